This design comes from an exercise in tuning for a short achievable clock period and few clock cycles on the open sky130 flow, not from production work.
Where RTL was checked, it was by simulation tests only, not by an equivalence proof against the original.
Order is by start time. A run may have started before the one above it ended, and the first run may already hold edits.
Some runs may be left out. An edit can pass the tests and still lose a function that they never use.
For run 2, only the layout was checked, not whether the RTL still works.
No activity file was given, so power comes from the tool's default toggle rates.

<file path="design.v">
module ADDx1(A, B, C, S, carry);
    input A,B,C;
    output S, carry;
    wire w1, w2, w3;
    xor(w1, A, B);
    xor(S, w1, C);
    and(w2, A, B);
    and(w3, w1, C);
    or(carry, w3, w2);
endmodule
module ADDx64(A, B, sum, OF);
input signed [63:0] A;
input signed [63:0] B;
output signed [63:0] sum;
output OF;
wire [64:0] carry;
assign carry[0]=1'b0;
genvar j;
generate for(j = 0; j < 64; j = j + 1)
begin
    ADDx1 A11(A[j], B[j], carry[j], sum[j], carry[j+1]);
end
endgenerate
wire OF1, OF2, na, nb, ns;
not(ns, sum[63]);
not(nb, B[63]);
not(na, A[63]);
and(OF1, na, nb, sum[63]);
and(OF2, A[63], B[63], ns);
or(OF, OF1, OF2);
endmodule
module SUBx1(A, B, borrow_in, borrow_out, diff);
input A, B, borrow_in;
output diff, borrow_out;
xor X1(w1, A, B);
xor X2(diff, w1, borrow_in);
xnor XN1(w2, A, B);
and A1(w3, borrow_in, w2);
not NT1(w4, A);
and A2(w5, w4, B);
or O1(borrow_out, w3, w5);
endmodule
module SUBx64(num1, num2, diff, overflow);
input signed [63:0] num1, num2;
output signed [63:0] diff;
output overflow;
wire b[64:0];
assign b[0]=1'b0;
genvar x;
generate for(x=0;x<64;x=x+1)
begin
    SUBx1 M1(num1[x], num2[x], b[x], b[x+1], diff[x]);
end
endgenerate
xor X1(overflow, b[64], b[63]);
endmodule
module ANDx64(A, B, out);
input signed [63:0] A;
input signed [63:0] B;
output signed [63:0] out;
genvar j;
generate for(j = 0; j < 64; j = j + 1)
begin
    and(out[j], A[j], B[j]);
end
endgenerate
endmodule
module XORx64(num1, num2, result);
input signed[63:0] num1, num2;
output signed[63:0] result;
genvar x;
for(x=0;x<64;x=x+1)
begin
    xor (result[x], num1[x], num2[x]);
end
endmodule
module ALU(A, B, control, result, overflow);
input signed [63:0] A,B;
input signed [1:0] control;
output signed [63:0] result;
reg signed [63:0] result;
output signed overflow;
reg overflow;
wire signed [63:0] out_sum;
wire signed [63:0] out_diff;
wire signed [63:0] out_and;
wire signed [63:0] out_xor;
wire OF_add, OF_diff;
ADDx64 G1(A, B, out_sum, OF_sum);
SUBx64 G2(A, B, out_diff, OF_diff);
ANDx64 G3(A, B, out_and);
XORx64 G4(A, B, out_xor);
always @(*)
begin
case(control)
2'b00:
begin
result = out_sum;
overflow = OF_sum;
end
2'b01:
begin
result = out_diff;
overflow = OF_diff;
end
2'b10:
begin
result = out_and;
overflow = 0;
end
2'b11:
begin
result = out_xor;
overflow = 0;
end
endcase
end
endmodule
module pipe_control (
    F_stall,
    D_icode, d_srcA, d_srcB,
    D_stall, D_bubble,
    E_icode, E_dstM, e_cnd,
    E_bubble,
    M_icode, m_stat,
    M_bubble,
    W_stat,
    W_stall,
    set_cc
);
input [3:0] D_icode, d_srcA, d_srcB;
input [3:0] E_icode, E_dstM;
input e_cnd;
input [3:0] M_icode;
input [0:3] m_stat;
input [0:3] W_stat;
output reg set_cc, F_stall, D_stall, D_bubble, E_bubble, M_bubble, W_stall;
reg ret_hazard, mispredict, load_use, exception;
always @(*)
begin
    ret_hazard = (D_icode==4'b1001 | E_icode==4'b1001 | M_icode==4'b1001);
    mispredict = (E_icode==4'b0111 & !e_cnd);
    load_use = (E_icode == 4'b0101 | E_icode == 4'b1011) & (E_dstM==d_srcA | E_dstM==d_srcB);
    exception = (m_stat!=4'b1000) | (W_stat!=4'b1000);
    F_stall = load_use | ret_hazard;
    D_stall = load_use;
    D_bubble = mispredict | (ret_hazard & !load_use);
    E_bubble = mispredict | load_use;
    M_bubble = exception;
    W_stall = (W_stat!=4'b1000);
    set_cc = (E_icode == 4'b0110) & !exception;
end
endmodule
module fetch (
    clk, rst,
    F_stall,
    M_icode, W_icode, M_valA, W_valM, M_cnd,  
    imem_addr, imem_data,
    D_stall,
    D_bubble,
    D_icode, D_ifun,
    D_rA, D_rB,
    D_valC, D_valP,
    D_stat
);
input clk, rst;
input F_stall, D_stall, D_bubble, M_cnd;             
input [3:0] M_icode, W_icode;                        
input [63:0] M_valA, W_valM;                         
output [11:0] imem_addr;                             
input [79:0] imem_data;                              
output reg [3:0] D_icode, D_ifun, D_rA, D_rB;        
output reg signed [63:0] D_valC, D_valP;             
output reg [0:3] D_stat;                             
reg [63:0] F_predictedPC;                            
reg [63:0] f_predictedPC;                            
reg [3:0] icode, ifun, rA, rB;                       
reg [63:0] valC, valP;
reg [0:3] stat;                                      
wire [0:79] instruction;
reg [63:0] PC;
reg imem_error;
reg instr_invalid;
always @(*)
begin
    if(W_icode==4'b1001)
        PC = W_valM;             
    else if(M_icode==4'b0111 & !M_cnd)
        PC = M_valA;             
    else
        PC = F_predictedPC;      
    imem_error = (PC > 64'd4095);
end
assign imem_addr = PC[11:0];
assign instruction = imem_data;
always @(*)
begin
    icode = instruction[0:3];
    ifun = instruction[4:7];
    if (imem_error)
    begin
        icode = 4'h1;            
        ifun = 4'h0;
    end
end
always @(*)
begin
    rA = 4'hF;
    rB = 4'hF;
    valC = 64'd0;
    valP = PC;
    f_predictedPC = PC;
    instr_invalid = 1'b0;
    if(icode==4'h0)                  
    begin
        valP = PC;
        f_predictedPC = valP;
    end
    else if (icode==4'h1)            
    begin
        valP = PC+1;
        f_predictedPC = valP;
    end
    else if (icode==4'h3)            
    begin
        rA = instruction[8:11];
        rB = instruction[12:15];
        valC = instruction[16:79];
        valP = PC+10;
        f_predictedPC = valP;
    end
    else if (icode==4'h4)            
    begin
        rA = instruction[8:11];
        rB = instruction[12:15];
        valC = instruction[16:79];
        valP = PC+10;
        f_predictedPC = valP;
    end
    else if (icode==4'h5)            
    begin
        rA = instruction[8:11];
        rB = instruction[12:15];
        valC = instruction[16:79];
        valP = PC+10;
        f_predictedPC = valP;
    end
    else if (icode==4'h2)            
    begin
        rA = instruction[8:11];
        rB = instruction[12:15];
        valP = PC+2;
        f_predictedPC = valP;
    end
    else if (icode==4'h6)            
    begin
        rA = instruction[8:11];
        rB = instruction[12:15];
        valP = PC+2;
        f_predictedPC = valP;
    end
    else if (icode==4'hA)            
    begin
        rA = instruction[8:11];
        rB = instruction[12:15];
        valP = PC+2;
        f_predictedPC = valP;
    end
    else if (icode==4'hB)            
    begin
        rA = instruction[8:11];
        rB = instruction[12:15];
        valP = PC+2;
        f_predictedPC = valP;
    end
    else if (icode==4'h7)            
    begin
        valC = instruction[8:71];
        valP = PC+9;
        f_predictedPC = valC;  
    end
    else if (icode==4'h8)            
    begin
        valC = instruction[8:71];
        valP = PC+9;
        f_predictedPC = valC;
    end
    else if (icode==4'h9)            
    begin
        valP = PC+1;
    end
    else
    begin                            
        instr_invalid=1'b1;
    end
end
always @(*)
begin
    if (imem_error)
    stat = 4'h2;
    else if (instr_invalid)
    stat = 4'h1;
    else if (icode==4'h0)
    stat = 4'h4;
    else
    stat = 4'h8;
end
always @(posedge clk)
begin
    if (rst)
        F_predictedPC <= 64'd0;
    else if (F_stall==1'b0)
        F_predictedPC <= f_predictedPC;
end
always @(posedge clk )
begin
    if (rst | (D_stall==1'b0 & D_bubble==1'b1))
    begin
        D_icode <= 4'h1;
        D_ifun <= 4'h0;
        D_rA <= 4'hF;
        D_rB <= 4'hF;
        D_valC <= 64'b0;
        D_valP <= 64'b0;
        D_stat <= 4'h8;
    end
    else if (D_stall==1'b0)
    begin
        D_icode <= icode;
        D_ifun <= ifun;
        D_rA <= rA;
        D_rB <= rB;
        D_valC <= valC;
        D_valP <= valP;
        D_stat <= stat;
    end
end
endmodule
module decode (
    clk, rst,
    D_icode,D_ifun,D_rA, D_rB, D_valC, D_valP,
    D_stat,
    d_srcA, d_srcB,
    E_icode, E_ifun, E_valC, E_valA, E_valB,
    E_srcA, E_srcB, E_dstE, E_dstM,
    E_stat,
    E_bubble,
    e_dstE, e_valE,
    M_dstE, M_valE,
    M_dstM, m_valM,
    W_dstE, W_valE,
    W_dstM, W_valM,
    W_stall
);
input clk, rst;
input [3:0] D_icode, D_ifun, D_rA, D_rB;
input signed [63:0] D_valC, D_valP;                                 
input [0:3] D_stat;                                              
output reg[3:0] d_srcA, d_srcB;                                  
output reg [3:0] E_icode, E_ifun;                                
output reg signed [63:0] E_valA, E_valB, E_valC;
output reg [3:0] E_srcA, E_srcB, E_dstE, E_dstM;
output reg [0:3] E_stat;
input E_bubble;                                                  
input W_stall;                                                   
input [3:0] e_dstE, M_dstE, M_dstM, W_dstE, W_dstM;              
input signed [63:0] e_valE, M_valE, m_valM, W_valE, W_valM;      
reg [3:0] d_dstE, d_dstM;
reg [63:0] d_valA, d_valB;                                       
reg [63:0] d_rvalA, d_rvalB;                                     
reg [63:0] register[0:14];                                       
always @(*)
begin
    if (D_icode==4'h8 | D_icode==4'h7)           
    begin
        d_valA = D_valP;
    end
    else if (d_srcA == e_dstE & e_dstE!=4'hF)    
    begin
        d_valA = e_valE;
    end
    else if (d_srcA == M_dstM & M_dstM!=4'hF)    
    begin
        d_valA = m_valM;
    end
    else if (d_srcA == M_dstE & M_dstE!=4'hF)    
    begin
        d_valA = M_valE;
    end
    else if (d_srcA == W_dstM & W_dstM!=4'hF)    
    begin
        d_valA = W_valM;
    end
    else if (d_srcA == W_dstE & W_dstE!=4'hF)    
    begin
        d_valA = W_valE;
    end
    else                                          
    begin
        d_valA = d_rvalA;
    end
    if (d_srcB == e_dstE & e_dstE!=4'hF)           
    begin
        d_valB = e_valE;
    end
    else if (d_srcB == M_dstM & M_dstM!=4'hF)           
    begin
        d_valB = m_valM;
    end
    else if (d_srcB == M_dstE & M_dstE!=4'hF)           
    begin
        d_valB = M_valE;
    end
    else if (d_srcB == W_dstM & W_dstM!=4'hF)           
    begin
        d_valB = W_valM;
    end
    else if (d_srcB == W_dstE & W_dstE!=4'hF)           
    begin
        d_valB = W_valE;
    end
    else                                 
    begin
        d_valB = d_rvalB;
    end
end
always @(*)
begin
    d_srcA = 4'hF;
    d_srcB = 4'hF;
    d_dstE = 4'hF;
    d_dstM = 4'hF;
    if (D_icode==4'h2)       
    begin
        d_srcA = D_rA;
        d_dstE = D_rB;
    end
    else if (D_icode==4'h3)  
    begin
        d_dstE = D_rB;
    end
    else if (D_icode==4'h4)  
    begin
        d_srcA = D_rA;
        d_srcB = D_rB;
    end
    else if (D_icode==4'h5)  
    begin
        d_srcB = D_rB;
        d_dstM = D_rA;
    end
    else if (D_icode==4'h6)  
    begin
        d_srcA = D_rA;
        d_srcB = D_rB;
        d_dstE = D_rB;
    end
    else if (D_icode==4'h8)  
    begin
        d_srcB = 4;
        d_dstE = 4;
    end
    else if (D_icode==4'h9)  
    begin
        d_srcA = 4;
        d_srcB = 4;
        d_dstE = 4;
    end
    else if (D_icode==4'hA)  
    begin
        d_srcA = D_rA;
        d_srcB = 4;
        d_dstE = 4;
    end
    else if (D_icode==4'hB)  
    begin
        d_srcA = 4;
        d_srcB = 4;
        d_dstE = 4;
        d_dstM = D_rA;
    end
end
always @(*)
begin
    d_rvalA = (d_srcA == 4'hF) ? 64'd0 : register[d_srcA];
    d_rvalB = (d_srcB == 4'hF) ? 64'd0 : register[d_srcB];
end
always @(posedge clk )
begin
    if (rst | E_bubble==1'b1)  
    begin
        E_icode <= 4'h1;
        E_ifun <= 4'h0;
        E_valC <= 64'h0;
        E_valA <= 64'h0;
        E_valB <= 64'h0;
        E_dstE <= 4'hF;
        E_dstM <= 4'hF;
        E_srcA <= 4'hF;
        E_srcB <= 4'hF;
        E_stat <= 4'h8;
    end
    else                 
    begin
        E_icode <= D_icode;
        E_ifun <= D_ifun;
        E_srcA <= d_srcA;
        E_srcB <= d_srcB;
        E_dstE <= d_dstE;
        E_dstM <= d_dstM;
        E_valA <= d_valA;
        E_valB <= d_valB;
        E_valC <= D_valC;
        E_stat <= D_stat;
    end
end
always @(posedge clk )
begin
    if (!W_stall)
    begin
        if (W_dstE != 4'hF && !(W_dstM == W_dstE))
            register[W_dstE] <= W_valE;
        if (W_dstM != 4'hF)
            register[W_dstM] <= W_valM;
    end
end
endmodule
module execute(clk, rst, E_stat, E_icode, E_ifun, E_valC, E_valA, E_valB, E_dstE, E_dstM, set_cc, M_bubble,
                M_stat, M_icode, M_cnd, M_valE, M_valA, e_valE, M_dstE, M_dstM, e_dstE, e_cnd);
input clk, rst;
input [0:3] E_stat;
input [3:0] E_icode, E_ifun, E_dstE, E_dstM;
input signed [63:0] E_valC, E_valA, E_valB;
input set_cc;
input M_bubble;
output reg [0:3] M_stat;
output reg [3:0] M_icode;
output reg signed [63:0] M_valE, M_valA, e_valE;
output reg [3:0] M_dstE, M_dstM, e_dstE;
output reg M_cnd;
output reg e_cnd;
reg [2:0] CC;    
wire ZF, SF, OF;   
wire e_OF;         
wire t_OF1, t_OF3, t_OF4;
wire [63:0] valE_BC, valE_OP, valE_IN, valE_DE;
ALU E1(E_valB, E_valC, 2'b00, valE_BC, t_OF1);
ALU E3(E_valB, E_valA, E_ifun[1:0], valE_OP, e_OF);
ALU E4(E_valB, 64'd1, 2'b00, valE_IN, t_OF3);
ALU E5(E_valB, 64'd1, 2'b01, valE_DE, t_OF4);
always @(*)
begin
    case(E_icode)
    4'b0010: e_valE = E_valA;        
    4'b0011: e_valE = 0 + E_valC;    
    4'b0100: e_valE = valE_BC;       
    4'b0101: e_valE = valE_BC;       
    4'b0110: e_valE = valE_OP;       
    4'b1000: e_valE = valE_DE;      
    4'b1001: e_valE = valE_IN;      
    4'b1010: e_valE = valE_DE;      
    4'b1011: e_valE = valE_IN;      
    default: e_valE = 64'd0;
    endcase
end
always @(posedge clk)
begin
    if (rst)
        CC <= 3'b000;
    else if (set_cc)
    begin
        CC[0] <= (valE_OP == 0) ? 1'b1:1'b0;    
        CC[1] <= valE_OP[63];                   
        CC[2] <= e_OF;                          
    end
end
assign ZF = CC[0];
assign SF = CC[1];
assign OF = CC[2];
always @(*)
begin
    e_cnd = 1'b0;
    if(E_icode == 2 || E_icode == 7)   
    begin
        case(E_ifun)
        4'b0000: e_cnd = 1;            
        4'b0001: e_cnd = (OF^SF)|ZF;   
        4'b0010: e_cnd = (OF^SF);      
        4'b0011: e_cnd = ZF;           
        4'b0100: e_cnd = ~ZF;          
        4'b0101: e_cnd = ~(SF^OF);     
        4'b0110: e_cnd = ~(SF^OF)&~ZF; 
        default: e_cnd = 1'b0;
        endcase
    end
end
always @(*)
begin
    if(E_icode == 2)
    begin
        e_dstE = (e_cnd == 1) ? E_dstE : 4'b1111;     
    end
    else
    begin
        e_dstE = E_dstE;
    end
end
always @(posedge clk)
begin
    if (rst | M_bubble)
    begin
        M_stat <= 4'h8;
        M_icode <= 4'h1;
        M_cnd <= 1'b0;
        M_valE <= 64'd0;
        M_valA <= 64'd0;
        M_dstE <= 4'hF;
        M_dstM <= 4'hF;
    end
    else
    begin
        M_stat <= E_stat;
        M_icode <= E_icode;
        M_cnd <= e_cnd;
        M_valE <= e_valE;
        M_valA <= E_valA;
        M_dstE <= e_dstE;
        M_dstM <= E_dstM;
    end
end
endmodule
module memory ( clk, rst, M_stat, M_icode, M_cnd, M_valE, M_valA, M_dstE, M_dstM, W_stall,
                dmem_addr, dmem_wdata, dmem_we, dmem_rdata,
                W_stat, W_icode, W_valE, W_valM, W_dstE, W_dstM, m_valM, m_stat);
input clk, rst;
input [0:3] M_stat;
input [3:0] M_icode;
input M_cnd;
input signed [63:0] M_valE;
input signed [63:0] M_valA;
input [3:0] M_dstE;
input [3:0] M_dstM;
input W_stall;
output [13:0] dmem_addr;             
output [63:0] dmem_wdata;            
output dmem_we;                      
input [63:0] dmem_rdata;             
output reg [0:3] W_stat;
output reg [3:0] W_icode;
output reg signed [63:0] W_valE, W_valM;
output reg [3:0] W_dstE, W_dstM;
output reg signed [63:0] m_valM;
output reg [3:0] m_stat;
reg [63:0] mem_addr;
reg mem_read, mem_write;
reg mainmem_err;
always @(*)
begin
    mem_addr = M_valE;
    mem_read = 1'b0;
    mem_write = 1'b0;
    case(M_icode)
    4'b0100: mem_write = 1'b1;                       
    4'b0101: mem_read = 1'b1;                        
    4'b1000: mem_write = 1'b1;                       
    4'b1001: begin mem_read = 1'b1; mem_addr = M_valA; end   
    4'b1010: mem_write = 1'b1;                       
    4'b1011: begin mem_read = 1'b1; mem_addr = M_valA; end   
    default: ;
    endcase
    mainmem_err = (mem_read | mem_write) & (mem_addr > 16383);
    m_valM = mem_read ? dmem_rdata : 64'd0;
end
assign dmem_addr = mem_addr[13:0];
assign dmem_wdata = M_valA;
assign dmem_we = mem_write & !mainmem_err;
always @(*)
begin
    if(mainmem_err == 1)
        m_stat = 4'b0010;
    else
        m_stat = M_stat;
end
always @(posedge clk)
begin
    if (rst)
    begin
        W_dstE <= 4'hF;
        W_valE <= 64'd0;
        W_valM <= 64'd0;
        W_dstM <= 4'hF;
        W_stat <= 4'h8;
        W_icode <= 4'h1;
    end
    else if (!W_stall)
    begin
        W_dstE <= M_dstE;
        W_valE <= M_valE;
        W_valM <= m_valM;
        W_dstM <= M_dstM;
        W_stat <= m_stat;
        W_icode <= M_icode;
    end
end
endmodule
module y86_pipe (
    input clk,
    input rst,                   
    output [11:0] imem_addr,     
    input  [79:0] imem_data,     
    output [13:0] dmem_addr,     
    output [63:0] dmem_wdata,    
    output dmem_we,              
    input  [63:0] dmem_rdata,    
    output [1:0] stat            
);
wire [3:0] D_icode, D_ifun, D_rA, D_rB;
wire signed [63:0] D_valC, D_valP;
wire [0:3] D_stat;
wire [3:0] d_srcA, d_srcB;
wire [3:0] E_icode, E_ifun;
wire signed [63:0] E_valA, E_valB, E_valC;
wire [3:0] E_srcA, E_srcB, E_dstE, E_dstM;
wire [0:3] E_stat;
wire [3:0] e_dstE;
wire signed [63:0] e_valE;
wire e_cnd;
wire [3:0] M_icode, M_dstE, M_dstM;
wire signed [63:0] M_valA, M_valE;
wire [0:3] M_stat;
wire M_cnd;
wire signed [63:0] m_valM;
wire [0:3] m_stat;
wire [0:3] W_stat;
wire [3:0] W_icode, W_dstE, W_dstM;
wire signed [63:0] W_valE, W_valM;
wire F_stall, D_stall, D_bubble, E_bubble, M_bubble, W_stall, set_cc;
fetch fetch(
    .clk(clk), .rst(rst),
    .F_stall(F_stall),
    .M_icode(M_icode),.W_icode(W_icode),.M_valA(M_valA),.W_valM(W_valM),.M_cnd(M_cnd),
    .imem_addr(imem_addr), .imem_data(imem_data),
    .D_stall(D_stall),.D_bubble(D_bubble),
    .D_icode(D_icode),.D_ifun(D_ifun),.D_rA(D_rA),.D_rB(D_rB),
    .D_valC(D_valC),.D_valP(D_valP),.D_stat(D_stat)
    );
decode decode(
    .clk(clk), .rst(rst),
    .D_icode(D_icode),.D_ifun(D_ifun),.D_rA(D_rA),.D_rB(D_rB),.D_valC(D_valC),.D_valP(D_valP),
    .D_stat(D_stat),
    .d_srcA(d_srcA),.d_srcB(d_srcB),
    .E_icode(E_icode),.E_ifun(E_ifun),.E_valC(E_valC),.E_valA(E_valA),.E_valB(E_valB),
    .E_srcA(E_srcA),.E_srcB(E_srcB),.E_dstE(E_dstE),.E_dstM(E_dstM),
    .E_stat(E_stat),
    .E_bubble(E_bubble),
    .e_dstE(e_dstE),.e_valE(e_valE),
    .M_dstE(M_dstE),.M_valE(M_valE),
    .M_dstM(M_dstM),.m_valM(m_valM),
    .W_dstE(W_dstE),.W_valE(W_valE),
    .W_dstM(W_dstM),.W_valM(W_valM),
    .W_stall(W_stall)
    );
execute execute(
    .clk(clk), .rst(rst),
    .E_stat(E_stat),.E_icode(E_icode),.E_ifun(E_ifun),.E_valC(E_valC),.E_valA(E_valA),.E_valB(E_valB),
    .E_dstE(E_dstE),.E_dstM(E_dstM),
    .set_cc(set_cc),.M_bubble(M_bubble),
    .M_stat(M_stat),.M_icode(M_icode),.M_cnd(M_cnd),.M_valE(M_valE),.M_valA(M_valA),
    .e_valE(e_valE),.M_dstE(M_dstE),.M_dstM(M_dstM),.e_dstE(e_dstE),.e_cnd(e_cnd)
    );
memory memory(
    .clk(clk), .rst(rst),
    .M_stat(M_stat),.M_icode(M_icode),.M_cnd(M_cnd),.M_valE(M_valE),.M_valA(M_valA),
    .M_dstE(M_dstE),.M_dstM(M_dstM),.W_stall(W_stall),
    .dmem_addr(dmem_addr),.dmem_wdata(dmem_wdata),.dmem_we(dmem_we),.dmem_rdata(dmem_rdata),
    .W_stat(W_stat),.W_icode(W_icode),.W_valE(W_valE),.W_valM(W_valM),.W_dstE(W_dstE),.W_dstM(W_dstM),
    .m_valM(m_valM),.m_stat(m_stat)
    );
pipe_control pipe_control(
    .F_stall(F_stall),
    .D_icode(D_icode),.d_srcA(d_srcA),.d_srcB(d_srcB),
    .D_stall(D_stall),.D_bubble(D_bubble),
    .E_icode(E_icode),.E_dstM(E_dstM),.e_cnd(e_cnd),
    .E_bubble(E_bubble),
    .M_icode(M_icode),.m_stat(m_stat),
    .M_bubble(M_bubble),
    .W_stat(W_stat),
    .W_stall(W_stall),
    .set_cc(set_cc)
    );
assign stat = (W_stat == 4'h4) ? 2'd1 :
              (W_stat == 4'h2) ? 2'd2 :
              (W_stat == 4'h1) ? 2'd3 : 2'd0;
endmodule
</file>
<file path="run.sh">
#!/bin/bash
# synth_recipe.tcl (not shown) runs the flow's synth.tcl, then flattens the netlist and writes it again
# the make line also repeats each setting of config.mk as NAME=value (left out here)
make -C /OpenROAD-flow-scripts/flow DESIGN_CONFIG=/design/flow/config.mk WORK_HOME=/design/flow/orfs CLKGATE_MAP_FILE= SYNTH_SCRIPT=/design/flow/synth_recipe.tcl finish
</file>
<file path="config.mk">
export PLATFORM = sky130hd
export DESIGN_NAME = y86_pipe
export DESIGN_NICKNAME = y86_pipe
export VERILOG_FILES = /design/flow/design.v
export SDC_FILE = /design/flow/constraint.sdc
export NUM_CORES = 4
export LEC_CHECK = 0
export CAP_MARGIN = 20
export CORE_MARGIN = 2
export CORE_UTILIZATION = 40
export SLEW_MARGIN = 20
</file>
<file path="constraint.sdc">
create_clock -name core_clock -period 26.0 [get_ports {clk}]
set_input_delay 5.2000 -clock core_clock [delete_from_list [all_inputs] [get_ports {clk}]]
set_output_delay 5.2000 -clock core_clock [all_outputs]
set_load 0.01 [all_outputs]
</file>
==> results of run 1 <==
[per-stage QoR]
step | utilization | hold slack, ps | instances | cell area [um2] | setup WS, ps
2_1_floorplan | - | 386.3 | 11729 | 104700 | 19.16
3_3_place_gp | 0.4227 | 398.4 | 14458 | 109800 | -1106
3_5_place_dp | 0.4228 | 403.7 | 14458 | 109800 | -1117
4_1_cts | 0.4481 | 412.9 | 14808 | 116400 | 25.15
5_1_grt | 0.4483 | 442.0 | 14818 | 116400 | 23.45
6_report | 0.4484 | 410.6 | 14833 | 116500 | 619.1
[area by class of cell]
cell class	count	area, um2
multi-input cells	8671	57070
inverters	208	780.7
well taps	3402	4257
fillers	25012	143300
repair buffers	501	4537
diodes	25	62.56
clock inverters	95	1315
clock buffers	255	5266
flip-flops and latches	1676	43170
[what timing repair did]
action / CTS / global route
gates resized for setup: 3 / 2
setup buffers: 0 / 0
setup endpoints to repair: 12 / 6
pin swaps: 25 / 42
[per-layer routing]
metal / vias to the layer above / part of all wire
li1: 42185 / -
met3: 1680 / 0.14
met2: 7931 / 0.41
met5: - / 0.00021
met1: 49185 / 0.38
met4: 12 / 0.071
[final timing paths]
kind	start	end	slack (ps)	cells past startpoint
worst max-delay path	decode.E_valC[0]	decode.E_valA[63]	620	73
worst min register to register	decode.E_stat[0]	execute.M_stat[0]	410	1
worst max register to register	decode.E_valC[0]	decode.E_valA[63]	620	73
worst min-delay path	decode.E_stat[0]	execute.M_stat[0]	410	1
[where the power goes]
group	internal, uW	switching, uW
registers	3110	336
clock network	1680	1230
logic	1570	3340
[layout by cell type (no fill, tap or decap), types with 99 or more instances in the layout]
cell and n:
a221oi_1 396, a21oi_1 722, a211oi_1 221, and2_1 188, nand3_1 978, o21ai_0 464, nand2_1 1567, clkbuf_16 193
mux2i_1 260, clkdlybuf4s50_1 237, edfxtp_1 960, o211ai_1 212, buf_4 249, inv_1 203, dfxtp_1 711, xnor2_1 144
ha_1 131, mux2_2 977, nor3_1 123, o221ai_1 153, a31oi_1 99, nor2_1 961
[state kept, by name, summed over array words and instances, names as in the netlist, 64 cells and up]
name and flops:
execute.M_valA 64, execute.M_valE 64, fetch.D_valP 64, memory.W_valM 64
decode.E_valC 64, decode.E_valA 64, fetch.F_predictedPC 64, decode.register 960
memory.W_valE 64, decode.E_valB 64, fetch.D_valC 64
[worst max-delay path: cells and delay by family (launching register included)]
family / cells / cell delay (ps)
flip-flops: 1 / 330
buffers and inverters: 3 / 180
adder cells (fa/ha/maj): 63 / 23750
AND/OR/NAND/NOR: 2 / 210
AO/OA/AOI/OAI: 4 / 570
XOR/XNOR: 1 / 180
[kinds of logic after synthesis]
family / after synthesis
buffers and inverters: 1382
muxes: 1237
adders and majority gates: 194
AOI/OAI and AO/OA: 2754
DFF: 1676
and+or+nand+nor: 4295
xor gates and xnor gates: 191
==> impl_metrics.json, run 1 <==
{
  "status": "finished clean",
  "fin_skew_ps": 51.14,
  "irDropWorstVdd_mv": 0.2217,
  "place.gp.congestion": 1.048,
  "synth-simple-area-share": 0.1854,
  "synthArstFlopShare": 0,
  "routed_wl_mm": 528.0,
  "dp_hpwl_mm": 340.0,
  "drv_cap": 0,
  "clkSinkCount": 1676,
  "start_util": 0.4024,
  "synth_mux_area_frac": 0.1302,
  "wl_per_cell_um": 35.60,
  "start_kind": "register",
  "gr-usage-met2": 0.5523,
  "power_density_mw_per_mm2": 96.71,
  "cts_buffer_depth": 3,
  "setup_violations": 0,
  "htree_levels": 4,
  "firstDrtPassIters": 10,
  "die_y_um": 515.2,
  "io_buffers": 238,
  "vias_per_cell": 6.809,
  "yosys.area_share.xor_xnor": 0.01601,
  "hold_buffers": 0,
  "clk_pin_slew_ps": 60,
  "slew-limit-headroom": 0.1495,
  "min_period_over_period": 0.9762,
  "synthAdderAreaFrac": 0.02775,
  "rsz0062_at_grt": "no",
  "routed-via-count": 100993,
  "grtUsageMet3": 0.1135,
  "row_count": 187,
  "synth_cell_types": 106,
  "yosysTopAreaCellShare": 0.2758,
  "crit_required_ps": 26720,
  "area_growth_pct": 11.43,
  "clk_latency_ps": 910,
  "synth.area.top_cells": "edfxtp_1 28%, dfxtp_1 14%, mux2_2 11%",
  "finalPower_uw": 11260,
  "synth_warnings": 13,
  "critical-path-max-stage-delay_ps": 460,
  "grt.busiest_layer": "met2",
  "synth-compound-area-share": 0.1778,
  "netlist_area_mm2": 0.1045,
  "cts_buffers": 191,
  "drc": 0,
  "synth_ff_type": "edfxtp_1",
  "die_x_um": 515.2,
  "p_leak_uw": 0.04246,
  "antenna_found_initial": 49,
  "drive_gt1_frac": 0.1558,
  "cts_tree": "built",
  "finalHoldViolations": 0,
  "syn_area_per_cell_um2": 8.911,
  "setup_tns_ps": 0,
  "dieArea_mm2": 0.2654,
  "slowest_stage": "fa_2",
  "grt_pass1_vias": 93847,
  "drtAntennaViolNets": 0,
  "synth.most_common_cell": "nand2_1",
  "ys_top_cells_by_count": "1,571 x nand2_1, 1,013 x clkbuf_1, 982 x nand3_1",
  "synth_area_leader_cell": "edfxtp_1",
  "groute.layer.met1.usage": 0.5015,
  "slew_violations": 0,
  "ys_seq_area_frac": 0.4130,
  "syn_inst": 11729,
  "grt_usage": 0.3821,
  "synth_seq_cells": 1676,
  "drt_iter0_drc": 16094,
  "worst_pin_slew_ps": 1262,
  "clock-root-buffer": "clkbuf_16",
  "core_area_mm2": 0.2597,
  "critical_path_class": "reg2reg",
  "min_path_type": "reg2reg",
  "cpMostUsedCell": "fa_2",
  "cp_max_fo": 3,
  "arrival_ps": 26100,
  "synth_top_family_by_area": "simple AND/OR/NAND/NOR gates",
  "synth_enable_flop_cells": 960,
  "endpoint_kind": "register",
  "fin_nets": 11589,
  "max_freq_mhz": 39.40,
  "grt_max_degree": 167,
  "fin_crit_ps": 25380,
  "io_pins": 239,
  "grt_pass1_wl_mm": 729.1,
  "overflow": 0
}
Testbench counts, summed over its fixed seeds: cycles 24,664.
==> run 2, diff against run 1 <==
==> design.v (replaced) <==
module y86_pipe (
    input clk,
    input rst,                   
    output [11:0] imem_addr,     
    input  [79:0] imem_data,     
    output [13:0] dmem_addr,     
    output [63:0] dmem_wdata,    
    output dmem_we,              
    input  [63:0] dmem_rdata,    
    output [1:0] stat            
);
localparam [3:0] I_HALT = 4'h0, I_NOP = 4'h1, I_CMOV = 4'h2, I_IRMOV = 4'h3,
                 I_RMMOV = 4'h4, I_MRMOV = 4'h5, I_OP = 4'h6, I_JXX = 4'h7,
                 I_CALL = 4'h8, I_RET = 4'h9, I_PUSH = 4'hA, I_POP = 4'hB;
localparam [3:0] RNONE = 4'hF, RSP = 4'h4;
function cond;
    input [3:0] fn;
    input [2:0] cc;              
    reg zf, sf, of;
    begin
        zf = cc[0]; sf = cc[1]; of = cc[2];
        case (fn)
        4'd0: cond = 1'b1;
        4'd1: cond = (sf ^ of) | zf;
        4'd2: cond = sf ^ of;
        4'd3: cond = zf;
        4'd4: cond = ~zf;
        4'd5: cond = ~(sf ^ of);
        4'd6: cond = ~(sf ^ of) & ~zf;
        default: cond = 1'b0;
        endcase
    end
endfunction
reg [11:0] F_pc;
reg        F_bad;                
reg        D_valid;
reg [79:0] D_raw;
reg [11:0] D_pc;
reg        D_bad;
reg [12:0] D_pred;               
reg        E_valid;
reg [3:0]  E_icode, E_ifun, E_dstE, E_dstM;
reg [63:0] E_valA, E_valB, E_valC;
reg        E_exc;
reg [1:0]  E_stat;
reg [12:0] E_pred;
reg        M_valid;
reg [13:0] M_addr;
reg [63:0] M_wdata;
reg        M_we;
reg [63:0] M_valE;
reg [3:0]  M_dstE, M_dstM;
reg        M_isOP, M_isRet;
reg [2:0]  M_flags;
reg        M_exc;
reg [1:0]  M_stat;
reg [12:0] M_pred;
reg        W_valid;
reg [63:0] W_valE, W_valM;
reg [3:0]  W_dstE, W_dstM;
reg        W_isOP, W_isRet;
reg [2:0]  W_flags;
reg [12:0] W_pred;
reg [2:0]  CC;                   
reg [1:0]  S_stat;               
reg        stop;                 
reg [63:0] regs [0:14];
reg [12:0] ras [0:7];
reg [2:0]  ras_sp;               
wire W_mismatch = W_valid & W_isRet & (W_valM != {51'd0, W_pred});
wire [11:0] w_pc  = W_valM[11:0];
wire        w_bad = |W_valM[63:12];
wire [3:0] D_icode = D_raw[79:76];
wire [3:0] D_ifun  = D_raw[75:72];
wire [3:0] D_rA    = D_raw[71:68];
wire [3:0] D_rB    = D_raw[67:64];
wire D_isJC  = (D_icode == I_JXX) | (D_icode == I_CALL);
wire [63:0] D_valC = D_isJC ? D_raw[71:8] : D_raw[63:0];
reg [3:0] d_len;
always @(*) begin
    case (D_icode)
    I_CMOV, I_OP, I_PUSH, I_POP: d_len = 4'd2;
    I_IRMOV, I_RMMOV, I_MRMOV:   d_len = 4'd10;
    I_JXX, I_CALL:               d_len = 4'd9;
    default:                     d_len = 4'd1;
    endcase
end
wire [12:0] D_valP = {1'b0, D_pc} + {9'd0, d_len};
wire d_invalid = (D_icode > I_POP);
wire d_exc = D_bad | d_invalid | (D_icode == I_HALT);
wire [1:0] d_stat = D_bad ? 2'd2 : d_invalid ? 2'd3 : (D_icode == I_HALT) ? 2'd1 : 2'd0;
wire dv   = D_valid & ~stop;             
wire dok  = dv & ~d_exc;                 
reg [3:0] d_srcA, d_srcB, d_dstE, d_dstM;
always @(*) begin
    d_srcA = RNONE; d_srcB = RNONE; d_dstE = RNONE; d_dstM = RNONE;
    if (dok) begin
        case (D_icode)
        I_CMOV:  begin d_srcA = D_rA; d_dstE = D_rB; end
        I_IRMOV: begin d_dstE = D_rB; end
        I_RMMOV: begin d_srcA = D_rA; d_srcB = D_rB; end
        I_MRMOV: begin d_srcB = D_rB; d_dstM = D_rA; end
        I_OP:    begin d_srcA = D_rA; d_srcB = D_rB; d_dstE = D_rB; end
        I_CALL:  begin d_srcB = RSP; d_dstE = RSP; end
        I_RET:   begin d_srcA = RSP; d_srcB = RSP; d_dstE = RSP; end
        I_PUSH:  begin d_srcA = D_rA; d_srcB = RSP; d_dstE = RSP; end
        I_POP:   begin d_srcA = RSP; d_srcB = RSP; d_dstE = RSP; d_dstM = D_rA; end
        default: ;
        endcase
    end
end
wire [63:0] e_valE;
wire [3:0]  e_dstE;
wire [2:0]  e_flags;
wire        E_isOP   = E_valid & (E_icode == I_OP);
wire        E_isLoad = E_valid & ((E_icode == I_MRMOV) | (E_icode == I_POP));
wire        E_isRet  = E_valid & (E_icode == I_RET);
wire        M_isLoadDst = (M_dstM != RNONE);
function [63:0] fwd;
    input [3:0] src;
    input [3:0] e_dst;  input [63:0] e_val;
    input [3:0] m_dm;   input [63:0] m_vm;
    input [3:0] m_de;   input [63:0] m_ve;
    input [3:0] w_dm;   input [63:0] w_vm;
    input [3:0] w_de;   input [63:0] w_ve;
    input [63:0] rf;
    begin
        if (src == RNONE)       fwd = 64'd0;
        else if (src == e_dst)  fwd = e_val;
        else if (src == m_dm)   fwd = m_vm;
        else if (src == m_de)   fwd = m_ve;
        else if (src == w_dm)   fwd = w_vm;
        else if (src == w_de)   fwd = w_ve;
        else                    fwd = rf;
    end
endfunction
wire [63:0] rfA = regs[d_srcA[3:0] == RNONE ? 4'd0 : d_srcA];
wire [63:0] rfB = regs[d_srcB[3:0] == RNONE ? 4'd0 : d_srcB];
wire [63:0] d_fwdA = fwd(d_srcA, e_dstE, e_valE, M_dstM, dmem_rdata, M_dstE, M_valE,
                         W_dstM, W_valM, W_dstE, W_valE, rfA);
wire [63:0] d_valB = fwd(d_srcB, e_dstE, e_valE, M_dstM, dmem_rdata, M_dstE, M_valE,
                         W_dstM, W_valM, W_dstE, W_valE, rfB);
wire [63:0] d_valA = (D_icode == I_CALL) ? {51'd0, D_valP} : d_fwdA;
wire [2:0] cc_E = M_isOP ? M_flags : W_isOP ? W_flags : CC;      
wire [2:0] cc_D = E_isOP ? e_flags : cc_E;                       
wire d_jmp      = dok & (D_icode == I_JXX);
wire d_mispred  = d_jmp & ~cond(D_ifun, cc_D);        
wire d_isStore  = (D_icode == I_RMMOV) | (D_icode == I_PUSH) | (D_icode == I_CALL);
wire lu_hazard  = E_isLoad & (E_dstM != RNONE) & ((E_dstM == d_srcA) | (E_dstM == d_srcB));
wire ret_store  = E_isRet & dok & d_isStore;
wire D_stall    = dv & (lu_hazard | ret_store);
wire d_advance  = dv & ~D_stall & ~W_mismatch & ~rst;
assign imem_addr = F_pc;
wire [3:0] f_icode = imem_data[79:76];
wire [12:0] f_p1  = {1'b0, F_pc} + 13'd1;
wire [12:0] f_p2  = {1'b0, F_pc} + 13'd2;
wire [12:0] f_p10 = {1'b0, F_pc} + 13'd10;
wire d_call = dok & (D_icode == I_CALL);
wire d_ret  = dok & (D_icode == I_RET);
wire [12:0] ras_top = d_call ? D_valP :
                      d_ret  ? ras[ras_sp - 3'd2] : ras[ras_sp - 3'd1];
wire D_tgt_bad = |D_raw[71:20];
wire f_bad = F_bad | (dok & D_isJC & D_tgt_bad);
reg [12:0] f_next;       
always @(*) begin
    case (f_icode)
    I_CMOV, I_OP, I_PUSH, I_POP: f_next = f_p2;
    I_IRMOV, I_RMMOV, I_MRMOV:   f_next = f_p10;
    I_JXX, I_CALL:               f_next = {1'b0, imem_data[19:8]};
    I_RET:                       f_next = ras_top;
    default:                     f_next = f_p1;
    endcase
end
always @(posedge clk) begin
    if (rst) begin
        F_pc <= 12'd0;
        F_bad <= 1'b0;
    end else if (W_mismatch) begin
        F_pc <= w_pc;
        F_bad <= w_bad;
    end else if (d_mispred) begin
        F_pc <= D_valP[11:0];
        F_bad <= D_valP[12];
    end else if (!D_stall) begin
        F_pc <= f_next[11:0];
        F_bad <= f_next[12] | f_bad;
    end
end
always @(posedge clk) begin
    if (rst | W_mismatch | d_mispred)
        D_valid <= 1'b0;
    else if (!D_stall)
        D_valid <= 1'b1;
    if (!D_stall) begin
        D_raw  <= imem_data;
        D_pc   <= F_pc;
        D_bad  <= f_bad;
        D_pred <= ras_top;
    end
end
always @(posedge clk) begin
    if (rst)
        ras_sp <= 3'd0;
    else if (d_advance & d_call) begin
        ras[ras_sp] <= D_valP;
        ras_sp <= ras_sp + 3'd1;
    end else if (d_advance & d_ret)
        ras_sp <= ras_sp - 3'd1;
end
always @(posedge clk) begin
    if (rst | W_mismatch)
        stop <= 1'b0;
    else if (d_advance & d_exc)
        stop <= 1'b1;
end
always @(posedge clk) begin
    if (rst | W_mismatch | ~d_advance)
        E_valid <= 1'b0;
    else
        E_valid <= 1'b1;
    E_icode <= d_exc ? I_NOP : D_icode;
    E_ifun  <= D_ifun;
    E_dstE  <= d_advance ? d_dstE : RNONE;
    E_dstM  <= d_advance ? d_dstM : RNONE;
    E_valA  <= d_valA;
    E_valB  <= d_valB;
    E_valC  <= D_valC;
    E_exc   <= d_exc;
    E_stat  <= d_stat;
    E_pred  <= D_pred;
end
wire [63:0] e_sum_bc = E_valB + E_valC;
wire [63:0] e_add    = E_valB + E_valA;
wire [63:0] e_sub    = E_valB - E_valA;
wire [63:0] e_inc    = E_valB + 64'd1;
wire [63:0] e_dec    = E_valB - 64'd1;
reg [63:0] e_op;
reg        e_of;
always @(*) begin
    case (E_ifun[1:0])
    2'd0: begin e_op = e_add; e_of = (E_valA[63] == E_valB[63]) & (e_add[63] != E_valB[63]); end
    2'd1: begin e_op = e_sub; e_of = (E_valA[63] != E_valB[63]) & (e_sub[63] != E_valB[63]); end
    2'd2: begin e_op = E_valB & E_valA; e_of = 1'b0; end
    default: begin e_op = E_valB ^ E_valA; e_of = 1'b0; end
    endcase
end
assign e_flags = {e_of, e_op[63], e_op == 64'd0};
reg [63:0] e_val;
always @(*) begin
    case (E_icode)
    I_CMOV:          e_val = E_valA;
    I_IRMOV:         e_val = E_valC;
    I_RMMOV, I_MRMOV: e_val = e_sum_bc;
    I_OP:            e_val = e_op;
    I_CALL, I_PUSH:  e_val = e_dec;
    I_RET, I_POP:    e_val = e_inc;
    default:         e_val = 64'd0;
    endcase
end
assign e_valE = e_val;
wire e_cnd = cond(E_ifun, cc_E);
assign e_dstE = (E_icode == I_CMOV && !e_cnd) ? RNONE : E_dstE;
wire e_isMem   = (E_icode == I_RMMOV) | (E_icode == I_MRMOV) | (E_icode == I_CALL) |
                 (E_icode == I_RET) | (E_icode == I_PUSH) | (E_icode == I_POP);
wire e_isStore = (E_icode == I_RMMOV) | (E_icode == I_CALL) | (E_icode == I_PUSH);
wire e_useA    = (E_icode == I_RET) | (E_icode == I_POP);
wire [63:0] e_addr = e_useA ? E_valA : (E_icode == I_RMMOV || E_icode == I_MRMOV) ? e_sum_bc : e_dec;
wire e_fault = e_isMem & (|e_addr[63:14]);
wire block_store = (M_valid & M_exc) | (S_stat != 2'd0);
always @(posedge clk) begin
    if (rst | W_mismatch | ~E_valid) begin
        M_valid <= 1'b0;
        M_we    <= 1'b0;
        M_dstE  <= RNONE;
        M_dstM  <= RNONE;
        M_isOP  <= 1'b0;
        M_isRet <= 1'b0;
        M_exc   <= 1'b0;
    end else begin
        M_valid <= 1'b1;
        M_we    <= e_isStore & ~e_fault & ~E_exc & ~block_store;
        M_dstE  <= e_dstE;
        M_dstM  <= E_dstM;
        M_isOP  <= (E_icode == I_OP);
        M_isRet <= (E_icode == I_RET) & ~e_fault;
        M_exc   <= E_exc | e_fault;
    end
    M_addr  <= e_addr[13:0];
    M_wdata <= E_valA;
    M_valE  <= e_valE;
    M_flags <= e_flags;
    M_stat  <= E_exc ? E_stat : 2'd2;
    M_pred  <= E_pred;
end
assign dmem_addr  = M_addr;
assign dmem_wdata = M_wdata;
assign dmem_we    = M_we;
always @(posedge clk) begin
    if (rst | W_mismatch | ~M_valid) begin
        W_valid <= 1'b0;
        W_dstE  <= RNONE;
        W_dstM  <= RNONE;
        W_isOP  <= 1'b0;
        W_isRet <= 1'b0;
    end else begin
        W_valid <= 1'b1;
        W_dstE  <= M_dstE;
        W_dstM  <= M_dstM;
        W_isOP  <= M_isOP;
        W_isRet <= M_isRet;
    end
    W_valE  <= M_valE;
    W_valM  <= dmem_rdata;
    W_flags <= M_flags;
    W_pred  <= M_pred;
end
always @(posedge clk) begin
    if (rst)
        S_stat <= 2'd0;
    else if (S_stat == 2'd0 && M_valid && M_exc && !W_mismatch)
        S_stat <= M_stat;
end
assign stat = S_stat;
always @(posedge clk) begin
    if (rst)
        CC <= 3'b000;
    else if (W_isOP)
        CC <= W_flags;
end
always @(posedge clk) begin
    if (W_dstE != RNONE && W_dstE != W_dstM)
        regs[W_dstE] <= W_valE;
    if (W_dstM != RNONE)
        regs[W_dstM] <= W_valM;
end
endmodule
==> impl_metrics.json, run 2 <==
{
  "drt_iter0_drc": 19262,
  "cts_tree": "built",
  "cp_max_fo": 94,
  "slew_violations": 0,
  "grt_usage": 0.3744,
  "area_growth_pct": 11.03,
  "yosysTopAreaCellShare": 0.3253,
  "drc": 0,
  "fin_skew_ps": 74.57,
  "crit_required_ps": 26720,
  "clk_latency_ps": 930,
  "grt_pass1_wl_mm": 738.2,
  "irDropWorstVdd_mv": 0.05973,
  "synth_area_leader_cell": "edfxtp_1",
  "overflow": 0,
  "top_register": "regs",
  "drv_cap": 0,
  "dieArea_mm2": 0.2742,
  "ys_seq_area_frac": 0.4326,
  "synth_seq_cells": 1749,
  "wl_per_cell_um": 35.78,
  "firstDrtPassIters": 12,
  "ys_top_cells_by_count": "1,893 x nand2_1, 1,170 x edfxtp_1, 1,029 x mux2_2",
  "io_pins": 239,
  "r2r.worst_path.cells": 17,
  "routed_wl_mm": 535.5,
  "synth_enable_flop_cells": 1170,
  "synth_cell_types": 97,
  "io_buffers": 238,
  "clock-root-buffer": "clkbuf_16",
  "min_path_type": "reg2reg",
  "largest_reg_flops": 960,
  "min_period_over_period": 0.3170,
  "final_common_cell": "nand2_1",
  "setup_violations": 0,
  "grt_pass1_vias": 96730,
  "power_density_mw_per_mm2": 74.42,
  "finalPower_uw": 8924,
  "p_leak_uw": 0.04370,
  "worst_pin_slew_ps": 1341,
  "slew-limit-headroom": 0.09484,
  "endpoint_kind": "register",
  "place.gp.congestion": 1.064,
  "dp_hpwl_mm": 350.1,
  "syn_inst": 11645,
  "synth_warnings": 1,
  "status": "finished clean",
  "fin_crit_ps": 8241,
  "hold_path_depth": 0,
  "start_util": 0.4027,
  "clk_pin_slew_ps": 60,
  "routed-via-count": 104450,
  "die_x_um": 523.6,
  "start_kind": "register",
  "die_y_um": 523.6,
  "syn_area_per_cell_um2": 9.274,
  "finalHoldViolations": 0,
  "cts_buffer_depth": 4,
  "postCtsSetupBuffers": 0,
  "synth.area.top_cells": "edfxtp_1 33%, dfxtp_1 11%, mux2_2 11%",
  "rsz0062_at_grt": "no",
  "antenna_found_initial": 43,
  "synthArstFlopShare": 0,
  "synth_ff_type": "edfxtp_1",
  "max_freq_mhz": 121.3,
  "arrival_ps": 8970,
  "critical_path_class": "reg2reg",
  "drtAntennaViolNets": 0,
  "vias_per_cell": 6.979,
  "netlist_area_mm2": 0.1080,
  "final_cell_mix": "1,878 x nand2_1, 1,170 x edfxtp_1, 1,029 x mux2_2",
  "cts_buffers": 195,
  "htree_levels": 4,
  "synth.most_common_cell": "nand2_1",
  "clkSinkCount": 1749,
  "row_count": 190,
  "top_regs": "regs x960, ras x104, D_raw x80",
  "grt_max_degree": 141,
  "hold_buffers": 0,
  "core_area_mm2": 0.2682,
  "setup_tns_ps": 0,
  "nFillCells": 25439,
  "drive_gt1_frac": 0.1614,
  "post_cts_resized": 0,
  "fin_nets": 11576
}
## run 2: where the power goes
group | leakage [uW] | internal [uW] | total [uW] | switching [uW]
combinational | 0.0250 | 889 | 2690 | 1800
clock | 0.00309 | 1590 | 2830 | 1240
sequential | 0.0156 | 3130 | 3410 | 278
total | 0.0437 | 5610 | 8920 | 3320
## run 2: layout make-up
class | instances | area [um2] | share of cell area
clock inverter | 80 | 747.0 | 0.006229
tap | 3552 | 4444 | 0.03706
antenna | 35 | 87.58 | 0.0007304
timing repair buffer | 512 | 4594 | 0.03831
clock buffer | 274 | 5540 | 0.04620
sequential | 1749 | 46730 | 0.3897
inverter | 201 | 757.0 | 0.006313
multi-input combinational | 8563 | 57010 | 0.4754
## run 2: final timing paths
kind              startpoint          to  slack (ps)
setup reg to reg   D_raw[76]  E_valA[40]       17760
hold / removal     E_pred[4]   M_pred[4]         330
setup / recovery   D_raw[76]  E_valA[40]       17760
hold reg to reg    E_pred[4]   M_pred[4]         330
## run 2: cell families (layout without fill, tap and decap cells)
logic type                 Yosys count  after routing  synth area share
AOI/OAI and AO/OA                 2910           2910            0.1812
xor gates and xnor gates           281            281           0.02279
adders and majority gates          209            209           0.02447
buffers and inverters             1333           1067           0.04654
DFF                               1749           1749            0.4326
muxes                             1153           1153            0.1249
other                                0             35                 0
and+or+nand+nor                   4010           4010            0.1674
## run 2: metrics by stage
step	worst slack, ps	cells	utilization	hold slack [ps]	instance area [um2]
after floorplan	18570	11645	-	309.6	108000
after global placement	17720	14572	0.4230	312.0	113400
after detailed placement	17830	14575	0.4232	312.1	113500
after CTS	17940	14929	0.4467	321.5	119800
after global routing	17580	14947	0.4470	326.5	119900
final	17760	14966	0.4472	325.0	119900
## run 2: critical path, stage by stage (launching register included)
cell      delay, ps
edfxtp_1        830
or4_1           250
nand4_1         420
nor3b_2         360
buf_4           610
buf_4           700
nor3_1          220
nor2_4          630
buf_4           820
buf_12          570
o221ai_1        220
nand3_1         160
a21oi_1          80
o311ai_0        790
o211ai_1        240
a21oi_1         200
a21oi_1          70
o21ai_0         660
## run 2: routing by layer
layer / part of all wire / GRT usage / vias up
li1: - / - / 42686
met2: 0.41 / 0.5380 / 9075
met1: 0.37 / 0.4874 / 50661
met4: 0.077 / 0.2369 / 38
met5: 0.00054 / 0 / -
met3: 0.14 / 0.1158 / 1990
==> run 3, diff against run 2 <==
==> design.v (replaced) <==
module y86_pipe (
    input clk,
    input rst,                   
    output [11:0] imem_addr,     
    input  [79:0] imem_data,     
    output [13:0] dmem_addr,     
    output [63:0] dmem_wdata,    
    output dmem_we,              
    input  [63:0] dmem_rdata,    
    output [1:0] stat            
);
localparam [3:0] I_HALT = 4'h0, I_NOP = 4'h1, I_CMOV = 4'h2, I_IRMOV = 4'h3,
                 I_RMMOV = 4'h4, I_MRMOV = 4'h5, I_OP = 4'h6, I_JXX = 4'h7,
                 I_CALL = 4'h8, I_RET = 4'h9, I_PUSH = 4'hA, I_POP = 4'hB;
localparam [3:0] RNONE = 4'hF, RSP = 4'h4;
function cond;
    input [3:0] fn;
    input [1:0] cc;              
    reg zf, lt;
    begin
        zf = cc[0]; lt = cc[1];
        case (fn)
        4'd0: cond = 1'b1;
        4'd1: cond = lt | zf;
        4'd2: cond = lt;
        4'd3: cond = zf;
        4'd4: cond = ~zf;
        4'd5: cond = ~lt;
        4'd6: cond = ~lt & ~zf;
        default: cond = 1'b0;
        endcase
    end
endfunction
reg [11:0] F_pc;
reg        F_bad;                
reg        D_valid;
reg [79:0] D_raw;
reg [11:0] D_pc;
reg        D_bad;
reg [12:0] D_pred;               
reg        D_predT;              
reg        E_valid;
reg [3:0]  E_icode, E_ifun, E_dstE, E_dstM;
reg [63:0] E_X, E_Y;             
reg        E_ci;                 
reg [63:0] E_A;                  
reg        E_exc;
reg [1:0]  E_stat;
reg [12:0] E_pred;
reg        M_valid;
reg [13:0] M_addr;
reg [63:0] M_wdata;
reg        M_we;
reg [63:0] M_valE;
reg [3:0]  M_dstE, M_dstM;
reg        M_isOP, M_isRet;
reg [1:0]  M_flags;
reg        M_exc;
reg [1:0]  M_stat;
reg [12:0] M_pred;
reg        W_valid;
reg [63:0] W_valE, W_valM;
reg [3:0]  W_dstE, W_dstM;
reg        W_isOP;
reg        W_mis;                
reg        W_bad;                
reg [1:0]  W_flags;
reg [1:0]  CC;                   
reg [1:0]  S_stat;               
reg        stop;                 
reg [63:0] regs [0:14];
reg [12:0] ras [0:7];
reg [2:0]  ras_sp;               
wire W_mismatch = W_mis;
wire [3:0] D_icode = D_raw[79:76];
wire [3:0] D_ifun  = D_raw[75:72];
wire [3:0] D_rA    = D_raw[71:68];
wire [3:0] D_rB    = D_raw[67:64];
wire D_isJC  = (D_icode == I_JXX) | (D_icode == I_CALL);
wire [63:0] D_valC = D_isJC ? D_raw[71:8] : D_raw[63:0];
reg [3:0] d_len;
always @(*) begin
    case (D_icode)
    I_CMOV, I_OP, I_PUSH, I_POP: d_len = 4'd2;
    I_IRMOV, I_RMMOV, I_MRMOV:   d_len = 4'd10;
    I_JXX, I_CALL:               d_len = 4'd9;
    default:                     d_len = 4'd1;
    endcase
end
wire [12:0] D_valP = {1'b0, D_pc} + {9'd0, d_len};
wire d_invalid = (D_icode > I_POP);
wire d_exc = D_bad | d_invalid | (D_icode == I_HALT);
wire [1:0] d_stat = D_bad ? 2'd2 : d_invalid ? 2'd3 : (D_icode == I_HALT) ? 2'd1 : 2'd0;
wire dv   = D_valid & ~stop;             
wire dok  = dv & ~d_exc;                 
reg [3:0] d_srcA, d_srcB, d_dstE, d_dstM;
always @(*) begin
    d_srcA = RNONE; d_srcB = RNONE; d_dstE = RNONE; d_dstM = RNONE;
    if (dok) begin
        case (D_icode)
        I_CMOV:  begin d_srcA = D_rA; d_dstE = D_rB; end
        I_IRMOV: begin d_dstE = D_rB; end
        I_RMMOV: begin d_srcA = D_rA; d_srcB = D_rB; end
        I_MRMOV: begin d_srcB = D_rB; d_dstM = D_rA; end
        I_OP:    begin d_srcA = D_rA; d_srcB = D_rB; d_dstE = D_rB; end
        I_CALL:  begin d_srcB = RSP; d_dstE = RSP; end
        I_RET:   begin d_srcA = RSP; d_srcB = RSP; d_dstE = RSP; end
        I_PUSH:  begin d_srcA = D_rA; d_srcB = RSP; d_dstE = RSP; end
        I_POP:   begin d_srcA = RSP; d_srcB = RSP; d_dstE = RSP; d_dstM = D_rA; end
        default: ;
        endcase
    end
end
wire [63:0] e_valE;
wire [3:0]  e_dstE;
wire [1:0]  e_flags;
wire        E_isOP   = E_valid & (E_icode == I_OP);
wire        E_isLoad = E_valid & ((E_icode == I_MRMOV) | (E_icode == I_POP));
function [63:0] fwd;
    input [3:0] src;
    input [3:0] e_dst;  input [63:0] e_val;
    input [3:0] m_de;   input [63:0] m_ve;
    input [3:0] w_dm;   input [63:0] w_vm;
    input [3:0] w_de;   input [63:0] w_ve;
    input [63:0] rf;
    begin
        if (src == RNONE)       fwd = 64'd0;
        else if (src == e_dst)  fwd = e_val;
        else if (src == m_de)   fwd = m_ve;
        else if (src == w_dm)   fwd = w_vm;
        else if (src == w_de)   fwd = w_ve;
        else                    fwd = rf;
    end
endfunction
wire [63:0] rfA = regs[d_srcA == RNONE ? 4'd0 : d_srcA];
wire [63:0] rfB = regs[d_srcB == RNONE ? 4'd0 : d_srcB];
wire d_mA = (d_srcA != RNONE) & (d_srcA != e_dstE) & (d_srcA == M_dstM);
wire d_mB = (d_srcB != RNONE) & (d_srcB != e_dstE) & (d_srcB == M_dstM);
wire [63:0] d_oA = fwd(d_srcA, e_dstE, e_valE, M_dstE, M_valE, W_dstM, W_valM, W_dstE, W_valE, rfA);
wire [63:0] d_oB = fwd(d_srcB, e_dstE, e_valE, M_dstE, M_valE, W_dstM, W_valM, W_dstE, W_valE, rfB);
wire d_sub  = (D_icode == I_OP) & (D_ifun[1:0] == 2'd1);
wire d_xB   = (D_icode == I_OP) | (D_icode == I_RMMOV) | (D_icode == I_MRMOV) |
              (D_icode == I_CALL) | (D_icode == I_RET) | (D_icode == I_PUSH) | (D_icode == I_POP);
wire d_yA   = (D_icode == I_OP) | (D_icode == I_CMOV);
wire d_yC   = (D_icode == I_RMMOV) | (D_icode == I_MRMOV) | (D_icode == I_IRMOV);
wire d_yM1  = (D_icode == I_CALL) | (D_icode == I_PUSH);
wire d_ci   = d_sub | (D_icode == I_RET) | (D_icode == I_POP);
wire d_aP   = (D_icode == I_CALL);
wire [63:0] x_o = d_xB ? d_oB : 64'd0;
wire [63:0] y_o = d_yA ? (d_oA ^ {64{d_sub}}) : d_yC ? D_valC : {64{d_yM1}};
wire [63:0] a_o = d_aP ? {51'd0, D_valP} : d_oA;
wire [63:0] x_n, y_n, a_n;
late_sel u_selx (.sel(d_xB & d_mB), .inv(1'b0),  .late(dmem_rdata), .other(x_o), .out(x_n));
late_sel u_sely (.sel(d_yA & d_mA), .inv(d_sub), .late(dmem_rdata), .other(y_o), .out(y_n));
late_sel u_sela (.sel(~d_aP & d_mA), .inv(1'b0), .late(dmem_rdata), .other(a_o), .out(a_n));
wire [1:0] cc_E = M_isOP ? M_flags : W_isOP ? W_flags : CC;      
wire [1:0] cc_D = E_isOP ? e_flags : cc_E;                       
wire d_jmp      = dok & (D_icode == I_JXX);
wire d_taken    = cond(D_ifun, cc_D);
wire d_mispred  = d_jmp & (d_taken != D_predT);
wire D_tgt_bad  = |D_raw[71:20];
wire [12:0] d_redir = d_taken ? {D_tgt_bad, D_valC[11:0]} : D_valP;
wire lu_hazard  = E_isLoad & (E_dstM != RNONE) & ((E_dstM == d_srcA) | (E_dstM == d_srcB));
wire d_replay   = dv & lu_hazard;
wire d_advance  = dv & ~d_replay & ~W_mismatch & ~rst;
assign imem_addr = F_pc;
wire d_call = dok & (D_icode == I_CALL);
wire d_ret  = dok & (D_icode == I_RET);
wire [12:0] ras_top = d_call ? D_valP :
                      d_ret  ? ras[ras_sp - 3'd2] : ras[ras_sp - 3'd1];
wire D_wentT = (D_icode == I_CALL) | D_predT;
wire f_bad = F_bad | (dok & D_isJC & D_wentT & D_tgt_bad);
wire f_cc_known = ~(dok & (D_icode == I_OP));
wire [15:0] f_tk;
genvar gk;
generate
    for (gk = 0; gk < 16; gk = gk + 1) begin : tk
        assign f_tk[gk] = ~f_cc_known | cond(gk, cc_D);
    end
endgenerate
wire        f_ovr = rst | W_mismatch | d_mispred | d_replay;
wire [12:0] f_ovr_val = rst        ? 13'd0 :
                        W_mismatch ? {W_bad, W_valM[11:0]} :
                        d_mispred  ? d_redir : {D_bad, D_pc};
wire [12:0] f_p1  = {1'b0, F_pc} + 13'd1;
wire [12:0] f_p2  = {1'b0, F_pc} + 13'd2;
wire [12:0] f_p9  = {1'b0, F_pc} + 13'd9;
wire [12:0] f_p10 = {1'b0, F_pc} + 13'd10;
wire [12:0] f_next;      
wire        f_taken;
fetch_next u_fnext (
    .icode(imem_data[79:76]), .ifun(imem_data[75:72]), .tgt(imem_data[19:8]),
    .p1(f_p1), .p2(f_p2), .p9(f_p9), .p10(f_p10),
    .bad(f_bad), .ras_top(ras_top), .tk(f_tk),
    .ovr(f_ovr), .ovr_val(f_ovr_val),
    .next(f_next), .taken(f_taken)
);
always @(posedge clk) begin
    F_pc  <= f_next[11:0];
    F_bad <= f_next[12];
end
always @(posedge clk) begin
    D_valid <= ~(rst | W_mismatch | d_mispred | d_replay);
    D_raw   <= imem_data;
    D_pc    <= F_pc;
    D_bad   <= f_bad;
    D_pred  <= ras_top;
    D_predT <= f_taken;
end
always @(posedge clk) begin
    if (rst)
        ras_sp <= 3'd0;
    else if (d_advance & d_call) begin
        ras[ras_sp] <= D_valP;
        ras_sp <= ras_sp + 3'd1;
    end else if (d_advance & d_ret)
        ras_sp <= ras_sp - 3'd1;
end
always @(posedge clk) begin
    if (rst | W_mismatch)
        stop <= 1'b0;
    else if (d_advance & d_exc)
        stop <= 1'b1;
end
always @(posedge clk) begin
    if (rst | W_mismatch | ~d_advance)
        E_valid <= 1'b0;
    else
        E_valid <= 1'b1;
    E_icode <= d_exc ? I_NOP : D_icode;
    E_ifun  <= D_ifun;
    E_dstE  <= d_advance ? d_dstE : RNONE;
    E_dstM  <= d_advance ? d_dstM : RNONE;
    E_X     <= x_n;
    E_Y     <= y_n;
    E_ci    <= d_ci;
    E_A     <= a_n;
    E_exc   <= d_exc;
    E_stat  <= d_stat;
    E_pred  <= D_pred;
end
wire [63:0] e_sum;
wire        e_co;
ks_add64 u_add (.a(E_X), .b(E_Y), .ci(E_ci), .s(e_sum), .co(e_co));
wire [63:0] e_and = E_X & E_Y;
wire [63:0] e_xor = E_X ^ E_Y;
wire        e_logic = (E_icode == I_OP) & E_ifun[1];
assign e_valE = e_logic ? (E_ifun[0] ? e_xor : e_and) : e_sum;
wire [63:0] e_or = E_X | E_Y;
wire z_sum = ~|(e_xor ^ {e_or[62:0], E_ci});
wire e_zf = e_logic ? (E_ifun[0] ? ~|e_xor : ~|e_and) : z_sum;
wire e_lt = e_logic ? (E_ifun[0] ? e_xor[63] : e_and[63]) : (E_X[63] ^ E_Y[63] ^ e_co);
assign e_flags = {e_lt, e_zf};
wire e_cnd = cond(E_ifun, cc_E);
assign e_dstE = (E_icode == I_CMOV && !e_cnd) ? RNONE : E_dstE;
wire e_isMem   = (E_icode == I_RMMOV) | (E_icode == I_MRMOV) | (E_icode == I_CALL) |
                 (E_icode == I_RET) | (E_icode == I_PUSH) | (E_icode == I_POP);
wire e_isStore = (E_icode == I_RMMOV) | (E_icode == I_CALL) | (E_icode == I_PUSH);
wire e_useX    = (E_icode == I_RET) | (E_icode == I_POP);   
wire [63:0] e_addr = e_useX ? E_X : e_sum;
wire e_fault = e_isMem & (|e_addr[63:14]);
wire block_store = (M_valid & M_exc) | (S_stat != 2'd0);
wire m_we_pre = ~(rst | W_mismatch | ~E_valid) & e_isStore & ~e_fault & ~E_exc & ~block_store;
wire m_ret    = M_isRet & ~rst & ~W_mismatch;
wire m_we_n, w_mis_n, m_hibad;
ret_check u_rchk (.rdata(dmem_rdata), .pred(M_pred), .is_ret(m_ret), .we_pre(m_we_pre),
                  .we(m_we_n), .mis(w_mis_n), .hibad(m_hibad));
always @(posedge clk) begin
    if (rst | W_mismatch | ~E_valid) begin
        M_valid <= 1'b0;
        M_dstE  <= RNONE;
        M_dstM  <= RNONE;
        M_isOP  <= 1'b0;
        M_isRet <= 1'b0;
        M_exc   <= 1'b0;
    end else begin
        M_valid <= 1'b1;
        M_dstE  <= e_dstE;
        M_dstM  <= E_dstM;
        M_isOP  <= (E_icode == I_OP);
        M_isRet <= (E_icode == I_RET) & ~e_fault;
        M_exc   <= E_exc | e_fault;
    end
    M_we    <= m_we_n;
    M_addr  <= e_addr[13:0];
    M_wdata <= E_A;
    M_valE  <= e_valE;
    M_flags <= e_flags;
    M_stat  <= E_exc ? E_stat : 2'd2;
    M_pred  <= E_pred;
end
assign dmem_addr  = M_addr;
assign dmem_wdata = M_wdata;
assign dmem_we    = M_we;
always @(posedge clk) begin
    if (rst | W_mismatch | ~M_valid) begin
        W_valid <= 1'b0;
        W_dstE  <= RNONE;
        W_dstM  <= RNONE;
        W_isOP  <= 1'b0;
    end else begin
        W_valid <= 1'b1;
        W_dstE  <= M_dstE;
        W_dstM  <= M_dstM;
        W_isOP  <= M_isOP;
    end
    W_mis   <= w_mis_n;
    W_valE  <= M_valE;
    W_valM  <= dmem_rdata;
    W_bad   <= m_hibad;
    W_flags <= M_flags;
end
always @(posedge clk) begin
    if (rst)
        S_stat <= 2'd0;
    else if (S_stat == 2'd0 && !W_mismatch) begin
        if (M_valid && M_exc)
            S_stat <= M_stat;
        else if (E_valid && (E_exc || e_fault) && !M_isRet)
            S_stat <= E_exc ? E_stat : 2'd2;
    end
end
assign stat = S_stat;
always @(posedge clk) begin
    if (rst)
        CC <= 2'b00;
    else if (W_isOP)
        CC <= W_flags;
end
always @(posedge clk) begin
    if (W_dstE != RNONE && W_dstE != W_dstM)
        regs[W_dstE] <= W_valE;
    if (W_dstM != RNONE)
        regs[W_dstM] <= W_valM;
end
endmodule
module fetch_next (
    input  [3:0]  icode,
    input  [3:0]  ifun,
    input  [11:0] tgt,
    input  [12:0] p1, p2, p9, p10,   
    input         bad,
    input  [12:0] ras_top,
    input  [15:0] tk,
    input         ovr,
    input  [12:0] ovr_val,
    output [12:0] next,
    output        taken
);
    assign taken = tk[ifun];
    wire to_tgt = (icode == 4'h8) | ((icode == 4'h7) & taken);
    reg [12:0] seq;
    always @(*) begin
        case (icode)
        4'h2, 4'h6, 4'hA, 4'hB: seq = p2;
        4'h3, 4'h4, 4'h5:       seq = p10;
        4'h7:                   seq = p9;
        4'h9:                   seq = ras_top;
        default:                seq = p1;
        endcase
    end
    assign next = ovr ? ovr_val :
                  to_tgt ? {bad, tgt} : {seq[12] | bad, seq[11:0]};
endmodule
module late_sel (
    input         sel,
    input         inv,
    input  [63:0] late,
    input  [63:0] other,
    output [63:0] out
);
    assign out = sel ? (late ^ {64{inv}}) : other;
endmodule
module ret_check (
    input  [63:0] rdata,
    input  [12:0] pred,
    input         is_ret,
    input         we_pre,
    output        we,
    output        mis,
    output        hibad
);
    wire differ = rdata != {51'd0, pred};
    assign mis   = is_ret & differ;
    assign we    = we_pre & ~(is_ret & differ);
    assign hibad = |rdata[63:12];
endmodule
module ks_add64 (input [63:0] a, input [63:0] b, input ci, output [63:0] s, output co);
    wire [63:0] p0 = a ^ b;
    wire [64:0] g [0:7];
    wire [64:0] p [0:7];
    assign g[0] = {a & b, ci};
    assign p[0] = {p0, 1'b0};
    genvar l, i;
    generate
        for (l = 0; l < 7; l = l + 1) begin : lvl
            for (i = 0; i < 65; i = i + 1) begin : bt
                if (i >= (1 << l)) begin : pg
                    assign g[l+1][i] = g[l][i] | (p[l][i] & g[l][i - (1 << l)]);
                    assign p[l+1][i] = p[l][i] & p[l][i - (1 << l)];
                end else begin : ps
                    assign g[l+1][i] = g[l][i];
                    assign p[l+1][i] = p[l][i];
                end
            end
        end
    endgenerate
    wire [64:0] c = g[7];        
    assign s  = p0 ^ c[63:0];
    assign co = c[64];
endmodule
==> flow/run.sh (new file) <==
#!/bin/bash
set -uo pipefail
cd "$(dirname "$0")/.."
MARGIN=$(cat flow/margin.txt)
bash standard.sh \
    SETUP_SLACK_MARGIN="$MARGIN" \
    MATCH_CELL_FOOTPRINT=0 \
    "BUFFER_PORTS_ARGS=-buffer_cell sky130_fd_sc_hd__buf_6" \
    finish > flow_standard.log 2>&1
status=$?
exit $status
==> flow/margin.txt (new file) <==
19.5
==> standard.sh (new file) <==
#!/bin/bash
# synth_recipe.tcl (not shown) runs the flow's synth.tcl, then flattens the netlist and writes it again
# the make line also repeats each setting of config.mk as NAME=value (left out here)
make -C /OpenROAD-flow-scripts/flow DESIGN_CONFIG=/design/flow/config.mk WORK_HOME=/design/flow/orfs CLKGATE_MAP_FILE= SYNTH_SCRIPT=/design/flow/synth_recipe.tcl "${@:-finish}"
--- a/config.mk
+++ b/config.mk
@@ -7,5 +7,6 @@
 export LEC_CHECK = 0
 export CAP_MARGIN = 20
 export CORE_MARGIN = 2
-export CORE_UTILIZATION = 40
+export CORE_UTILIZATION = 50
 export SLEW_MARGIN = 20
+export SYNTH_HIERARCHICAL = 1
removed: run.sh
==> impl_metrics.json, run 3 <==
{
  "yosysTopAreaCellShare": 0.3148,
  "critPathLaunch": "D_raw[77]",
  "slew_violations": 0,
  "status": "finished clean",
  "synth_top_family_by_area": "multiplexers",
  "antenna_found_initial": 23,
  "start_util": 0.5027,
  "row_count": 165,
  "vias_per_cell": 7.161,
  "rsz0062_at_grt": "yes",
  "critical_path_class": "reg2reg",
  "min_path_type": "reg2reg",
  "clk_latency_ps": 910,
  "synth.most_common_cell": "nand2_1",
  "synth-simple-area-share": 0.1281,
  "syn_inst": 10085,
  "p_leak_uw": 0.04201,
  "comb_power_share": 0.222,
  "clkSinkCount": 1735,
  "reg2reg_from": "D_raw[77]",
  "syn_area_per_cell_um2": 10.06,
  "endpoint_kind": "register",
  "slowest_stage": "nor3_1",
  "dieArea_mm2": 0.2066,
  "die_x_um": 454.5,
  "cts_buffers": 197,
  "power_density_mw_per_mm2": 69.95,
  "crit_buf_inv": 2,
  "hold_buffers": 0,
  "fin_nets": 10196,
  "synth_area_leader_cell": "edfxtp_1",
  "crit_required_ps": 26800,
  "r2r.worst_path.cells": 14,
  "fin_skew_ps": 55.32,
  "seqPwrFrac": 0.424,
  "overflow": 0,
  "firstDrtPassIters": 9,
  "cp_max_fo": 35,
  "die_y_um": 454.5,
  "synth_warnings": 9,
  "top_register": "regs",
  "final_common_cell": "nand2_1",
  "routed_wl_mm": 489.4,
  "synth_ff_type": "edfxtp_1",
  "largest_reg_flops": 960,
  "synthArstFlopShare": 0,
  "drtAntennaViolNets": 0,
  "synthAdderAreaFrac": 0.02540,
  "min_from": "E_A[0]",
  "io_buffers": 238,
  "yosys.area_share.xor_xnor": 0.03538,
  "grt_usage": 0.4602,
  "crit_family": "simple AND/OR/NAND/NOR gates",
  "cts_buffer_depth": 3,
  "irDropWorstVdd_mv": 0.07756,
  "grt_pass1_vias": 86399,
  "setup_violations": 0,
  "area_growth_pct": 11.74,
  "drv_cap": 0,
  "synth_seq_cells": 1735,
  "final_cell_mix": "1,256 x nand2_1, 1,064 x edfxtp_1, 1,003 x mux2_2",
  "top_regs": "regs x960, ras x104, D_raw x80",
  "p_sw_uw": 2602,
  "critical-path-max-stage-delay_ps": 1060,
  "grt_pass1_wl_mm": 669.8,
  "wl_per_cell_um": 38.54,
  "hold_path_depth": 0,
  "arrival_ps": 7570,
  "synth_enable_flop_cells": 1064,
  "dp_hpwl_mm": 308.0,
  "start_kind": "register",
  "grt_max_degree": 129,
  "drt_iter0_drc": 14843,
  "clk_pin_slew_ps": 60,
  "cts_tree": "built",
  "core_area_mm2": 0.2019,
  "whs_ps": 321.1,
  "worstPathCellList": "buf_4 > nor3_1 > or3_1 > nor2_1 > a32o_1 > o21ai_2 > nand2_4 > buf_4 > nor3_1 > o22ai_1 > o21ai_0 > o211a_1 > nor2_1 > a21oi_1",
  "drc": 0,
  "synth.area.top_cells": "edfxtp_1 31%, dfxtp_1 13%, mux2_2 11%",
  "place.gp.congestion": 1.077,
  "intPower_uw": 5332,
  "slew-limit-headroom": 0.1269,
  "max_freq_mhz": 147.7,
  "ys_top_cells_by_count": "1,269 x nand2_1, 1,064 x edfxtp_1, 1,004 x mux2_2",
  "drive_gt1_frac": 0.2206,
  "worst_pin_slew_ps": 1307,
  "path_depth": 14,
  "finalHoldViolations": 0,
  "clockPowerShare": 0.354,
  "switching_share": 0.3279,
  "ys_seq_area_frac": 0.4472,
  "setup_tns_ps": 0,
  "netlist_area_mm2": 0.1015,
  "htree_levels": 4,
  "clock-root-buffer": "clkbuf_16",
  "synth_mux_area_frac": 0.1616,
  "io_pins": 239,
  "fin_crit_ps": 6771,
  "min_period_over_period": 0.2604,
  "routed-via-count": 90950,
  "synth-compound-area-share": 0.1539,
  "synth_cell_types": 117
}
[run 3: kinds of logic after synthesis]
logic type / after synthesis
and+or+nand+nor: 2872
AOI/OAI and AO/OA: 2273
DFF: 1735
muxes: 1402
buffers and inverters: 1186
xor gates and xnor gates: 410
adders and majority gates: 205
other: 2
[run 3: per-module statistics from Yosys (local to each module, per instance)]
module      area, um2  cells  flip-flops and latches  copies in the design
ret_check       295.3     40                       0                     1
fetch_next       1242    175                       0                     1
late_sel         1286    213                       0                     3
y86_pipe        92470   8735                    1735                     1
ks_add64         3627    496                       0                     1
[run 3: repair_timing]
action                                 4_1_cts  5_1_grt
gates cloned                                 2        1
gates resized for setup                    115       26
pin swaps                                    3        8
endpoints found under the hold margin        0        0
setup endpoints to repair                  232      281
buffers inserted                            19        6
[run 3: power by group through the flow]
| stage | combinational [uW] | clock [uW] | sequential [uW] |
|---|---|---|---|
| 2_1_floorplan | 1040 | 0 | 3250 |
| 3_3_place_gp | 1610 | 0 | 3410 |
| 3_5_place_dp | 1630 | 0 | 3410 |
| 4_1_cts | 1660 | 2800 | 3350 |
| 5_1_grt | 1800 | 2910 | 3380 |
| 6_report | 1760 | 2810 | 3370 |
[run 3: stage by stage]
stage	setup WS, ps	area (um2)	std cells	power, uW	utilization
finish	19230	113400	12701	7933	0.5617
global route	19350	113400	12687	8084	0.5615
CTS	19350	113100	12673	7817	0.5602
detailed placement	18100	106400	12288	5046	0.5268
global placement	18160	106300	12286	5022	0.5266
floorplan	19300	101600	10086	4295	-
[run 3: path summary, 6_finish.rpt]
check | to | slack (ps)
max | E_Y[48] | 19230
min | M_wdata[0] | 320
max reg2reg | E_Y[48] | 19230
min reg2reg | M_wdata[0] | 320
[run 3: area by class of cell]
class                   count  area [um2]
well taps                2672        3343
repair buffers            503        4964
inverters                 241       904.6
clock inverters           104        1006
diodes                     18       45.04
multi-input cells        7168       52290
flip-flops and latches   1735       45540
fillers                 17475       88500
clock buffers             260        5318
[run 3: metal layers]
layer  global-route usage  wire length [um]  vias to the layer above
li1                     -                 -                    37136
met1               0.5612            170700                    44388
met2               0.6741            205500                     7503
met3               0.1297             63020                     1901
met4               0.3847             49970                       22
met5                    0               167                        -
[run 3: worst register-to-register path, stage by stage, from the launching register on]
cell and delay (ps):
dfxtp_1 300, buf_4 220, nor3_1 640, or3_1 740
nor2_1 400, a32o_1 350, o21ai_2 610, nand2_4 530
buf_4 500, nor3_1 1210, o22ai_1 540, o21ai_0 290
o211a_1 170, nor2_1 40, a21oi_1 160
Testbench counts for the RTL of run 3, summed over its fixed seeds: cycles 20,777.
==> run 4, diff against run 3 <==
--- a/design.v
+++ b/design.v
@@ -39,11 +39,17 @@
 reg        D_bad;
 reg [12:0] D_pred;               
 reg        D_predT;              
+reg [3:0]  D_srcA, D_srcB, D_dstE, D_dstM;
+reg [14:0] D_ohA, D_ohB;         
+reg        D_xB, D_yA, D_yC, D_yM1, D_ci, D_sub, D_isJC, D_isJxx, D_isCall, D_isRet,
+           D_isOP, D_isHalt, D_invalid, D_Adata;
+reg [12:0] D_valP;
 reg        E_valid;
 reg [3:0]  E_icode, E_ifun, E_dstE, E_dstM;
 reg [63:0] E_X, E_Y;             
 reg        E_ci;                 
 reg [63:0] E_A;                  
+reg        E_Afwd;               
 reg        E_exc;
 reg [1:0]  E_stat;
 reg [12:0] E_pred;
@@ -76,41 +82,12 @@
 wire [3:0] D_ifun  = D_raw[75:72];
 wire [3:0] D_rA    = D_raw[71:68];
 wire [3:0] D_rB    = D_raw[67:64];
-wire D_isJC  = (D_icode == I_JXX) | (D_icode == I_CALL);
 wire [63:0] D_valC = D_isJC ? D_raw[71:8] : D_raw[63:0];
-reg [3:0] d_len;
-always @(*) begin
-    case (D_icode)
-    I_CMOV, I_OP, I_PUSH, I_POP: d_len = 4'd2;
-    I_IRMOV, I_RMMOV, I_MRMOV:   d_len = 4'd10;
-    I_JXX, I_CALL:               d_len = 4'd9;
-    default:                     d_len = 4'd1;
-    endcase
-end
-wire [12:0] D_valP = {1'b0, D_pc} + {9'd0, d_len};
-wire d_invalid = (D_icode > I_POP);
-wire d_exc = D_bad | d_invalid | (D_icode == I_HALT);
-wire [1:0] d_stat = D_bad ? 2'd2 : d_invalid ? 2'd3 : (D_icode == I_HALT) ? 2'd1 : 2'd0;
+wire d_exc = D_bad | D_invalid | D_isHalt;
+wire [1:0] d_stat = D_bad ? 2'd2 : D_invalid ? 2'd3 : D_isHalt ? 2'd1 : 2'd0;
 wire dv   = D_valid & ~stop;             
 wire dok  = dv & ~d_exc;                 
-reg [3:0] d_srcA, d_srcB, d_dstE, d_dstM;
-always @(*) begin
-    d_srcA = RNONE; d_srcB = RNONE; d_dstE = RNONE; d_dstM = RNONE;
-    if (dok) begin
-        case (D_icode)
-        I_CMOV:  begin d_srcA = D_rA; d_dstE = D_rB; end
-        I_IRMOV: begin d_dstE = D_rB; end
-        I_RMMOV: begin d_srcA = D_rA; d_srcB = D_rB; end
-        I_MRMOV: begin d_srcB = D_rB; d_dstM = D_rA; end
-        I_OP:    begin d_srcA = D_rA; d_srcB = D_rB; d_dstE = D_rB; end
-        I_CALL:  begin d_srcB = RSP; d_dstE = RSP; end
-        I_RET:   begin d_srcA = RSP; d_srcB = RSP; d_dstE = RSP; end
-        I_PUSH:  begin d_srcA = D_rA; d_srcB = RSP; d_dstE = RSP; end
-        I_POP:   begin d_srcA = RSP; d_srcB = RSP; d_dstE = RSP; d_dstM = D_rA; end
-        default: ;
-        endcase
-    end
-end
+wire [3:0] d_srcA = D_srcA, d_srcB = D_srcB;
 wire [63:0] e_valE;
 wire [3:0]  e_dstE;
 wire [1:0]  e_flags;
@@ -118,59 +95,67 @@
 wire        E_isLoad = E_valid & ((E_icode == I_MRMOV) | (E_icode == I_POP));
 function [63:0] fwd;
     input [3:0] src;
-    input [3:0] e_dst;  input [63:0] e_val;
     input [3:0] m_de;   input [63:0] m_ve;
     input [3:0] w_dm;   input [63:0] w_vm;
     input [3:0] w_de;   input [63:0] w_ve;
     input [63:0] rf;
     begin
         if (src == RNONE)       fwd = 64'd0;
-        else if (src == e_dst)  fwd = e_val;
         else if (src == m_de)   fwd = m_ve;
         else if (src == w_dm)   fwd = w_vm;
         else if (src == w_de)   fwd = w_ve;
         else                    fwd = rf;
     end
 endfunction
-wire [63:0] rfA = regs[d_srcA == RNONE ? 4'd0 : d_srcA];
-wire [63:0] rfB = regs[d_srcB == RNONE ? 4'd0 : d_srcB];
-wire d_mA = (d_srcA != RNONE) & (d_srcA != e_dstE) & (d_srcA == M_dstM);
-wire d_mB = (d_srcB != RNONE) & (d_srcB != e_dstE) & (d_srcB == M_dstM);
-wire [63:0] d_oA = fwd(d_srcA, e_dstE, e_valE, M_dstE, M_valE, W_dstM, W_valM, W_dstE, W_valE, rfA);
-wire [63:0] d_oB = fwd(d_srcB, e_dstE, e_valE, M_dstE, M_valE, W_dstM, W_valM, W_dstE, W_valE, rfB);
-wire d_sub  = (D_icode == I_OP) & (D_ifun[1:0] == 2'd1);
-wire d_xB   = (D_icode == I_OP) | (D_icode == I_RMMOV) | (D_icode == I_MRMOV) |
-              (D_icode == I_CALL) | (D_icode == I_RET) | (D_icode == I_PUSH) | (D_icode == I_POP);
-wire d_yA   = (D_icode == I_OP) | (D_icode == I_CMOV);
-wire d_yC   = (D_icode == I_RMMOV) | (D_icode == I_MRMOV) | (D_icode == I_IRMOV);
-wire d_yM1  = (D_icode == I_CALL) | (D_icode == I_PUSH);
-wire d_ci   = d_sub | (D_icode == I_RET) | (D_icode == I_POP);
-wire d_aP   = (D_icode == I_CALL);
+reg [63:0] rfA, rfB;
+integer ri;
+always @(*) begin
+    rfA = 64'd0;
+    rfB = 64'd0;
+    for (ri = 0; ri < 15; ri = ri + 1) begin
+        rfA = rfA | (regs[ri] & {64{D_ohA[ri]}});
+        rfB = rfB | (regs[ri] & {64{D_ohB[ri]}});
+    end
+end
+wire d_eA = (d_srcA != RNONE) & (d_srcA == e_dstE);
+wire d_eB = (d_srcB != RNONE) & (d_srcB == e_dstE);
+wire d_mA = (d_srcA != RNONE) & ~d_eA & (d_srcA == M_dstM);
+wire d_mB = (d_srcB != RNONE) & ~d_eB & (d_srcB == M_dstM);
+wire [63:0] d_oA = fwd(d_srcA, M_dstE, M_valE, W_dstM, W_valM, W_dstE, W_valE, rfA);
+wire [63:0] d_oB = fwd(d_srcB, M_dstE, M_valE, W_dstM, W_valM, W_dstE, W_valE, rfB);
+wire d_sub = D_sub, d_xB = D_xB, d_yA = D_yA, d_yC = D_yC, d_yM1 = D_yM1, d_ci = D_ci;
+wire d_aP  = D_isCall;
 wire [63:0] x_o = d_xB ? d_oB : 64'd0;
 wire [63:0] y_o = d_yA ? (d_oA ^ {64{d_sub}}) : d_yC ? D_valC : {64{d_yM1}};
 wire [63:0] a_o = d_aP ? {51'd0, D_valP} : d_oA;
 wire [63:0] x_n, y_n, a_n;
-late_sel u_selx (.sel(d_xB & d_mB), .inv(1'b0),  .late(dmem_rdata), .other(x_o), .out(x_n));
-late_sel u_sely (.sel(d_yA & d_mA), .inv(d_sub), .late(dmem_rdata), .other(y_o), .out(y_n));
-late_sel u_sela (.sel(~d_aP & d_mA), .inv(1'b0), .late(dmem_rdata), .other(a_o), .out(a_n));
+fwd_sel u_selx (.sel_e(d_xB & d_eB), .sel_m(d_xB & d_mB), .inv(1'b0),
+                .e_val(e_valE), .m_val(dmem_rdata), .other(x_o), .out(x_n));
+fwd_sel u_sely (.sel_e(d_yA & d_eA), .sel_m(d_yA & d_mA), .inv(d_sub),
+                .e_val(e_valE), .m_val(dmem_rdata), .other(y_o), .out(y_n));
+fwd_sel u_sela (.sel_e(~d_aP & d_eA), .sel_m(~d_aP & d_mA), .inv(1'b0),
+                .e_val(e_valE), .m_val(dmem_rdata), .other(a_o), .out(a_n));
 wire [1:0] cc_E = M_isOP ? M_flags : W_isOP ? W_flags : CC;      
-wire [1:0] cc_D = E_isOP ? e_flags : cc_E;                       
-wire d_jmp      = dok & (D_icode == I_JXX);
-wire d_taken    = cond(D_ifun, cc_D);
-wire d_mispred  = d_jmp & (d_taken != D_predT);
+wire [1:0] cc_D;                                                 
+wire d_jmp      = dok & D_isJxx;
+wire d_taken, d_mispred;
+br_check u_brchk (.e_flags(e_flags), .e_op(E_isOP), .cc_e(cc_E), .fn(D_ifun), .jmp(d_jmp),
+                  .pred(D_predT), .cc(cc_D), .taken(d_taken), .mispred(d_mispred));
 wire D_tgt_bad  = |D_raw[71:20];
 wire [12:0] d_redir = d_taken ? {D_tgt_bad, D_valC[11:0]} : D_valP;
-wire lu_hazard  = E_isLoad & (E_dstM != RNONE) & ((E_dstM == d_srcA) | (E_dstM == d_srcB));
-wire d_replay   = dv & lu_hazard;
+wire d_Adata    = D_Adata;
+wire d_lA       = E_isLoad & (E_dstM != RNONE) & (E_dstM == d_srcA);
+wire lu_hazard  = (d_lA & ~d_Adata) | (E_isLoad & (E_dstM != RNONE) & (E_dstM == d_srcB));
+wire d_replay   = dok & lu_hazard;
 wire d_advance  = dv & ~d_replay & ~W_mismatch & ~rst;
 assign imem_addr = F_pc;
-wire d_call = dok & (D_icode == I_CALL);
-wire d_ret  = dok & (D_icode == I_RET);
+wire d_call = dok & D_isCall;
+wire d_ret  = dok & D_isRet;
 wire [12:0] ras_top = d_call ? D_valP :
                       d_ret  ? ras[ras_sp - 3'd2] : ras[ras_sp - 3'd1];
-wire D_wentT = (D_icode == I_CALL) | D_predT;
+wire D_wentT = D_isCall | D_predT;
 wire f_bad = F_bad | (dok & D_isJC & D_wentT & D_tgt_bad);
-wire f_cc_known = ~(dok & (D_icode == I_OP));
+wire f_cc_known = ~(dok & D_isOP);
 wire [15:0] f_tk;
 genvar gk;
 generate
@@ -199,9 +184,66 @@
     F_pc  <= f_next[11:0];
     F_bad <= f_next[12];
 end
+wire [3:0] f_ic = imem_data[79:76];
+wire [3:0] f_fn = imem_data[75:72];
+wire [3:0] f_rA = imem_data[71:68];
+wire [3:0] f_rB = imem_data[67:64];
+reg [3:0] f_srcA, f_srcB, f_dstE, f_dstM;
+reg [12:0] f_valP;
+always @(*) begin
+    f_srcA = RNONE; f_srcB = RNONE; f_dstE = RNONE; f_dstM = RNONE;
+    case (f_ic)
+    I_CMOV:  begin f_srcA = f_rA; f_dstE = f_rB; end
+    I_IRMOV: begin f_dstE = f_rB; end
+    I_RMMOV: begin f_srcA = f_rA; f_srcB = f_rB; end
+    I_MRMOV: begin f_srcB = f_rB; f_dstM = f_rA; end
+    I_OP:    begin f_srcA = f_rA; f_srcB = f_rB; f_dstE = f_rB; end
+    I_CALL:  begin f_srcB = RSP; f_dstE = RSP; end
+    I_RET:   begin f_srcA = RSP; f_srcB = RSP; f_dstE = RSP; end
+    I_PUSH:  begin f_srcA = f_rA; f_srcB = RSP; f_dstE = RSP; end
+    I_POP:   begin f_srcA = RSP; f_srcB = RSP; f_dstE = RSP; f_dstM = f_rA; end
+    default: ;
+    endcase
+    case (f_ic)
+    I_CMOV, I_OP, I_PUSH, I_POP: f_valP = f_p2;
+    I_IRMOV, I_RMMOV, I_MRMOV:   f_valP = f_p10;
+    I_JXX, I_CALL:               f_valP = f_p9;
+    default:                     f_valP = f_p1;
+    endcase
+end
+wire [14:0] f_ohA, f_ohB;
+genvar go;
+generate
+    for (go = 0; go < 15; go = go + 1) begin : oh
+        assign f_ohA[go] = (f_srcA == go);
+        assign f_ohB[go] = (f_srcB == go);
+    end
+endgenerate
 always @(posedge clk) begin
     D_valid <= ~(rst | W_mismatch | d_mispred | d_replay);
     D_raw   <= imem_data;
+    D_srcA  <= f_srcA;
+    D_srcB  <= f_srcB;
+    D_dstE  <= f_dstE;
+    D_dstM  <= f_dstM;
+    D_ohA   <= f_ohA;
+    D_ohB   <= f_ohB;
+    D_valP  <= f_valP;
+    D_sub   <= (f_ic == I_OP) & (f_fn[1:0] == 2'd1);
+    D_xB    <= (f_ic == I_OP) | (f_ic == I_RMMOV) | (f_ic == I_MRMOV) |
+               (f_ic == I_CALL) | (f_ic == I_RET) | (f_ic == I_PUSH) | (f_ic == I_POP);
+    D_yA    <= (f_ic == I_OP) | (f_ic == I_CMOV);
+    D_yC    <= (f_ic == I_RMMOV) | (f_ic == I_MRMOV) | (f_ic == I_IRMOV);
+    D_yM1   <= (f_ic == I_CALL) | (f_ic == I_PUSH);
+    D_ci    <= ((f_ic == I_OP) & (f_fn[1:0] == 2'd1)) | (f_ic == I_RET) | (f_ic == I_POP);
+    D_isJC  <= (f_ic == I_JXX) | (f_ic == I_CALL);
+    D_isJxx <= (f_ic == I_JXX);
+    D_isCall <= (f_ic == I_CALL);
+    D_isRet <= (f_ic == I_RET);
+    D_isOP  <= (f_ic == I_OP);
+    D_isHalt <= (f_ic == I_HALT);
+    D_invalid <= (f_ic > I_POP);
+    D_Adata <= (f_ic == I_RMMOV) | (f_ic == I_PUSH);
     D_pc    <= F_pc;
     D_bad   <= f_bad;
     D_pred  <= ras_top;
@@ -229,12 +271,13 @@
         E_valid <= 1'b1;
     E_icode <= d_exc ? I_NOP : D_icode;
     E_ifun  <= D_ifun;
-    E_dstE  <= d_advance ? d_dstE : RNONE;
-    E_dstM  <= d_advance ? d_dstM : RNONE;
+    E_dstE  <= (d_advance & ~d_exc) ? D_dstE : RNONE;
+    E_dstM  <= (d_advance & ~d_exc) ? D_dstM : RNONE;
     E_X     <= x_n;
     E_Y     <= y_n;
     E_ci    <= d_ci;
     E_A     <= a_n;
+    E_Afwd  <= d_lA & d_Adata;
     E_exc   <= d_exc;
     E_stat  <= d_stat;
     E_pred  <= D_pred;
@@ -260,6 +303,8 @@
 wire [63:0] e_addr = e_useX ? E_X : e_sum;
 wire e_fault = e_isMem & (|e_addr[63:14]);
 wire block_store = (M_valid & M_exc) | (S_stat != 2'd0);
+wire [63:0] e_wdata;
+late_sel u_selw (.sel(E_Afwd), .inv(1'b0), .late(dmem_rdata), .other(E_A), .out(e_wdata));
 wire m_we_pre = ~(rst | W_mismatch | ~E_valid) & e_isStore & ~e_fault & ~E_exc & ~block_store;
 wire m_ret    = M_isRet & ~rst & ~W_mismatch;
 wire m_we_n, w_mis_n, m_hibad;
@@ -283,7 +328,7 @@
     end
     M_we    <= m_we_n;
     M_addr  <= e_addr[13:0];
-    M_wdata <= E_A;
+    M_wdata <= e_wdata;
     M_valE  <= e_valE;
     M_flags <= e_flags;
     M_stat  <= E_exc ? E_stat : 2'd2;
@@ -362,6 +407,46 @@
     assign next = ovr ? ovr_val :
                   to_tgt ? {bad, tgt} : {seq[12] | bad, seq[11:0]};
 endmodule
+module br_check (
+    input  [1:0] e_flags,
+    input        e_op,
+    input  [1:0] cc_e,
+    input  [3:0] fn,
+    input        jmp,
+    input        pred,
+    output [1:0] cc,
+    output       taken,
+    output       mispred
+);
+    assign cc = e_op ? e_flags : cc_e;
+    wire zf = cc[0], lt = cc[1];
+    reg t;
+    always @(*) begin
+        case (fn)
+        4'd0: t = 1'b1;
+        4'd1: t = lt | zf;
+        4'd2: t = lt;
+        4'd3: t = zf;
+        4'd4: t = ~zf;
+        4'd5: t = ~lt;
+        4'd6: t = ~lt & ~zf;
+        default: t = 1'b0;
+        endcase
+    end
+    assign taken = t;
+    assign mispred = jmp & (t != pred);
+endmodule
+module fwd_sel (
+    input         sel_e,
+    input         sel_m,
+    input         inv,
+    input  [63:0] e_val,
+    input  [63:0] m_val,
+    input  [63:0] other,
+    output [63:0] out
+);
+    assign out = sel_e ? (e_val ^ {64{inv}}) : sel_m ? (m_val ^ {64{inv}}) : other;
+endmodule
 module late_sel (
     input         sel,
     input         inv,
==> impl_metrics.json, run 4 <==
{
  "endpoint_kind": "output port",
  "crit_required_ps": 20800,
  "nFillCells": 16608,
  "grt_pass1_vias": 81926,
  "whs_ps": 325.2,
  "clk_pin_slew_ps": 60,
  "setup_violations": 0,
  "clock-root-buffer": "clkbuf_16",
  "hold_path_depth": 0,
  "fin_crit_ps": 6663,
  "final_cell_mix": "1,064 x edfxtp_1, 976 x mux2_2, 660 x a22oi_1",
  "grt_usage": 0.4521,
  "clockPowerShare": 0.301,
  "p_sw_uw": 3376,
  "cts_buffers": 200,
  "dieArea_mm2": 0.2012,
  "power_density_mw_per_mm2": 89.05,
  "largest_reg_flops": 960,
  "start_util": 0.5022,
  "area_growth_pct": 11.13,
  "hold_end": "E_pred[10]",
  "comb_power_share": 0.276,
  "io_pins": 239,
  "cts_buffer_depth": 3,
  "io_buffers": 238,
  "min_path_type": "reg2reg",
  "slew-limit-headroom": 0.1421,
  "synth_warnings": 10,
  "grt_max_degree": 129,
  "synth.area.top_cells": "edfxtp_1 32%, dfxtp_1 15%, mux2_2 11%",
  "groute.layer.met1.usage": 0.5602,
  "finalPower_uw": 9782,
  "die_y_um": 448.6,
  "htree_levels": 4,
  "grt_pass1_wl_mm": 646.9,
  "drive_gt1_frac": 0.2378,
  "rrSetupSlack_ps": 19620,
  "finalHoldViolations": 0,
  "r2r.worst_path.cells": 18,
  "min_period_over_period": 0.2563,
  "p_leak_uw": 0.03881,
  "cts_tree": "built",
  "synth_enable_flop_cells": 1064,
  "routed-via-count": 86197,
  "slew_violations": 0,
  "critPathLaunch": "F_pc[6]",
  "grt.busiest_layer": "met2",
  "fin_nets": 8923,
  "min_from": "D_pred[10]",
  "routed_wl_mm": 474.2,
  "dp_hpwl_mm": 295.6,
  "hold_buffers": 0,
  "switching_share": 0.3452,
  "grtUsageMet3": 0.1352,
  "place.gp.congestion": 1.052,
  "syn_inst": 8837,
  "worstReg2RegEnd": "M_we",
  "wl_per_cell_um": 41.60,
  "yosysTopAreaCellShare": 0.3233,
  "drt_iter0_drc": 16257,
  "rsz0062_at_grt": "yes",
  "core_area_mm2": 0.1968,
  "final_common_cell": "edfxtp_1",
  "clkSinkCount": 1806,
  "drv_cap": 0,
  "start_kind": "register",
  "synth_seq_cells": 1806,
  "cp_max_fo": 2,
  "setup_tns_ps": 0,
  "critical_path_class": "reg2out",
  "reg2reg_from": "E_X[0]",
  "drtAntennaViolNets": 0,
  "status": "finished clean",
  "synth_cell_types": 101,
  "gr-usage-met2": 0.6528,
  "worst_pin_slew_ps": 1287,
  "vias_per_cell": 7.562,
  "drc": 0,
  "ys_seq_area_frac": 0.4736,
  "intPower_uw": 6405,
  "firstDrtPassIters": 13,
  "synthArstFlopShare": 0,
  "max_freq_mhz": 150.1,
  "overflow": 0,
  "placed_area_mm2": 0.1027,
  "row_count": 163,
  "seqPwrFrac": 0.423,
  "irDropWorstVdd_mv": 0.07479,
  "top_regs": "regs x960, ras x104, D_raw x80",
  "top_register": "regs",
  "ys_top_cells_by_count": "1,064 x edfxtp_1, 977 x mux2_2, 742 x dfxtp_1",
  "die_x_um": 448.6,
  "antenna_found_initial": 24,
  "synth.most_common_cell": "edfxtp_1",
  "synth_ff_type": "edfxtp_1",
  "netlist_area_mm2": 0.09884,
  "syn_area_per_cell_um2": 11.18,
  "arrival_ps": 1460,
  "clk_latency_ps": 900,
  "finalInstanceArea_mm2": 0.1098,
  "fin_skew_ps": 59.61,
  "synth_area_leader_cell": "edfxtp_1"
}
run 4: cell types whose count changed in the layout (fill, tap and decap cells not counted), sizes merged, moves of 104 or more:
cell,before,now
a22oi,50,661
a211oi,229,87
nand3,378,172
nor2,605,501
nand4,92,200
o22ai,154,274
a21oi,597,285
mux2i,310,178
xnor2,292,185
a221o,56,190
a222oi,17,129
a32o,4,190
a31oi,175,10
nand2,1274,235
run 4: Yosys stat by module, one instance, submodules excluded:
module	times used	cells inside	cell area, um2
late_sel	1	213	1286
ks_add64	1	546	3735
fetch_next	1	175	1242
ret_check	1	40	295.3
fwd_sel	3	249	1993
y86_pipe	1	7097	86160
br_check	1	19	140.1
run 4: cell type report:
| class | count | area (um2) | area share |
|---|---|---|---|
| diodes | 15 | 37.54 | 0.0003417 |
| clock buffers | 255 | 5430 | 0.04944 |
| repair buffers | 425 | 4143 | 0.03772 |
| well taps | 2640 | 3303 | 0.03007 |
| clock inverters | 114 | 1220 | 0.01111 |
| flip-flops and latches | 1806 | 47070 | 0.4285 |
| inverters | 188 | 706.9 | 0.006436 |
| multi-input cells | 5956 | 47930 | 0.4364 |
run 4: critical path, stage by stage, from the launching register on:
cell,delay [ps]
dfxtp_2,330
buf_12,140
buf_6,120
run 4: what timing repair did:
item,CTS,global route
cloned,0,1
buffers inserted,17,0
endpoints found under the setup margin,205,88
gates resized for setup,100,24
pin swaps,1,2
run 4: worst max-delay path by stage:
stage,end,slack [ps],cells after the start
4_1_cts,imem_addr[6],19310,2
3_5_place_dp,ras[7][5],18150,6
5_1_grt,imem_addr[6],19320,2
2_1_floorplan,ras[0][0],19390,6
6_report,imem_addr[6],19340,2
3_3_place_gp,ras[7][5],18230,6
run 4: kinds of logic (layout without fill, tap and decap cells):
kind of cell | count (synthesis) | in the layout | synth area share
xor+xnor | 288 | 288 | 0.02567
buf+inv | 1082 | 982 | 0.04867
other cells | 2 | 23 | 0.00007598
flops | 1806 | 1806 | 0.4736
simple gates | 1571 | 1572 | 0.08183
fa+ha+maj | 200 | 200 | 0.02539
mux | 1210 | 1210 | 0.1419
compound gates | 2678 | 2678 | 0.2029
run 4: stage by stage:
stage               worst slack (ps)  utilization  instances
CTS                            19310       0.5573      11381
global placement               18230       0.5217      10995
finish                         19340       0.5581      11399
global route                   19320       0.5579      11385
detailed placement             18150       0.5218      10995
floorplan                      19390            -       8843
run 4: layer usage:
metal / wire length [um] / vias to the layer above
li1: - / 34326
met5: 166 / -
met1: 165900 / 41788
met3: 63770 / 2177
met4: 47960 / 20
met2: 196400 / 7886
run 4: power groups by stage:
stage | Sequential, uW | Combinational, uW | Clock [uW]
2_1_floorplan | 3790 | 1760 | 0
4_1_cts | 4110 | 2590 | 2940
6_report | 4140 | 2700 | 2940
3_5_place_dp | 4170 | 2560 | 0
3_3_place_gp | 4160 | 2520 | 0
5_1_grt | 4150 | 2820 | 3050
Testbench counts for the RTL of run 4, summed over its fixed seeds: cycles 20,707.
==> run 5, diff against run 4 <==
--- a/design.v
+++ b/design.v
@@ -148,7 +148,7 @@
 wire lu_hazard  = (d_lA & ~d_Adata) | (E_isLoad & (E_dstM != RNONE) & (E_dstM == d_srcB));
 wire d_replay   = dok & lu_hazard;
 wire d_advance  = dv & ~d_replay & ~W_mismatch & ~rst;
-assign imem_addr = F_pc;
+assign imem_addr = F_pco;
 wire d_call = dok & D_isCall;
 wire d_ret  = dok & D_isRet;
 wire [12:0] ras_top = d_call ? D_valP :
@@ -173,21 +173,33 @@
 wire [12:0] f_p10 = {1'b0, F_pc} + 13'd10;
 wire [12:0] f_next;      
 wire        f_taken;
+wire [12:0] f_p3  = {1'b0, F_pc} + 13'd3;
+wire [12:0] f_p11 = {1'b0, F_pc} + 13'd11;
+wire        f_fold;
 fetch_next u_fnext (
-    .icode(imem_data[79:76]), .ifun(imem_data[75:72]), .tgt(imem_data[19:8]),
-    .p1(f_p1), .p2(f_p2), .p9(f_p9), .p10(f_p10),
+    .window(imem_data),
+    .p1(f_p1), .p2(f_p2), .p3(f_p3), .p9(f_p9), .p10(f_p10), .p11(f_p11),
     .bad(f_bad), .ras_top(ras_top), .tk(f_tk),
     .ovr(f_ovr), .ovr_val(f_ovr_val),
-    .next(f_next), .taken(f_taken)
+    .next(f_next), .taken(f_taken), .fold(f_fold)
 );
+wire [79:0] f_inst = f_fold ? {imem_data[71:0], 8'h00} : imem_data;
+reg [11:0] F_pco;
+always @(posedge clk) begin
+    if (rst) F_pco <= 12'd0;
+    else     F_pco <= f_next[11:0];
+end
 always @(posedge clk) begin
     F_pc  <= f_next[11:0];
     F_bad <= f_next[12];
 end
-wire [3:0] f_ic = imem_data[79:76];
-wire [3:0] f_fn = imem_data[75:72];
-wire [3:0] f_rA = imem_data[71:68];
-wire [3:0] f_rB = imem_data[67:64];
+wire [3:0] f_ic = f_inst[79:76];
+wire [3:0] f_fn = f_inst[75:72];
+wire [3:0] f_rA = f_inst[71:68];
+wire [3:0] f_rB = f_inst[67:64];
+wire [12:0] f_q1  = f_fold ? f_p2  : f_p1;
+wire [12:0] f_q2  = f_fold ? f_p3  : f_p2;
+wire [12:0] f_q9  = f_fold ? f_p10 : f_p9;
 reg [3:0] f_srcA, f_srcB, f_dstE, f_dstM;
 reg [12:0] f_valP;
 always @(*) begin
@@ -205,10 +217,10 @@
     default: ;
     endcase
     case (f_ic)
-    I_CMOV, I_OP, I_PUSH, I_POP: f_valP = f_p2;
-    I_IRMOV, I_RMMOV, I_MRMOV:   f_valP = f_p10;
-    I_JXX, I_CALL:               f_valP = f_p9;
-    default:                     f_valP = f_p1;
+    I_CMOV, I_OP, I_PUSH, I_POP: f_valP = f_q2;
+    I_IRMOV, I_RMMOV, I_MRMOV:   f_valP = f_p10;     
+    I_JXX, I_CALL:               f_valP = f_q9;
+    default:                     f_valP = f_q1;
     endcase
 end
 wire [14:0] f_ohA, f_ohB;
@@ -221,7 +233,7 @@
 endgenerate
 always @(posedge clk) begin
     D_valid <= ~(rst | W_mismatch | d_mispred | d_replay);
-    D_raw   <= imem_data;
+    D_raw   <= f_inst;
     D_srcA  <= f_srcA;
     D_srcB  <= f_srcB;
     D_dstE  <= f_dstE;
@@ -244,8 +256,8 @@
     D_isHalt <= (f_ic == I_HALT);
     D_invalid <= (f_ic > I_POP);
     D_Adata <= (f_ic == I_RMMOV) | (f_ic == I_PUSH);
-    D_pc    <= F_pc;
-    D_bad   <= f_bad;
+    D_pc    <= f_fold ? f_p1[11:0] : F_pc;
+    D_bad   <= f_bad | (f_fold & f_p1[12]);
     D_pred  <= ras_top;
     D_predT <= f_taken;
 end
@@ -380,28 +392,36 @@
 end
 endmodule
 module fetch_next (
-    input  [3:0]  icode,
-    input  [3:0]  ifun,
-    input  [11:0] tgt,
-    input  [12:0] p1, p2, p9, p10,   
+    input  [79:0] window,            
+    input  [12:0] p1, p2, p3, p9, p10, p11,   
     input         bad,
     input  [12:0] ras_top,
     input  [15:0] tk,
     input         ovr,
     input  [12:0] ovr_val,
     output [12:0] next,
-    output        taken
+    output        taken,
+    output        fold
 );
+    wire [3:0] ic0 = window[79:76], ic1 = window[71:68];
+    assign fold = (ic0 == 4'h1) & ~((ic1 == 4'h3) | (ic1 == 4'h4) | (ic1 == 4'h5)) & ~bad;
+    wire [3:0]  icode = fold ? ic1 : ic0;
+    wire [3:0]  ifun  = fold ? window[67:64] : window[75:72];
+    wire [11:0] tgt   = fold ? window[11:0] : window[19:8];
+    wire [12:0] q1  = fold ? p2  : p1;
+    wire [12:0] q2  = fold ? p3  : p2;
+    wire [12:0] q9  = fold ? p10 : p9;
+    wire [12:0] q10 = fold ? p11 : p10;
     assign taken = tk[ifun];
     wire to_tgt = (icode == 4'h8) | ((icode == 4'h7) & taken);
     reg [12:0] seq;
     always @(*) begin
         case (icode)
-        4'h2, 4'h6, 4'hA, 4'hB: seq = p2;
-        4'h3, 4'h4, 4'h5:       seq = p10;
-        4'h7:                   seq = p9;
+        4'h2, 4'h6, 4'hA, 4'hB: seq = q2;
+        4'h3, 4'h4, 4'h5:       seq = q10;
+        4'h7:                   seq = q9;
         4'h9:                   seq = ras_top;
-        default:                seq = p1;
+        default:                seq = q1;
         endcase
     end
     assign next = ovr ? ovr_val :
==> impl_metrics.json, run 5 <==
{
  "critical-path-max-stage-delay_ps": 520,
  "p_leak_uw": 0.04144,
  "core_area_mm2": 0.1997,
  "start_util": 0.5030,
  "finalHoldViolations": 0,
  "cts_buffer_depth": 3,
  "irDropWorstVdd_mv": 0.08055,
  "clk_latency_ps": 880,
  "die_y_um": 452.2,
  "row_count": 164,
  "final_cells": 11835,
  "crit_buf_inv": 9,
  "drc": 0,
  "power_density_mw_per_mm2": 89.58,
  "status": "finished clean",
  "die_x_um": 452.2,
  "hold_buffers": 0,
  "clkSinkCount": 1818,
  "overflow": 0,
  "io_pins": 239,
  "fin_skew_ps": 44.53,
  "drv_cap": 0,
  "fin_nets": 9347,
  "fin_crit_ps": 7297,
  "intPower_uw": 6579,
  "grt_pass1_wl_mm": 669.3,
  "dp_hpwl_mm": 315.4,
  "top_regs": "regs x960, ras x104, D_raw x80",
  "grt_pass1_vias": 85980,
  "p_sw_uw": 3660,
  "cts_buffers": 195,
  "firstDrtPassIters": 13,
  "antenna_found_initial": 29,
  "min_period_over_period": 0.2807,
  "area_growth_pct": 13.82,
  "critical_path_class": "in2reg",
  "clockPowerShare": 0.289,
  "final_common_cell": "edfxtp_1",
  "setup_violations": 0,
  "min_path_type": "reg2reg",
  "netlist_area_mm2": 0.1004,
  "synth_warnings": 10,
  "io_buffers": 238,
  "utilization": 0.5725,
  "arrival_ps": 8040,
  "syn_inst": 9112,
  "switching_share": 0.3575,
  "start_kind": "input port",
  "drtAntennaViolNets": 0,
  "rsz0062_at_grt": "yes",
  "cp_max_fo": 6,
  "worstPathCellList": "buf_12 > nor4b_4 > or4b_4 > buf_12 > clkinv_16 > buf_6 > buf_8 > mux2i_4 > buf_12 > clkinv_8 > nand2_8 > nor2_4 > nor2_4 > clkinv_4 > buf_4 > a22o_1 > a222oi_1 > nand2_1",
  "wl_per_cell_um": 41.43,
  "drt_iter0_drc": 17239,
  "top_register": "regs",
  "clk_pin_slew_ps": 70,
  "routed_wl_mm": 490.4,
  "place.gp.congestion": 1.053,
  "largest_reg_flops": 960,
  "seqPwrFrac": 0.408,
  "worst_pin_slew_ps": 1245,
  "slew-limit-headroom": 0.1610,
  "drive_gt1_frac": 0.2610,
  "nFillCells": 16739,
  "final_cell_mix": "1,064 x edfxtp_1, 1,024 x mux2_2, 640 x a22oi_1",
  "crit_required_ps": 26740,
  "comb_power_share": 0.303,
  "slowest_stage": "or4b_4",
  "clock-root-buffer": "clkbuf_16",
  "place_inst": 11346,
  "endpoint_kind": "register",
  "max_freq_mhz": 137.0,
  "dieArea_mm2": 0.2045,
  "placed_area_mm2": 0.1053,
  "slew_violations": 0,
  "cts_tree": "built",
  "cpMostUsedCell": "buf_12",
  "whs_ps": 324.8,
  "htree_levels": 4,
  "grt_max_degree": 80,
  "syn_area_per_cell_um2": 11.02,
  "finalInstanceArea_mm2": 0.1143,
  "vias_per_cell": 7.535,
  "routed-via-count": 89172,
  "grt_usage": 0.4611,
  "crit_family": "simple AND/OR/NAND/NOR gates",
  "setup_tns_ps": 0
}
-- run 5: cell types whose count changed in the layout (fill, tap and decap cells not counted), moves of 59 or more --
cell and delta:
nand2_1 +222, nand4_1 -59, nor4_1 +60, nor2_1 -144
buf_4 +111, a211o_1 -65, o31a_1 -63, xnor2_1 +88
or2_1 -63
-- run 5: path summary, 6_finish.rpt --
check / start / endpoint / slack [ps] / depth (start not counted)
setup / recovery: imem_data[79] / D_valP[9] / 18700 / 18
hold / removal: E_pred[12] / M_pred[12] / 320 / 0
setup reg to reg: E_X[16] / F_pco[10] / 18960 / 26
hold reg to reg: E_pred[12] / M_pred[12] / 320 / 0
-- run 5: timing repair --
action,CTS,global route
buffers inserted,77,23
pin swaps,66,48
cloned,10,0
endpoints found under the setup margin,275,263
resized for setup,224,100
-- run 5: stage by stage --
stage	setup WS (ps)	power, uW
6_report	18700	10240
5_1_grt	18600	10470
4_1_cts	18730	10060
3_5_place_dp	15970	7118
3_3_place_gp	16010	7070
2_1_floorplan	18050	5705
-- run 5: routing by layer --
metal / GRT usage / share of wire
met1: 0.5674 / 0.35
met2: 0.6850 / 0.43
met3: 0.1306 / 0.13
met4: 0.3513 / 0.093
met5: 0 / 0.00023
-- run 5: layout make-up --
class	count	area [um2]	share of cell area
clock inverter	84	918.4	0.008035
clock buffer	283	5804	0.05078
inverter	200	802.0	0.007017
antenna	10	25.02	0.0002189
sequential	1818	47300	0.4138
multi-input combinational	6200	50460	0.4414
timing repair buffer	580	5612	0.04909
timing repair inverter	4	63.81	0.0005583
tap	2656	3323	0.02907
-- run 5: power by group through the flow --
stage | sequential [uW] | combinational [uW] | clock, uW
floorplan | 3810 | 1890 | 0
finish | 4180 | 3100 | 2960
CTS | 4150 | 2970 | 2950
global route | 4190 | 3210 | 3060
detailed placement | 4200 | 2920 | 0
global placement | 4190 | 2880 | 0
Testbench counts for the RTL of run 5, summed over its fixed seeds: cycles 20,467.
==> run 6, diff against run 5 <==
--- a/design.v
+++ b/design.v
@@ -148,7 +148,7 @@
 wire lu_hazard  = (d_lA & ~d_Adata) | (E_isLoad & (E_dstM != RNONE) & (E_dstM == d_srcB));
 wire d_replay   = dok & lu_hazard;
 wire d_advance  = dv & ~d_replay & ~W_mismatch & ~rst;
-assign imem_addr = F_pco;
+assign imem_addr = F_pc;
 wire d_call = dok & D_isCall;
 wire d_ret  = dok & D_isRet;
 wire [12:0] ras_top = d_call ? D_valP :
@@ -184,11 +184,6 @@
     .next(f_next), .taken(f_taken), .fold(f_fold)
 );
 wire [79:0] f_inst = f_fold ? {imem_data[71:0], 8'h00} : imem_data;
-reg [11:0] F_pco;
-always @(posedge clk) begin
-    if (rst) F_pco <= 12'd0;
-    else     F_pco <= f_next[11:0];
-end
 always @(posedge clk) begin
     F_pc  <= f_next[11:0];
     F_bad <= f_next[12];
==> impl_metrics.json, run 6 <==
{
  "status": "finished clean",
  "p_sw_uw": 3678,
  "netlist_area_mm2": 0.1002,
  "fin_nets": 9332,
  "syn_inst": 9108,
  "fin_skew_ps": 37.89,
  "crit_required_ps": 26760,
  "grt_pass1_vias": 84444,
  "cts_tree": "built",
  "min_period_over_period": 0.2787,
  "routed_wl_mm": 494.6,
  "critical_path_class": "in2reg",
  "slew_violations": 0,
  "slew-limit-headroom": 0.1046,
  "dieArea_mm2": 0.2041,
  "min_path_type": "reg2reg",
  "dp_hpwl_mm": 306.7,
  "fin_crit_ps": 7247,
  "overflow": 0,
  "setup_violations": 0,
  "drv_cap": 0,
  "finalInstanceArea_mm2": 0.1137,
  "grt_max_degree": 129,
  "cts_buffers": 195,
  "grt_usage": 0.4657,
  "cp_max_fo": 8,
  "p_leak_uw": 0.04155,
  "vias_per_cell": 7.602,
  "power_density_mw_per_mm2": 90.33,
  "top_register": "regs",
  "nFillCells": 16887,
  "start_util": 0.5025,
  "endpoint_kind": "register",
  "comb_power_share": 0.307,
  "clk_latency_ps": 880,
  "drt_iter0_drc": 18018,
  "cts_buffer_depth": 3,
  "start_kind": "input port",
  "area_growth_pct": 13.41,
  "arrival_ps": 8010,
  "switching_share": 0.3582,
  "io_buffers": 238,
  "drc": 0,
  "intPower_uw": 6589,
  "rsz0062_at_grt": "yes",
  "antenna_found_initial": 34,
  "wl_per_cell_um": 41.80,
  "largest_reg_flops": 960,
  "drive_gt1_frac": 0.2570,
  "clockPowerShare": 0.290,
  "seqPwrFrac": 0.404,
  "placed_area_mm2": 0.1048,
  "final_common_cell": "edfxtp_1",
  "row_count": 164,
  "irDropWorstVdd_mv": 0.08082,
  "setup_tns_ps": 0,
  "synth_warnings": 10,
  "syn_area_per_cell_um2": 11.00,
  "io_pins": 239,
  "finalHoldViolations": 0,
  "routed-via-count": 89945,
  "drtAntennaViolNets": 0,
  "clkSinkCount": 1806,
  "die_y_um": 451.7,
  "final_cell_mix": "1,064 x edfxtp_1, 1,051 x mux2_2, 645 x a22oi_1",
  "top_regs": "regs x960, ras x104, D_raw x80",
  "firstDrtPassIters": 12,
  "clock-root-buffer": "clkbuf_16",
  "core_area_mm2": 0.1995,
  "hold_buffers": 0,
  "max_freq_mhz": 138.0,
  "worst_pin_slew_ps": 1335,
  "htree_levels": 4,
  "die_x_um": 451.7,
  "grt_pass1_wl_mm": 672.5,
  "clk_pin_slew_ps": 60,
  "place.gp.congestion": 1.007
}
## run 6: changes by cell type in the layout (fill, tap and decap cells not counted), moves of 66 or more
cell / previous run / this run
nor2_1: 338 / 430
a211oi_1: 140 / 74
o21ai_0: 319 / 199
xnor2_1: 271 / 201
a211o_1: 1 / 68
nand2_1: 453 / 599
a21o_1: 106 / 39
## run 6: area by class of cell
class	instances	area [um2]	area share
timing repair inverter	6	141.4	0.001244
antenna	20	50.05	0.0004403
clock inverter	101	1196	0.01052
inverter	201	795.8	0.007001
timing repair buffer	572	5635	0.04958
clock buffer	267	5499	0.04838
sequential	1806	47070	0.4141
tap	2656	3323	0.02924
multi-input combinational	6202	49960	0.4395
## run 6: power groups by stage
stage / logic [uW] / clock network, uW / registers (uW)
2_1_floorplan: 1900 / 0 / 3800
3_3_place_gp: 2880 / 0 / 4150
3_5_place_dp: 2920 / 0 / 4150
4_1_cts: 2980 / 2960 / 4110
5_1_grt: 3250 / 3070 / 4160
6_report: 3150 / 2970 / 4140
## run 6: timing repair
| action | in CTS | in global routing |
|---|---|---|
| buffers inserted | 69 | 17 |
| setup endpoints to repair | 276 | 195 |
| resized for setup | 221 | 85 |
| gates cloned | 6 | 4 |
| pin swaps | 24 | 24 |
## run 6: critical path: stages
cell	delay, ps
buf_12	100
nor4b_4	270
or4b_4	530
buf_16	170
clkinv_16	70
buf_12	130
mux2i_4	320
inv_4	80
nand2_4	100
nor2_4	50
nor2_4	220
inv_4	100
a221o_1	360
a221o_1	280
## run 6: path summary, 6_finish.rpt
kind / slack, ps / depth (start not counted) / endpoint / from
max: 18750 / 14 / D_valP[7] / imem_data[77]
min: 330 / 0 / E_pred[10] / D_pred[10]
max reg2reg: 19110 / 22 / F_bad / E_Y[0]
min reg2reg: 330 / 0 / E_pred[10] / D_pred[10]
## run 6: metrics by stage
step                      utilization  total power, uW  worst slack (ps)  hold WS, ps  std cells
after global routing           0.5697            10480             18700        330.7      11817
final                          0.5699            10270             18750        325.4      11831
after CTS                      0.5662            10050             18840        322.1      11781
after detailed placement       0.5256             7077             16310        312.1      11338
after global placement         0.5255             7033             16270        310.7      11338
after floorplan                     -             5707             17960        309.6       9115
## run 6: metal layers
| layer | up-vias | track usage | wire [um] |
|---|---|---|---|
| li1 | 35468 | - | - |
| met5 | - | 0 | 154 |
| met3 | 2032 | 0.1544 | 73230 |
| met4 | 24 | 0.3284 | 43210 |
| met1 | 44042 | 0.5953 | 175100 |
| met2 | 8379 | 0.6614 | 202900 |
Testbench counts for the RTL of run 6, summed over its fixed seeds: cycles 20,467.
==> run 7, diff against run 6 <==
--- a/design.v
+++ b/design.v
@@ -148,7 +148,7 @@
 wire lu_hazard  = (d_lA & ~d_Adata) | (E_isLoad & (E_dstM != RNONE) & (E_dstM == d_srcB));
 wire d_replay   = dok & lu_hazard;
 wire d_advance  = dv & ~d_replay & ~W_mismatch & ~rst;
-assign imem_addr = F_pc;
+assign imem_addr = F_pco;
 wire d_call = dok & D_isCall;
 wire d_ret  = dok & D_isRet;
 wire [12:0] ras_top = d_call ? D_valP :
@@ -173,28 +173,26 @@
 wire [12:0] f_p10 = {1'b0, F_pc} + 13'd10;
 wire [12:0] f_next;      
 wire        f_taken;
-wire [12:0] f_p3  = {1'b0, F_pc} + 13'd3;
-wire [12:0] f_p11 = {1'b0, F_pc} + 13'd11;
-wire        f_fold;
 fetch_next u_fnext (
-    .window(imem_data),
-    .p1(f_p1), .p2(f_p2), .p3(f_p3), .p9(f_p9), .p10(f_p10), .p11(f_p11),
+    .icode(imem_data[79:76]), .ifun(imem_data[75:72]), .tgt(imem_data[19:8]),
+    .p1(f_p1), .p2(f_p2), .p9(f_p9), .p10(f_p10),
     .bad(f_bad), .ras_top(ras_top), .tk(f_tk),
     .ovr(f_ovr), .ovr_val(f_ovr_val),
-    .next(f_next), .taken(f_taken), .fold(f_fold)
+    .next(f_next), .taken(f_taken)
 );
-wire [79:0] f_inst = f_fold ? {imem_data[71:0], 8'h00} : imem_data;
+reg [11:0] F_pco;
+always @(posedge clk) begin
+    if (rst) F_pco <= 12'd0;
+    else     F_pco <= f_next[11:0];
+end
 always @(posedge clk) begin
     F_pc  <= f_next[11:0];
     F_bad <= f_next[12];
 end
-wire [3:0] f_ic = f_inst[79:76];
-wire [3:0] f_fn = f_inst[75:72];
-wire [3:0] f_rA = f_inst[71:68];
-wire [3:0] f_rB = f_inst[67:64];
-wire [12:0] f_q1  = f_fold ? f_p2  : f_p1;
-wire [12:0] f_q2  = f_fold ? f_p3  : f_p2;
-wire [12:0] f_q9  = f_fold ? f_p10 : f_p9;
+wire [3:0] f_ic = imem_data[79:76];
+wire [3:0] f_fn = imem_data[75:72];
+wire [3:0] f_rA = imem_data[71:68];
+wire [3:0] f_rB = imem_data[67:64];
 reg [3:0] f_srcA, f_srcB, f_dstE, f_dstM;
 reg [12:0] f_valP;
 always @(*) begin
@@ -212,10 +210,10 @@
     default: ;
     endcase
     case (f_ic)
-    I_CMOV, I_OP, I_PUSH, I_POP: f_valP = f_q2;
-    I_IRMOV, I_RMMOV, I_MRMOV:   f_valP = f_p10;     
-    I_JXX, I_CALL:               f_valP = f_q9;
-    default:                     f_valP = f_q1;
+    I_CMOV, I_OP, I_PUSH, I_POP: f_valP = f_p2;
+    I_IRMOV, I_RMMOV, I_MRMOV:   f_valP = f_p10;
+    I_JXX, I_CALL:               f_valP = f_p9;
+    default:                     f_valP = f_p1;
     endcase
 end
 wire [14:0] f_ohA, f_ohB;
@@ -228,7 +226,7 @@
 endgenerate
 always @(posedge clk) begin
     D_valid <= ~(rst | W_mismatch | d_mispred | d_replay);
-    D_raw   <= f_inst;
+    D_raw   <= imem_data;
     D_srcA  <= f_srcA;
     D_srcB  <= f_srcB;
     D_dstE  <= f_dstE;
@@ -251,8 +249,8 @@
     D_isHalt <= (f_ic == I_HALT);
     D_invalid <= (f_ic > I_POP);
     D_Adata <= (f_ic == I_RMMOV) | (f_ic == I_PUSH);
-    D_pc    <= f_fold ? f_p1[11:0] : F_pc;
-    D_bad   <= f_bad | (f_fold & f_p1[12]);
+    D_pc    <= F_pc;
+    D_bad   <= f_bad;
     D_pred  <= ras_top;
     D_predT <= f_taken;
 end
@@ -387,36 +385,28 @@
 end
 endmodule
 module fetch_next (
-    input  [79:0] window,            
-    input  [12:0] p1, p2, p3, p9, p10, p11,   
+    input  [3:0]  icode,
+    input  [3:0]  ifun,
+    input  [11:0] tgt,
+    input  [12:0] p1, p2, p9, p10,   
     input         bad,
     input  [12:0] ras_top,
     input  [15:0] tk,
     input         ovr,
     input  [12:0] ovr_val,
     output [12:0] next,
-    output        taken,
-    output        fold
+    output        taken
 );
-    wire [3:0] ic0 = window[79:76], ic1 = window[71:68];
-    assign fold = (ic0 == 4'h1) & ~((ic1 == 4'h3) | (ic1 == 4'h4) | (ic1 == 4'h5)) & ~bad;
-    wire [3:0]  icode = fold ? ic1 : ic0;
-    wire [3:0]  ifun  = fold ? window[67:64] : window[75:72];
-    wire [11:0] tgt   = fold ? window[11:0] : window[19:8];
-    wire [12:0] q1  = fold ? p2  : p1;
-    wire [12:0] q2  = fold ? p3  : p2;
-    wire [12:0] q9  = fold ? p10 : p9;
-    wire [12:0] q10 = fold ? p11 : p10;
     assign taken = tk[ifun];
     wire to_tgt = (icode == 4'h8) | ((icode == 4'h7) & taken);
     reg [12:0] seq;
     always @(*) begin
         case (icode)
-        4'h2, 4'h6, 4'hA, 4'hB: seq = q2;
-        4'h3, 4'h4, 4'h5:       seq = q10;
-        4'h7:                   seq = q9;
+        4'h2, 4'h6, 4'hA, 4'hB: seq = p2;
+        4'h3, 4'h4, 4'h5:       seq = p10;
+        4'h7:                   seq = p9;
         4'h9:                   seq = ras_top;
-        default:                seq = q1;
+        default:                seq = p1;
         endcase
     end
     assign next = ovr ? ovr_val :
==> impl_metrics.json, run 7 <==
{
  "die_x_um": 447.3,
  "slowest_stage": "dfxtp_4",
  "htree_levels": 4,
  "syn_area_per_cell_um2": 11.11,
  "seqPwrFrac": 0.424,
  "drive_gt1_frac": 0.2372,
  "slew_violations": 0,
  "min_period_over_period": 0.2526,
  "ys_top_cells_by_count": "1,064 x edfxtp_1, 976 x mux2_2, 754 x dfxtp_1",
  "overflow": 0,
  "io_buffers": 238,
  "antenna_found_initial": 19,
  "final_common_cell": "edfxtp_1",
  "finalHoldViolations": 0,
  "synth_area_leader_cell": "edfxtp_1",
  "ys_seq_area_frac": 0.4788,
  "fin_nets": 8974,
  "clk_latency_ps": 890,
  "core_area_mm2": 0.1952,
  "firstDrtPassIters": 14,
  "routed-via-count": 86409,
  "yosysTopAreaCellShare": 0.3252,
  "critical_path_class": "reg2out",
  "synth_enable_flop_cells": 1064,
  "hold_buffers": 0,
  "clkSinkCount": 1818,
  "multi_input_area_mm2": 0.04747,
  "grt_max_degree": 76,
  "arrival_ps": 1370,
  "setup_tns_ps": 0,
  "place_inst": 11040,
  "start_kind": "register",
  "finalPower_uw": 9701,
  "rrSetupSlack_ps": 19600,
  "synth_cell_types": 98,
  "slew-limit-headroom": 0.09238,
  "switching_share": 0.3476,
  "dp_hpwl_mm": 302.8,
  "rsz0062_at_grt": "yes",
  "fin_crit_ps": 6569,
  "row_count": 162,
  "final_cell_mix": "1,064 x edfxtp_1, 975 x mux2_2, 658 x a22oi_1",
  "hold_path_depth": 0,
  "crit_buf_inv": 1,
  "cts_buffer_depth": 3,
  "critical-path-max-stage-delay_ps": 380,
  "vias_per_cell": 7.561,
  "drtAntennaViolNets": 0,
  "dieArea_mm2": 0.2001,
  "drv_cap": 0,
  "synth.area.top_cells": "edfxtp_1 33%, dfxtp_1 15%, mux2_2 11%",
  "synth_warnings": 10,
  "start_util": 0.5033,
  "netlist_area_mm2": 0.09825,
  "drc": 0,
  "fin_skew_ps": 41.31,
  "clk_pin_slew_ps": 70,
  "reg2reg_from": "E_X[0]",
  "synth_ff_type": "edfxtp_1",
  "cp_max_fo": 1,
  "worstReg2RegEnd": "M_we",
  "r2r.worst_path.cells": 17,
  "worstPathCellList": "buf_6",
  "irDropWorstVdd_mv": 0.08850,
  "p_leak_uw": 0.03948,
  "worst_pin_slew_ps": 1349,
  "final_cells": 11428,
  "comb_power_share": 0.279,
  "synth.most_common_cell": "edfxtp_1",
  "cts_tree": "built",
  "clock-root-buffer": "clkbuf_16",
  "clockPowerShare": 0.297,
  "grt_pass1_vias": 81934,
  "crit_required_ps": 20800,
  "intPower_uw": 6328,
  "max_freq_mhz": 152.2,
  "hold_end": "M_pred[3]",
  "largest_reg_flops": 960,
  "status": "finished clean",
  "die_y_um": 447.3,
  "place.gp.congestion": 1.073,
  "min_from": "E_pred[3]",
  "synthArstFlopShare": 0,
  "min_path_type": "reg2reg",
  "finalInstanceArea_mm2": 0.1097,
  "p_sw_uw": 3372,
  "endpoint_kind": "output port",
  "synth_seq_cells": 1818,
  "syn_inst": 8841,
  "wl_per_cell_um": 41.69,
  "seq_area_mm2": 0.04731,
  "crit_family": "flip-flops",
  "grt_usage": 0.4604,
  "placed_area_mm2": 0.1028,
  "top_regs": "regs x960, ras x104, D_raw x80",
  "grt_pass1_wl_mm": 647.2,
  "routed_wl_mm": 476.4,
  "power_density_mw_per_mm2": 88.42,
  "nFillCells": 16489,
  "area_growth_pct": 11.66,
  "top_register": "regs",
  "io_pins": 239,
  "drt_iter0_drc": 16621,
  "setup_violations": 0,
  "cts_buffers": 198
}
## run 7: cell types whose count changed in the layout (fill, tap and decap cells not counted), moves of 65 or more
cell	previous run	this run
mux2_2	1051	975
a211o_1	68	2
mux2i_1	244	175
a21o_1	39	104
nand2_1	599	429
nor2_1	430	353
o21ai_0	199	341
a211oi_1	74	151
a21oi_1	210	278
## run 7: worst max-delay path by stage
stage / from / endpoint / slack (ps) / cells past startpoint
after CTS: M_wdata[12] / dmem_wdata[12] / 19400 / 1
after global routing: M_wdata[12] / dmem_wdata[12] / 19410 / 1
after global placement: dmem_rdata[13] / W_mis / 18060 / 5
after detailed placement: dmem_rdata[13] / W_mis / 18120 / 5
final: M_wdata[12] / dmem_wdata[12] / 19430 / 1
after floorplan: imem_data[72] / F_pco[10] / 19270 / 7
## run 7: metrics by stage
step / hold WS (ps) / util / worst slack (ps)
floorplan: 309.6 / - / 19270
global placement: 310.5 / 0.5263 / 18060
detailed placement: 312.1 / 0.5264 / 18120
CTS: 318.4 / 0.5610 / 19400
global route: 330.0 / 0.5620 / 19410
finish: 315.1 / 0.5620 / 19430
## run 7: cells by family after synthesis
logic type	synth area share
XOR/XNOR	0.03147
flip-flops	0.4788
adder cells (fa/ha/maj)	0.02555
AND/OR/NAND/NOR	0.07501
buffers and inverters	0.04539
other	0.00007644
AO/OA/AOI/OAI	0.2008
multiplexers	0.1429
## run 7: timing repair
item                                    4_1_cts  5_1_grt
endpoints found under the setup margin      122      116
gates resized for setup                      99       19
pin swaps                                     5       11
cloned                                        1        0
setup buffers                                 3        6
## run 7: area by class of cell
class / count / area share
diodes: 6 / 0.0001369
well taps: 2624 / 0.02993
clock buffers: 264 / 0.05042
flip-flops and latches: 1818 / 0.4312
inverters: 181 / 0.006227
repair buffers: 470 / 0.04046
clock inverters: 106 / 0.008941
multi-input cells: 5959 / 0.4327
## run 7: power groups by stage
stage / registers (uW) / logic [uW] / clock network, uW
floorplan: 3790 / 1710 / 0
global placement: 4130 / 2540 / 0
detailed placement: 4140 / 2580 / 0
CTS: 4090 / 2600 / 2880
global route: 4130 / 2810 / 2990
finish: 4110 / 2710 / 2890
## run 7: Yosys stat by module, one instance, submodules excluded
| module | cell area (um2) | flip-flops and latches | cells inside | copies in the design |
|---|---|---|---|---|
| fetch_next | 1242 | 0 | 175 | 1 |
| y86_pipe | 85570 | 1818 | 7101 | 1 |
| late_sel | 1286 | 0 | 213 | 1 |
| ret_check | 295.3 | 0 | 40 | 1 |
| ks_add64 | 3735 | 0 | 546 | 1 |
| br_check | 140.1 | 0 | 19 | 1 |
| fwd_sel | 1993 | 0 | 249 | 3 |
## run 7: metal layers
layer	track usage	up-vias	wire (um)
li1	-	34252	-
met1	0.5808	42213	167100
met5	0	-	67
met2	0.6673	7898	199300
met3	0.1288	2036	64650
met4	0.3542	10	45180
Testbench counts for the RTL of run 7, summed over its fixed seeds: cycles 20,707.
==> run 8, diff against run 7 <==
--- a/config.mk
+++ b/config.mk
@@ -7,6 +7,8 @@
 export LEC_CHECK = 0
 export CAP_MARGIN = 20
 export CORE_MARGIN = 2
-export CORE_UTILIZATION = 50
+export CORE_UTILIZATION = 55
+export CTS_CLUSTER_DIAMETER = 80
+export CTS_CLUSTER_SIZE = 30
 export SLEW_MARGIN = 20
 export SYNTH_HIERARCHICAL = 1
==> impl_metrics.json, run 8 <==
{
  "synthAdderAreaFrac": 0.02555,
  "syn_area_per_cell_um2": 11.11,
  "place.gp.congestion": 1.054,
  "top_register": "regs",
  "die_x_um": 426.7,
  "synth_ff_type": "edfxtp_1",
  "overflow": 0,
  "synth_seq_cells": 1818,
  "clock-root-buffer": "clkbuf_16",
  "crit_required_ps": 20800,
  "dp_hpwl_mm": 286.9,
  "rrSetupSlack_ps": 19430,
  "gr-usage-met2": 0.6894,
  "cts_buffer_depth": 3,
  "clkSinkCount": 1818,
  "max_freq_mhz": 151.9,
  "vias_per_cell": 7.813,
  "slew-limit-headroom": 0.08046,
  "start_kind": "register",
  "irDropWorstVdd_mv": 0.07270,
  "min_path_type": "reg2reg",
  "slew_violations": 0,
  "largest_reg_flops": 960,
  "synth_cell_types": 98,
  "netlist_area_mm2": 0.09825,
  "synth.most_common_cell": "edfxtp_1",
  "antenna_found_initial": 27,
  "synth-compound-area-share": 0.2008,
  "syn_inst": 8841,
  "ys_top_cells_by_count": "1,064 x edfxtp_1, 976 x mux2_2, 754 x dfxtp_1",
  "worstPathCellList": "buf_6",
  "finalInstanceArea_mm2": 0.1071,
  "crit_buf_inv": 1,
  "synth_mux_area_frac": 0.1429,
  "final_common_cell": "edfxtp_1",
  "fin_nets": 8880,
  "wl_per_cell_um": 41.14,
  "fin_crit_ps": 6582,
  "power_density_mw_per_mm2": 83.57,
  "synth_enable_flop_cells": 1064,
  "drv_cap": 0,
  "drc": 0,
  "synth.area.top_cells": "edfxtp_1 33%, dfxtp_1 15%, mux2_2 11%",
  "setup_violations": 0,
  "endpoint_kind": "output port",
  "die_y_um": 426.7,
  "routed-via-count": 85969,
  "grtUsageMet3": 0.1498,
  "top_regs": "regs x960, ras x104, D_raw x80",
  "cts_tree": "built",
  "ys_seq_area_frac": 0.4788,
  "yosys.area_share.xor_xnor": 0.03147,
  "area_growth_pct": 8.981,
  "placed_area_mm2": 0.1023,
  "critical-path-max-stage-delay_ps": 400,
  "routed_wl_mm": 452.7,
  "p_leak_uw": 0.03831,
  "grt.busiest_layer": "met2",
  "arrival_ps": 1380,
  "slowest_stage": "dfxtp_4",
  "synth_top_family_by_area": "compound AO/OA/AOI/OAI gates",
  "grt_max_degree": 85,
  "whs_ps": 331.8,
  "clk_latency_ps": 870,
  "drtAntennaViolNets": 0,
  "io_buffers": 238,
  "synth-simple-area-share": 0.07501,
  "finalHoldViolations": 0,
  "status": "finished clean",
  "cp_max_fo": 1,
  "clk_pin_slew_ps": 100,
  "yosysTopAreaCellShare": 0.3252,
  "synthArstFlopShare": 0,
  "io_pins": 239,
  "worst_pin_slew_ps": 1367,
  "firstDrtPassIters": 13,
  "crit_family": "flip-flops",
  "hold_buffers": 0,
  "row_count": 155,
  "groute.layer.met1.usage": 0.6030,
  "rsz0062_at_grt": "yes",
  "min_period_over_period": 0.2532,
  "critical_path_class": "reg2out",
  "drive_gt1_frac": 0.2277,
  "nFillCells": 14592,
  "start_util": 0.5519,
  "final_cell_mix": "1,064 x edfxtp_1, 975 x mux2_2, 658 x a22oi_1",
  "grt_pass1_vias": 80936,
  "cts_buffers": 113,
  "htree_levels": 3,
  "synth_area_leader_cell": "edfxtp_1",
  "fin_skew_ps": 66.01,
  "grt_usage": 0.4807,
  "core_area_mm2": 0.1780,
  "grt_pass1_wl_mm": 621.1,
  "dieArea_mm2": 0.1820,
  "drt_iter0_drc": 17647,
  "setup_tns_ps": 0,
  "synth_warnings": 10
}
==> run 8: timing repair <==
action,CTS,global route
gates cloned,0,0
pin swaps,2,5
setup buffers,5,5
resized for setup,78,34
endpoints found under the setup margin,95,105
==> run 8: final timing paths <==
kind | from | to | cells past startpoint
hold reg to reg | E_pred[7] | M_pred[7] | 0
setup reg to reg | E_X[43] | F_pco[5] | 22
hold / removal | E_pred[7] | M_pred[7] | 0
setup / recovery | F_pco[9] | imem_addr[9] | 1
==> run 8: per-layer routing <==
metal  routed length (um)  up-vias
li1                     -    33985
met1               154600    41595
met2               187400     8256
met3                65590     2111
met4                44920       22
met5                  149        -
==> run 8: stage by stage <==
step | setup WS (ps) | power, uW | std cells | utilization
floorplan | 19270 | 5494 | 8847 | -
global placement | 18050 | 6616 | 10761 | 0.5746
detailed placement | 18100 | 6670 | 10761 | 0.5747
CTS | 19380 | 8805 | 10982 | 0.6001
global route | 19390 | 9164 | 10990 | 0.6012
finish | 19420 | 8948 | 11004 | 0.6014
==> run 8: power by group <==
part | internal [uW] | switching [uW]
logic | 1170 | 1480
registers | 3540 | 571
clock network | 958 | 1230
==> run 8: cell families (layout without fill, tap and decap cells) <==
| kind of cell | after synthesis | in the layout |
|---|---|---|
| buffers and inverters | 1071 | 859 |
| adders and majority gates | 200 | 200 |
| xor gates and xnor gates | 353 | 353 |
| other | 2 | 22 |
| DFF | 1818 | 1818 |
| muxes | 1210 | 1210 |
| and+or+nand+nor | 1514 | 1514 |
| AOI/OAI and AO/OA | 2673 | 2673 |
==> run 8: cell type report <==
cell class              instances  area [um2]  share of cell area
clock buffers                 123        2949             0.02754
diodes                         14       35.03           0.0003272
multi-input cells            5958       47410              0.4428
flip-flops and latches       1818       47310              0.4418
inverters                     181       679.4            0.006345
clock inverters                93        1355             0.01266
repair buffers                462        4389             0.04099
well taps                    2355        2947             0.02752
==> run 8: modules after synthesis (local to each module, per instance) <==
module / times used / cells / area [um2]
fwd_sel: 3 / 249 / 1993
br_check: 1 / 19 / 140.1
late_sel: 1 / 213 / 1286
ks_add64: 1 / 546 / 3735
fetch_next: 1 / 175 / 1242
y86_pipe: 1 / 7101 / 85570
ret_check: 1 / 40 / 295.3
==> run 9, diff against run 8 <==
--- a/design.v
+++ b/design.v
@@ -142,7 +142,7 @@
 br_check u_brchk (.e_flags(e_flags), .e_op(E_isOP), .cc_e(cc_E), .fn(D_ifun), .jmp(d_jmp),
                   .pred(D_predT), .cc(cc_D), .taken(d_taken), .mispred(d_mispred));
 wire D_tgt_bad  = |D_raw[71:20];
-wire [12:0] d_redir = d_taken ? {D_tgt_bad, D_valC[11:0]} : D_valP;
+wire [12:0] d_redir = D_predT ? D_valP : {D_tgt_bad, D_valC[11:0]};
 wire d_Adata    = D_Adata;
 wire d_lA       = E_isLoad & (E_dstM != RNONE) & (E_dstM == d_srcA);
 wire lu_hazard  = (d_lA & ~d_Adata) | (E_isLoad & (E_dstM != RNONE) & (E_dstM == d_srcB));
@@ -257,13 +257,16 @@
 always @(posedge clk) begin
     if (rst)
         ras_sp <= 3'd0;
-    else if (d_advance & d_call) begin
-        ras[ras_sp] <= D_valP;
+    else if (d_advance & d_call)
         ras_sp <= ras_sp + 3'd1;
-    end else if (d_advance & d_ret)
+    else if (d_advance & d_ret)
         ras_sp <= ras_sp - 3'd1;
 end
 always @(posedge clk) begin
+    if (d_call & ~d_replay & ~W_mismatch)
+        ras[ras_sp] <= D_valP;
+end
+always @(posedge clk) begin
     if (rst | W_mismatch)
         stop <= 1'b0;
     else if (d_advance & d_exc)
@@ -306,7 +309,9 @@
 wire e_isStore = (E_icode == I_RMMOV) | (E_icode == I_CALL) | (E_icode == I_PUSH);
 wire e_useX    = (E_icode == I_RET) | (E_icode == I_POP);   
 wire [63:0] e_addr = e_useX ? E_X : e_sum;
-wire e_fault = e_isMem & (|e_addr[63:14]);
+wire [14:0] e_lo  = {1'b0, E_X[13:0]} + {1'b0, E_Y[13:0]};
+wire e_hi_zero = (e_xor[14] == e_lo[14]) & ~|(e_xor[63:15] ^ e_or[62:14]);
+wire e_fault = e_isMem & (e_useX ? |E_X[63:14] : ~e_hi_zero);
 wire block_store = (M_valid & M_exc) | (S_stat != 2'd0);
 wire [63:0] e_wdata;
 late_sel u_selw (.sel(E_Afwd), .inv(1'b0), .late(dmem_rdata), .other(E_A), .out(e_wdata));
--- a/config.mk
+++ b/config.mk
@@ -7,8 +7,6 @@
 export LEC_CHECK = 0
 export CAP_MARGIN = 20
 export CORE_MARGIN = 2
-export CORE_UTILIZATION = 55
-export CTS_CLUSTER_DIAMETER = 80
-export CTS_CLUSTER_SIZE = 30
+export CORE_UTILIZATION = 50
 export SLEW_MARGIN = 20
 export SYNTH_HIERARCHICAL = 1
==> impl_metrics.json, run 9 <==
{
  "synth_ff_type": "edfxtp_1",
  "hold_buffers": 0,
  "critPathLaunch": "F_pco[4]",
  "crit_required_ps": 20800,
  "synth.most_common_cell": "edfxtp_1",
  "worstReg2RegEnd": "F_pco[5]",
  "min_from": "E_pred[6]",
  "final_cell_mix": "1,064 x edfxtp_1, 921 x mux2_2, 625 x dfxtp_1",
  "wl_per_cell_um": 41.40,
  "final_common_cell": "edfxtp_1",
  "routed-via-count": 85597,
  "worst_pin_slew_ps": 1344,
  "ys_seq_area_frac": 0.4787,
  "yosysTopAreaCellShare": 0.3251,
  "clk_latency_ps": 880,
  "r2r.worst_path.cells": 23,
  "grt_max_degree": 129,
  "fin_crit_ps": 6570,
  "clkSinkCount": 1818,
  "die_y_um": 447.3,
  "core_area_mm2": 0.1952,
  "io_pins": 239,
  "endpoint_kind": "output port",
  "syn_area_per_cell_um2": 11.21,
  "cts_buffers": 199,
  "top_register": "regs",
  "largest_reg_flops": 960,
  "fin_nets": 8880,
  "synth.area.top_cells": "edfxtp_1 33%, dfxtp_1 15%, mux2_2 11%",
  "syn_inst": 8767,
  "grt_usage": 0.4555,
  "synth_area_leader_cell": "edfxtp_1",
  "crit_buf_inv": 1,
  "synth_warnings": 10,
  "cp_max_fo": 1,
  "start_util": 0.5034,
  "drive_gt1_frac": 0.2269,
  "start_kind": "register",
  "place.gp.congestion": 1.062,
  "power_density_mw_per_mm2": 88.19,
  "synth_enable_flop_cells": 1064,
  "vias_per_cell": 7.548,
  "htree_levels": 4,
  "drc": 0,
  "arrival_ps": 1370,
  "setup_tns_ps": 0,
  "drt_iter0_drc": 16559,
  "grt_pass1_wl_mm": 641.7,
  "p_leak_uw": 0.03863,
  "synth_seq_cells": 1818,
  "area_growth_pct": 11.20,
  "irDropWorstVdd_mv": 0.07001,
  "clk_pin_slew_ps": 60,
  "ys_top_cells_by_count": "1,064 x edfxtp_1, 921 x mux2_2, 754 x dfxtp_1",
  "crit_family": "flip-flops",
  "min_path_type": "reg2reg",
  "setup_violations": 0,
  "nFillCells": 16613,
  "path_depth": 1,
  "drtAntennaViolNets": 0,
  "fin_skew_ps": 36.74,
  "critical_path_class": "reg2out",
  "clock-root-buffer": "clkbuf_16",
  "critical-path-max-stage-delay_ps": 370,
  "slew-limit-headroom": 0.09577,
  "rrSetupSlack_ps": 19810,
  "slowest_stage": "dfxtp_4",
  "crit_path_end": "imem_addr[4]",
  "routed_wl_mm": 469.4,
  "overflow": 0,
  "status": "finished clean",
  "dp_hpwl_mm": 297.7,
  "min_period_over_period": 0.2527,
  "worstPathCellList": "buf_6",
  "antenna_found_initial": 20,
  "netlist_area_mm2": 0.09827,
  "firstDrtPassIters": 13,
  "slew_violations": 0,
  "finalHoldViolations": 0,
  "row_count": 162,
  "top_regs": "regs x960, ras x104, D_raw x80",
  "reg2reg_from": "E_X[3]",
  "cts_tree": "built",
  "rsz0062_at_grt": "yes",
  "die_x_um": 447.3,
  "utilization": 0.5598,
  "drv_cap": 0,
  "dieArea_mm2": 0.2001,
  "max_freq_mhz": 152.2,
  "cts_buffer_depth": 3,
  "synthArstFlopShare": 0,
  "synth_cell_types": 105,
  "grt_pass1_vias": 81236,
  "io_buffers": 238
}
-- run 9: changes by cell type after synthesis, sizes merged, moves of 72 or more --
cell,delta
nor4,-72
buf,+96
a22oi,-379
o21ai,-77
a221oi,+187
a22o,+189
nor2,+74
clkbuf,-92
-- run 9: cell type report --
class	instances	area, um2	area share
Antenna cell	12	30.03	0.0002748
Clock buffer	264	5482	0.05016
Timing Repair Buffer	454	4332	0.03964
Tap cell	2624	3283	0.03005
Sequential cell	1818	47310	0.4330
Clock inverter	107	1026	0.009389
Inverter	177	668.1	0.006115
Multi-Input combinational cell	5884	47140	0.4314
-- run 9: repair_timing --
action / in CTS / in global routing
gates resized for setup: 94 / 15
pin swaps: 0 / 4
endpoints found under the hold margin: 0 / 0
setup endpoints to repair: 121 / 125
setup buffers: 2 / 10
-- run 9: power by group --
| group | switching (uW) | internal (uW) |
|---|---|---|
| registers | 562 | 3550 |
| logic | 1480 | 1140 |
| clock network | 1250 | 1650 |
| total | 3300 | 6340 |
-- run 9: kinds of logic after synthesis --
| logic type | after synthesis | share of synthesized area |
|---|---|---|
| other | 2 | 0.00007642 |
| adder cells (fa/ha/maj) | 200 | 0.02554 |
| multiplexers | 1226 | 0.1445 |
| flip-flops | 1818 | 0.4787 |
| XOR/XNOR | 289 | 0.02576 |
| AO/OA/AOI/OAI | 2618 | 0.2009 |
| AND/OR/NAND/NOR | 1543 | 0.07759 |
| buffers and inverters | 1071 | 0.04689 |
-- run 9: worst min path at each step --
stage / slack [ps] / end / cells after the start
floorplan: 310 / E_ci / 0
global placement: 310 / E_pred[0] / 0
detailed placement: 310 / M_pred[4] / 0
CTS: 320 / M_pred[6] / 0
global route: 320 / M_pred[6] / 0
finish: 320 / M_pred[6] / 0
-- run 9: modules after synthesis, one instance, submodules excluded --
module / area [um2] / times used / cells / flops+latches
ks_add64: 3735 / 1 / 546 / 0
y86_pipe: 85590 / 1 / 7027 / 1818
ret_check: 295.3 / 1 / 40 / 0
br_check: 140.1 / 1 / 19 / 0
fetch_next: 1242 / 1 / 175 / 0
late_sel: 1286 / 1 / 213 / 0
fwd_sel: 1993 / 3 / 249 / 0
-- run 9: per-layer routing --
| layer | wire length (um) | vias to the layer above | track usage |
|---|---|---|---|
| met4 | 44590 | 10 | 0.3564 |
| met2 | 195300 | 7648 | 0.6551 |
| met3 | 63120 | 1888 | 0.1340 |
| met5 | 68 | - | 0 |
| li1 | - | 34156 | - |
| met1 | 166400 | 41895 | 0.5724 |
-- run 9: metrics by stage --
step	cells	total power (uW)	cell area [um2]	setup WS (ps)	hold slack, ps
6_report	11340	9636	109300	19430	324.2
3_3_place_gp	10941	6601	102400	18310	311.4
2_1_floorplan	8773	5481	98380	19220	309.6
5_1_grt	11329	9882	109200	19410	323.1
4_1_cts	11314	9506	109100	19400	324.0
3_5_place_dp	10941	6645	102400	18320	312.1
Testbench counts for the RTL of run 9, summed over its fixed seeds: cycles 20,707.
==> run 10, diff against run 9 <==
==> flow/run.sh (replaced) <==
#!/bin/bash
set -uo pipefail
cd "$(dirname "$0")/.."
MARGIN=$(cat flow/margin.txt)
bash standard.sh \
    SETUP_SLACK_MARGIN="$MARGIN" \
    MATCH_CELL_FOOTPRINT=0 \
    "BUFFER_PORTS_ARGS=-buffer_cell sky130_fd_sc_hd__buf_8" \
    finish > flow_standard.log 2>&1
status=$?
exit $status
==> flow/margin.txt (replaced) <==
19.7
==> impl_metrics.json, run 10 <==
{
  "worst_pin_slew_ps": 1375,
  "cp_max_fo": 1,
  "place_inst": 10950,
  "dp_hpwl_mm": 299.7,
  "htree_levels": 4,
  "arrival_ps": 1400,
  "synth_enable_flop_cells": 1064,
  "drtAntennaViolNets": 0,
  "place.gp.congestion": 1.061,
  "final_cell_mix": "1,064 x edfxtp_1, 919 x mux2_2, 622 x dfxtp_1",
  "core_area_mm2": 0.1952,
  "row_count": 162,
  "min_period_over_period": 0.2538,
  "crit_family": "flip-flops",
  "largest_reg_flops": 960,
  "finalInstanceArea_mm2": 0.1103,
  "synth_ff_type": "edfxtp_1",
  "synth_warnings": 10,
  "finalHoldViolations": 0,
  "die_x_um": 447.3,
  "setup_violations": 0,
  "grt_pass1_vias": 81706,
  "drv_cap": 0,
  "final_common_cell": "edfxtp_1",
  "syn_inst": 8767,
  "drive_gt1_frac": 0.2270,
  "synth.most_common_cell": "edfxtp_1",
  "rsz0062_at_grt": "yes",
  "io_pins": 239,
  "grt_max_degree": 129,
  "clkSinkCount": 1818,
  "critical_path_class": "reg2out",
  "area_growth_pct": 12.19,
  "ys_top_cells_by_count": "1,064 x edfxtp_1, 921 x mux2_2, 754 x dfxtp_1",
  "antenna_found_initial": 24,
  "min_path_type": "reg2reg",
  "fin_crit_ps": 6598,
  "switching_share": 0.3442,
  "netlist_area_mm2": 0.09827,
  "clk_pin_slew_ps": 60,
  "io_buffers": 238,
  "comb_power_share": 0.279,
  "clockPowerShare": 0.298,
  "dieArea_mm2": 0.2001,
  "power_density_mw_per_mm2": 88.35,
  "seq_area_mm2": 0.04733,
  "syn_area_per_cell_um2": 11.21,
  "cts_buffers": 197,
  "routed-via-count": 85925,
  "overflow": 0,
  "firstDrtPassIters": 10,
  "p_leak_uw": 0.03893,
  "worstPathCellList": "buf_8",
  "synth_area_leader_cell": "edfxtp_1",
  "intPower_uw": 6388,
  "p_sw_uw": 3353,
  "final_cells": 11347,
  "top_regs": "regs x960, ras x104, D_raw x80",
  "fin_skew_ps": 51.12,
  "slew_violations": 0,
  "utilization": 0.5648,
  "synthArstFlopShare": 0,
  "drt_iter0_drc": 17169,
  "setup_tns_ps": 0,
  "start_kind": "register",
  "fin_nets": 8878,
  "start_util": 0.5034,
  "drc": 0,
  "placed_area_mm2": 0.1034,
  "cts_buffer_depth": 3,
  "irDropWorstVdd_mv": 0.08415,
  "finalWorstSetupSlack_ps": 19400,
  "cts_tree": "built",
  "routed_wl_mm": 479.6,
  "max_freq_mhz": 151.6,
  "top_register": "regs",
  "nFillCells": 16438,
  "vias_per_cell": 7.572,
  "ys_seq_area_frac": 0.4787,
  "seqPwrFrac": 0.423,
  "clock-root-buffer": "clkbuf_16",
  "synth.area.top_cells": "edfxtp_1 33%, dfxtp_1 15%, mux2_2 11%",
  "crit_buf_inv": 1,
  "synth_cell_types": 105,
  "endpoint_kind": "output port",
  "wl_per_cell_um": 42.27,
  "synth_seq_cells": 1818,
  "yosysTopAreaCellShare": 0.3251,
  "hold_buffers": 0,
  "status": "finished clean",
  "die_y_um": 447.3,
  "crit_required_ps": 20800,
  "slowest_stage": "dfxtp_2",
  "slew-limit-headroom": 0.07504,
  "multi_input_area_mm2": 0.04718,
  "preCtsSetupSlack_ps": 18330,
  "grt_pass1_wl_mm": 651.0,
  "grt_usage": 0.4649,
  "clk_latency_ps": 900,
  "critical-path-max-stage-delay_ps": 330
}
## run 10: timing repair
action                     4_1_cts  5_1_grt
gates resized for setup        115       12
pin swaps                        2        2
setup endpoints to repair      132      128
setup buffers                    5        1
## run 10: logic make-up (layout without fill, tap and decap cells)
logic type,after synthesis,count (layout),share of synthesized area
AO/OA/AOI/OAI,2618,2618,0.2009
flip-flops,1818,1818,0.4787
AND/OR/NAND/NOR,1543,1543,0.07759
multiplexers,1226,1226,0.1445
buffers and inverters,1071,1002,0.04689
XOR/XNOR,289,289,0.02576
adder cells (fa/ha/maj),200,200,0.02554
other,2,27,0.00007642
## run 10: path summary, 6_finish.rpt
path	from	endpoint	slack, ps	depth (start not counted)
max reg2reg	E_Y[10]	F_pco[0]	20020	24
max	M_wdata[40]	dmem_wdata[40]	19400	1
min reg2reg	E_pred[10]	M_pred[10]	310	0
min	E_pred[10]	M_pred[10]	310	0
## run 10: layer usage
metal | vias up | global-route usage | part of all wire
met5 | - | 0 | 0.00015
met4 | 12 | 0.3684 | 0.098
met3 | 2048 | 0.1389 | 0.14
met2 | 7854 | 0.6678 | 0.41
met1 | 41844 | 0.5816 | 0.35
li1 | 34167 | - | -
## run 10: area by class of cell
| class | count | area share |
|---|---|---|
| timing repair buffer | 454 | 0.04734 |
| clock inverter | 99 | 0.01024 |
| tap | 2624 | 0.02978 |
| antenna | 19 | 0.0004312 |
| multi-input combinational | 5884 | 0.4279 |
| clock buffer | 272 | 0.04894 |
| inverter | 177 | 0.006060 |
| sequential | 1818 | 0.4293 |
## run 10: metrics by stage
stage               hold WS, ps  power, uW
floorplan                 309.6       5483
global placement          309.9       6685
detailed placement        312.1       6727
CTS                       306.1       9601
global route              307.1       9976
finish                    308.3       9741
## run 10: power by group through the flow
stage	clock (uW)	sequential, uW	combinational [uW]
after floorplan	0	3780	1700
after CTS	2900	4100	2600
after global routing	3020	4140	2820
final	2910	4120	2710
after global placement	0	4140	2540
after detailed placement	0	4140	2580
## run 10: Yosys stat by module (local to each module, per instance)
module,copies in the design,cell area (um2)
br_check,1,140.1
ks_add64,1,3735
y86_pipe,1,85590
ret_check,1,295.3
fwd_sel,3,1993
fetch_next,1,1242
late_sel,1,1286
==> run 11, diff against run 10 <==
--- a/design.v
+++ b/design.v
@@ -13,6 +13,7 @@
                  I_RMMOV = 4'h4, I_MRMOV = 4'h5, I_OP = 4'h6, I_JXX = 4'h7,
                  I_CALL = 4'h8, I_RET = 4'h9, I_PUSH = 4'hA, I_POP = 4'hB;
 localparam [3:0] RNONE = 4'hF, RSP = 4'h4;
+localparam PD_W = 4*4 + 15*2 + 13 + 14;        
 function cond;
     input [3:0] fn;
     input [1:0] cc;              
@@ -171,15 +172,27 @@
 wire [12:0] f_p2  = {1'b0, F_pc} + 13'd2;
 wire [12:0] f_p9  = {1'b0, F_pc} + 13'd9;
 wire [12:0] f_p10 = {1'b0, F_pc} + 13'd10;
-wire [12:0] f_next;      
-wire        f_taken;
-fetch_next u_fnext (
+wire [12:0] f_p3  = {1'b0, F_pc} + 13'd3;
+wire [12:0] f_p11 = {1'b0, F_pc} + 13'd11;
+wire [79:0] f_win1 = {imem_data[71:0], 8'h00};       
+wire        f_fold;
+fold_check u_fold (.ic0(imem_data[79:76]), .ic1(imem_data[71:68]), .bad(f_bad), .fold(f_fold));
+wire [12:0] f_n0, f_n1;
+wire        f_t0, f_t1;
+next_pc u_next0 (
     .icode(imem_data[79:76]), .ifun(imem_data[75:72]), .tgt(imem_data[19:8]),
     .p1(f_p1), .p2(f_p2), .p9(f_p9), .p10(f_p10),
-    .bad(f_bad), .ras_top(ras_top), .tk(f_tk),
-    .ovr(f_ovr), .ovr_val(f_ovr_val),
-    .next(f_next), .taken(f_taken)
+    .bad(f_bad), .ras_top(ras_top), .tk(f_tk), .next(f_n0), .taken(f_t0)
 );
+next_pc u_next1 (
+    .icode(f_win1[79:76]), .ifun(f_win1[75:72]), .tgt(f_win1[19:8]),
+    .p1(f_p2), .p2(f_p3), .p9(f_p10), .p10(f_p11),
+    .bad(f_bad), .ras_top(ras_top), .tk(f_tk), .next(f_n1), .taken(f_t1)
+);
+wire [12:0] f_next;      
+wire        f_taken;
+fetch_pick u_fpick (.fold(f_fold), .n0(f_n0), .n1(f_n1), .t0(f_t0), .t1(f_t1),
+                    .ovr(f_ovr), .ovr_val(f_ovr_val), .next(f_next), .taken(f_taken));
 reg [11:0] F_pco;
 always @(posedge clk) begin
     if (rst) F_pco <= 12'd0;
@@ -189,68 +202,19 @@
     F_pc  <= f_next[11:0];
     F_bad <= f_next[12];
 end
-wire [3:0] f_ic = imem_data[79:76];
-wire [3:0] f_fn = imem_data[75:72];
-wire [3:0] f_rA = imem_data[71:68];
-wire [3:0] f_rB = imem_data[67:64];
-reg [3:0] f_srcA, f_srcB, f_dstE, f_dstM;
-reg [12:0] f_valP;
-always @(*) begin
-    f_srcA = RNONE; f_srcB = RNONE; f_dstE = RNONE; f_dstM = RNONE;
-    case (f_ic)
-    I_CMOV:  begin f_srcA = f_rA; f_dstE = f_rB; end
-    I_IRMOV: begin f_dstE = f_rB; end
-    I_RMMOV: begin f_srcA = f_rA; f_srcB = f_rB; end
-    I_MRMOV: begin f_srcB = f_rB; f_dstM = f_rA; end
-    I_OP:    begin f_srcA = f_rA; f_srcB = f_rB; f_dstE = f_rB; end
-    I_CALL:  begin f_srcB = RSP; f_dstE = RSP; end
-    I_RET:   begin f_srcA = RSP; f_srcB = RSP; f_dstE = RSP; end
-    I_PUSH:  begin f_srcA = f_rA; f_srcB = RSP; f_dstE = RSP; end
-    I_POP:   begin f_srcA = RSP; f_srcB = RSP; f_dstE = RSP; f_dstM = f_rA; end
-    default: ;
-    endcase
-    case (f_ic)
-    I_CMOV, I_OP, I_PUSH, I_POP: f_valP = f_p2;
-    I_IRMOV, I_RMMOV, I_MRMOV:   f_valP = f_p10;
-    I_JXX, I_CALL:               f_valP = f_p9;
-    default:                     f_valP = f_p1;
-    endcase
-end
-wire [14:0] f_ohA, f_ohB;
-genvar go;
-generate
-    for (go = 0; go < 15; go = go + 1) begin : oh
-        assign f_ohA[go] = (f_srcA == go);
-        assign f_ohB[go] = (f_srcB == go);
-    end
-endgenerate
+wire [PD_W-1:0] f_pd0, f_pd1;
+predecode u_pd0 (.inst(imem_data), .p1(f_p1), .p2(f_p2), .p9(f_p9), .p10(f_p10), .pd(f_pd0));
+predecode u_pd1 (.inst(f_win1),    .p1(f_p2), .p2(f_p3), .p9(f_p10), .p10(f_p11), .pd(f_pd1));
+wire [PD_W-1:0] f_pd   = f_fold ? f_pd1  : f_pd0;
+wire [79:0]     f_inst = f_fold ? f_win1 : imem_data;
 always @(posedge clk) begin
     D_valid <= ~(rst | W_mismatch | d_mispred | d_replay);
-    D_raw   <= imem_data;
-    D_srcA  <= f_srcA;
-    D_srcB  <= f_srcB;
-    D_dstE  <= f_dstE;
-    D_dstM  <= f_dstM;
-    D_ohA   <= f_ohA;
-    D_ohB   <= f_ohB;
-    D_valP  <= f_valP;
-    D_sub   <= (f_ic == I_OP) & (f_fn[1:0] == 2'd1);
-    D_xB    <= (f_ic == I_OP) | (f_ic == I_RMMOV) | (f_ic == I_MRMOV) |
-               (f_ic == I_CALL) | (f_ic == I_RET) | (f_ic == I_PUSH) | (f_ic == I_POP);
-    D_yA    <= (f_ic == I_OP) | (f_ic == I_CMOV);
-    D_yC    <= (f_ic == I_RMMOV) | (f_ic == I_MRMOV) | (f_ic == I_IRMOV);
-    D_yM1   <= (f_ic == I_CALL) | (f_ic == I_PUSH);
-    D_ci    <= ((f_ic == I_OP) & (f_fn[1:0] == 2'd1)) | (f_ic == I_RET) | (f_ic == I_POP);
-    D_isJC  <= (f_ic == I_JXX) | (f_ic == I_CALL);
-    D_isJxx <= (f_ic == I_JXX);
-    D_isCall <= (f_ic == I_CALL);
-    D_isRet <= (f_ic == I_RET);
-    D_isOP  <= (f_ic == I_OP);
-    D_isHalt <= (f_ic == I_HALT);
-    D_invalid <= (f_ic > I_POP);
-    D_Adata <= (f_ic == I_RMMOV) | (f_ic == I_PUSH);
-    D_pc    <= F_pc;
-    D_bad   <= f_bad;
+    D_raw   <= f_inst;
+    {D_srcA, D_srcB, D_dstE, D_dstM, D_ohA, D_ohB, D_valP,
+     D_sub, D_xB, D_yA, D_yC, D_yM1, D_ci, D_isJC, D_isJxx, D_isCall, D_isRet,
+     D_isOP, D_isHalt, D_invalid, D_Adata} <= f_pd;
+    D_pc    <= f_fold ? f_p1[11:0] : F_pc;
+    D_bad   <= f_bad | (f_fold & f_p1[12]);
     D_pred  <= ras_top;
     D_predT <= f_taken;
 end
@@ -389,7 +353,7 @@
         regs[W_dstM] <= W_valM;
 end
 endmodule
-module fetch_next (
+module next_pc (
     input  [3:0]  icode,
     input  [3:0]  ifun,
     input  [11:0] tgt,
@@ -397,8 +361,6 @@
     input         bad,
     input  [12:0] ras_top,
     input  [15:0] tk,
-    input         ovr,
-    input  [12:0] ovr_val,
     output [12:0] next,
     output        taken
 );
@@ -414,8 +376,85 @@
         default:                seq = p1;
         endcase
     end
-    assign next = ovr ? ovr_val :
-                  to_tgt ? {bad, tgt} : {seq[12] | bad, seq[11:0]};
+    assign next = to_tgt ? {bad, tgt} : {seq[12] | bad, seq[11:0]};
+endmodule
+module fold_check (
+    input  [3:0] ic0,
+    input  [3:0] ic1,
+    input        bad,
+    output       fold
+);
+    assign fold = (ic0 == 4'h1) & (ic1 != 4'h3) & (ic1 != 4'h4) & (ic1 != 4'h5) & ~bad;
+endmodule
+module fetch_pick (
+    input         fold,
+    input  [12:0] n0, n1,
+    input         t0, t1,
+    input         ovr,
+    input  [12:0] ovr_val,
+    output [12:0] next,
+    output        taken
+);
+    assign next  = ovr ? ovr_val : fold ? n1 : n0;
+    assign taken = fold ? t1 : t0;
+endmodule
+module predecode (
+    input  [79:0] inst,
+    input  [12:0] p1, p2, p9, p10,   
+    output [4*4+15*2+13+14-1:0] pd
+);
+    localparam [3:0] I_HALT = 4'h0, I_CMOV = 4'h2, I_IRMOV = 4'h3,
+                     I_RMMOV = 4'h4, I_MRMOV = 4'h5, I_OP = 4'h6, I_JXX = 4'h7,
+                     I_CALL = 4'h8, I_RET = 4'h9, I_PUSH = 4'hA, I_POP = 4'hB;
+    localparam [3:0] RNONE = 4'hF, RSP = 4'h4;
+    wire [3:0] ic = inst[79:76];
+    wire [3:0] fn = inst[75:72];
+    wire [3:0] rA = inst[71:68];
+    wire [3:0] rB = inst[67:64];
+    reg [3:0] srcA, srcB, dstE, dstM;
+    reg [12:0] valP;
+    always @(*) begin
+        srcA = RNONE; srcB = RNONE; dstE = RNONE; dstM = RNONE;
+        case (ic)
+        I_CMOV:  begin srcA = rA; dstE = rB; end
+        I_IRMOV: begin dstE = rB; end
+        I_RMMOV: begin srcA = rA; srcB = rB; end
+        I_MRMOV: begin srcB = rB; dstM = rA; end
+        I_OP:    begin srcA = rA; srcB = rB; dstE = rB; end
+        I_CALL:  begin srcB = RSP; dstE = RSP; end
+        I_RET:   begin srcA = RSP; srcB = RSP; dstE = RSP; end
+        I_PUSH:  begin srcA = rA; srcB = RSP; dstE = RSP; end
+        I_POP:   begin srcA = RSP; srcB = RSP; dstE = RSP; dstM = rA; end
+        default: ;
+        endcase
+        case (ic)
+        I_CMOV, I_OP, I_PUSH, I_POP: valP = p2;
+        I_IRMOV, I_RMMOV, I_MRMOV:   valP = p10;
+        I_JXX, I_CALL:               valP = p9;
+        default:                     valP = p1;
+        endcase
+    end
+    wire [14:0] ohA, ohB;
+    genvar i;
+    generate
+        for (i = 0; i < 15; i = i + 1) begin : oh
+            assign ohA[i] = (srcA == i);
+            assign ohB[i] = (srcB == i);
+        end
+    endgenerate
+    wire sub = (ic == I_OP) & (fn[1:0] == 2'd1);
+    assign pd = {srcA, srcB, dstE, dstM, ohA, ohB, valP,
+                 sub,
+                 (ic == I_OP) | (ic == I_RMMOV) | (ic == I_MRMOV) |
+                 (ic == I_CALL) | (ic == I_RET) | (ic == I_PUSH) | (ic == I_POP),    
+                 (ic == I_OP) | (ic == I_CMOV),                                       
+                 (ic == I_RMMOV) | (ic == I_MRMOV) | (ic == I_IRMOV),                 
+                 (ic == I_CALL) | (ic == I_PUSH),                                     
+                 sub | (ic == I_RET) | (ic == I_POP),                                 
+                 (ic == I_JXX) | (ic == I_CALL),                                      
+                 (ic == I_JXX), (ic == I_CALL), (ic == I_RET), (ic == I_OP),
+                 (ic == I_HALT), (ic > I_POP),
+                 (ic == I_RMMOV) | (ic == I_PUSH)};                                   
 endmodule
 module br_check (
     input  [1:0] e_flags,
==> flow/run.sh (replaced) <==
#!/bin/bash
set -uo pipefail
cd "$(dirname "$0")/.."
MARGIN=$(cat flow/margin.txt)
bash standard.sh \
    SETUP_SLACK_MARGIN="$MARGIN" \
    MATCH_CELL_FOOTPRINT=0 \
    "BUFFER_PORTS_ARGS=-buffer_cell sky130_fd_sc_hd__buf_6" \
    finish > flow_standard.log 2>&1
status=$?
exit $status
==> flow/margin.txt (replaced) <==
19.5
==> impl_metrics.json, run 11 <==
{
  "wl_per_cell_um": 41.80,
  "routed-via-count": 92314,
  "synth_ff_type": "edfxtp_1",
  "clkSinkCount": 1818,
  "ys_seq_area_frac": 0.4542,
  "fin_crit_ps": 6583,
  "arrival_ps": 1380,
  "slew_violations": 0,
  "worstPathCellList": "buf_6",
  "dp_hpwl_mm": 321.2,
  "synth_enable_flop_cells": 1064,
  "io_buffers": 238,
  "syn_area_per_cell_um2": 10.88,
  "final_cell_mix": "1,064 x edfxtp_1, 983 x mux2_2, 626 x dfxtp_1",
  "clock-root-buffer": "clkbuf_16",
  "ys_top_cells_by_count": "1,128 x mux2_2, 1,064 x edfxtp_1, 754 x dfxtp_1",
  "place.gp.congestion": 1.012,
  "drt_iter0_drc": 18152,
  "irDropWorstVdd_mv": 0.09138,
  "finalInstanceArea_mm2": 0.1159,
  "grt_usage": 0.4634,
  "critical_path_class": "reg2out",
  "io_pins": 239,
  "worst_pin_slew_ps": 1318,
  "synth_area_leader_cell": "edfxtp_1",
  "max_freq_mhz": 151.9,
  "clk_pin_slew_ps": 60,
  "core_area_mm2": 0.2064,
  "synth_cell_types": 111,
  "die_y_um": 459.2,
  "dieArea_mm2": 0.2108,
  "grt_max_degree": 128,
  "place_inst": 11732,
  "start_kind": "register",
  "drive_gt1_frac": 0.2469,
  "fin_nets": 9598,
  "crit_family": "flip-flops",
  "cts_tree": "built",
  "row_count": 167,
  "cts_buffer_depth": 3,
  "p_leak_uw": 0.04128,
  "crit_required_ps": 20800,
  "final_common_cell": "edfxtp_1",
  "syn_inst": 9519,
  "drc": 0,
  "status": "finished clean",
  "critical-path-max-stage-delay_ps": 400,
  "fin_skew_ps": 53.20,
  "start_util": 0.5018,
  "setup_tns_ps": 0,
  "overflow": 0,
  "largest_reg_flops": 960,
  "synth_seq_cells": 1818,
  "drtAntennaViolNets": 0,
  "grt_pass1_wl_mm": 692.3,
  "drv_cap": 0,
  "cts_buffers": 201,
  "netlist_area_mm2": 0.1036,
  "firstDrtPassIters": 12,
  "top_register": "regs",
  "antenna_found_initial": 32,
  "vias_per_cell": 7.602,
  "synth.area.top_cells": "edfxtp_1 31%, dfxtp_1 15%, mux2_2 12%",
  "finalHoldViolations": 0,
  "rsz0062_at_grt": "yes",
  "synthArstFlopShare": 0,
  "top_regs": "regs x960, ras x104, D_raw x80",
  "synth_warnings": 11,
  "clk_latency_ps": 900,
  "htree_levels": 4,
  "endpoint_kind": "output port",
  "cp_max_fo": 1,
  "min_period_over_period": 0.2532,
  "synth.most_common_cell": "mux2_2",
  "area_growth_pct": 11.91,
  "slowest_stage": "dfxtp_4",
  "slew-limit-headroom": 0.1154,
  "setup_violations": 0,
  "placed_area_mm2": 0.1083,
  "final_cells": 12144,
  "hold_buffers": 0,
  "grt_pass1_vias": 87549,
  "crit_buf_inv": 1,
  "power_density_mw_per_mm2": 87.46,
  "die_x_um": 459.2,
  "min_path_type": "reg2reg",
  "routed_wl_mm": 507.6,
  "yosysTopAreaCellShare": 0.3084
}
run 11: cell count changes in the layout (fill, tap and decap cells not counted), moves of 44 or more:
cell	delta
buf_8	-236
a22oi_1	+76
nor2_1	+73
buf_6	+234
nand2_1	+114
mux2_1	-44
mux2_2	+64
mux2_4	+164
o21ai_0	+55
run 11: where the power goes:
group / switching [uW] / leakage, uW / internal (uW)
Clock: 1290 / 0.00337 / 1740
Sequential: 537 / 0.0160 / 3550
Combinational: 1760 / 0.0219 / 1270
Total: 3580 / 0.0413 / 6550
run 11: final cells by class:
cell class,count,area (um2)
tap,2704,3383
antenna,22,55.05
sequential,1818,47310
clock buffer,271,5714
fill,17588,90520
multi-input combinational,6552,52760
clock inverter,100,1196
inverter,186,706.9
timing repair buffer,491,4796
run 11: worst paths after layout:
check,startpoint,endpoint,slack [ps],cells past startpoint
worst min-delay path,E_pred[8],M_pred[8],320,0
worst max register to register,E_X[0],F_pco[1],19680,25
worst min register to register,E_pred[8],M_pred[8],320,0
worst max-delay path,M_wdata[26],dmem_wdata[26],19420,1
run 11: Yosys stat by module (local to each module, per instance), excerpt:
module / flops+latches / times used / cell area (um2)
ks_add64: 0 / 1 / 3891
next_pc: 0 / 2 / 970.9
fwd_sel: 0 / 3 / 1993
y86_pipe: 1818 / 1 / 86980
predecode: 0 / 2 / 1369
fetch_pick: 0 / 1 / 296.5
late_sel: 0 / 1 / 1286
fold_check: 0 / 1 / 37.54
run 11: kinds of logic after synthesis:
family,synth area share
AO/OA/AOI/OAI,0.2046
XOR/XNOR,0.02672
adder cells (fa/ha/maj),0.02447
buffers and inverters,0.04851
flip-flops,0.4542
multiplexers,0.1559
other,0.00007250
AND/OR/NAND/NOR,0.08553
run 11: through the flow:
step                      power, uW    util  hold slack (ps)  setup WS (ps)
after CTS                      9983  0.5600            326.1          19400
final                         10140  0.5615            316.2          19420
after detailed placement       6983  0.5245            312.1          17380
after global routing          10380  0.5613            331.0          19400
after global placement         6938  0.5243            310.0          17310
after floorplan                5664       -            309.6          18930
run 11: worst reg2reg max path, delay by kind of cell (launching register included):
| kind | cells | cell delay [ps] |
|---|---|---|
| AOI/OAI and AO/OA | 12 | 2720 |
| and+or+nand+nor | 6 | 1420 |
| muxes | 4 | 1070 |
| DFF | 1 | 350 |
| buffers and inverters | 2 | 340 |
| adders and majority gates | 1 | 300 |
run 11: what timing repair did:
| item | CTS | global route |
|---|---|---|
| gates resized for setup | 126 | 38 |
| gates cloned | 5 | 1 |
| endpoints found under the setup margin | 289 | 120 |
| hold endpoints to repair | 0 | 0 |
| pin swaps | 3 | 4 |
| setup buffers | 9 | 3 |
run 11: layer usage:
metal | vias up | routed length [um] | track usage
li1 | 36815 | - | -
met1 | 45048 | 176600 | 0.5683
met2 | 8250 | 213600 | 0.6830
met3 | 2185 | 67820 | 0.1391
met4 | 16 | 49400 | 0.3556
met5 | - | 121 | 0.002067
Testbench counts for the RTL of run 11, summed over its fixed seeds: cycles 20,467.
==> run 12, diff against run 11 <==
--- a/config.mk
+++ b/config.mk
@@ -7,6 +7,6 @@
 export LEC_CHECK = 0
 export CAP_MARGIN = 20
 export CORE_MARGIN = 2
-export CORE_UTILIZATION = 50
+export CORE_UTILIZATION = 45
 export SLEW_MARGIN = 20
 export SYNTH_HIERARCHICAL = 1
==> impl_metrics.json, run 12 <==
{
  "status": "finished clean",
  "min_path_type": "reg2reg",
  "setup_tns_ps": 0,
  "utilization": 0.5068,
  "grt_max_degree": 129,
  "slowest_stage": "nor4_4",
  "cts_tree": "built",
  "drv_cap": 0,
  "netlist_area_mm2": 0.1036,
  "synth.area.top_cells": "edfxtp_1 31%, dfxtp_1 15%, mux2_2 12%",
  "wl_per_cell_um": 40.14,
  "p_leak_uw": 0.04125,
  "hold_path_depth": 0,
  "row_count": 176,
  "final_common_cell": "edfxtp_1",
  "cts_buffer_depth": 3,
  "start_kind": "input port",
  "largest_reg_flops": 960,
  "fin_skew_ps": 73.80,
  "routed-via-count": 92427,
  "cts_buffers": 198,
  "final_cells": 12449,
  "yosysTopAreaCellShare": 0.3084,
  "antenna_found_initial": 25,
  "drc": 0,
  "worstPathCellList": "buf_6 > nor4_1 > nand4_1 > nor4_4 > a41oi_1",
  "finalHoldViolations": 0,
  "synth_ff_type": "edfxtp_1",
  "clk_pin_slew_ps": 60,
  "worst_pin_slew_ps": 1307,
  "synth_cell_types": 111,
  "critical_path_class": "in2reg",
  "dp_hpwl_mm": 318.8,
  "power_density_mw_per_mm2": 86.82,
  "drtAntennaViolNets": 0,
  "slew_violations": 0,
  "syn_inst": 9519,
  "syn_area_per_cell_um2": 10.88,
  "routed_wl_mm": 499.7,
  "place.gp.congestion": 1.017,
  "rsz0062_at_grt": "yes",
  "drive_gt1_frac": 0.2439,
  "final_cell_mix": "1,064 x edfxtp_1, 983 x mux2_2, 627 x dfxtp_1",
  "core_area_mm2": 0.2295,
  "grt_pass1_wl_mm": 683.7,
  "synthArstFlopShare": 0,
  "dieArea_mm2": 0.2340,
  "nFillCells": 20231,
  "grt_pass1_vias": 87394,
  "drt_iter0_drc": 17774,
  "overflow": 0,
  "grt_usage": 0.4080,
  "io_buffers": 238,
  "area_growth_pct": 12.26,
  "synth_seq_cells": 1818,
  "setup_violations": 0,
  "place_inst": 12041,
  "clk_latency_ps": 950,
  "slew-limit-headroom": 0.1284,
  "synth_warnings": 11,
  "start_util": 0.4514,
  "max_freq_mhz": 150.4,
  "synth_area_leader_cell": "edfxtp_1",
  "fin_nets": 9583,
  "arrival_ps": 7400,
  "clkSinkCount": 1818,
  "vias_per_cell": 7.424,
  "crit_required_ps": 26750,
  "clock-root-buffer": "clkbuf_16",
  "whs_ps": 326.2,
  "endpoint_kind": "register",
  "top_register": "regs",
  "cp_max_fo": 9,
  "finalWorstSetupSlack_ps": 19350,
  "synth.most_common_cell": "mux2_2",
  "ys_seq_area_frac": 0.4542,
  "htree_levels": 4,
  "io_pins": 239,
  "die_x_um": 483.8,
  "die_y_um": 483.8,
  "top_regs": "regs x960, ras x104, D_raw x80",
  "irDropWorstVdd_mv": 0.07920,
  "ys_top_cells_by_count": "1,128 x mux2_2, 1,064 x edfxtp_1, 754 x dfxtp_1",
  "critical-path-max-stage-delay_ps": 820,
  "firstDrtPassIters": 12,
  "fin_crit_ps": 6647,
  "synth_enable_flop_cells": 1064,
  "preCtsSetupSlack_ps": 16520,
  "r2r.worst_path.cells": 24,
  "min_period_over_period": 0.2557
}
-- run 12: cell counts after synthesis --
Identical to the previous run, type by type.
-- run 12: cell type report --
class | instances | area, um2 | area share
Tap cell | 3026 | 3786 | 0.03256
Antenna cell | 12 | 30.03 | 0.0002582
Timing Repair Buffer | 479 | 4782 | 0.04112
Inverter | 186 | 705.7 | 0.006069
Multi-Input combinational cell | 6552 | 52710 | 0.4533
Clock inverter | 112 | 1483 | 0.01275
Clock buffer | 264 | 5489 | 0.04720
Sequential cell | 1818 | 47300 | 0.4068
-- run 12: cell families after synthesis --
logic type	count (synthesis)	synth area share
buf+inv	1156	0.04851
flops	1818	0.4542
other cells	2	0.00007250
simple gates	1821	0.08553
xor+xnor	316	0.02672
mux	1395	0.1559
compound gates	2809	0.2046
fa+ha+maj	202	0.02447
-- run 12: timing repair --
item,CTS,global route
endpoints found under the hold margin,0,0
cloned,5,1
resized for setup,135,34
endpoints found under the setup margin,235,181
hold buffers,0,0
pin swaps,5,5
buffers inserted,9,2
-- run 12: layer usage --
| metal | global-route usage | routed length, um | vias to the layer above | share of wire |
|---|---|---|---|---|
| met1 | 0.5139 | 178300 | 45277 | 0.36 |
| met4 | 0.2999 | 45970 | 24 | 0.092 |
| met5 | 0.0008165 | 181 | - | 0.00036 |
| met3 | 0.1184 | 68090 | 2141 | 0.14 |
| met2 | 0.5939 | 207200 | 8157 | 0.41 |
| li1 | - | - | 36828 | - |
-- run 12: stage by stage --
step / instance area [um2] / power (uW)
detailed placement: 108600 / 6921
global placement: 108500 / 6869
finish: 116300 / 10100
CTS: 116000 / 9942
global route: 116300 / 10340
floorplan: 104400 / 5664
-- run 12: modules after synthesis (local to each module, per instance) --
| module | flip-flops and latches | cell area (um2) |
|---|---|---|
| y86_pipe | 1818 | 86980 |
| ks_add64 | 0 | 3891 |
| fwd_sel | 0 | 1993 |
| predecode | 0 | 1369 |
| late_sel | 0 | 1286 |
| next_pc | 0 | 970.9 |
| fetch_pick | 0 | 296.5 |
| ret_check | 0 | 295.3 |
| br_check | 0 | 140.1 |
| fold_check | 0 | 37.54 |
-- run 12: worst paths after layout --
kind / to / from / slack (ps)
worst max-delay path: W_mis / dmem_rdata[13] / 19350
worst min-delay path: E_pred[4] / D_pred[4] / 330
worst max register to register: F_pco[0] / E_X[15] / 19640
worst min register to register: E_pred[4] / D_pred[4] / 330
-- run 12: worst max-delay path, delay by kind of cell --
kind            cells  cell delay (ps)
simple gates        3             1840
buf+inv             1              130
compound gates      1              220
-- run 12: where the power goes --
part | total, uW | internal [uW] | switching (uW)
combinational | 2930 | 1250 | 1680
clock | 3050 | 1740 | 1310
sequential | 4110 | 3550 | 562
total | 10100 | 6540 | 3560
==> run 13, diff against run 12 <==
--- a/design.v
+++ b/design.v
@@ -69,8 +69,8 @@
 reg [63:0] W_valE, W_valM;
 reg [3:0]  W_dstE, W_dstM;
 reg        W_isOP;
-reg        W_mis;                
-reg        W_bad;                
+reg        W_isRet;              
+reg [12:0] W_pred;               
 reg [1:0]  W_flags;
 reg [1:0]  CC;                   
 reg [1:0]  S_stat;               
@@ -78,7 +78,8 @@
 reg [63:0] regs [0:14];
 reg [12:0] ras [0:7];
 reg [2:0]  ras_sp;               
-wire W_mismatch = W_mis;
+wire W_mismatch = W_isRet & (W_valM != {51'd0, W_pred});
+wire W_bad      = |W_valM[63:12];
 wire [3:0] D_icode = D_raw[79:76];
 wire [3:0] D_ifun  = D_raw[75:72];
 wire [3:0] D_rA    = D_raw[71:68];
@@ -281,9 +282,9 @@
 late_sel u_selw (.sel(E_Afwd), .inv(1'b0), .late(dmem_rdata), .other(E_A), .out(e_wdata));
 wire m_we_pre = ~(rst | W_mismatch | ~E_valid) & e_isStore & ~e_fault & ~E_exc & ~block_store;
 wire m_ret    = M_isRet & ~rst & ~W_mismatch;
-wire m_we_n, w_mis_n, m_hibad;
+wire m_we_n;
 ret_check u_rchk (.rdata(dmem_rdata), .pred(M_pred), .is_ret(m_ret), .we_pre(m_we_pre),
-                  .we(m_we_n), .mis(w_mis_n), .hibad(m_hibad));
+                  .we(m_we_n));
 always @(posedge clk) begin
     if (rst | W_mismatch | ~E_valid) begin
         M_valid <= 1'b0;
@@ -317,16 +318,17 @@
         W_dstE  <= RNONE;
         W_dstM  <= RNONE;
         W_isOP  <= 1'b0;
+        W_isRet <= 1'b0;
     end else begin
         W_valid <= 1'b1;
         W_dstE  <= M_dstE;
         W_dstM  <= M_dstM;
         W_isOP  <= M_isOP;
+        W_isRet <= M_isRet;
     end
-    W_mis   <= w_mis_n;
     W_valE  <= M_valE;
     W_valM  <= dmem_rdata;
-    W_bad   <= m_hibad;
+    W_pred  <= M_pred;
     W_flags <= M_flags;
 end
 always @(posedge clk) begin
@@ -510,14 +512,10 @@
     input  [12:0] pred,
     input         is_ret,
     input         we_pre,
-    output        we,
-    output        mis,
-    output        hibad
+    output        we
 );
     wire differ = rdata != {51'd0, pred};
-    assign mis   = is_ret & differ;
-    assign we    = we_pre & ~(is_ret & differ);
-    assign hibad = |rdata[63:12];
+    assign we = we_pre & ~(is_ret & differ);
 endmodule
 module ks_add64 (input [63:0] a, input [63:0] b, input ci, output [63:0] s, output co);
     wire [63:0] p0 = a ^ b;
--- a/config.mk
+++ b/config.mk
@@ -7,6 +7,6 @@
 export LEC_CHECK = 0
 export CAP_MARGIN = 20
 export CORE_MARGIN = 2
-export CORE_UTILIZATION = 45
+export CORE_UTILIZATION = 50
 export SLEW_MARGIN = 20
 export SYNTH_HIERARCHICAL = 1
==> impl_metrics.json, run 13 <==
{
  "status": "finished clean",
  "start_kind": "register",
  "dieArea_mm2": 0.2119,
  "rsz0062_at_grt": "yes",
  "endpoint_kind": "output port",
  "max_freq_mhz": 151.4,
  "synthArstFlopShare": 0,
  "drv_cap": 0,
  "worstReg2RegEnd": "F_pco[0]",
  "grtUsageMet3": 0.1441,
  "ys_seq_area_frac": 0.4541,
  "slowest_stage": "dfxtp_4",
  "crit_path_end": "dmem_wdata[30]",
  "grt_usage": 0.4639,
  "power_density_mw_per_mm2": 86.93,
  "syn_inst": 9575,
  "groute.layer.met1.usage": 0.5883,
  "die_y_um": 460.4,
  "synth_enable_flop_cells": 1064,
  "clk_latency_ps": 900,
  "finalInstanceArea_mm2": 0.1157,
  "clkSinkCount": 1830,
  "routed-via-count": 92956,
  "synth_seq_cells": 1830,
  "critPathLaunch": "M_wdata[30]",
  "r2r.worst_path.cells": 23,
  "min_path_type": "reg2reg",
  "routed_wl_mm": 509.2,
  "critical_path_class": "reg2out",
  "final_common_cell": "mux2_2",
  "grt.busiest_layer": "met2",
  "vias_per_cell": 7.576,
  "start_util": 0.5029,
  "setup_tns_ps": 0,
  "wl_per_cell_um": 41.50,
  "slew_violations": 0,
  "drive_gt1_frac": 0.2457,
  "io_buffers": 238,
  "min_period_over_period": 0.2540,
  "rrSetupSlack_ps": 19650,
  "cts_buffer_depth": 3,
  "worstPathCellList": "buf_6",
  "p_leak_uw": 0.04087,
  "cp_max_fo": 1,
  "synth_area_leader_cell": "edfxtp_1",
  "grt_pass1_wl_mm": 696.2,
  "arrival_ps": 1400,
  "crit_family": "flip-flops",
  "top_register": "regs",
  "crit_required_ps": 20800,
  "place_inst": 11849,
  "place.gp.congestion": 1.045,
  "syn_area_per_cell_um2": 10.87,
  "drtAntennaViolNets": 0,
  "cts_tree": "built",
  "netlist_area_mm2": 0.1041,
  "yosysTopAreaCellShare": 0.3068,
  "placed_area_mm2": 0.1083,
  "antenna_found_initial": 34,
  "dp_hpwl_mm": 320.6,
  "row_count": 167,
  "overflow": 0,
  "grt_max_degree": 109,
  "slew-limit-headroom": 0.1397,
  "critical-path-max-stage-delay_ps": 400,
  "reg2reg_from": "E_X[15]",
  "irDropWorstVdd_mv": 0.07038,
  "fin_skew_ps": 59.49,
  "crit_buf_inv": 1,
  "setup_violations": 0,
  "final_cells": 12270,
  "synth.most_common_cell": "mux2_2",
  "finalPower_uw": 10060,
  "worst_pin_slew_ps": 1290,
  "io_pins": 239,
  "top_regs": "regs x960, ras x104, D_raw x80",
  "htree_levels": 4,
  "drt_iter0_drc": 18760,
  "synth.area.top_cells": "edfxtp_1 31%, dfxtp_1 15%, mux2_2 12%",
  "min_from": "E_pred[2]",
  "gr-usage-met2": 0.6592,
  "fin_crit_ps": 6603,
  "cts_buffers": 201,
  "final_cell_mix": "1,151 x mux2_2, 1,064 x edfxtp_1, 640 x dfxtp_1",
  "die_x_um": 460.4,
  "finalHoldViolations": 0,
  "fin_nets": 9628,
  "largest_reg_flops": 960,
  "ys_top_cells_by_count": "1,153 x mux2_2, 1,064 x edfxtp_1, 766 x dfxtp_1",
  "clock-root-buffer": "clkbuf_16",
  "drc": 0,
  "clk_pin_slew_ps": 60,
  "firstDrtPassIters": 13,
  "area_growth_pct": 11.16,
  "grt_pass1_vias": 87759,
  "synth_warnings": 11,
  "synth_ff_type": "edfxtp_1",
  "path_depth": 1,
  "synth_cell_types": 106,
  "core_area_mm2": 0.2071
}
## run 13: cell count changes after synthesis, sizes merged, moves of 10 or more
cell	previous run	this run
xnor2	199	221
nand2	519	509
dfxtp	754	766
or2	23	40
buf	377	339
clkbuf	593	642
## run 13: cell families (layout without fill, tap and decap cells)
kind of cell    after synthesis  count (layout)  share of synthesized area
compound gates             2800            2800                     0.2028
simple gates               1838            1838                    0.08678
flops                      1830            1830                     0.4541
mux                        1404            1404                     0.1560
buf+inv                    1169            1047                    0.04814
xor+xnor                    330             330                    0.02776
fa+ha+maj                   202             202                    0.02434
other cells                   2              31                 0.00007212
## run 13: worst min path at each step
stage	slack [ps]	depth (start not counted)	end
final	320	0	M_pred[2]
after global routing	330	0	M_pred[5]
after CTS	310	0	E_pred[2]
after detailed placement	310	0	E_pred[12]
after global placement	310	0	E_pred[11]
after floorplan	310	0	E_ci
## run 13: per-module statistics from Yosys (local to each module, per instance)
module | times used | flops+latches | cells | area, um2
fetch_pick | 1 | 0 | 44 | 296.5
fwd_sel | 3 | 0 | 249 | 1993
next_pc | 2 | 0 | 124 | 970.9
br_check | 1 | 0 | 19 | 140.1
y86_pipe | 1 | 1830 | 7205 | 87520
fold_check | 1 | 0 | 6 | 37.54
predecode | 2 | 0 | 241 | 1369
ks_add64 | 1 | 0 | 575 | 3891
late_sel | 1 | 0 | 213 | 1286
ret_check | 1 | 0 | 36 | 294.0
## run 13: final cells by class
class	count	area [um2]
inverter	188	714.4
antenna	22	55.05
clock buffer	287	5718
fill	17715	91320
timing repair buffer	476	4662
tap	2788	3488
multi-input combinational	6583	52500
clock inverter	96	1033
sequential	1830	47580
## run 13: power breakdown
part	total (uW)	internal, uW	switching, uW
combinational	2960	1250	1710
clock	2970	1650	1320
sequential	4130	3570	562
total	10100	6480	3590
## run 13: metrics by stage
stage | util | hold slack (ps) | worst slack [ps]
after floorplan | - | 309.6 | 18920
after global placement | 0.5229 | 310.5 | 17760
after detailed placement | 0.5231 | 312.1 | 17740
after CTS | 0.5580 | 313.6 | 19380
after global routing | 0.5587 | 331.7 | 19390
final | 0.5590 | 323.0 | 19400
## run 13: what timing repair did
action                                  in CTS  in global routing
cloned                                       3                  0
gates resized for setup                    135                 36
pin swaps                                    9                  4
buffers inserted                            11                  2
endpoints found under the setup margin     266                228
hold buffers                                 0                  0
## run 13: metal layers
layer  vias up  routed length, um
met5         -                346
met4        24              47140
met3      2056              70210
met2      8213             209400
met1     45692             182000
li1      36971                  -
Testbench counts for the RTL of run 13, summed over its fixed seeds: cycles 20,467.
==> run 14, diff against run 13 <==
==> flow/margin.txt (replaced) <==
19.6
==> impl_metrics.json, run 14 <==
{
  "overflow": 0,
  "nFillCells": 17713,
  "worstReg2RegEnd": "F_pco[9]",
  "dieArea_mm2": 0.2119,
  "synth_ff_type": "edfxtp_1",
  "drt_iter0_drc": 18321,
  "endpoint_kind": "output port",
  "htree_levels": 4,
  "critical_path_class": "reg2out",
  "cts_tree": "built",
  "start_kind": "register",
  "synth_enable_flop_cells": 1064,
  "worstPathCellList": "buf_6",
  "die_y_um": 460.4,
  "grt.busiest_layer": "met2",
  "slew-limit-headroom": 0.1085,
  "ys_top_cells_by_count": "1,153 x mux2_2, 1,064 x edfxtp_1, 766 x dfxtp_1",
  "clkSinkCount": 1830,
  "critPathLaunch": "M_we",
  "preCtsSetupSlack_ps": 17440,
  "drv_cap": 0,
  "dp_hpwl_mm": 317.5,
  "finalInstanceArea_mm2": 0.1166,
  "cp_max_fo": 1,
  "ys_seq_area_frac": 0.4541,
  "synth_warnings": 11,
  "arrival_ps": 1410,
  "clockPowerShare": 0.297,
  "setup_violations": 0,
  "cts_buffer_depth": 3,
  "hold_buffers": 0,
  "comb_power_share": 0.293,
  "core_area_mm2": 0.2071,
  "place.gp.congestion": 1.039,
  "groute.layer.met1.usage": 0.5752,
  "synth_area_leader_cell": "edfxtp_1",
  "top_register": "regs",
  "io_pins": 239,
  "largest_reg_flops": 960,
  "min_from": "D_pred[8]",
  "final_cell_mix": "1,064 x edfxtp_1, 1,008 x mux2_2, 636 x dfxtp_1",
  "irDropWorstVdd_mv": 0.07756,
  "top_regs": "regs x960, ras x104, D_raw x80",
  "seqPwrFrac": 0.410,
  "io_buffers": 238,
  "switching_share": 0.3510,
  "wl_per_cell_um": 40.86,
  "routed-via-count": 92289,
  "synthArstFlopShare": 0,
  "gr-usage-met2": 0.6572,
  "start_util": 0.5029,
  "p_sw_uw": 3550,
  "hold_path_depth": 0,
  "grt_pass1_wl_mm": 683.6,
  "finalWorstSetupSlack_ps": 19390,
  "status": "finished clean",
  "clk_latency_ps": 900,
  "power_density_mw_per_mm2": 86.71,
  "vias_per_cell": 7.525,
  "synth_seq_cells": 1830,
  "synth.area.top_cells": "edfxtp_1 31%, dfxtp_1 15%, mux2_2 12%",
  "grt_usage": 0.4557,
  "setup_tns_ps": 0,
  "clk_pin_slew_ps": 60,
  "crit_family": "flip-flops",
  "routed_wl_mm": 501.1,
  "fin_skew_ps": 54.52,
  "drtAntennaViolNets": 0,
  "antenna_found_initial": 19,
  "max_freq_mhz": 151.3,
  "grtUsageMet3": 0.1359,
  "reg2reg_from": "E_X[3]",
  "finalHoldViolations": 0,
  "rrSetupSlack_ps": 19720,
  "fin_nets": 9636,
  "p_leak_uw": 0.04145,
  "drc": 0,
  "grt_max_degree": 83,
  "synth_cell_types": 106,
  "syn_area_per_cell_um2": 10.87,
  "rsz0062_at_grt": "yes",
  "syn_inst": 9575,
  "yosysTopAreaCellShare": 0.3068,
  "synth.most_common_cell": "mux2_2",
  "slew_violations": 0,
  "die_x_um": 460.4,
  "fin_crit_ps": 6607,
  "firstDrtPassIters": 9,
  "area_growth_pct": 12.01,
  "cts_buffers": 199,
  "whs_ps": 326.5,
  "min_path_type": "reg2reg",
  "slowest_stage": "dfxtp_4",
  "r2r.worst_path.cells": 25,
  "hold_end": "E_pred[8]",
  "intPower_uw": 6563,
  "place_inst": 11842,
  "crit_required_ps": 20800,
  "critical-path-max-stage-delay_ps": 420,
  "worst_pin_slew_ps": 1326,
  "grt_pass1_vias": 86762,
  "final_cells": 12265,
  "clock-root-buffer": "clkbuf_16",
  "netlist_area_mm2": 0.1041,
  "placed_area_mm2": 0.1088,
  "final_common_cell": "edfxtp_1",
  "min_period_over_period": 0.2541,
  "drive_gt1_frac": 0.2487,
  "row_count": 167,
  "crit_buf_inv": 1
}
-- run 14: cell types whose count changed in the layout (fill, tap and decap cells not counted), sizes merged --
cell,delta
bufinv,+8
clkbuf,+10
inv,-1
diode,-5
clkinvlp,-4
buf,+2
clkinv,-15
-- run 14: area by class of cell --
class / instances / area (um2) / area share
diodes: 17 / 42.54 / 0.0003648
clock buffers: 289 / 5729 / 0.04912
clock inverters: 84 / 1055 / 0.009044
inverters: 188 / 716.9 / 0.006147
multi-input cells: 6583 / 53140 / 0.4556
flip-flops and latches: 1830 / 47570 / 0.4079
well taps: 2788 / 3488 / 0.02991
repair buffers: 486 / 4891 / 0.04194
-- run 14: how the worst max path moves through the flow --
stage                     to  slack [ps]  cells past startpoint
finish               dmem_we       19390                      1
global placement    F_pco[1]       17400                      9
floorplan               M_we       18920                     10
CTS                  dmem_we       19370                      1
global route         dmem_we       19380                      1
detailed placement  F_pco[1]       17440                      9
-- run 14: power by group through the flow --
stage	logic [uW]	registers, uW	clock network, uW
2_1_floorplan	1880	3810	0
3_3_place_gp	2770	4150	0
3_5_place_dp	2820	4160	0
4_1_cts	2840	4110	2990
5_1_grt	3080	4160	3100
6_report	2970	4150	3000
-- run 14: kinds of logic (layout without fill, tap and decap cells) --
kind of cell               Yosys count  count (layout)  synth area share
adders and majority gates          202             202           0.02434
and+or+nand+nor                   1838            1838           0.08678
AOI/OAI and AO/OA                 2800            2800            0.2028
DFF                               1830            1830            0.4541
xor gates and xnor gates           330             330           0.02776
buffers and inverters             1169            1047           0.04814
other                                2              26        0.00007212
muxes                             1404            1404            0.1560
-- run 14: per-module statistics from Yosys, one instance, submodules excluded --
| module | copies in the design | cells inside |
|---|---|---|
| next_pc | 2 | 124 |
| predecode | 2 | 241 |
| ret_check | 1 | 36 |
| fold_check | 1 | 6 |
| br_check | 1 | 19 |
| late_sel | 1 | 213 |
| fwd_sel | 3 | 249 |
| ks_add64 | 1 | 575 |
| fetch_pick | 1 | 44 |
| y86_pipe | 1 | 7205 |
-- run 14: stage by stage --
stage | util | total power (uW)
final | 0.5632 | 10110
after global routing | 0.5631 | 10350
after CTS | 0.5617 | 9945
after detailed placement | 0.5255 | 6975
after global placement | 0.5252 | 6925
after floorplan | - | 5684
-- run 14: metal layers --
layer  part of all wire  vias to the layer above
met5            0.00016                        -
met4              0.093                       10
met3               0.14                     2048
met2               0.41                     8124
met1               0.36                    45103
li1                   -                    37004
-- run 14: what timing repair did --
| item | in CTS | in global routing |
|---|---|---|
| gates resized for setup | 163 | 38 |
| pin swaps | 10 | 9 |
| setup endpoints to repair | 284 | 192 |
| cloned | 9 | 1 |
| buffers inserted | 12 | 7 |

[afterwards: timing with drivers on the ports]
In the flow no input, the clock included, has a driving cell. The finished layouts below were timed again as built, in two steps. Step 1 sets driving cells, clkbuf_16 on the clock port and buf_2 on the other inputs (assumed; they add their load-dependent delay and slew). Step 2 adds t to the input delays and takes it off the output delays; t is the mean of the earliest and latest rising clock arrival at the registers after step 1. Input paths then give back, and output paths get back, about the clock's delay inside the block. Three values: ideal ports, drivers, drivers and shift; two values: the first two.
run	t, ns	slack for setup (ns)	hold slack, ns	worst data-port slew with drivers (ns)	pins driven straight from the clock port
run 1	0.986	0.619 / 0.619 / 0.619	0.411 / 0.411 / 0.411	0.22	1
run 2	0.994	17.759 / 17.759 / 17.759	0.325 / 0.325 / 0.325	0.32	1
run 3	0.985	19.229 / 19.229 / 18.573	0.321 / 0.321 / 0.321	0.16	1
run 4	0.964	19.337 / 19.240 / 18.664	0.325 / 0.325 / 0.325	0.07	1
run 5	0.956	18.703 / 18.754 / 17.798	0.325 / 0.325 / 0.325	0.12	1
run 6	0.967	18.753 / 18.792 / 17.825	0.325 / 0.325 / 0.325	0.17	1
run 7	0.967	19.431 / 19.336 / 18.611	0.315 / 0.315 / 0.315	0.13	1
run 8	0.925	19.418 / 19.325 / 18.635	0.332 / 0.332 / 0.332	0.10	1
run 9	0.952	19.430 / 19.341 / 18.685	0.324 / 0.324 / 0.324	0.10	1
run 10	0.968	19.402 / 19.311 / 18.790	0.308 / 0.308 / 0.308	0.12	1
run 11	0.988	19.417 / 19.300 / 18.507	0.316 / 0.316 / 0.316	0.19	1
run 12	1.001	19.353 / 19.285 / 18.406	0.326 / 0.326 / 0.326	0.17	1
run 13	0.973	19.397 / 19.296 / 18.539	0.323 / 0.323 / 0.323	0.24	1
run 14	0.972	19.393 / 19.294 / 18.467	0.327 / 0.327 / 0.327	0.27	1
After both steps setup and hold are still met in every run listed. The setup slack of run 12, which loses most, moves by -0.068 ns with the drivers and by -0.947 ns with both steps.
